This is an optimization exercise on Yosys and OpenROAD, whose aim is small area and a short achievable clock period, not a production implementation.
RTL that was checked went through simulation tests only; none was proved equivalent to the original.
Runs are listed by start time; runs that overlapped did not see each other's results, and the first one shown may already differ from the original design.
The series may have gaps, and a smaller design here may also do less where the tests do not look.
Function not checked in runs 6 to 8: the RTL went through the layout flow alone.

$ cat flow/run.sh
#!/bin/bash
# synth_recipe.tcl (not shown) runs the flow's synth.tcl, then flattens the netlist and writes it again
# the make line also repeats each setting of config.mk as NAME=value (left out here)
make -C /OpenROAD-flow-scripts/flow DESIGN_CONFIG=/design/flow/config.mk WORK_HOME=/design/flow/orfs CLKGATE_MAP_FILE= SYNTH_SCRIPT=/design/flow/synth_recipe.tcl finish
$ cat flow/constraint.sdc
create_clock -name core_clock -period 1000.0 [get_ports {clk}]
set_input_delay 200.0000 -clock core_clock [delete_from_list [all_inputs] [get_ports {clk}]]
set_output_delay 200.0000 -clock core_clock [all_outputs]
set_load 0.01 [all_outputs]
$ cat flow/config.mk
export PLATFORM = sky130hd
export DESIGN_NAME = puzzle3_2
export DESIGN_NICKNAME = puzzle3_2
export VERILOG_FILES = /design/flow/design.v
export SDC_FILE = /design/flow/constraint.sdc
export NUM_CORES = 4
export LEC_CHECK = 0
export ABC_AREA = 1
export CAP_MARGIN = 20
export CORE_MARGIN = 2
export CORE_UTILIZATION = 40
export SLEW_MARGIN = 20
$ cat flow/design.v
module puzzle3_2 (
    input clk,
    input rst_n,
    input [3:0] data_in,
    input wr_en,
    input bank_end,
    output logic [63:0] sum
);
logic        w1, w2, be1;
logic [3:0]  cnt;
logic [2:0]  ph;
logic [3:0]  dl [0:10];
logic [3:0]  r  [1:9];
logic [33:0] J;
function automatic [39:0] radd40(input [39:0] a, input [39:0] b, input ci);
    logic c;
    c = ci;
    for (int i = 0; i < 40; i++) begin
        radd40[i] = a[i] ^ b[i] ^ c;
        c = (a[i] & b[i]) | (a[i] & c) | (b[i] & c);
    end
endfunction
function automatic [63:0] addsum(input [63:0] a, input [39:0] b);
    logic c;
    c = 1'b0;
    for (int i = 0; i < 64; i++) begin
        if (i < 40) begin
            addsum[i] = a[i] ^ b[i] ^ c;
            c = (a[i] & b[i]) | (a[i] & c) | (b[i] & c);
        end else begin
            addsum[i] = a[i] ^ c;
            c = a[i] & c;
        end
    end
endfunction
function automatic [39:0] mul10add(input [39:0] x, input [3:0] d);
    logic [2:0] u;
    u = d[3] ? 3'd7 : d[2:0];
    mul10add = radd40({x[36:0], u}, {x[38:0], d[3]}, d[3] & d[0]);
endfunction
function automatic [3:0] cnt9(input [9:1] t);
    cnt9 = '0;
    for (int v = 1; v <= 9; v++) cnt9 = cnt9 + {3'd0, t[v]};
endfunction
function automatic [3:0] pushval(input [3:0] x, input [3:0] f);
    logic [3:0] m;
    m = (x > f) ? x : f;
    pushval = (m == 4'd15) ? m : m + 4'd1;
endfunction
logic fresh, start, stream, drain;
assign fresh  = w1 & w2;
assign start  = fresh & be1;
assign stream = fresh & ~be1 & (cnt == 4'd10);
assign drain  = start | (ph != 3'd0);
logic [3:0] d1, d2, x1, x2, y1, y2, f1, f2, top1, top2;
logic [3:0] r1 [1:9];
logic [3:0] r2 [1:9];
logic [9:1] t1, t2;
logic [39:0] hz, h;
always_comb begin
    d1 = dl[4'd10 - {1'b0, ph}];
    d2 = dl[4'd9  - {1'b0, ph}];
    f1 = {ph, drain};
    f2 = {ph, 1'b0} + 4'd2;
    for (int v = 1; v <= 9; v++) t1[v] = r[v] > {ph, 1'b0};
    top1 = cnt9(t1);
    x1 = r[d1];
    y1 = pushval(x1, f1);
    for (int v = 1; v <= 9; v++) r1[v] = (v <= d1) ? y1 : r[v];
    for (int v = 1; v <= 9; v++) t2[v] = r1[v] > {ph, 1'b1};
    top2 = cnt9(t2);
    x2 = r1[d2];
    y2 = pushval(x2, f2);
    for (int v = 1; v <= 9; v++) r2[v] = (v <= d2) ? y2 : r1[v];
    hz = mul10add({6'd0, J}, top1);
    h  = mul10add(hz, top2);
end
always_ff @(posedge clk) begin
    dl[0] <= data_in;
    for (int k = 1; k <= 10; k++) dl[k] <= dl[k-1];
    for (int v = 1; v <= 9; v++)
        r[v] <= drain ? r2[v] : (stream ? r1[v] : 4'd0);
    J <= (drain && ph != 3'd5) ? h[33:0] : 34'd0;
end
always_ff @(posedge clk, negedge rst_n) begin
    if (!rst_n) begin
        w1  <= 1'b0;
        w2  <= 1'b0;
        be1 <= 1'b0;
        cnt <= '0;
        ph  <= '0;
        sum <= '0;
    end else begin
        w1  <= wr_en;
        w2  <= w1;
        be1 <= bank_end;
        cnt <= !fresh ? 4'd0 : (cnt == 4'd10) ? cnt : cnt + 4'd1;
        ph  <= start ? 3'd1 : (ph == 3'd0 || ph == 3'd5) ? 3'd0 : ph + 3'd1;
        sum <= addsum(sum, (ph == 3'd5) ? h : 40'd0);
    end
end
endmodule
==> results of run 1 <==
## worst paths after layout
| kind | to | slack (ns) | cells after the start |
|---|---|---|---|
| max | sum[15] | 798.58 | 1 |
| min | dl[1][0] | 0.36 | 0 |
| max reg2reg | sum[63] | 969.25 | 113 |
| min reg2reg | dl[1][0] | 0.36 | 0 |
| max in group asynchronous | sum[14] | 799.70 | 1 |
| min in group asynchronous | sum[42] | 199.68 | 1 |
## kinds of logic (layout without fill, tap and decap cells)
group / count (synthesis) / in the layout
and+or+nand+nor: 765 / 765
buffers and inverters: 314 / 391
adders and majority gates: 227 / 227
DFF: 188 / 188
AOI/OAI and AO/OA: 119 / 119
xor gates and xnor gates: 4 / 4
## final cells by class
type,instances,area share [%]
tap,448,3.69
sequential,188,27.2
timing repair buffer,77,4.95
multi-input combinational,1115,53.3
clock inverter,13,0.995
clock buffer,19,2.98
inverter,282,6.96
## worst reg2reg max path: cells and delay by family (launching register included)
family / cells / cell delay, ns
buf+inv: 12 / 1.48
simple gates: 22 / 3.46
xor+xnor: 1 / 0.16
fa+ha+maj: 72 / 23.81
flops: 1 / 0.58
compound gates: 6 / 1.10
## layout by cell type, fill, tap and decap left out, types with 10 or more instances in the layout
| master | n |
|---|---|
| a21oi_1 | 26 |
| nand4_1 | 25 |
| o22ai_1 | 10 |
| dfxtp_1 | 114 |
| inv_1 | 265 |
| o21ai_0 | 48 |
| dfrtp_1 | 74 |
| clkbuf_16 | 17 |
| inv_2 | 14 |
| or2_2 | 18 |
| nand3_1 | 169 |
| ha_1 | 106 |
| fa_1 | 121 |
| nor2_1 | 172 |
| o21ai_1 | 12 |
| nand2_1 | 309 |
| nand2_2 | 17 |
| clkdlybuf4s50_1 | 70 |
## metrics by stage
step / setup WS, ns / hold WS [ns]
finish: 798.58 / 0.359
global placement: 799.07 / 0.346
CTS: 798.55 / 0.361
floorplan: 799.60 / 0.331
global route: 798.53 / 0.365
detailed placement: 799.04 / 0.342
## Yosys cell counts (5+ instances only)
library cell  number
nand2_4            8
a21oi_1           26
a211oi_1           5
o21ai_1           12
o22ai_1           10
clkbuf_1          24
nand2_1          309
o21ai_0           48
ha_1             106
nand3_1          169
nor2_4             7
or2_2             18
inv_1            265
nor2_2             7
nand2_2           17
dfxtp_1          114
dfrtp_1           74
inv_2             14
nor2_1           172
fa_1             121
nand4_1           25
nand3_2            7
## layer usage
layer / part of all wire (%) / up-vias
met5: 0 / -
met2: 46 / 380
met4: 2.3 / 0
met1: 45 / 5311
met3: 6.6 / 61
li1: - / 5213
## sequential cells by signal (all words and copies together) (netlist names)
register	count
sum	64
dl	44
r	36
J	34
cnt	4
ph	3
be1	1
w1	1
w2	1
==> notes.md, run 1 <==
Routing usage on met3: 3.75%
Design area: 15200 um2
Crit path DAT: 1.42 ns
Reg2reg start: ph[1]
Overall global routing resource usage: 21.0%
Synth Net Count: 1852
Via Count: 11.0k
Post-layout minimum cycle time: 201.42 ns
DRT Wirelength: 35600 um
Worst path cell trace: clkdlybuf4s50_1
Met2 Use GR: 33.6%
RSZ-0062 raised after global routing: no
Die height: 187 um
Root cell of the clock tree: clkbuf_16
Routed WL per cell: 16.6 um
Hold Buf Count CTS: 0
GRT Max-Usage Layer: met2
M1 GR Usage: 29.0%
Final setup vio count: 0
Multi-input gate area in the final layout: 8100 um2
Resize count post-CTS: 0
Placed inst area: 14600 um2
Mapped cell area: 13400 um2
CP top delay family: buffers and inverters
Compound-cell area share of the yosys netlist: 5.23%
Port buffer count: 71
Yosys cell types: 51
DRC: 0
Ys Warns: 13
Simple-gate share of the synthesized area: 26.8%
Fin cells: 2142
Horiz. Die Dim: 187 um
Clock sinks: 188
HP Start: dl[0][0]
Initial core utilization: 40.4%
Critical path buffers and inverters: 1
Iter 0 DRT Violations: 887
Largest cells by area after synthesis: fa_1 18%, dfxtp_1 17%, dfrtp_1 14%, ha_1 9.9%, nand2_1 8.6%
Syn_area_per_cell: 8.31 um2
Slew @ Worst Pin: 0.930 ns
Max-capacitance violation count: 0
CP required: 800.00 ns
Final net count: 1916
CTS max path bufs: 2
Outcome: complete, no violations
CP startpoint: sum[15]
Total CTS buffers: 17
Top_reg_cell synth: dfxtp_1
Critical path peak fanout: 2
Placed Cells incl. Taps: 2110
Post-synthesis cell count: 1617
Vias in the first global route: 11.0k
Core Box Area: 33300 um2
CTS tree: done
Worst setup SP type: register
Rows: 67
Total congestion overflow: 0
Synth Area in Adders: 27.9%
CP max stage delay: 0.59 ns
Top Ports: 72
Critical Path Sink Type: primary output
Antenna-violating nets left: 0
Post-CTS setup buffer count: 0
Gpl congestion: 0.972
Area growth syn-to-layout: 13.2%
Fin crit share: 20.1%
Register area share after synthesis: 30.8%
1st-pass router iterations: 5
Slew Viols, Final: 0
Slowest CP cell: clkdlybuf4s50_1
Slew Limit Headroom: 38.0%
Synthesis-stage register bit count: 188
Latest clock arrival within the worst-skew pair: 0.45 ns
Post-synth ARST share: 39.4%
Antenna violations before repair: 0
Mux contribution to synthesized area: 0%
Utilization after layout: 45.7%
Largest net degree at the start of global routing: 75
Clock Skew: 0.0174 ns
Sum of negative setup slack: 0 ns
Clk pin slew, worst setup/hold paths: 0.07 ns
Storage element area: 4130 um2
H-Tree Depth: 4
Post-Synth XOR/XNOR Area: 0.261%
Vias/cell: 5.12
Synth top area share: 18.0%
Post-synth EDFFs: 0
Die area: 35100 um2
Post-detail-place hpwl: 26500 um
Layout cells sized above 1: 7.91%
Yosys top cell by area: fa_1
Max frequency: 0.00496 GHz
Fillers: 3298
First-pass GRT wire length: 58100 um
Critical path class: register to primary output
Final Hold Vio Count: 0
Largest family of logic cells by synthesized area: adder cells
ANT cells: 0
Worst hold path class: register to register
Power of run 1 is not shown: default switching activity piles up to over one toggle a cycle in this logic, so the estimate is an artifact.
==> run 2, diff against run 1 <==
==> flow/design.v (replaced) <==
module puzzle3_2 (
    input clk,
    input rst_n,
    input [3:0] data_in,
    input wr_en,
    input bank_end,
    output logic [63:0] sum
);
logic        w1, w2, be1;
logic [3:0]  cnt;
logic [2:0]  ph;
logic [3:0]  dl [0:10];
logic [3:0]  r  [2:9];
logic [33:0] J;
logic fresh, start, stream, drain;
assign fresh  = w1 & w2;
assign start  = fresh & be1;
assign stream = fresh & ~be1 & (cnt == 4'd10);
assign drain  = start | (ph != 3'd0);
logic [3:0] d1, d2, x1, x2, m1, m2, y1, y2, f1, f2, top1, top2, n2;
logic [9:1] le1, le2, eq1, eq2, t1, t2;
logic act;
function automatic [3:0] therm2bin(input [9:1] t);
    therm2bin[3] = t[8];
    therm2bin[2] = t[4] & ~t[8];
    therm2bin[1] = (t[2] & ~t[4]) | (t[6] & ~t[8]);
    therm2bin[0] = (t[1] & ~t[2]) | (t[3] & ~t[4]) | (t[5] & ~t[6]) | (t[7] & ~t[8]) | t[9];
endfunction
function automatic gt4(input [3:0] a, input [3:0] b);
    gt4 = 1'b0;
    for (int i = 0; i < 4; i++) gt4 = (a[i] & ~b[i]) | ((a[i] | ~b[i]) & gt4);
endfunction
function automatic [3:0] inc4s(input [3:0] a);
    logic s;
    s = a[3] & a[2] & a[1] & a[0];
    inc4s[0] = ~a[0] | s;
    inc4s[1] = (a[1] ^ a[0]) | s;
    inc4s[2] = (a[2] ^ (a[1] & a[0])) | s;
    inc4s[3] = a[3] | (a[2] & a[1] & a[0]);
endfunction
function automatic [3:0] dec4s(input [3:0] a);   
    logic z;
    z = ~(a[3] | a[2] | a[1] | a[0]);
    dec4s[0] = ~a[0] & ~z;
    dec4s[1] = a[1] ^ ~a[0] & ~z;
    dec4s[2] = (a[2] ^ (~a[1] & ~a[0])) & ~z;
    dec4s[3] = (a[3] ^ (~a[2] & ~a[1] & ~a[0])) & ~z;
endfunction
function automatic [9:1] dec_eq(input [3:0] d);
    dec_eq[1] = ~d[3] & ~d[2] & ~d[1] &  d[0];
    dec_eq[2] = ~d[3] & ~d[2] &  d[1] & ~d[0];
    dec_eq[3] = ~d[3] & ~d[2] &  d[1] &  d[0];
    dec_eq[4] = ~d[3] &  d[2] & ~d[1] & ~d[0];
    dec_eq[5] = ~d[3] &  d[2] & ~d[1] &  d[0];
    dec_eq[6] = ~d[3] &  d[2] &  d[1] & ~d[0];
    dec_eq[7] = ~d[3] &  d[2] &  d[1] &  d[0];
    dec_eq[8] =  d[3] & ~d[0];
    dec_eq[9] =  d[3] &  d[0];
endfunction
function automatic [9:1] dec_le(input [3:0] d);
    dec_le[1] = 1'b1;
    dec_le[2] = d[3] | d[2] | d[1];
    dec_le[3] = d[3] | d[2] | (d[1] & d[0]);
    dec_le[4] = d[3] | d[2];
    dec_le[5] = d[3] | (d[2] & (d[1] | d[0]));
    dec_le[6] = d[3] | (d[2] & d[1]);
    dec_le[7] = d[3] | (d[2] & d[1] & d[0]);
    dec_le[8] = d[3];
    dec_le[9] = d[3] & d[0];
endfunction
always_comb begin
    act = drain | stream;
    d1 = '0; d2 = '0;
    for (int k = 0; k < 6; k++) begin
        d1 = d1 | ({4{ph == 3'(k)}} & dl[10-k]);
        d2 = d2 | ({4{ph == 3'(k)}} & dl[9-k]);
    end
    f1 = {ph, drain};
    f2 = {ph[2] | (ph[1] & ph[0]), ph[1] ^ ph[0], ~ph[0], 1'b0};
    eq1 = dec_eq(d1); eq2 = dec_eq(d2);
    le1 = dec_le(d1); le2 = dec_le(d2);
    t1[1] = 1'b1; t2[1] = 1'b1;
    for (int v = 2; v <= 9; v++) begin
        t2[v] = gt4({1'b0, r[v][3:1]}, {1'b0, ph});
        t1[v] = gt4(r[v], {ph, 1'b0});
    end
    top1 = therm2bin(t1);
    n2   = therm2bin(t2);
    top2 = gt4(n2, d1) ? n2 : d1;
    x1 = '0; x2 = '0;
    for (int v = 2; v <= 9; v++) begin
        x1 = x1 | ({4{eq1[v]}} & r[v]);
        x2 = x2 | ({4{eq2[v]}} & r[v]);
    end
    m1 = gt4(x1, f1) ? x1 : f1;
    y1 = inc4s(m1);
    x2 = (|(eq2 & le1)) ? y1 : x2;
    m2 = gt4(x2, f2) ? x2 : f2;
    y2 = inc4s(m2);
end
logic [39:0] hz, h;
mul10add u_h1 (.x({6'd0, J}), .d(top1), .y(hz));
mul10add u_h2 (.x(hz), .d(top2), .y(h));
logic [63:0] sum_n;
addsum u_sum (.a(sum), .b((ph == 3'd5) ? h : 40'd0), .s(sum_n));
always_ff @(posedge clk) begin
    dl[0] <= data_in;
    for (int k = 1; k <= 10; k++) dl[k] <= dl[k-1];
    for (int v = 2; v <= 9; v++)
        r[v] <= ({4{drain & le2[v]}} & y2) |
                ({4{act & le1[v] & ~(drain & le2[v])}} & y1) |
                ({4{act & ~le1[v] & ~(drain & le2[v])}} & r[v]);
    J <= (drain && ph != 3'd5) ? h[33:0] : 34'd0;
end
always_ff @(posedge clk, negedge rst_n) begin
    if (!rst_n) begin
        w1  <= 1'b0;
        w2  <= 1'b0;
        be1 <= 1'b0;
        cnt <= '0;
        ph  <= '0;
        sum <= '0;
    end else begin
        w1  <= wr_en;
        w2  <= w1;
        be1 <= bank_end;
        cnt <= !fresh ? 4'd0 : (cnt == 4'd10) ? cnt : cnt + 4'd1;
        ph  <= start ? 3'd1 : (ph == 3'd0 || ph == 3'd5) ? 3'd0 : ph + 3'd1;
        sum <= sum_n;
    end
end
endmodule
module mul10add (
    input  [39:0] x,
    input  [3:0]  d,
    output logic [39:0] y
);
    logic [39:0] a, b;
    logic c;
    always_comb begin
        a = {x[36:0], d[3] ? 3'd7 : d[2:0]};
        b = {x[38:0], d[3]};
        c = d[3] & d[0];
        for (int i = 0; i < 40; i++) begin
            y[i] = a[i] ^ b[i] ^ c;
            c = (a[i] & b[i]) | (a[i] & c) | (b[i] & c);
        end
    end
endmodule
module addsum (
    input  [63:0] a,
    input  [39:0] b,
    output logic [63:0] s
);
    logic c;
    always_comb begin
        c = 1'b0;
        for (int i = 0; i < 64; i++) begin
            if (i < 40) begin
                s[i] = a[i] ^ b[i] ^ c;
                c = (a[i] & b[i]) | (a[i] & c) | (b[i] & c);
            end else begin
                s[i] = a[i] ^ c;
                c = a[i] & c;
            end
        end
    end
endmodule
==> notes.md, run 2 <==
Synthesis-stage register bit count: 184
Worst path cell trace: clkdlybuf4s50_1
DRT Wirelength: 25700 um
Yosys top cell by area: dfxtp_1
CP max stage delay: 0.57 ns
Sum of negative setup slack: 0 ns
Worst setup SP type: register
Post-synth ARST share: 40.2%
Die height: 165 um
Critical path class: register to primary output
Ys Warns: 5
CTS max path bufs: 2
Routed WL per cell: 16.6 um
Layout cells sized above 1: 6.75%
Post-Synth XOR/XNOR Area: 0.337%
Largest family of logic cells by synthesized area: adder cells
Post-synthesis cell count: 1129
Synth Area in Adders: 25.6%
Antenna violations before repair: 0
Placed Cells incl. Taps: 1512
H-Tree Depth: 4
Vias/cell: 5.09
First-pass GRT wire length: 42300 um
CP required: 800.00 ns
Resize count post-CTS: 0
Syn_area_per_cell: 9.20 um2
Crit path DAT: 1.39 ns
Hold Buf Count CTS: 0
Compound-cell area share of the yosys netlist: 7.11%
Commonest non-fill, non-tap cell in the layout: nand2_1
Post-layout minimum cycle time: 201.39 ns
Outcome: complete, no violations
Yosys cell types: 45
DRC: 0
Iter 0 DRT Violations: 592
Clk pin slew, worst setup/hold paths: 0.08 ns
Total CTS buffers: 17
Critical path buffers and inverters: 1
Biggest register: sum
Fin crit share: 20.1%
Latest clock arrival within the worst-skew pair: 0.44 ns
Synth cell count leaders: 217 x nand2_1, 163 x nor2_1, 138 x inv_1, 110 x dfxtp_1, 109 x fa_1
Rows: 58
Worst hold path class: register to register
Critical Path Sink Type: primary output
Antenna-violating nets left: 0
Synth top area share: 21.2%
Post-detail-place hpwl: 19600 um
Horiz. Die Dim: 165 um
Top_reg_cell synth: dfxtp_1
Largest register FFs: 64
Mux contribution to synthesized area: 0%
Fillers: 2384
Initial core utilization: 41.0%
Port buffer count: 71
Critical path peak fanout: 2
Final net count: 1357
Max frequency: 0.00497 GHz
Final Hold Vio Count: 0
Slew @ Worst Pin: 0.938 ns
Post-CTS setup buffer count: 0
Slew Viols, Final: 0
Slew Limit Headroom: 37.5%
CTS tree: done
Largest cells by area after synthesis: dfxtp_1 21%, fa_1 21%, dfrtp_1 18%, nand2_1 7.8%, nor2_1 5.9%
Most common cell in the netlist: nand2_1
Via Count: 7864
Max-capacitance violation count: 0
Top Ports: 72
Clock Skew: 0.0124 ns
Simple-gate share of the synthesized area: 21.7%
Clock sinks: 184
Gpl congestion: 0.936
Final setup vio count: 0
Fin cells: 1545
Total congestion overflow: 0
Most frequent cells in the layout: 217 x nand2_1, 163 x nor2_1, 138 x inv_1, 110 x dfxtp_1, 109 x fa_1
Area growth syn-to-layout: 15.9%
CP top delay family: buffers and inverters
Largest regs: sum: 64 flops, dl: 44 flops, J: 34 flops
1st-pass router iterations: 7
Synth Net Count: 1284
Mapped cell area: 10400 um2
Post-synth EDFFs: 0
Register area share after synthesis: 39.0%
Largest net degree at the start of global routing: 75
Root cell of the clock tree: clkbuf_16
Slowest CP cell: clkdlybuf4s50_1
Overall global routing resource usage: 20.2%
Vias in the first global route: 7947
Die area: 27300 um2
RSZ-0062 raised after global routing: no
Core Box Area: 25300 um2
ANT cells: 0
[run 2: path summary, 6_finish.rpt]
path                                from  endpoint  slack (ns)  cells after the start
worst max register to register     ph[1]   sum[63]      975.91                     83
min in group asynchronous          rst_n   sum[23]      199.70                      1
worst min-delay path            dl[0][1]  dl[1][1]        0.33                      0
worst min register to register  dl[0][1]  dl[1][1]        0.33                      0
worst max-delay path              sum[7]    sum[7]      798.61                      1
max in group asynchronous          rst_n    cnt[0]      799.69                      1
[run 2: area by class of cell]
type	instances	area, um2	area share (%)
clock inverter	14	151	1.26
multi-input combinational	780	5690	47.3
sequential	184	4050	33.7
clock buffer	18	450	3.74
timing repair buffer	76	746	6.19
tap	330	413	3.43
inverter	143	537	4.46
[run 2: cells by family after synthesis]
| kind of cell | after synthesis |
|---|---|
| AO/OA/AOI/OAI | 114 |
| XOR/XNOR | 4 |
| adder cells (fa/ha/maj) | 147 |
| buffers and inverters | 165 |
| flip-flops | 184 |
| AND/OR/NAND/NOR | 515 |
[run 2: per-stage QoR]
stage | utilization [%] | hold WS, ns | area [um2] | setup slack [ns]
6_report | 47.5 | 0.328 | 12000 | 798.61
5_1_grt | 47.5 | 0.334 | 12000 | 798.54
4_1_cts | 47.5 | 0.330 | 12000 | 798.58
3_5_place_dp | 45.1 | 0.312 | 11400 | 799.06
3_3_place_gp | 45.1 | 0.310 | 11400 | 799.08
2_1_floorplan | - | 0.310 | 10400 | 799.60
[run 2: layer usage]
metal / vias to the layer above / part of all wire, % / track usage [%]
met5: - / 0 / 0
met3: 32 / 6.2 / 4.00
met1: 3847 / 45 / 28.1
met2: 236 / 47 / 32.7
met4: 0 / 1.4 / 4.86
li1: 3749 / - / -
Power of run 2 is left out for the same reason.
==> run 3, diff against run 2 <==
==> flow/flow/run.sh (new file) <==
#!/bin/bash
# Layout flow: the standard synthesis, then its combinational logic
# re-mapped by ABC with a stronger area script (registers and adder cells
# untouched), then the standard layout with small port buffers and
# clock tree synthesis without dummy loads.
set -eo pipefail
R=$PWD/orfs/results/sky130hd/puzzle3_2/base
bash standard.sh $R/1_2_yosys.v > 1_standard_synth.log 2>&1
cp $R/1_2_yosys.v synth_standard.v
bash flow/reopt.sh synth_standard.v $R/1_2_yosys.v > reopt.ys
yosys -s reopt.ys > 2_reopt.log 2>&1
export BUFFER_PORTS_ARGS="-buffer_cell sky130_fd_sc_hd__buf_1"
export CTS_ARGS="-sink_clustering_enable -repair_clock_nets -dont_use_dummy_load"
bash standard.sh finish > 3_standard_layout.log 2>&1
==> flow/flow/dontuse.txt (new file) <==
-dont_use sky130_fd_sc_hd__lpflow_bleeder_1 -dont_use sky130_fd_sc_hd__lpflow_clkbufkapwr_1 -dont_use sky130_fd_sc_hd__lpflow_clkbufkapwr_16 -dont_use sky130_fd_sc_hd__lpflow_clkbufkapwr_2 -dont_use sky130_fd_sc_hd__lpflow_clkbufkapwr_4 -dont_use sky130_fd_sc_hd__lpflow_clkbufkapwr_8 -dont_use sky130_fd_sc_hd__lpflow_clkinvkapwr_1 -dont_use sky130_fd_sc_hd__lpflow_clkinvkapwr_16 -dont_use sky130_fd_sc_hd__lpflow_clkinvkapwr_2 -dont_use sky130_fd_sc_hd__lpflow_clkinvkapwr_4 -dont_use sky130_fd_sc_hd__lpflow_clkinvkapwr_8 -dont_use sky130_fd_sc_hd__lpflow_decapkapwr_12 -dont_use sky130_fd_sc_hd__lpflow_decapkapwr_3 -dont_use sky130_fd_sc_hd__lpflow_decapkapwr_4 -dont_use sky130_fd_sc_hd__lpflow_decapkapwr_6 -dont_use sky130_fd_sc_hd__lpflow_decapkapwr_8 -dont_use sky130_fd_sc_hd__lpflow_inputiso0n_1 -dont_use sky130_fd_sc_hd__lpflow_inputiso0p_1 -dont_use sky130_fd_sc_hd__lpflow_inputiso1n_1 -dont_use sky130_fd_sc_hd__lpflow_inputiso1p_1 -dont_use sky130_fd_sc_hd__lpflow_inputisolatch_1 -dont_use sky130_fd_sc_hd__lpflow_isobufsrc_1 -dont_use sky130_fd_sc_hd__lpflow_isobufsrc_16 -dont_use sky130_fd_sc_hd__lpflow_isobufsrc_2 -dont_use sky130_fd_sc_hd__lpflow_isobufsrc_4 -dont_use sky130_fd_sc_hd__lpflow_isobufsrc_8 -dont_use sky130_fd_sc_hd__lpflow_isobufsrckapwr_16 -dont_use sky130_fd_sc_hd__lpflow_lsbuf_lh_hl_isowell_tap_1 -dont_use sky130_fd_sc_hd__lpflow_lsbuf_lh_hl_isowell_tap_2 -dont_use sky130_fd_sc_hd__lpflow_lsbuf_lh_hl_isowell_tap_4 -dont_use sky130_fd_sc_hd__lpflow_lsbuf_lh_isowell_4 -dont_use sky130_fd_sc_hd__lpflow_lsbuf_lh_isowell_tap_1 -dont_use sky130_fd_sc_hd__lpflow_lsbuf_lh_isowell_tap_2 -dont_use sky130_fd_sc_hd__lpflow_lsbuf_lh_isowell_tap_4 -dont_use sky130_fd_sc_hd__probe_p_8 -dont_use sky130_fd_sc_hd__probec_p_8 
==> flow/flow/reopt.sh (new file) <==
#!/bin/bash
# Writes a Yosys script that re-maps the combinational logic of a mapped
# netlist ($1) with a stronger ABC script and writes the result to $2.
# Flip-flops, latches, adder cells and tie cells are kept as they are, so
# every register keeps its name and cell type.
LIB=$FLOW_HOME/platforms/sky130hd/lib/sky130_fd_sc_hd__tt_025C_1v80.lib
DU=$(cat $(dirname $0)/dontuse.txt)
cat <<EOT
read_liberty -ignore_miss_func $LIB
read_verilog $1
hierarchy -top $FLOW_TOP
setattr -mod -set blackbox 1 sky130_fd_sc_hd__df* sky130_fd_sc_hd__edf* sky130_fd_sc_hd__sdf* sky130_fd_sc_hd__sedf* sky130_fd_sc_hd__dl* sky130_fd_sc_hd__fa_* sky130_fd_sc_hd__ha_* sky130_fd_sc_hd__conb_*
flatten
opt_clean
stat -liberty $LIB
abc -liberty $LIB $DU -script +strash;&get,-n;&deepsyn,-T,60;&dch,-f;&nf,-R,1000;&put
opt_clean -purge
stat -liberty $LIB
write_verilog -noattr -nohex -nodec $2
EOT
==> flow/standard.sh (new file) <==
#!/bin/bash
# synth_recipe.tcl (not shown) runs the flow's synth.tcl, then flattens the netlist and writes it again
# the make line also repeats each setting of config.mk as NAME=value (left out here)
make -C /OpenROAD-flow-scripts/flow DESIGN_CONFIG=/design/flow/config.mk WORK_HOME=/design/flow/orfs CLKGATE_MAP_FILE= SYNTH_SCRIPT=/design/flow/synth_recipe.tcl "${@:-finish}"
removed: flow/run.sh
==> notes.md, run 3 <==
Wl on met1: 9970 um
First-pass GRT wire length: 36000 um
Cell depth of the worst setup path: 1
Vias/cell: 5.37
Worst path cell trace: buf_1
Sum of negative setup slack: 0 ns
Clk pin slew, worst setup/hold paths: 0.08 ns
Latest clock arrival within the worst-skew pair: 0.44 ns
Post-CTS setup buffer count: 0
Syn_area_per_cell: 11.4 um2
Utilization after layout: 45.1%
Biggest register: sum
Top sig layer: met4
ANT cells: 0
DRT Wirelength: 21600 um
CP top delay family: flip-flops
Port buffer count: 71
Max-capacitance violation count: 0
Crit path DAT: 1.01 ns
Initial core utilization: 40.3%
Top Ports: 72
Clock Skew: 0.0284 ns
Slew Limit Headroom: 24.7%
Critical path class: register to primary output
Iter 0 DRT Violations: 686
Worst setup SP type: register
Mapped cell area: 9370 um2
Slowest CP cell: dfrtp_1
Outcome: complete, no violations
1st-pass router iterations: 7
WL met3: 1290 um
Via Count: 6632
Die height: 157 um
Fin cells: 1236
Post-synthesis cell count: 825
Final setup vio count: 0
Antenna-violating nets left: 0
Ys Warns: 5
Horiz. Die Dim: 157 um
CTS tree: done
Commonest non-fill, non-tap cell in the layout: nor2_1
Gpl congestion: 0.921
Vias in the first global route: 6739
Die area: 24700 um2
Critical path peak fanout: 2
H-Tree Depth: 4
Critical Path Sink Type: primary output
Core Box Area: 23300 um2
Routed length on met2: 9800 um
CTS max path bufs: 2
Rows: 56
Placed Cells incl. Taps: 1219
Hold path depth: 0
Overall global routing resource usage: 19.0%
Final Hold Vio Count: 0
Fin crit share: 20.1%
Most frequent cells in the layout: 129 x nor2_1, 110 x dfxtp_1, 109 x fa_1, 74 x dfrtp_1, 70 x buf_1
Total CTS buffers: 17
Largest register FFs: 64
Routed WL per cell: 17.5 um
Largest regs: sum: 64 flops, dl: 44 flops, J: 34 flops
RSZ-0062 raised after global routing: no
Resize count post-CTS: 0
Synth Net Count: 980
DRC: 0
Max frequency: 0.00497 GHz
Final net count: 1074
Area growth syn-to-layout: 12.0%
Slew @ Worst Pin: 1.13 ns
Hold Buf Count CTS: 0
CP required: 800.00 ns
Largest net degree at the start of global routing: 75
Slew Viols, Final: 0
Post-layout minimum cycle time: 201.01 ns
Antenna violations before repair: 0
Worst hold path class: register to register
Critical path buffers and inverters: 1
Total congestion overflow: 0
CP max stage delay: 0.39 ns
Post-detail-place hpwl: 16400 um
Layout cells sized above 1: 2.40%
Clock sinks: 184
Reg2reg path depth: 77
Root cell of the clock tree: clkbuf_16
-- run 3: layer usage --
layer	global-route usage, %	up-vias
met3	3.14	52
met5	0	-
met4	7.40	0
li1	-	3057
met1	27.0	3273
met2	29.1	250
-- run 3: worst paths after layout --
check / startpoint / to / slack (ns)
max: sum[24] / sum[24] / 798.99
min: dl[2][0] / dl[3][0] / 0.33
max reg2reg: ph[0] / sum[63] / 975.85
min reg2reg: dl[2][0] / dl[3][0] / 0.33
max in group asynchronous: rst_n / be1 / 799.67
min in group asynchronous: rst_n / sum[24] / 199.70
-- run 3: cell type report --
cell class / count / area, um2
Timing Repair Buffer: 75 / 300
Sequential cell: 184 / 4050
Tap cell: 319 / 399
Multi-Input combinational cell: 577 / 5080
Inverter: 64 / 240
Clock buffer: 17 / 425
Fill cell: 2256 / 12800
-- run 3: through the flow --
stage	cell area [um2]	hold WS (ns)	setup WS (ns)
floorplan	9370	0.310	799.60
global placement	10100	0.310	799.08
detailed placement	10100	0.312	799.05
CTS	10500	0.328	798.96
global route	10500	0.332	798.92
finish	10500	0.326	798.99
Power of run 3 is left out for the same reason.
==> run 4, diff against run 3 <==
==> flow/run.sh (new file) <==
#!/bin/bash
# synth_recipe.tcl (not shown) runs the flow's synth.tcl, then flattens the netlist and writes it again
# the make line also repeats each setting of config.mk as NAME=value (left out here)
make -C /OpenROAD-flow-scripts/flow DESIGN_CONFIG=/design/flow/config.mk WORK_HOME=/design/flow/orfs CLKGATE_MAP_FILE= SYNTH_SCRIPT=/design/flow/synth_recipe.tcl finish
--- a/flow/config.mk
+++ b/flow/config.mk
@@ -9,4 +9,5 @@
 export CAP_MARGIN = 20
 export CORE_MARGIN = 2
 export CORE_UTILIZATION = 40
+export CTS_BUF_LIST = sky130_fd_sc_hd__clkbuf_4 sky130_fd_sc_hd__clkbuf_8
 export SLEW_MARGIN = 20
removed: flow/flow/run.sh
removed: flow/flow/dontuse.txt
removed: flow/flow/reopt.sh
removed: flow/standard.sh
==> notes.md, run 4 <==
Horiz. Die Dim: 165 um
CTS tree: done
Placed Cells incl. Taps: 1512
Final setup vio count: 0
Critical path class: register to primary output
Worst setup SP type: register
First-pass GRT wire length: 42300 um
Final net count: 1356
H-Tree Depth: 4
Die height: 165 um
Layout cells sized above 1: 6.75%
Clock Skew: 0.0162 ns
Total CTS buffers: 17
CP required: 800.00 ns
Iter 0 DRT Violations: 618
DRC: 0
Area growth syn-to-layout: 14.1%
Slew Limit Headroom: 37.7%
Yosys top cell by area: dfxtp_1
Final Hold Vio Count: 0
Total congestion overflow: 0
Outcome: complete, no violations
CTS max path bufs: 2
Biggest register: sum
Post-detail-place hpwl: 19600 um
Mapped cell area: 10400 um2
Vias in the first global route: 8008
Overall global routing resource usage: 20.2%
Synthesis-stage register bit count: 184
Slew @ Worst Pin: 0.935 ns
Sum of negative setup slack: 0 ns
Slew Viols, Final: 0
Yosys cell types: 45
Synth top area share: 21.2%
Largest regs: sum: 64 flops, dl: 44 flops, J: 34 flops
Register area share after synthesis: 39.0%
Root cell of the clock tree: clkbuf_8
Most common cell in the netlist: nand2_1
Slowest CP cell: clkdlybuf4s50_1
Hold Buf Count CTS: 0
Fin cells: 1544
Fin crit share: 20.1%
Antenna violations before repair: 0
Syn_area_per_cell: 9.20 um2
Crit path DAT: 1.44 ns
1st-pass router iterations: 5
ANT cells: 0
Routed WL per cell: 16.6 um
Clk pin slew, worst setup/hold paths: 0.11 ns
DRT Wirelength: 25700 um
Post-layout minimum cycle time: 201.44 ns
Critical Path Sink Type: primary output
Post-synth ARST share: 40.2%
Post-CTS setup buffer count: 0
Synth cell count leaders: 217 x nand2_1, 163 x nor2_1, 138 x inv_1, 110 x dfxtp_1, 109 x fa_1
Worst hold slack: 0.335 ns
Worst hold path class: register to register
Vias/cell: 5.12
Initial core utilization: 41.0%
Commonest non-fill, non-tap cell in the layout: nand2_1
Latest clock arrival within the worst-skew pair: 0.48 ns
Post-synth EDFFs: 0
RSZ-0062 raised after global routing: no
Synth Net Count: 1284
Max frequency: 0.00496 GHz
Most frequent cells in the layout: 217 x nand2_1, 162 x nor2_1, 138 x inv_1, 110 x dfxtp_1, 109 x fa_1
Worst path cell trace: clkdlybuf4s50_1
Core Box Area: 25300 um2
Resize count post-CTS: 0
Largest net degree at the start of global routing: 75
Max-capacitance violation count: 0
Largest cells by area after synthesis: dfxtp_1 21%, fa_1 21%, dfrtp_1 18%, nand2_1 7.8%, nor2_1 5.9%
CP top delay family: buffers and inverters
Gpl congestion: 0.936
Critical path buffers and inverters: 1
Rows: 58
Top Ports: 72
Ys Warns: 5
Port buffer count: 71
Top_reg_cell synth: dfxtp_1
Antenna-violating nets left: 0
Critical path peak fanout: 2
Largest register FFs: 64
Fillers: 2411
Clock sinks: 184
Via Count: 7898
CP max stage delay: 0.57 ns
Die area: 27300 um2
Post-synthesis cell count: 1129
==> run 4: routing by layer <==
metal / track usage, % / vias to the layer above / wire length [um] / share of wire [%]
met1: 28.4 / 3890 / 11600 / 45
met5: 0 / - / 0 / 0
met4: 5.49 / 0 / 402 / 1.6
li1: - / 3741 / - / -
met3: 3.45 / 32 / 1520 / 5.9
met2: 32.4 / 235 / 12100 / 47
==> run 4: logic make-up (layout without fill, tap and decap cells) <==
kind of cell / after synthesis / in the layout / synth area share (%)
AO/OA/AOI/OAI: 114 / 114 / 7.11
flip-flops: 184 / 184 / 39.0
buffers and inverters: 165 / 250 / 6.21
adder cells (fa/ha/maj): 147 / 147 / 25.6
AND/OR/NAND/NOR: 515 / 515 / 21.7
XOR/XNOR: 4 / 4 / 0.337
==> run 4: path summary, 6_finish.rpt <==
| path | startpoint | endpoint | slack [ns] | cells past startpoint |
|---|---|---|---|---|
| min reg2reg | dl[0][1] | dl[1][1] | 0.34 | 0 |
| min in group asynchronous | rst_n | sum[23] | 199.64 | 1 |
| min | dl[0][1] | dl[1][1] | 0.34 | 0 |
| max | sum[35] | sum[35] | 798.56 | 1 |
| max in group asynchronous | rst_n | cnt[0] | 799.74 | 1 |
| max reg2reg | ph[1] | sum[63] | 975.88 | 83 |
==> run 4: area by class of cell <==
type	count	area (um2)	area share, %
multi-input cells	780	5690	48.0
flip-flops and latches	184	4050	34.2
repair buffers	75	738	6.23
inverters	143	537	4.53
well taps	330	413	3.48
clock buffers	17	234	1.97
clock inverters	15	181	1.53
==> run 4: metrics by stage <==
| stage | area [um2] | utilization [%] | worst slack (ns) |
|---|---|---|---|
| after floorplan | 10400 | - | 799.60 |
| after global placement | 11400 | 45.1 | 799.08 |
| after detailed placement | 11400 | 45.1 | 799.06 |
| after CTS | 11800 | 46.8 | 798.52 |
| after global routing | 11800 | 46.8 | 798.48 |
| final | 11800 | 46.8 | 798.56 |
Power of run 4 is left out for the same reason.
==> run 5, diff against run 4 <==
==> flow/flow/run.sh (new file) <==
#!/bin/bash
# Layout flow: the standard synthesis, then its combinational logic
# re-mapped by ABC with a stronger area script (registers and adder cells
# untouched), then the standard layout with small port buffers and
# clock tree synthesis without dummy loads.
set -eo pipefail
R=$PWD/orfs/results/sky130hd/puzzle3_2/base
bash standard.sh $R/1_2_yosys.v > 1_standard_synth.log 2>&1
cp $R/1_2_yosys.v synth_standard.v
bash flow/reopt.sh synth_standard.v $R/1_2_yosys.v > reopt.ys
yosys -s reopt.ys > 2_reopt.log 2>&1
export BUFFER_PORTS_ARGS="-buffer_cell sky130_fd_sc_hd__buf_1"
export CTS_ARGS="-sink_clustering_enable -repair_clock_nets -dont_use_dummy_load"
bash standard.sh finish > 3_standard_layout.log 2>&1
==> flow/flow/dontuse.txt (new file) <==
-dont_use sky130_fd_sc_hd__lpflow_bleeder_1 -dont_use sky130_fd_sc_hd__lpflow_clkbufkapwr_1 -dont_use sky130_fd_sc_hd__lpflow_clkbufkapwr_16 -dont_use sky130_fd_sc_hd__lpflow_clkbufkapwr_2 -dont_use sky130_fd_sc_hd__lpflow_clkbufkapwr_4 -dont_use sky130_fd_sc_hd__lpflow_clkbufkapwr_8 -dont_use sky130_fd_sc_hd__lpflow_clkinvkapwr_1 -dont_use sky130_fd_sc_hd__lpflow_clkinvkapwr_16 -dont_use sky130_fd_sc_hd__lpflow_clkinvkapwr_2 -dont_use sky130_fd_sc_hd__lpflow_clkinvkapwr_4 -dont_use sky130_fd_sc_hd__lpflow_clkinvkapwr_8 -dont_use sky130_fd_sc_hd__lpflow_decapkapwr_12 -dont_use sky130_fd_sc_hd__lpflow_decapkapwr_3 -dont_use sky130_fd_sc_hd__lpflow_decapkapwr_4 -dont_use sky130_fd_sc_hd__lpflow_decapkapwr_6 -dont_use sky130_fd_sc_hd__lpflow_decapkapwr_8 -dont_use sky130_fd_sc_hd__lpflow_inputiso0n_1 -dont_use sky130_fd_sc_hd__lpflow_inputiso0p_1 -dont_use sky130_fd_sc_hd__lpflow_inputiso1n_1 -dont_use sky130_fd_sc_hd__lpflow_inputiso1p_1 -dont_use sky130_fd_sc_hd__lpflow_inputisolatch_1 -dont_use sky130_fd_sc_hd__lpflow_isobufsrc_1 -dont_use sky130_fd_sc_hd__lpflow_isobufsrc_16 -dont_use sky130_fd_sc_hd__lpflow_isobufsrc_2 -dont_use sky130_fd_sc_hd__lpflow_isobufsrc_4 -dont_use sky130_fd_sc_hd__lpflow_isobufsrc_8 -dont_use sky130_fd_sc_hd__lpflow_isobufsrckapwr_16 -dont_use sky130_fd_sc_hd__lpflow_lsbuf_lh_hl_isowell_tap_1 -dont_use sky130_fd_sc_hd__lpflow_lsbuf_lh_hl_isowell_tap_2 -dont_use sky130_fd_sc_hd__lpflow_lsbuf_lh_hl_isowell_tap_4 -dont_use sky130_fd_sc_hd__lpflow_lsbuf_lh_isowell_4 -dont_use sky130_fd_sc_hd__lpflow_lsbuf_lh_isowell_tap_1 -dont_use sky130_fd_sc_hd__lpflow_lsbuf_lh_isowell_tap_2 -dont_use sky130_fd_sc_hd__lpflow_lsbuf_lh_isowell_tap_4 -dont_use sky130_fd_sc_hd__probe_p_8 -dont_use sky130_fd_sc_hd__probec_p_8 
==> flow/flow/reopt.sh (new file) <==
#!/bin/bash
# Writes a Yosys script that re-maps the combinational logic of a mapped
# netlist ($1) with a stronger ABC script and writes the result to $2.
# Flip-flops, latches, adder cells and tie cells are kept as they are, so
# every register keeps its name and cell type.
LIB=$FLOW_HOME/platforms/sky130hd/lib/sky130_fd_sc_hd__tt_025C_1v80.lib
DU=$(cat $(dirname $0)/dontuse.txt)
cat <<EOT
read_liberty -ignore_miss_func $LIB
read_verilog $1
hierarchy -top $FLOW_TOP
setattr -mod -set blackbox 1 sky130_fd_sc_hd__df* sky130_fd_sc_hd__edf* sky130_fd_sc_hd__sdf* sky130_fd_sc_hd__sedf* sky130_fd_sc_hd__dl* sky130_fd_sc_hd__fa_* sky130_fd_sc_hd__ha_* sky130_fd_sc_hd__conb_*
flatten
opt_clean
stat -liberty $LIB
abc -liberty $LIB $DU -script +strash;&get,-n;&deepsyn,-T,60;&dch,-f;&nf,-R,1000;&put
opt_clean -purge
stat -liberty $LIB
write_verilog -noattr -nohex -nodec $2
EOT
==> flow/standard.sh (new file) <==
#!/bin/bash
# synth_recipe.tcl (not shown) runs the flow's synth.tcl, then flattens the netlist and writes it again
# the make line also repeats each setting of config.mk as NAME=value (left out here)
make -C /OpenROAD-flow-scripts/flow DESIGN_CONFIG=/design/flow/config.mk WORK_HOME=/design/flow/orfs CLKGATE_MAP_FILE= SYNTH_SCRIPT=/design/flow/synth_recipe.tcl "${@:-finish}"
removed: flow/run.sh
==> notes.md, run 5 <==
CP max stage delay: 0.39 ns
Iter 0 DRT Violations: 686
Syn_area_per_cell: 11.4 um2
Rows: 56
Sum of negative setup slack: 0 ns
Post-synthesis cell count: 825
Final net count: 1074
Antenna-violating nets left: 0
H-Tree Depth: 4
DRC: 0
Critical path buffers and inverters: 1
CP top delay family: flip-flops
Gpl congestion: 0.921
ANT cells: 0
Largest net degree at the start of global routing: 75
Biggest register: sum
Post-detail-place hpwl: 16400 um
Routed WL per cell: 17.5 um
Horiz. Die Dim: 157 um
Vias/cell: 5.37
CTS max path bufs: 2
First-pass GRT wire length: 36000 um
Clock sinks: 184
Worst setup SP type: register
Vias in the first global route: 6739
Mapped cell area: 9370 um2
Top Ports: 72
Synth Net Count: 980
Final setup vio count: 0
Commonest non-fill, non-tap cell in the layout: nor2_1
Largest register FFs: 64
Antenna violations before repair: 0
Post-CTS setup buffer count: 0
Worst path cell trace: buf_1
Fillers: 2256
Area growth syn-to-layout: 12.0%
Critical path peak fanout: 2
Ys Warns: 5
Resize count post-CTS: 0
Largest regs: sum: 64 flops, dl: 44 flops, J: 34 flops
Max-capacitance violation count: 0
Total congestion overflow: 0
Core Box Area: 23300 um2
Fin crit share: 20.1%
Max frequency: 0.00497 GHz
Die area: 24700 um2
Most frequent cells in the layout: 129 x nor2_1, 110 x dfxtp_1, 109 x fa_1, 74 x dfrtp_1, 70 x buf_1
CP required: 800.00 ns
Total CTS buffers: 17
Outcome: complete, no violations
Crit path DAT: 1.01 ns
Via Count: 6632
Latest clock arrival within the worst-skew pair: 0.44 ns
Final Hold Vio Count: 0
Critical path class: register to primary output
Storage element area: 4050 um2
1st-pass router iterations: 7
Slew Limit Headroom: 24.7%
Hold Buf Count CTS: 0
Root cell of the clock tree: clkbuf_16
Clock Skew: 0.0284 ns
Utilization after layout: 45.1%
RSZ-0062 raised after global routing: no
Port buffer count: 71
Slew @ Worst Pin: 1.13 ns
Multi-input gate area in the final layout: 5080 um2
CTS tree: done
Overall global routing resource usage: 19.0%
Slowest CP cell: dfrtp_1
Slew Viols, Final: 0
Worst hold path class: register to register
Clk pin slew, worst setup/hold paths: 0.08 ns
Initial core utilization: 40.3%
Die height: 157 um
Post-layout minimum cycle time: 201.01 ns
Layout cells sized above 1: 2.40%
DRT Wirelength: 21600 um
Critical Path Sink Type: primary output
[run 5: per-layer routing]
layer | part of all wire (%) | vias up | GRT usage [%]
li1 | - | 3057 | -
met1 | 46 | 3273 | 27.0
met2 | 45 | 250 | 29.1
met3 | 6.0 | 52 | 3.14
met4 | 2.7 | 0 | 7.40
met5 | 0 | - | 0
[run 5: cell type report]
cell class                 count  share of cell area [%]
clock buffer                  17                    4.05
multi-input combinational    577                    48.4
tap                          319                    3.80
timing repair buffer          75                    2.86
sequential                   184                    38.6
inverter                      64                    2.29
[run 5: path summary, 6_finish.rpt]
path	depth (start not counted)	slack, ns	endpoint	start
worst min-delay path	0	0.33	dl[3][0]	dl[2][0]
max in group asynchronous	1	799.67	be1	rst_n
worst max-delay path	1	798.99	sum[24]	sum[24]
worst max register to register	77	975.85	sum[63]	ph[0]
min in group asynchronous	1	199.70	sum[24]	rst_n
worst min register to register	0	0.33	dl[3][0]	dl[2][0]
[run 5: per-stage QoR]
step	worst slack [ns]	std cells	area (um2)	hold WS (ns)
floorplan	799.60	825	9370	0.310
global placement	799.08	1219	10100	0.310
detailed placement	799.05	1219	10100	0.312
CTS	798.96	1236	10500	0.328
global route	798.92	1236	10500	0.332
finish	798.99	1236	10500	0.326
Power of run 5 is left out for the same reason.
==> run 6, diff against run 5 <==
--- a/flow/design.v
+++ b/flow/design.v
@@ -11,7 +11,9 @@
 logic [2:0]  ph;
 logic [3:0]  dl [0:10];
 logic [3:0]  r  [2:9];
+logic [33:0] Jn;   
 logic [33:0] J;
+assign J = ~Jn;
 logic fresh, start, stream, drain;
 assign fresh  = w1 & w2;
 assign start  = fresh & be1;
@@ -110,7 +112,7 @@
         r[v] <= ({4{drain & le2[v]}} & y2) |
                 ({4{act & le1[v] & ~(drain & le2[v])}} & y1) |
                 ({4{act & ~le1[v] & ~(drain & le2[v])}} & r[v]);
-    J <= (drain && ph != 3'd5) ? h[33:0] : 34'd0;
+    Jn <= ~((drain && ph != 3'd5) ? h[33:0] : 34'd0);
 end
 always_ff @(posedge clk, negedge rst_n) begin
     if (!rst_n) begin
--- a/flow/flow/run.sh
+++ b/flow/flow/run.sh
@@ -7,8 +7,9 @@
 R=$PWD/orfs/results/sky130hd/puzzle3_2/base
 bash standard.sh $R/1_2_yosys.v > 1_standard_synth.log 2>&1
 cp $R/1_2_yosys.v synth_standard.v
-bash flow/reopt.sh synth_standard.v $R/1_2_yosys.v > reopt.ys
-yosys -s reopt.ys > 2_reopt.log 2>&1
+python3 flow/prep.py synth_standard.v synth_prep.v > 2_prep.log 2>&1
+bash flow/reopt.sh synth_prep.v $R/1_2_yosys.v > reopt.ys
+yosys -s reopt.ys > 3_reopt.log 2>&1
 export BUFFER_PORTS_ARGS="-buffer_cell sky130_fd_sc_hd__buf_1"
 export CTS_ARGS="-sink_clustering_enable -repair_clock_nets -dont_use_dummy_load"
-bash standard.sh finish > 3_standard_layout.log 2>&1
+bash standard.sh finish > 4_standard_layout.log 2>&1
==> flow/flow/prep.py (new file) <==
#!/usr/bin/env python3
# Half adders with an unused output are replaced by the plain gate for the
# output that is used (COUT = A & B, SUM = A ^ B), so that the re-mapping
# step can merge them into the surrounding logic.
import re, sys
src = open(sys.argv[1]).read()
cell_re = re.compile(r'(sky130_fd_sc_hd__\w+)(\s+)(\S+)(\s*)\((.*?)\);', re.S)
pin_re = re.compile(r'\.(\w+)\(([^()]*)\)')
OUT = ('Y', 'X', 'COUT', 'SUM', 'Q', 'Q_N', 'HI', 'LO')
used = {}
cells = list(cell_re.finditer(src))
for m in cells:
    for p, n in pin_re.findall(m.group(5)):
        if p not in OUT:
            used[n.strip()] = True
# nets that leave the module are used too
for m in re.finditer(r'^\s*output\s+(?:\[[^\]]*\]\s*)?([^;]+);', src, re.M):
    for n in m.group(1).split(','):
        used[n.strip()] = True
def port_used(n):
    n = n.strip()
    if n in used:
        return True
    base = re.sub(r'\s*\[\d+\]\s*$', '', n)
    return base in used
out = []
last = 0
nrep = 0
for m in cells:
    if m.group(1).startswith('sky130_fd_sc_hd__ha_'):
        pins = {p: n for p, n in pin_re.findall(m.group(5))}
        cu, su = port_used(pins['COUT']), port_used(pins['SUM'])
        rep = None
        if cu and not su:
            rep = 'sky130_fd_sc_hd__and2_1 %s (.A(%s), .B(%s), .X(%s));' % (m.group(3), pins['A'], pins['B'], pins['COUT'])
        elif su and not cu:
            rep = 'sky130_fd_sc_hd__xor2_1 %s (.A(%s), .B(%s), .X(%s));' % (m.group(3), pins['A'], pins['B'], pins['SUM'])
        if rep:
            nrep += 1
            out.append(src[last:m.start()])
            out.append(rep)
            last = m.end()
out.append(src[last:])
open(sys.argv[2], 'w').write(''.join(out))
print('replaced', nrep, 'half adders')
==> notes.md, run 6 <==
Largest register FFs: 64
Largest net degree at the start of global routing: 75
First-pass GRT wire length: 35000 um
Worst setup SP type: register
Horiz. Die Dim: 156 um
CP top delay family: flip-flops
Sum of negative setup slack: 0 ns
CTS max path bufs: 2
Commonest non-fill, non-tap cell in the layout: dfxtp_1
Die area: 24300 um2
Slew @ Worst Pin: 0.972 ns
Fillers: 2130
Ys Warns: 5
Hold Buf Count CTS: 0
H-Tree Depth: 4
ANT cells: 0
CP max stage delay: 0.40 ns
Routed WL per cell: 18.1 um
Syn_area_per_cell: 11.8 um2
Iter 0 DRT Violations: 529
Resize count post-CTS: 0
Mapped cell area: 9220 um2
Fin crit share: 20.1%
Max-capacitance violation count: 0
Gpl congestion: 0.991
Most frequent cells in the layout: 110 x dfxtp_1, 109 x fa_1, 94 x nor2_1, 74 x dfrtp_1, 70 x buf_1
Utilization after layout: 45.6%
Synth Net Count: 931
Crit path DAT: 1.03 ns
Layout cells sized above 1: 2.97%
Area growth syn-to-layout: 12.0%
DRT Wirelength: 21000 um
Critical path peak fanout: 2
Initial core utilization: 40.7%
Clock sinks: 184
Final net count: 1028
Overall global routing resource usage: 18.7%
Outcome: complete, no violations
Slew Limit Headroom: 34.5%
CP required: 800.00 ns
Clock Skew: 0.0307 ns
Antenna-violating nets left: 0
Core Box Area: 22600 um2
Worst hold path class: register to register
Vias/cell: 5.54
Slew Viols, Final: 0
Final setup vio count: 0
DRC: 0
Latest clock arrival within the worst-skew pair: 0.43 ns
Clk pin slew, worst setup/hold paths: 0.08 ns
CTS tree: done
Vias in the first global route: 6666
Worst path cell trace: buf_1
Max frequency: 0.00497 GHz
Post-detail-place hpwl: 15500 um
Total congestion overflow: 0
Slowest CP cell: dfrtp_1
1st-pass router iterations: 6
RSZ-0062 raised after global routing: no
Total CTS buffers: 17
Biggest register: sum
Setup ws final: 798.97 ns
Die height: 156 um
Top Ports: 72
Post-CTS setup buffer count: 0
Final Hold Vio Count: 0
Port buffer count: 71
Root cell of the clock tree: clkbuf_16
Critical Path Sink Type: primary output
Rows: 55
Post-layout minimum cycle time: 201.03 ns
Post-placement setup slack: 799.06 ns
Critical path buffers and inverters: 1
Largest regs: sum: 64 flops, dl: 44 flops, Jn: 34 flops
Critical path class: register to primary output
Post-synthesis cell count: 781
Antenna violations before repair: 0
Via Count: 6435
run 6: area by class of cell:
class / instances / area [um2] / area share (%)
multi-input combinational: 569 / 5070 / 49.0
sequential: 184 / 4050 / 39.2
tap: 285 / 357 / 3.45
clock buffer: 17 / 425 / 4.12
timing repair buffer: 78 / 323 / 3.12
inverter: 28 / 105 / 1.02
run 6: path summary, 6_finish.rpt:
kind / to / slack [ns] / start / cells after the start
max reg2reg: sum[63] / 975.74 / ph[0] / 76
max: sum[23] / 798.97 / sum[23] / 1
min: dl[4][3] / 0.32 / dl[3][3] / 0
min in group asynchronous: sum[30] / 199.70 / rst_n / 1
min reg2reg: dl[4][3] / 0.32 / dl[3][3] / 0
max in group asynchronous: be1 / 799.67 / rst_n / 1
run 6: per-stage QoR:
stage          cell area [um2]  hold WS (ns)  instances
2_1_floorplan             9220         0.310        781
6_report                 10300         0.316       1161
3_3_place_gp              9910         0.310       1144
3_5_place_dp              9910         0.312       1144
4_1_cts                  10300         0.322       1161
5_1_grt                  10300         0.330       1161
run 6: layer usage:
| layer | vias to the layer above | GRT usage [%] | share of wire (%) |
|---|---|---|---|
| met3 | 47 | 3.39 | 5.1 |
| met2 | 204 | 30.6 | 47 |
| met4 | 0 | 6.60 | 2.6 |
| met5 | - | 0 | 0 |
| li1 | 3000 | - | - |
| met1 | 3184 | 25.1 | 45 |
Power of run 6 is left out for the same reason.
==> run 7, diff against run 6 <==
--- a/flow/flow/run.sh
+++ b/flow/flow/run.sh
@@ -11,5 +11,5 @@
 bash flow/reopt.sh synth_prep.v $R/1_2_yosys.v > reopt.ys
 yosys -s reopt.ys > 3_reopt.log 2>&1
 export BUFFER_PORTS_ARGS="-buffer_cell sky130_fd_sc_hd__buf_1"
-export CTS_ARGS="-sink_clustering_enable -repair_clock_nets -dont_use_dummy_load"
+export CTS_ARGS="-sink_clustering_enable -repair_clock_nets -dont_use_dummy_load -buf_list sky130_fd_sc_hd__clkbuf_8"
 bash standard.sh finish > 4_standard_layout.log 2>&1
--- a/flow/config.mk
+++ b/flow/config.mk
@@ -9,5 +9,4 @@
 export CAP_MARGIN = 20
 export CORE_MARGIN = 2
 export CORE_UTILIZATION = 40
-export CTS_BUF_LIST = sky130_fd_sc_hd__clkbuf_4 sky130_fd_sc_hd__clkbuf_8
 export SLEW_MARGIN = 20
==> notes.md, run 7 <==
Outcome: complete, no violations
Mapped cell area: 9220 um2
Synth Net Count: 931
Most frequent cells in the layout: 110 x dfxtp_1, 109 x fa_1, 94 x nor2_1, 74 x dfrtp_1, 70 x buf_1
CP max stage delay: 0.41 ns
Syn_area_per_cell: 11.8 um2
Largest regs: sum: 64 flops, dl: 44 flops, Jn: 34 flops
Reg2reg start: ph[0]
Initial core utilization: 40.7%
Top Ports: 72
Max frequency: 0.00497 GHz
Worst hold path class: register to register
RSZ-0062 raised after global routing: no
1st-pass router iterations: 7
Via Count: 6445
Critical path peak fanout: 2
H-Tree Depth: 4
Slew Viols, Final: 0
Met2 Use GR: 30.5%
Latest clock arrival within the worst-skew pair: 0.47 ns
Antenna violations before repair: 0
First-pass GRT wire length: 34900 um
GRT Max-Usage Layer: met2
CTS tree: done
Worst path cell trace: buf_1
Gpl congestion: 0.991
Biggest register: sum
Final setup vio count: 0
Critical path class: register to primary output
Reg2reg path depth: 76
Post-layout minimum cycle time: 201.07 ns
Core Box Area: 22600 um2
Die height: 156 um
Largest net degree at the start of global routing: 75
Total congestion overflow: 0
DRT Wirelength: 21000 um
Routed WL per cell: 18.1 um
Antenna-violating nets left: 0
Clk pin slew, worst setup/hold paths: 0.11 ns
Hold Buf Count CTS: 0
Slowest CP cell: dfrtp_1
Critical Path Sink Type: primary output
Slew Limit Headroom: 34.8%
Clock sinks: 184
Horiz. Die Dim: 156 um
Slew @ Worst Pin: 0.968 ns
Reg2reg setup slack: 975.76 ns
Max-capacitance violation count: 0
Root cell of the clock tree: clkbuf_8
Rows: 55
Total CTS buffers: 17
Worst setup SP type: register
Largest register FFs: 64
Vias in the first global route: 6640
Routing usage on met3: 3.67%
Resize count post-CTS: 0
Post-CTS setup buffer count: 0
Worst hold slack: 0.313 ns
Area growth syn-to-layout: 9.96%
Worst flop-to-flop path endpoint: sum[63]
Hold path depth: 0
Commonest non-fill, non-tap cell in the layout: dfxtp_1
Vias/cell: 5.55
Sum of negative setup slack: 0 ns
Crit path DAT: 1.07 ns
ANT cells: 0
Clock Skew: 0.0504 ns
Port buffer count: 71
Hold Path End: dl[4][3]
Layout cells sized above 1: 2.97%
CP required: 800.00 ns
Critical path buffers and inverters: 1
M1 GR Usage: 25.1%
Fin crit share: 20.1%
Post-detail-place hpwl: 15500 um
Final Hold Vio Count: 0
HP Start: dl[3][3]
Cell depth of the worst setup path: 1
Overall global routing resource usage: 18.6%
CTS max path bufs: 2
Post-synthesis cell count: 781
CP top delay family: flip-flops
CP startpoint: sum[23]
Die area: 24300 um2
DRC: 0
Ys Warns: 5
Iter 0 DRT Violations: 532
Final net count: 1028
run 7: changes by cell type in the layout (fill, tap and decap cells not counted):
cell       previous run  this run
clkbuf_8              0        17
clkbuf_16            17         0
run 7: metal layers:
metal | part of all wire, % | up-vias
met5 | 0 | -
li1 | - | 3001
met1 | 45 | 3192
met3 | 5.4 | 39
met2 | 47 | 213
met4 | 2.4 | 0
run 7: layout make-up:
type,instances,area [um2]
clock buffers,17,234
fillers,2148,12500
inverters,28,105
multi-input cells,569,5070
flip-flops and latches,184,4050
well taps,285,357
repair buffers,78,323
run 7: worst max path at each step:
stage | end | slack, ns
4_1_cts | sum[23] | 798.88
3_3_place_gp | cnt[0] | 799.07
5_1_grt | sum[23] | 798.85
3_5_place_dp | cnt[0] | 799.06
6_report | sum[23] | 798.93
2_1_floorplan | sum[10] | 799.60
run 7: through the flow:
step	cell area, um2	util (%)	worst slack (ns)	cells
after floorplan	9220	-	799.60	781
after global placement	9910	43.8	799.07	1144
after detailed placement	9910	43.8	799.06	1144
after CTS	10100	44.8	798.88	1161
after global routing	10100	44.8	798.85	1161
final	10100	44.8	798.93	1161
Power of run 7 is left out for the same reason.
==> run 8, diff against run 7 <==
--- a/flow/config.mk
+++ b/flow/config.mk
@@ -8,5 +8,6 @@
 export ABC_AREA = 1
 export CAP_MARGIN = 20
 export CORE_MARGIN = 2
-export CORE_UTILIZATION = 40
+export CORE_UTILIZATION = 65
+export GPL_TIMING_DRIVEN = 0
 export SLEW_MARGIN = 20
==> notes.md, run 8 <==
Clk pin slew, worst setup/hold paths: 0.10 ns
Total congestion overflow: 0
Syn_area_per_cell: 11.8 um2
CP top delay family: flip-flops
1st-pass router iterations: 5
Routed WL per cell: 21.1 um
Worst setup SP type: register
ANT cells: 0
Largest net degree at the start of global routing: 40
RSZ-0062 raised after global routing: no
Post-layout minimum cycle time: 201.04 ns
Max-capacitance violation count: 0
Synth Net Count: 931
Layout cells sized above 1: 3.20%
Worst path cell trace: buf_1
Worst hold path class: register to register
CP required: 800.00 ns
Iter 0 DRT Violations: 703
Latest clock arrival within the worst-skew pair: 0.48 ns
Hold Buf Count CTS: 0
Post-CTS setup buffer count: 0
Critical path class: register to primary output
Critical path peak fanout: 2
DRT Wirelength: 22200 um
Vias/cell: 6.43
Core Box Area: 13900 um2
Critical path buffers and inverters: 1
Port buffer count: 71
Final Hold Vio Count: 0
Reg2reg path depth: 76
Mapped cell area: 9220 um2
Slew Viols, Final: 0
Largest register FFs: 64
Fin crit share: 20.1%
Biggest register: sum
Commonest non-fill, non-tap cell in the layout: dfxtp_1
Vias in the first global route: 6858
Crit path DAT: 1.05 ns
Max frequency: 0.00497 GHz
Final net count: 1026
CTS tree: done
Fillers: 974
Hold path depth: 0
Die area: 15200 um2
Most frequent cells in the layout: 110 x dfxtp_1, 109 x fa_1, 94 x nor2_1, 74 x dfrtp_1, 70 x buf_1
Rows: 43
First-pass GRT wire length: 35600 um
Hold Path End: dl[1][3]
Largest regs: sum: 64 flops, dl: 44 flops, Jn: 34 flops
Post-detail-place hpwl: 16700 um
Slowest CP cell: dfrtp_1
Total CTS buffers: 17
Ys Warns: 5
Worst flop-to-flop path endpoint: sum[63]
Final setup vio count: 0
Via Count: 6776
Outcome: complete, no violations
Post-synthesis cell count: 781
Gpl congestion: 0.968
H-Tree Depth: 4
Slew @ Worst Pin: 1.10 ns
DRC: 0
Root cell of the clock tree: clkbuf_8
Clock sinks: 184
Slew Limit Headroom: 25.8%
Clock Skew: 0.0402 ns
CP max stage delay: 0.40 ns
Resize count post-CTS: 0
Area growth syn-to-layout: 8.79%
Reg2reg start: ph[0]
Critical Path Sink Type: primary output
HP Start: dl[0][3]
Antenna violations before repair: 0
Initial core utilization: 66.4%
Horiz. Die Dim: 123 um
Sum of negative setup slack: 0 ns
Reg2reg setup slack: 975.52 ns
Die height: 123 um
Overall global routing resource usage: 31.2%
Top Ports: 72
Antenna-violating nets left: 0
CTS max path bufs: 2
run 8: metal layers:
metal | routed length (um) | GRT usage [%] | share of wire (%) | vias up
met2 | 10900 | 50.1 | 49 | 328
met5 | 0 | 0 | 0 | -
met4 | 623 | 11.4 | 2.8 | 0
met3 | 1530 | 6.50 | 6.9 | 58
li1 | - | - | - | 2983
met1 | 9110 | 42.3 | 41 | 3407
run 8: worst max-delay path by stage:
stage | startpoint | endpoint | slack (ns) | cells after the start
after floorplan | sum[10] | sum[10] | 799.60 | 0
after CTS | sum[29] | sum[29] | 798.93 | 1
after detailed placement | sum[22] | sum[22] | 799.44 | 1
after global placement | rst_n | sum[2] | 796.44 | 1
after global routing | sum[29] | sum[29] | 798.89 | 1
final | sum[29] | sum[29] | 798.96 | 1
run 8: layout make-up:
| class | count | area (um2) | share of cell area (%) |
|---|---|---|---|
| inverter | 28 | 105 | 1.05 |
| multi-input combinational | 569 | 5080 | 50.7 |
| sequential | 184 | 4050 | 40.4 |
| timing repair buffer | 76 | 330 | 3.29 |
| clock buffer | 17 | 234 | 2.33 |
| tap | 180 | 225 | 2.24 |
run 8: metrics by stage:
stage / hold WS (ns) / instance area, um2 / worst slack, ns / cells / util [%]
after CTS: 0.336 / 10000 / 798.93 / 1054 / 72.2
after global placement: 0.312 / 9710 / 796.44 / 1032 / 70.0
after floorplan: 0.310 / 9220 / 799.60 / 781 / -
after detailed placement: 0.313 / 9790 / 799.44 / 1037 / 70.6
final: 0.333 / 10000 / 798.96 / 1054 / 72.3
after global routing: 0.332 / 10000 / 798.89 / 1054 / 72.3
Power of run 8 is left out for the same reason.
==> run 9, diff against run 8 <==
--- a/flow/design.v
+++ b/flow/design.v
@@ -19,7 +19,7 @@
 assign start  = fresh & be1;
 assign stream = fresh & ~be1 & (cnt == 4'd10);
 assign drain  = start | (ph != 3'd0);
-logic [3:0] d1, d2, x1, x2, m1, m2, y1, y2, f1, f2, top1, top2, n2;
+logic [3:0] d1, d2, x1, x2, s2, m1, m2, y1, y2, f1, f2, top1, top2, n2;
 logic [9:1] le1, le2, eq1, eq2, t1, t2;
 logic act;
 function automatic [3:0] therm2bin(input [9:1] t);
@@ -39,14 +39,6 @@
     inc4s[1] = (a[1] ^ a[0]) | s;
     inc4s[2] = (a[2] ^ (a[1] & a[0])) | s;
     inc4s[3] = a[3] | (a[2] & a[1] & a[0]);
-endfunction
-function automatic [3:0] dec4s(input [3:0] a);   
-    logic z;
-    z = ~(a[3] | a[2] | a[1] | a[0]);
-    dec4s[0] = ~a[0] & ~z;
-    dec4s[1] = a[1] ^ ~a[0] & ~z;
-    dec4s[2] = (a[2] ^ (~a[1] & ~a[0])) & ~z;
-    dec4s[3] = (a[3] ^ (~a[2] & ~a[1] & ~a[0])) & ~z;
 endfunction
 function automatic [9:1] dec_eq(input [3:0] d);
     dec_eq[1] = ~d[3] & ~d[2] & ~d[1] &  d[0];
@@ -89,14 +81,14 @@
     top1 = therm2bin(t1);
     n2   = therm2bin(t2);
     top2 = gt4(n2, d1) ? n2 : d1;
-    x1 = '0; x2 = '0;
+    x1 = '0; s2 = '0;
     for (int v = 2; v <= 9; v++) begin
         x1 = x1 | ({4{eq1[v]}} & r[v]);
-        x2 = x2 | ({4{eq2[v]}} & r[v]);
+        s2 = s2 | ({4{eq2[v]}} & r[v]);
     end
     m1 = gt4(x1, f1) ? x1 : f1;
     y1 = inc4s(m1);
-    x2 = (|(eq2 & le1)) ? y1 : x2;
+    x2 = (|(eq2 & le1)) ? y1 : s2;
     m2 = gt4(x2, f2) ? x2 : f2;
     y2 = inc4s(m2);
 end
--- a/flow/config.mk
+++ b/flow/config.mk
@@ -8,6 +8,5 @@
 export ABC_AREA = 1
 export CAP_MARGIN = 20
 export CORE_MARGIN = 2
-export CORE_UTILIZATION = 65
-export GPL_TIMING_DRIVEN = 0
+export CORE_UTILIZATION = 40
 export SLEW_MARGIN = 20
==> notes.md, run 9 <==
Fin crit share: 20.1%
Port buffer count: 71
Reg2reg path depth: 79
Routed WL per cell: 18.1 um
Commonest non-fill, non-tap cell in the layout: dfxtp_1
Die area: 24300 um2
Critical Path Sink Type: primary output
Clk pin slew, worst setup/hold paths: 0.12 ns
Worst path cell trace: buf_1
Post-synthesis cell count: 790
Total congestion overflow: 0
Slowest CP cell: dfrtp_1
DRC: 0
Sum of negative setup slack: 0 ns
Iter 0 DRT Violations: 743
Most frequent cells in the layout: 110 x dfxtp_1, 109 x fa_1, 93 x nor2_1, 74 x dfrtp_1, 70 x buf_1
Via Count: 6528
Final setup vio count: 0
H-Tree Depth: 4
Post-layout minimum cycle time: 201.08 ns
Setup ws final: 798.92 ns
Outcome: complete, no violations
First-pass GRT wire length: 34900 um
Vias in the first global route: 6577
Clock sinks: 184
Initial core utilization: 40.8%
CTS max path bufs: 2
Overall global routing resource usage: 18.5%
Gpl congestion: 0.973
Syn_area_per_cell: 11.7 um2
Post-placement setup slack: 799.09 ns
ANT cells: 0
Largest net degree at the start of global routing: 75
CP top delay family: flip-flops
Biggest register: sum
Horiz. Die Dim: 156 um
Slew Viols, Final: 0
CP max stage delay: 0.41 ns
Critical path peak fanout: 2
Latest clock arrival within the worst-skew pair: 0.49 ns
Crit path DAT: 1.08 ns
RSZ-0062 raised after global routing: no
Total CTS buffers: 17
Cell depth of the worst setup path: 1
Hold path depth: 0
Antenna violations before repair: 0
Max-capacitance violation count: 0
Mapped cell area: 9230 um2
Final net count: 1041
Worst hold path class: register to register
Hold Buf Count CTS: 0
Placed inst area: 9940 um2
Post-detail-place hpwl: 15700 um
Design area: 10200 um2
Root cell of the clock tree: clkbuf_8
Critical path buffers and inverters: 1
Die height: 156 um
Largest regs: sum: 64 flops, dl: 44 flops, Jn: 34 flops
Slew @ Worst Pin: 1.01 ns
Resize count post-CTS: 0
Post-CTS setup buffer count: 0
1st-pass router iterations: 6
Area growth syn-to-layout: 10.2%
Layout cells sized above 1: 3.37%
Core Box Area: 22600 um2
CP required: 800.00 ns
Final Hold Vio Count: 0
Antenna-violating nets left: 0
Worst setup SP type: register
Synth Net Count: 940
DRT Wirelength: 21300 um
Ys Warns: 5
Max frequency: 0.00497 GHz
Top Ports: 72
Slew Limit Headroom: 32.8%
Largest register FFs: 64
Rows: 55
Critical path class: register to primary output
CTS tree: done
Vias/cell: 5.56
Clock Skew: 0.0560 ns
## run 9: cell type report
class,instances,area [um2]
fill,2120,12500
multi-input combinational,573,5050
sequential,184,4050
tap,285,357
timing repair buffer,82,353
clock buffer,17,234
inverter,33,124
## run 9: worst register-to-register path: cells and delay by family, from the launching register on
family          cells  cell delay [ns]
flops               1             0.58
simple gates        9             1.85
buf+inv             1             0.52
xor+xnor            1             0.16
compound gates      4             0.81
fa+ha+maj          64            20.30
## run 9: worst paths after layout
kind / start / to / slack (ns)
worst min register to register: dl[3][0] / dl[4][0] / 0.33
worst max register to register: ph[0] / sum[63] / 975.72
worst min-delay path: dl[3][0] / dl[4][0] / 0.33
worst max-delay path: sum[32] / sum[32] / 798.92
max in group asynchronous: rst_n / sum[8] / 799.73
min in group asynchronous: rst_n / sum[61] / 199.63
## run 9: metal layers
layer | share of wire [%] | up-vias | GRT usage, %
li1 | - | 3028 | -
met1 | 46 | 3211 | 25.9
met2 | 45 | 245 | 29.0
met3 | 6.1 | 44 | 3.72
met4 | 2.8 | 0 | 5.81
met5 | 0 | - | 0
## run 9: through the flow
| step | std cells | util [%] | hold slack (ns) |
|---|---|---|---|
| finish | 1174 | 44.9 | 0.331 |
| global route | 1174 | 44.9 | 0.341 |
| CTS | 1174 | 44.9 | 0.332 |
| detailed placement | 1157 | 43.9 | 0.312 |
| global placement | 1157 | 43.9 | 0.310 |
| floorplan | 790 | - | 0.310 |
Power of run 9 is left out for the same reason.
==> run 10, diff against run 9 <==
--- a/flow/config.mk
+++ b/flow/config.mk
@@ -6,7 +6,7 @@
 export NUM_CORES = 4
 export LEC_CHECK = 0
 export ABC_AREA = 1
-export CAP_MARGIN = 20
+export CAP_MARGIN = 0
 export CORE_MARGIN = 2
 export CORE_UTILIZATION = 40
-export SLEW_MARGIN = 20
+export SLEW_MARGIN = 0
==> notes.md, run 10 <==
Outcome: complete, no violations
Total CTS buffers: 17
Synth Net Count: 940
Placed Cells incl. Taps: 1157
Largest register FFs: 64
Clock sinks: 184
CP max stage delay: 0.41 ns
Sum of negative setup slack: 0 ns
Largest net degree at the start of global routing: 75
CP top delay family: flip-flops
Biggest register: sum
CTS tree: done
First-pass GRT wire length: 34900 um
Slowest CP cell: dfrtp_1
Post-detail-place hpwl: 15700 um
Root cell of the clock tree: clkbuf_8
Crit path DAT: 1.08 ns
DRT Wirelength: 21200 um
RSZ-0062 raised after global routing: no
Clk pin slew, worst setup/hold paths: 0.12 ns
Die area: 24300 um2
Resize count post-CTS: 0
Most frequent cells in the layout: 110 x dfxtp_1, 109 x fa_1, 93 x nor2_1, 74 x dfrtp_1, 70 x buf_1
Port buffer count: 71
Hold Buf Count CTS: 0
Post-layout minimum cycle time: 201.08 ns
Antenna-violating nets left: 0
Slew @ Worst Pin: 1.01 ns
Critical path buffers and inverters: 1
CTS max path bufs: 2
Iter 0 DRT Violations: 743
Syn_area_per_cell: 11.7 um2
Ys Warns: 5
Critical Path Sink Type: primary output
Worst hold path class: register to register
ANT cells: 0
Layout cells sized above 1: 3.37%
DRC: 0
Top Ports: 72
Worst path cell trace: buf_1
Max-capacitance violation count: 0
Latest clock arrival within the worst-skew pair: 0.49 ns
Post-CTS setup buffer count: 0
Setup ws final: 798.93 ns
Vias/cell: 5.56
Critical path peak fanout: 2
Mapped cell area: 9230 um2
Final Hold Vio Count: 0
1st-pass router iterations: 6
Horiz. Die Dim: 156 um
Rows: 55
Initial core utilization: 40.8%
Largest regs: sum: 64 flops, dl: 44 flops, Jn: 34 flops
Overall global routing resource usage: 18.5%
Gpl congestion: 0.973
Fin crit share: 20.1%
H-Tree Depth: 4
CP required: 800.00 ns
Core Box Area: 22600 um2
Fin cells: 1174
Area growth syn-to-layout: 10.2%
Commonest non-fill, non-tap cell in the layout: dfxtp_1
Die height: 156 um
Routed WL per cell: 18.1 um
Clock Skew: 0.0566 ns
Worst setup SP type: register
Slew Limit Headroom: 32.8%
Final net count: 1041
Total congestion overflow: 0
Post-placement setup slack: 799.09 ns
Fillers: 2120
Final setup vio count: 0
Max frequency: 0.00497 GHz
Slew Viols, Final: 0
Critical path class: register to primary output
Via Count: 6526
Antenna violations before repair: 0
Vias in the first global route: 6577
Post-synthesis cell count: 790
run 10: cell types whose count changed in the layout (fill, tap and decap cells not counted), sizes merged:
cell,before,now
clkbuf,17,18
buf,82,81
run 10: layout make-up:
class                           instances  area (um2)  share of cell area (%)
Sequential cell                       184        4050                    39.8
Inverter                               33         124                    1.22
Tap cell                              285         357                    3.50
Timing Repair Buffer                   82         353                    3.47
Clock buffer                           17         234                    2.30
Multi-Input combinational cell        573        5050                    49.7
run 10: stage by stage:
| step | hold slack (ns) | utilization, % | cell area [um2] |
|---|---|---|---|
| finish | 0.331 | 44.9 | 10200 |
| global route | 0.341 | 44.9 | 10200 |
| CTS | 0.332 | 44.9 | 10200 |
| detailed placement | 0.312 | 43.9 | 9940 |
| global placement | 0.310 | 43.9 | 9940 |
| floorplan | 0.310 | - | 9230 |
run 10: path summary, 6_finish.rpt:
check / startpoint / to / slack, ns / cells after the start
max in group asynchronous: rst_n / sum[8] / 799.63 / 1
max: sum[32] / sum[32] / 798.93 / 1
min reg2reg: dl[3][0] / dl[4][0] / 0.33 / 0
min in group asynchronous: rst_n / sum[61] / 199.68 / 1
max reg2reg: ph[0] / sum[63] / 975.71 / 79
min: dl[3][0] / dl[4][0] / 0.33 / 0
run 10: layer usage:
metal  GRT usage (%)  wire [um]
met1            25.9       9760
met2            29.0       9650
met3            3.72       1280
met4            5.81        554
met5               0          0
Power of run 10 is left out for the same reason.
==> run 11, diff against run 10 <==
--- a/flow/design.v
+++ b/flow/design.v
@@ -19,8 +19,9 @@
 assign start  = fresh & be1;
 assign stream = fresh & ~be1 & (cnt == 4'd10);
 assign drain  = start | (ph != 3'd0);
-logic [3:0] d1, d2, x1, x2, s2, m1, m2, y1, y2, f1, f2, top1, top2, n2;
-logic [9:1] le1, le2, eq1, eq2, t1, t2;
+logic [3:0] d1, d2, x, m, b, b1, fd, top1, top2, n2;
+logic [9:1] le1, le2, led, eqd, t1, t2;
+logic two;
 logic act;
 function automatic [3:0] therm2bin(input [9:1] t);
     therm2bin[3] = t[8];
@@ -69,10 +70,11 @@
         d1 = d1 | ({4{ph == 3'(k)}} & dl[10-k]);
         d2 = d2 | ({4{ph == 3'(k)}} & dl[9-k]);
     end
-    f1 = {ph, drain};
-    f2 = {ph[2] | (ph[1] & ph[0]), ph[1] ^ ph[0], ~ph[0], 1'b0};
-    eq1 = dec_eq(d1); eq2 = dec_eq(d2);
-    le1 = dec_le(d1); le2 = dec_le(d2);
+    le1 = dec_le(d1);
+    le2 = drain ? dec_le(d2) : 9'd0;
+    two = |(dec_eq(d2) & le1) & drain;
+    led = le1 | le2;
+    eqd = led & ~{1'b0, led[9:2]};
     t1[1] = 1'b1; t2[1] = 1'b1;
     for (int v = 2; v <= 9; v++) begin
         t2[v] = gt4({1'b0, r[v][3:1]}, {1'b0, ph});
@@ -81,16 +83,12 @@
     top1 = therm2bin(t1);
     n2   = therm2bin(t2);
     top2 = gt4(n2, d1) ? n2 : d1;
-    x1 = '0; s2 = '0;
-    for (int v = 2; v <= 9; v++) begin
-        x1 = x1 | ({4{eq1[v]}} & r[v]);
-        s2 = s2 | ({4{eq2[v]}} & r[v]);
-    end
-    m1 = gt4(x1, f1) ? x1 : f1;
-    y1 = inc4s(m1);
-    x2 = (|(eq2 & le1)) ? y1 : s2;
-    m2 = gt4(x2, f2) ? x2 : f2;
-    y2 = inc4s(m2);
+    x = '0;
+    for (int v = 2; v <= 9; v++) x = x | ({4{eqd[v]}} & r[v]);
+    fd = !drain ? 4'd0 : two ? {ph, 1'b1} : {ph + 3'd1, 1'b0};
+    m  = gt4(x, fd) ? x : fd;
+    b  = inc4s(m);
+    b1 = inc4s(b);
 end
 logic [39:0] hz, h;
 mul10add u_h1 (.x({6'd0, J}), .d(top1), .y(hz));
@@ -101,9 +99,9 @@
     dl[0] <= data_in;
     for (int k = 1; k <= 10; k++) dl[k] <= dl[k-1];
     for (int v = 2; v <= 9; v++)
-        r[v] <= ({4{drain & le2[v]}} & y2) |
-                ({4{act & le1[v] & ~(drain & le2[v])}} & y1) |
-                ({4{act & ~le1[v] & ~(drain & le2[v])}} & r[v]);
+        r[v] <= ({4{two & le2[v]}} & b1) |
+                ({4{act & led[v] & ~(two & le2[v])}} & b) |
+                ({4{act & ~led[v]}} & r[v]);
     Jn <= ~((drain && ph != 3'd5) ? h[33:0] : 34'd0);
 end
 always_ff @(posedge clk, negedge rst_n) begin
--- a/flow/config.mk
+++ b/flow/config.mk
@@ -6,7 +6,7 @@
 export NUM_CORES = 4
 export LEC_CHECK = 0
 export ABC_AREA = 1
-export CAP_MARGIN = 0
+export CAP_MARGIN = 20
 export CORE_MARGIN = 2
-export CORE_UTILIZATION = 40
-export SLEW_MARGIN = 0
+export CORE_UTILIZATION = 65
+export SLEW_MARGIN = 20
==> notes.md, run 11 <==
Outcome: complete, no violations
Die area: 14900 um2
RSZ-0062 raised after global routing: no
Total congestion overflow: 0
Slew @ Worst Pin: 1.11 ns
Biggest register: sum
Top Ports: 72
Max frequency: 0.00497 GHz
Largest register FFs: 64
Initial core utilization: 66.0%
Worst hold path class: register to register
Synth Net Count: 916
Via Count: 6459
Core Box Area: 13700 um2
Resize count post-CTS: 0
CTS max path bufs: 2
Post-detail-place hpwl: 15900 um
Worst setup SP type: register
Critical Path Sink Type: primary output
Critical path peak fanout: 2
Final setup vio count: 0
Reg2reg setup slack: 976.45 ns
Commonest non-fill, non-tap cell in the layout: dfxtp_1
Hold Buf Count CTS: 0
Critical path buffers and inverters: 1
First-pass GRT wire length: 34400 um
Storage element area: 4050 um2
Post-synthesis cell count: 766
Final net count: 1013
CP top delay family: flip-flops
Multi-input gate area in the final layout: 4860 um2
Reg2reg path depth: 74
Sum of negative setup slack: 0 ns
CP required: 800.00 ns
Critical path class: register to primary output
Rows: 43
Post-layout minimum cycle time: 201.03 ns
Largest net degree at the start of global routing: 75
Overall global routing resource usage: 30.5%
Total CTS buffers: 17
Mapped cell area: 9050 um2
Clock Skew: 0.0454 ns
Root cell of the clock tree: clkbuf_8
Port buffer count: 71
Most frequent cells in the layout: 110 x dfxtp_1, 109 x fa_1, 89 x nor2_1, 74 x dfrtp_1, 71 x nand2_1
Vias/cell: 6.20
Gpl congestion: 0.947
Slowest CP cell: dfrtp_1
Reg2reg start: ph[1]
Clock sinks: 184
Fillers: 937
Final Hold Vio Count: 0
Layout cells sized above 1: 3.02%
Routed WL per cell: 20.3 um
Post-CTS setup buffer count: 0
Clk pin slew, worst setup/hold paths: 0.12 ns
Setup ws final: 798.97 ns
Hold path depth: 0
Slew Limit Headroom: 25.9%
Worst path cell trace: buf_1
H-Tree Depth: 4
CP max stage delay: 0.41 ns
Worst flop-to-flop path endpoint: sum[63]
Vias in the first global route: 6711
Horiz. Die Dim: 122 um
Syn_area_per_cell: 11.8 um2
Die height: 122 um
Ys Warns: 5
Area growth syn-to-layout: 8.83%
Latest clock arrival within the worst-skew pair: 0.48 ns
Hold Path End: dl[4][3]
Post-placement setup slack: 799.09 ns
Largest regs: sum: 64 flops, dl: 44 flops, Jn: 34 flops
ANT cells: 0
DRT Wirelength: 21200 um
Antenna-violating nets left: 0
Max-capacitance violation count: 0
Antenna violations before repair: 0
HP Start: dl[3][3]
CTS tree: done
Slew Viols, Final: 0
Crit path DAT: 1.03 ns
Fin crit share: 20.1%
1st-pass router iterations: 7
DRC: 0
Iter 0 DRT Violations: 659
==> run 11: layer usage <==
metal	GRT usage, %	up-vias	routed length, um
met5	0	-	0
met4	13.2	0	839
met3	6.23	64	1400
met2	49.6	285	10500
met1	40.2	3223	8440
li1	-	2887	-
==> run 11: final cells by class <==
| cell class | count | area share, % |
|---|---|---|
| Clock buffer | 17 | 2.37 |
| Multi-Input combinational cell | 544 | 49.4 |
| Inverter | 38 | 1.45 |
| Tap cell | 180 | 2.29 |
| Sequential cell | 184 | 41.1 |
| Timing Repair Buffer | 78 | 3.40 |
==> run 11: metrics by stage <==
step,utilization [%],hold slack (ns),instance area [um2],instances
after detailed placement,70.0,0.312,9600,1023
after global placement,70.0,0.312,9600,1023
after CTS,71.7,0.341,9830,1040
final,71.8,0.336,9850,1041
after floorplan,-,0.310,9050,766
after global routing,71.8,0.348,9850,1041
==> run 11: worst max path at each step <==
stage,to,depth (start not counted),startpoint,slack (ns)
floorplan,sum[10],0,sum[10],799.60
global placement,be1,1,rst_n,799.16
detailed placement,be1,1,rst_n,799.09
CTS,sum[42],1,sum[42],798.95
global route,sum[27],1,sum[27],798.89
finish,sum[42],1,sum[42],798.97
Power of run 11 is left out for the same reason.
==> run 12, diff against run 11 <==
--- a/flow/config.mk
+++ b/flow/config.mk
@@ -8,5 +8,5 @@
 export ABC_AREA = 1
 export CAP_MARGIN = 20
 export CORE_MARGIN = 2
-export CORE_UTILIZATION = 65
+export CORE_UTILIZATION = 50
 export SLEW_MARGIN = 20
==> notes.md, run 12 <==
Critical path class: register to primary output
Hold Buf Count CTS: 0
Overall global routing resource usage: 22.3%
Vias/cell: 5.76
HP Start: dl[3][0]
Worst setup SP type: register
Clock sinks: 184
Ys Warns: 5
Reg2reg setup slack: 976.65 ns
Clock Skew: 0.0418 ns
Port buffer count: 71
1st-pass router iterations: 8
Via Count: 6273
CP startpoint: sum[31]
Slew Limit Headroom: 29.2%
Slew @ Worst Pin: 1.05 ns
Max-capacitance violation count: 0
Critical path buffers and inverters: 1
Reg2reg start: ph[0]
Horiz. Die Dim: 139 um
CP max stage delay: 0.40 ns
First-pass GRT wire length: 34200 um
Slowest CP cell: dfrtp_1
Post-CTS setup buffer count: 0
Post-placement setup slack: 799.07 ns
Fin crit share: 20.1%
CP required: 800.00 ns
Largest regs: sum: 64 flops, dl: 44 flops, Jn: 34 flops
Rows: 49
Synth Net Count: 916
CTS tree: done
Final net count: 1013
Reg2reg path depth: 75
Gpl congestion: 1.01
Total CTS buffers: 17
Mapped cell area: 9050 um2
CTS max path bufs: 2
Area growth syn-to-layout: 9.37%
Initial core utilization: 50.8%
Die height: 139 um
Outcome: complete, no violations
Clk pin slew, worst setup/hold paths: 0.11 ns
CP top delay family: flip-flops
Antenna violations before repair: 0
Sum of negative setup slack: 0 ns
Final setup vio count: 0
DRC: 0
Vias in the first global route: 6647
Die area: 19200 um2
Worst path cell trace: buf_1
Latest clock arrival within the worst-skew pair: 0.47 ns
Setup ws final: 798.98 ns
ANT cells: 0
Resize count post-CTS: 0
Critical path peak fanout: 2
H-Tree Depth: 4
DRT Wirelength: 19900 um
Worst hold path class: register to register
Biggest register: sum
Commonest non-fill, non-tap cell in the layout: dfxtp_1
Slew Viols, Final: 0
Setup crit end: sum[31]
Critical Path Sink Type: primary output
Antenna-violating nets left: 0
Post-detail-place hpwl: 15100 um
Top Ports: 72
Max frequency: 0.00497 GHz
Root cell of the clock tree: clkbuf_8
Most frequent cells in the layout: 110 x dfxtp_1, 109 x fa_1, 89 x nor2_1, 74 x dfrtp_1, 71 x nand2_1
Crit path DAT: 1.02 ns
RSZ-0062 raised after global routing: no
Largest register FFs: 64
Core Box Area: 17800 um2
Hold path depth: 0
Iter 0 DRT Violations: 564
Largest net degree at the start of global routing: 75
Post-layout minimum cycle time: 201.02 ns
Syn_area_per_cell: 11.8 um2
Post-synthesis cell count: 766
Total congestion overflow: 0
Layout cells sized above 1: 3.02%
Fillers: 1519
Final Hold Vio Count: 0
Cell depth of the worst setup path: 1
Routed WL per cell: 18.3 um
Worst flop-to-flop path endpoint: sum[63]
-- run 12: routing by layer --
layer / wire length, um / track usage, % / vias up
li1: - / - / 2882
met1: 8810 / 31.3 / 3141
met2: 9560 / 35.8 / 228
met3: 1320 / 5.15 / 22
met4: 231 / 5.26 / 0
met5: 0 / 0 / -
-- run 12: layout make-up --
| cell class | count | area (um2) | area share, % |
|---|---|---|---|
| multi-input cells | 544 | 4860 | 49.1 |
| flip-flops and latches | 184 | 4050 | 40.9 |
| well taps | 229 | 287 | 2.89 |
| clock buffers | 17 | 234 | 2.36 |
| inverters | 38 | 143 | 1.44 |
| repair buffers | 78 | 323 | 3.26 |
-- run 12: worst min-delay path by stage --
stage	endpoint	slack [ns]
floorplan	dl[1][0]	0.31
finish	dl[4][0]	0.31
CTS	dl[4][0]	0.31
global route	dl[4][0]	0.32
detailed placement	dl[3][3]	0.31
global placement	dl[2][0]	0.31
-- run 12: metrics by stage --
step,std cells,hold WS [ns],util (%),instance area [um2]
2_1_floorplan,766,0.310,-,9050
3_3_place_gp,1073,0.310,54.2,9670
3_5_place_dp,1073,0.312,54.2,9670
4_1_cts,1090,0.309,55.5,9900
5_1_grt,1090,0.319,55.5,9900
6_report,1090,0.314,55.5,9900
Power of run 12 is left out for the same reason.
==> run 13, diff against run 12 <==
==> flow/flow/run.sh (replaced) <==
#!/bin/bash
# Layout flow: the standard synthesis; half adders with one output
# unused turned into plain gates; the combinational logic then re-mapped
# by ABC with a stronger area script, three random seeds, the smallest
# result kept (registers and adder cells untouched); then the standard
# layout with buf_1 port buffers and a clock tree of clkbuf_8 without
# dummy loads.
set -eo pipefail
R=$PWD/orfs/results/sky130hd/puzzle3_2/base
bash standard.sh $R/1_2_yosys.v > 1_standard_synth.log 2>&1
cp $R/1_2_yosys.v synth_standard.v
python3 flow/prep.py synth_standard.v synth_prep.v > 2_prep.log 2>&1
for s in 1 2 3; do
  bash flow/reopt.sh synth_prep.v reopt_$s.v $s > reopt_$s.ys
  yosys -s reopt_$s.ys > 3_reopt_$s.log 2>&1 &
done
wait
best=$(for s in 1 2 3; do
  if [[ -s reopt_$s.v ]] && grep -q 'End of script' 3_reopt_$s.log; then
    echo "$(grep 'Chip area' 3_reopt_$s.log | tail -1 | awk '{print $NF}') $s"
  fi
done | sort -g | head -1 | awk '{print $2}')
echo "kept seed $best" > 3_reopt_pick.log
cp reopt_$best.v $R/1_2_yosys.v
export BUFFER_PORTS_ARGS="-buffer_cell sky130_fd_sc_hd__buf_1"
export CTS_ARGS="-sink_clustering_enable -repair_clock_nets -dont_use_dummy_load -buf_list sky130_fd_sc_hd__clkbuf_8"
bash standard.sh finish > 4_standard_layout.log 2>&1
==> flow/flow/reopt.sh (replaced) <==
#!/bin/bash
# Writes a Yosys script that re-maps the combinational logic of a mapped
# netlist ($1) with a stronger ABC script (random seed $3) and writes the
# result to $2. Flip-flops, adder cells and tie cells are kept as they are,
# so every register keeps its name and cell type.
LIB=$FLOW_HOME/platforms/sky130hd/lib/sky130_fd_sc_hd__tt_025C_1v80.lib
DU=$(cat $(dirname $0)/dontuse.txt)
cat <<EOT
read_liberty -ignore_miss_func $LIB
read_verilog $1
hierarchy -top $FLOW_TOP
setattr -mod -set blackbox 1 sky130_fd_sc_hd__df* sky130_fd_sc_hd__edf* sky130_fd_sc_hd__sdf* sky130_fd_sc_hd__sedf* sky130_fd_sc_hd__dl* sky130_fd_sc_hd__fa_* sky130_fd_sc_hd__ha_* sky130_fd_sc_hd__conb_*
flatten
opt_clean
stat -liberty $LIB
abc -liberty $LIB $DU -script +strash;&get,-n;&deepsyn,-T,40,-S,$3;&dch,-f;&nf,-R,1000;&put
opt_clean -purge
stat -liberty $LIB
write_verilog -noattr -nohex -nodec $2
EOT
==> notes.md, run 13 <==
Outcome: complete, no violations
Overall global routing resource usage: 23.2%
Wl on met1: 9380 um
Most frequent cells in the layout: 110 x dfxtp_1, 109 x fa_1, 78 x nand2_1, 76 x nor2_1, 74 x dfrtp_1
Largest net degree at the start of global routing: 75
Clock Skew: 0.0525 ns
Top sig layer: met4
Post-synthesis cell count: 746
Resize count post-CTS: 0
DRT Wirelength: 21100 um
Latest clock arrival within the worst-skew pair: 0.47 ns
Routed WL per cell: 19.8 um
Post-CTS setup buffer count: 0
Slew @ Worst Pin: 1.04 ns
Clock sinks: 184
Die height: 138 um
Ys Warns: 5
Iter 0 DRT Violations: 589
Port buffer count: 71
Fillers: 1537
First-pass GRT wire length: 35300 um
Horiz. Die Dim: 138 um
Total CTS buffers: 17
Rows: 49
Vias in the first global route: 6742
Slew Limit Headroom: 30.3%
CTS tree: done
Placed inst area: 9600 um2
Top Ports: 72
Via Count: 6243
Area growth syn-to-layout: 9.35%
1st-pass router iterations: 9
Post-layout minimum cycle time: 201.05 ns
Critical path peak fanout: 2
CTS max path bufs: 2
Critical path class: register to primary output
Syn_area_per_cell: 12.1 um2
Clk pin slew, worst setup/hold paths: 0.12 ns
Final setup vio count: 0
Max-capacitance violation count: 0
Utilization after layout: 55.3%
Critical path buffers and inverters: 1
DRC: 0
Max frequency: 0.00497 GHz
Antenna-violating nets left: 0
Routed length on met2: 10500 um
Vias/cell: 5.84
Sum of negative setup slack: 0 ns
Hold Buf Count CTS: 0
Post-detail-place hpwl: 16000 um
Core Box Area: 17800 um2
Die area: 19100 um2
Fin cells: 1069
Final net count: 992
Commonest non-fill, non-tap cell in the layout: dfxtp_1
Final Hold Vio Count: 0
Design area: 9840 um2
CP max stage delay: 0.41 ns
Worst path cell trace: buf_1
Worst setup SP type: register
Fin crit share: 20.1%
Slew Viols, Final: 0
CP top delay family: flip-flops
Worst hold path class: register to register
Initial core utilization: 50.6%
Largest register FFs: 64
Placed Cells incl. Taps: 1052
ANT cells: 0
Gpl congestion: 0.945
RSZ-0062 raised after global routing: no
Antenna violations before repair: 0
Crit path DAT: 1.05 ns
Root cell of the clock tree: clkbuf_8
Biggest register: sum
Critical Path Sink Type: primary output
Slowest CP cell: dfrtp_1
Mapped cell area: 9000 um2
Total congestion overflow: 0
Synth Net Count: 896
H-Tree Depth: 4
CP required: 800.00 ns
WL met3: 949 um
Largest regs: sum: 64 flops, dl: 44 flops, Jn: 34 flops
Layout cells sized above 1: 2.98%
run 13: final timing paths:
check                              start        to  slack [ns]  cells past startpoint
worst min register to register  dl[1][1]  dl[2][1]        0.33                      0
worst max-delay path             sum[32]   sum[32]      798.95                      1
worst min-delay path            dl[1][1]  dl[2][1]        0.33                      0
min in group asynchronous          rst_n   sum[62]      199.66                      1
max in group asynchronous          rst_n    cnt[2]      799.72                      1
worst max register to register     ph[0]   sum[63]      975.59                     79
run 13: metrics by stage:
step	setup slack, ns	hold WS, ns
floorplan	799.60	0.310
global placement	799.13	0.313
detailed placement	799.07	0.314
CTS	798.93	0.336
global route	798.87	0.325
finish	798.95	0.331
run 13: area by class of cell:
type	instances	area [um2]	share of cell area [%]
clock buffers	17	234	2.38
inverters	23	86.3	0.878
multi-input cells	539	4860	49.4
flip-flops and latches	184	4050	41.2
well taps	229	287	2.91
repair buffers	77	315	3.21
run 13: worst register-to-register path: cells and delay by family (launching register included):
kind            cells  cell delay [ns]
compound gates      5             1.48
xor+xnor            2             0.33
fa+ha+maj          64            20.34
buf+inv             2             0.63
flops               1             0.53
simple gates        6             1.04
run 13: routing by layer:
layer,track usage [%],vias up
met1,31.7,3201
met5,0,-
met2,38.4,173
met3,4.50,22
li1,-,2847
met4,6.18,0
Power of run 13 is left out for the same reason.
==> run 14, diff against run 13 <==
--- a/flow/design.v
+++ b/flow/design.v
@@ -6,19 +6,20 @@
     input bank_end,
     output logic [63:0] sum
 );
-logic        w1, w2, be1;
-logic [3:0]  cnt;
-logic [2:0]  ph;
+logic [3:0]  run;   
+logic [2:0]  ph;    
+logic [2:0]  q;     
 logic [3:0]  dl [0:10];
 logic [3:0]  r  [2:9];
 logic [33:0] Jn;   
 logic [33:0] J;
 assign J = ~Jn;
-logic fresh, start, stream, drain;
-assign fresh  = w1 & w2;
-assign start  = fresh & be1;
-assign stream = fresh & ~be1 & (cnt == 4'd10);
-assign drain  = start | (ph != 3'd0);
+logic stream, drain;
+assign stream = (ph == 3'd0) & (run == 4'd12);
+assign drain  = ph != 3'd0;
+assign q      = ph - 3'd1;
+logic [2:0]  k1;
+assign k1     = (ph == 3'd0) ? 3'd0 : q;
 logic [3:0] d1, d2, x, m, b, b1, fd, top1, top2, n2;
 logic [9:1] le1, le2, led, eqd, t1, t2;
 logic two;
@@ -67,25 +68,25 @@
     act = drain | stream;
     d1 = '0; d2 = '0;
     for (int k = 0; k < 6; k++) begin
-        d1 = d1 | ({4{ph == 3'(k)}} & dl[10-k]);
-        d2 = d2 | ({4{ph == 3'(k)}} & dl[9-k]);
+        d1 = d1 | ({4{k1 == 3'(k)}} & dl[10-k]);
+        d2 = d2 | ({4{q == 3'(k)}} & dl[9-k]);
     end
     le1 = dec_le(d1);
     le2 = drain ? dec_le(d2) : 9'd0;
-    two = |(dec_eq(d2) & le1) & drain;
+    two = ~gt4(d2, d1) & drain;
     led = le1 | le2;
     eqd = led & ~{1'b0, led[9:2]};
     t1[1] = 1'b1; t2[1] = 1'b1;
     for (int v = 2; v <= 9; v++) begin
-        t2[v] = gt4({1'b0, r[v][3:1]}, {1'b0, ph});
-        t1[v] = gt4(r[v], {ph, 1'b0});
+        t2[v] = gt4({1'b0, r[v][3:1]}, {1'b0, q});
+        t1[v] = gt4(r[v], {q, 1'b0});
     end
     top1 = therm2bin(t1);
     n2   = therm2bin(t2);
     top2 = gt4(n2, d1) ? n2 : d1;
     x = '0;
     for (int v = 2; v <= 9; v++) x = x | ({4{eqd[v]}} & r[v]);
-    fd = !drain ? 4'd0 : two ? {ph, 1'b1} : {ph + 3'd1, 1'b0};
+    fd = !drain ? 4'd0 : two ? {q, 1'b1} : {ph, 1'b0};
     m  = gt4(x, fd) ? x : fd;
     b  = inc4s(m);
     b1 = inc4s(b);
@@ -94,7 +95,7 @@
 mul10add u_h1 (.x({6'd0, J}), .d(top1), .y(hz));
 mul10add u_h2 (.x(hz), .d(top2), .y(h));
 logic [63:0] sum_n;
-addsum u_sum (.a(sum), .b((ph == 3'd5) ? h : 40'd0), .s(sum_n));
+addsum u_sum (.a(sum), .b((ph == 3'd6) ? h : 40'd0), .s(sum_n));
 always_ff @(posedge clk) begin
     dl[0] <= data_in;
     for (int k = 1; k <= 10; k++) dl[k] <= dl[k-1];
@@ -102,22 +103,16 @@
         r[v] <= ({4{two & le2[v]}} & b1) |
                 ({4{act & led[v] & ~(two & le2[v])}} & b) |
                 ({4{act & ~led[v]}} & r[v]);
-    Jn <= ~((drain && ph != 3'd5) ? h[33:0] : 34'd0);
+    Jn <= ~((drain && ph != 3'd6) ? h[33:0] : 34'd0);
 end
 always_ff @(posedge clk, negedge rst_n) begin
     if (!rst_n) begin
-        w1  <= 1'b0;
-        w2  <= 1'b0;
-        be1 <= 1'b0;
-        cnt <= '0;
+        run <= '0;
         ph  <= '0;
         sum <= '0;
     end else begin
-        w1  <= wr_en;
-        w2  <= w1;
-        be1 <= bank_end;
-        cnt <= !fresh ? 4'd0 : (cnt == 4'd10) ? cnt : cnt + 4'd1;
-        ph  <= start ? 3'd1 : (ph == 3'd0 || ph == 3'd5) ? 3'd0 : ph + 3'd1;
+        run <= !wr_en ? 4'd0 : (run == 4'd12) ? run : run + 4'd1;
+        ph  <= bank_end ? 3'd1 : (ph == 3'd0 || ph == 3'd6) ? 3'd0 : ph + 3'd1;
         sum <= sum_n;
     end
 end
==> flow/flow/run.sh (replaced) <==
#!/bin/bash
# Layout flow: the standard synthesis; its half adder cells split
# into plain gates; the combinational logic then re-mapped
# by ABC with a stronger area script, four random seeds, the smallest
# result kept (registers and full adder cells untouched); then the standard
# layout with buf_1 port buffers and a clock tree of clkbuf_8 without
# dummy loads.
set -eo pipefail
R=$PWD/orfs/results/sky130hd/puzzle3_2/base
bash standard.sh $R/1_2_yosys.v > 1_standard_synth.log 2>&1
cp $R/1_2_yosys.v synth_standard.v
python3 flow/prep.py synth_standard.v synth_prep.v > 2_prep.log 2>&1
for s in 1 2 3 4; do
  bash flow/reopt.sh synth_prep.v reopt_$s.v $s > reopt_$s.ys
  yosys -s reopt_$s.ys > 3_reopt_$s.log 2>&1 &
done
wait
best=$(for s in 1 2 3 4; do
  if [[ -s reopt_$s.v ]] && grep -q 'End of script' 3_reopt_$s.log; then
    echo "$(grep 'Chip area' 3_reopt_$s.log | tail -1 | awk '{print $NF}') $s"
  fi
done | sort -g | head -1 | awk '{print $2}')
echo "kept seed $best" > 3_reopt_pick.log
cp reopt_$best.v $R/1_2_yosys.v
export BUFFER_PORTS_ARGS="-buffer_cell sky130_fd_sc_hd__buf_1"
export CTS_ARGS="-sink_clustering_enable -repair_clock_nets -dont_use_dummy_load -buf_list sky130_fd_sc_hd__clkbuf_8"
bash standard.sh finish > 4_standard_layout.log 2>&1
==> flow/flow/prep.py (replaced) <==
#!/usr/bin/env python3
# Half adder cells are split into their two gates (COUT = A & B,
# SUM = A ^ B), so that the re-mapping step can merge them into the
# surrounding logic. Full adder cells are kept.
import re, sys
src = open(sys.argv[1]).read()
cell_re = re.compile(r'(sky130_fd_sc_hd__ha_\w+)(\s+)(\S+)(\s*)\((.*?)\);', re.S)
pin_re = re.compile(r'\.(\w+)\(([^()]*)\)')
n = 0
def rep(m):
    global n
    n += 1
    pins = {p: v for p, v in pin_re.findall(m.group(5))}
    return ('sky130_fd_sc_hd__and2_1 %s_c (.A(%s), .B(%s), .X(%s));\n'
            '  sky130_fd_sc_hd__xor2_1 %s_s (.A(%s), .B(%s), .X(%s));'
            % (m.group(3), pins['A'], pins['B'], pins['COUT'],
               m.group(3), pins['A'], pins['B'], pins['SUM']))
open(sys.argv[2], 'w').write(cell_re.sub(rep, src))
print('split', n, 'half adders')
==> notes.md, run 14 <==
Worst setup SP type: register
Max frequency: 0.00497 GHz
Horiz. Die Dim: 137 um
Critical path peak fanout: 5
Reg2reg setup slack: 978.67 ns
Final setup vio count: 0
CP top delay family: flip-flops
Slew Viols, Final: 0
Routed WL per cell: 17.8 um
Vias in the first global route: 6251
Post-layout minimum cycle time: 201.04 ns
Post-synthesis cell count: 758
Total congestion overflow: 0
Antenna violations before repair: 0
First-pass GRT wire length: 32000 um
Overall global routing resource usage: 22.4%
Sum of negative setup slack: 0 ns
Resize count post-CTS: 0
Crit path DAT: 1.04 ns
Outcome: complete, no violations
Syn_area_per_cell: 11.6 um2
Largest regs: sum: 64 flops, dl: 44 flops, Jn: 34 flops
Commonest non-fill, non-tap cell in the layout: dfxtp_1
CTS tree: done
Clock sinks: 181
Ys Warns: 5
DRT Wirelength: 19300 um
Most frequent cells in the layout: 110 x dfxtp_1, 109 x fa_1, 96 x nor2_1, 71 x dfrtp_1, 70 x buf_1
Top Ports: 72
Slowest CP cell: dfrtp_1
Post-CTS setup buffer count: 0
Critical path buffers and inverters: 1
Initial core utilization: 51.0%
Synth Net Count: 875
CTS max path bufs: 2
Hold Buf Count CTS: 0
Largest net degree at the start of global routing: 72
Die area: 18600 um2
Critical Path Sink Type: primary output
CP required: 800.00 ns
Gpl congestion: 0.953
Total CTS buffers: 17
Die height: 137 um
Max-capacitance violation count: 0
ANT cells: 0
Largest register FFs: 64
Post-detail-place hpwl: 14200 um
CP max stage delay: 0.43 ns
1st-pass router iterations: 5
Critical path class: register to primary output
Final net count: 973
Worst path cell trace: buf_1
Iter 0 DRT Violations: 538
Worst hold path class: register to register
Area growth syn-to-layout: 9.86%
Layout cells sized above 1: 3.16%
DRC: 0
Final Hold Vio Count: 0
Biggest register: sum
Clock Skew: 0.0432 ns
Vias/cell: 5.67
Via Count: 6122
Port buffer count: 71
Latest clock arrival within the worst-skew pair: 0.46 ns
Clk pin slew, worst setup/hold paths: 0.08 ns
Core Box Area: 17200 um2
Slew @ Worst Pin: 1.15 ns
Rows: 48
Mapped cell area: 8780 um2
RSZ-0062 raised after global routing: no
Fin crit share: 20.1%
Root cell of the clock tree: clkbuf_8
H-Tree Depth: 4
Slew Limit Headroom: 23.3%
Antenna-violating nets left: 0
==> run 14: final timing paths <==
check	startpoint	end	cells past startpoint
worst max register to register	ph[0]	sum[63]	68
min in group asynchronous	rst_n	sum[28]	1
max in group asynchronous	rst_n	ph[0]	2
worst min register to register	dl[3][2]	dl[4][2]	0
worst max-delay path	sum[59]	sum[59]	1
worst min-delay path	dl[3][2]	dl[4][2]	0
==> run 14: layer usage <==
layer | vias to the layer above | share of wire (%) | GRT usage [%]
li1 | 2832 | - | -
met1 | 3089 | 46 | 31.4
met2 | 181 | 47 | 35.1
met3 | 20 | 5.0 | 4.93
met4 | 0 | 1.3 | 6.66
met5 | - | 0 | 0
==> run 14: final cells by class <==
class,count,area (um2)
Clock buffer,17,234
Fill cell,1439,7590
Inverter,24,90.1
Multi-Input combinational cell,553,4720
Sequential cell,181,3980
Tap cell,225,282
Timing Repair Buffer,79,343
==> run 14: per-stage QoR <==
stage	util, %	area (um2)	hold WS [ns]	cells	worst slack (ns)
global placement	54.5	9390	0.311	1060	799.18
detailed placement	54.5	9390	0.312	1060	799.10
floorplan	-	8780	0.310	758	799.53
CTS	55.8	9620	0.336	1077	798.93
global route	56.0	9650	0.339	1079	798.87
finish	56.0	9650	0.332	1079	798.96
Power of run 14 is left out for the same reason.
==> run 15, diff against run 14 <==
--- a/flow/flow/run.sh
+++ b/flow/flow/run.sh
@@ -1,7 +1,7 @@
 #!/bin/bash
 # Layout flow: the standard synthesis; its half adder cells split
 # into plain gates; the combinational logic then re-mapped
-# by ABC with a stronger area script, four random seeds, the smallest
+# by ABC with a stronger area script, eight random seeds, the smallest
 # result kept (registers and full adder cells untouched); then the standard
 # layout with buf_1 port buffers and a clock tree of clkbuf_8 without
 # dummy loads.
@@ -10,12 +10,14 @@
 bash standard.sh $R/1_2_yosys.v > 1_standard_synth.log 2>&1
 cp $R/1_2_yosys.v synth_standard.v
 python3 flow/prep.py synth_standard.v synth_prep.v > 2_prep.log 2>&1
-for s in 1 2 3 4; do
-  bash flow/reopt.sh synth_prep.v reopt_$s.v $s > reopt_$s.ys
-  yosys -s reopt_$s.ys > 3_reopt_$s.log 2>&1 &
+for batch in "1 2 3 4" "5 6 7 8"; do
+  for s in $batch; do
+    bash flow/reopt.sh synth_prep.v reopt_$s.v $s > reopt_$s.ys
+    yosys -s reopt_$s.ys > 3_reopt_$s.log 2>&1 &
+  done
+  wait
 done
-wait
-best=$(for s in 1 2 3 4; do
+best=$(for s in 1 2 3 4 5 6 7 8; do
   if [[ -s reopt_$s.v ]] && grep -q 'End of script' 3_reopt_$s.log; then
     echo "$(grep 'Chip area' 3_reopt_$s.log | tail -1 | awk '{print $NF}') $s"
   fi
--- a/flow/flow/reopt.sh
+++ b/flow/flow/reopt.sh
@@ -13,7 +13,7 @@
 flatten
 opt_clean
 stat -liberty $LIB
-abc -liberty $LIB $DU -script +strash;&get,-n;&deepsyn,-T,40,-S,$3;&dch,-f;&nf,-R,1000;&put
+abc -liberty $LIB $DU -script +strash;&get,-n;&deepsyn,-T,20,-S,$3;&dch,-f;&nf,-R,1000;&put
 opt_clean -purge
 stat -liberty $LIB
 write_verilog -noattr -nohex -nodec $2
--- a/flow/config.mk
+++ b/flow/config.mk
@@ -9,4 +9,5 @@
 export CAP_MARGIN = 20
 export CORE_MARGIN = 2
 export CORE_UTILIZATION = 50
+export GPL_TIMING_DRIVEN = 0
 export SLEW_MARGIN = 20
==> notes.md, run 15 <==
Outcome: complete, no violations
Fillers: 1479
Die area: 18600 um2
Crit path DAT: 1.06 ns
Area growth syn-to-layout: 10.2%
Reg2reg path depth: 65
DRT Wirelength: 19200 um
Max-capacitance violation count: 0
Synth Net Count: 875
Final setup vio count: 0
Final net count: 970
Reg2reg start: ph[0]
Hold Buf Count CTS: 0
Routed WL per cell: 17.8 um
CP top delay family: flip-flops
Core Box Area: 17200 um2
Iter 0 DRT Violations: 486
Post-synthesis cell count: 758
Overall global routing resource usage: 22.2%
Root cell of the clock tree: clkbuf_8
Most frequent cells in the layout: 110 x dfxtp_1, 109 x fa_1, 95 x nor2_1, 70 x buf_1, 70 x dfrtp_1
Clk pin slew, worst setup/hold paths: 0.09 ns
Biggest register: sum
Critical path class: register to primary output
Vias/cell: 5.78
Gpl congestion: 0.955
DRC: 0
Die height: 137 um
Storage element area: 3980 um2
Rows: 48
Fin crit share: 20.1%
Total CTS buffers: 17
Horiz. Die Dim: 137 um
RSZ-0062 raised after global routing: no
First-pass GRT wire length: 31900 um
Total congestion overflow: 0
Port buffer count: 71
Critical path peak fanout: 5
Resize count post-CTS: 0
Final Hold Vio Count: 0
Hold path depth: 0
Largest net degree at the start of global routing: 35
Slew Limit Headroom: 26.5%
Commonest non-fill, non-tap cell in the layout: dfxtp_1
1st-pass router iterations: 6
Worst setup SP type: register
Largest regs: sum: 64 flops, dl: 44 flops, Jn: 34 flops
Slowest CP cell: dfrtp_1
Post-detail-place hpwl: 14500 um
Vias in the first global route: 6354
Largest register FFs: 64
Hold Path End: dl[2][2]
Via Count: 6218
Post-CTS setup buffer count: 0
CP required: 800.00 ns
Post-layout minimum cycle time: 201.06 ns
Top Ports: 72
Worst flop-to-flop path endpoint: sum[63]
Critical Path Sink Type: primary output
H-Tree Depth: 4
CTS max path bufs: 2
Sum of negative setup slack: 0 ns
Layout cells sized above 1: 3.29%
Latest clock arrival within the worst-skew pair: 0.46 ns
Slew @ Worst Pin: 1.10 ns
Max frequency: 0.00497 GHz
Antenna violations before repair: 0
Clock Skew: 0.0358 ns
Mapped cell area: 8780 um2
CTS tree: done
Slew Viols, Final: 0
Multi-input gate area in the final layout: 4730 um2
Ys Warns: 5
Worst path cell trace: buf_1
CP max stage delay: 0.43 ns
Initial core utilization: 51.0%
Syn_area_per_cell: 11.6 um2
ANT cells: 0
Critical path buffers and inverters: 1
Reg2reg setup slack: 978.44 ns
Clock sinks: 181
HP Start: dl[1][2]
Antenna-violating nets left: 0
Worst hold path class: register to register
## run 15: cell count changes in the layout (fill, tap and decap cells not counted), sizes merged
| cell | before | now |
|---|---|---|
| clkbuf | 18 | 17 |
| buf | 78 | 76 |
## run 15: layer usage
| layer | GRT usage, % | share of wire (%) |
|---|---|---|
| met5 | 0 | 0 |
| met4 | 6.77 | 1.6 |
| met3 | 4.70 | 5.8 |
| met2 | 35.9 | 49 |
| met1 | 30.3 | 44 |
## run 15: worst reg2reg max path, delay by kind of cell (launching register included)
kind	cells	cell delay, ns
AO/OA/AOI/OAI	4	0.86
XOR/XNOR	1	0.16
adder cells (fa/ha/maj)	40	15.26
flip-flops	1	0.76
AND/OR/NAND/NOR	20	4.46
## run 15: how the worst max path moves through the flow
stage / cells past startpoint / slack (ns) / startpoint / end
2_1_floorplan: 1 / 799.53 / bank_end / ph[0]
3_3_place_gp: 1 / 796.42 / rst_n / sum[44]
3_5_place_dp: 2 / 799.40 / bank_end / ph[0]
4_1_cts: 1 / 798.91 / sum[59] / sum[59]
5_1_grt: 1 / 798.87 / sum[47] / sum[47]
6_report: 1 / 798.94 / sum[59] / sum[59]
## run 15: area by class of cell
type | instances | share of cell area (%)
Multi-Input combinational cell | 553 | 48.9
Tap cell | 225 | 2.91
Timing Repair Buffer | 76 | 3.74
Sequential cell | 181 | 41.1
Inverter | 24 | 0.931
Clock buffer | 17 | 2.42
## run 15: through the flow
| step | worst slack, ns | util (%) | cells | hold slack (ns) | instance area, um2 |
|---|---|---|---|---|---|
| after global placement | 796.42 | 54.1 | 1054 | 0.311 | 9330 |
| after CTS | 798.91 | 56.1 | 1076 | 0.335 | 9680 |
| after detailed placement | 799.40 | 54.8 | 1059 | 0.312 | 9440 |
| after floorplan | 799.53 | - | 758 | 0.310 | 8780 |
| after global routing | 798.87 | 56.2 | 1076 | 0.344 | 9680 |
| final | 798.94 | 56.2 | 1076 | 0.335 | 9680 |
Power of run 15 is left out for the same reason.
==> run 16, diff against run 15 <==
--- a/flow/config.mk
+++ b/flow/config.mk
@@ -8,6 +8,5 @@
 export ABC_AREA = 1
 export CAP_MARGIN = 20
 export CORE_MARGIN = 2
-export CORE_UTILIZATION = 50
-export GPL_TIMING_DRIVEN = 0
+export CORE_UTILIZATION = 55
 export SLEW_MARGIN = 20
==> notes.md, run 16 <==
Outcome: complete, no violations
Critical path buffers and inverters: 1
Iter 0 DRT Violations: 548
1st-pass router iterations: 6
Worst setup SP type: register
Overall global routing resource usage: 24.8%
Latest clock arrival within the worst-skew pair: 0.46 ns
Post-CTS setup buffer count: 0
CTS tree: done
Critical path class: register to primary output
CTS max path bufs: 2
H-Tree Depth: 4
Largest net degree at the start of global routing: 72
Syn_area_per_cell: 11.6 um2
ANT cells: 0
Post-synthesis cell count: 758
Routed WL per cell: 18.5 um
Total CTS buffers: 17
Antenna violations before repair: 0
Commonest non-fill, non-tap cell in the layout: dfxtp_1
Clock Skew: 0.0371 ns
Vias in the first global route: 6353
Die height: 130 um
Rows: 46
Worst hold path class: register to register
CP top delay family: flip-flops
Root cell of the clock tree: clkbuf_8
Horiz. Die Dim: 130 um
Critical path peak fanout: 3
Max frequency: 0.00497 GHz
Final setup vio count: 0
Worst hold slack: 0.316 ns
Core Box Area: 15800 um2
Hold Buf Count CTS: 0
First-pass GRT wire length: 32300 um
Slew Viols, Final: 0
Initial core utilization: 55.7%
Antenna-violating nets left: 0
Layout cells sized above 1: 3.05%
Area growth syn-to-layout: 9.44%
Slowest CP cell: dfrtp_1
CP max stage delay: 0.39 ns
CP startpoint: sum[0]
RSZ-0062 raised after global routing: no
Clk pin slew, worst setup/hold paths: 0.11 ns
Reg2reg start: ph[0]
Resize count post-CTS: 0
Ys Warns: 5
HP Start: dl[1][3]
Port buffer count: 71
Most frequent cells in the layout: 110 x dfxtp_1, 109 x fa_1, 95 x nor2_1, 71 x dfrtp_1, 70 x buf_1
Fillers: 1332
Fin crit share: 20.1%
Final Hold Vio Count: 0
DRC: 0
Top Ports: 72
Post-detail-place hpwl: 14600 um
Total congestion overflow: 0
Gpl congestion: 0.935
Slew Limit Headroom: 21.4%
Mapped cell area: 8780 um2
Die area: 17000 um2
Critical Path Sink Type: primary output
Largest regs: sum: 64 flops, dl: 44 flops, Jn: 34 flops
CP required: 800.00 ns
Largest register FFs: 64
Crit path DAT: 1.05 ns
Vias/cell: 5.85
Worst path cell trace: buf_1
DRT Wirelength: 19800 um
Biggest register: sum
Via Count: 6248
Sum of negative setup slack: 0 ns
Post-layout minimum cycle time: 201.05 ns
Synth Net Count: 875
Max-capacitance violation count: 0
Slew @ Worst Pin: 1.18 ns
Clock sinks: 181
Final net count: 971
[run 16: per-stage QoR]
step	std cells	instance area [um2]	utilization (%)	worst slack, ns
after floorplan	758	8780	-	799.53
after global placement	1051	9380	59.5	799.19
after detailed placement	1051	9380	59.5	799.11
after CTS	1068	9610	61.0	798.92
after global routing	1068	9610	61.0	798.90
final	1068	9610	61.0	798.95
[run 16: metal layers]
layer / vias up / track usage (%) / share of wire, %
li1: 2826 / - / -
met5: - / 0 / 0
met4: 0 / 8.07 / 2.2
met1: 3169 / 32.9 / 42
met2: 220 / 41.9 / 50
met3: 33 / 4.64 / 6.0
[run 16: layout make-up]
type,count,area [um2],share of cell area [%]
Tap cell,216,270,2.81
Multi-Input combinational cell,553,4730,49.2
Timing Repair Buffer,77,315,3.28
Inverter,24,90.1,0.937
Clock buffer,17,234,2.43
Sequential cell,181,3980,41.4
[run 16: final timing paths]
path / end / slack (ns) / cells after the start
worst max-delay path: sum[0] / 798.95 / 1
worst min-delay path: dl[2][3] / 0.32 / 0
worst max register to register: sum[63] / 978.20 / 68
worst min register to register: dl[2][3] / 0.32 / 0
max in group asynchronous: sum[14] / 799.65 / 1
min in group asynchronous: sum[31] / 199.72 / 1
Power of run 16 is left out for the same reason.
==> run 17, diff against run 16 <==
--- a/flow/design.v
+++ b/flow/design.v
@@ -97,6 +97,7 @@
 logic [63:0] sum_n;
 addsum u_sum (.a(sum), .b((ph == 3'd6) ? h : 40'd0), .s(sum_n));
 always_ff @(posedge clk) begin
+    run <= !wr_en ? 4'd0 : (run == 4'd12) ? run : run + 4'd1;
     dl[0] <= data_in;
     for (int k = 1; k <= 10; k++) dl[k] <= dl[k-1];
     for (int v = 2; v <= 9; v++)
@@ -107,11 +108,9 @@
 end
 always_ff @(posedge clk, negedge rst_n) begin
     if (!rst_n) begin
-        run <= '0;
         ph  <= '0;
         sum <= '0;
     end else begin
-        run <= !wr_en ? 4'd0 : (run == 4'd12) ? run : run + 4'd1;
         ph  <= bank_end ? 3'd1 : (ph == 3'd0 || ph == 3'd6) ? 3'd0 : ph + 3'd1;
         sum <= sum_n;
     end
==> notes.md, run 17 <==
Resize count post-CTS: 0
Clock Skew: 0.0445 ns
H-Tree Depth: 4
Slew Limit Headroom: 23.2%
1st-pass router iterations: 5
Mapped cell area: 8850 um2
Reg2reg path depth: 70
Fin crit share: 20.1%
Post-synthesis cell count: 773
Critical Path Sink Type: primary output
Largest net degree at the start of global routing: 68
DRC: 0
Overall global routing resource usage: 25.0%
Final setup vio count: 0
Biggest register: sum
Vias in the first global route: 6263
Total congestion overflow: 0
Setup crit end: sum[59]
Final net count: 987
Slew Viols, Final: 0
Vias/cell: 5.69
Clk pin slew, worst setup/hold paths: 0.11 ns
Max-capacitance violation count: 0
Ys Warns: 5
Horiz. Die Dim: 131 um
RSZ-0062 raised after global routing: no
Iter 0 DRT Violations: 479
Fillers: 1337
Total CTS buffers: 17
Worst path cell trace: buf_1
Largest regs: sum: 64 flops, dl: 44 flops, Jn: 34 flops
Critical path class: register to primary output
Cell depth of the worst setup path: 1
DRT Wirelength: 19800 um
Outcome: complete, no violations
Hold path depth: 0
Hold Buf Count CTS: 0
Sum of negative setup slack: 0 ns
Antenna-violating nets left: 0
CP startpoint: sum[59]
CP top delay family: flip-flops
Syn_area_per_cell: 11.4 um2
Crit path DAT: 1.04 ns
CP max stage delay: 0.42 ns
Final Hold Vio Count: 0
First-pass GRT wire length: 32500 um
Layout cells sized above 1: 3.11%
Area growth syn-to-layout: 9.45%
CP required: 800.00 ns
Worst flop-to-flop path endpoint: sum[63]
Worst setup SP type: register
Most frequent cells in the layout: 114 x dfxtp_1, 109 x fa_1, 93 x nor2_1, 70 x buf_1, 67 x dfrtp_1
Worst hold path class: register to register
Critical path peak fanout: 5
Worst hold slack: 0.311 ns
Rows: 46
Slowest CP cell: dfrtp_1
Critical path buffers and inverters: 1
Top Ports: 72
Gpl congestion: 0.920
CTS tree: done
Antenna violations before repair: 0
Commonest non-fill, non-tap cell in the layout: dfxtp_1
Post-detail-place hpwl: 14900 um
Reg2reg start: ph[0]
Die area: 17100 um2
Port buffer count: 71
ANT cells: 0
Clock sinks: 181
Latest clock arrival within the worst-skew pair: 0.47 ns
Synth Net Count: 890
Reg2reg setup slack: 977.94 ns
Via Count: 6173
Slew @ Worst Pin: 1.15 ns
Routed WL per cell: 18.3 um
Post-CTS setup buffer count: 0
Root cell of the clock tree: clkbuf_8
Max frequency: 0.00497 GHz
Die height: 131 um
Core Box Area: 15800 um2
CTS max path bufs: 2
Post-layout minimum cycle time: 201.04 ns
Initial core utilization: 55.9%
Largest register FFs: 64
run 17: cell count changes in the layout (fill, tap and decap cells not counted), moves of 4 or more:
cell | before | now
and2_0 | 2 | 6
dfrtp_1 | 71 | 67
dfxtp_1 | 110 | 114
nand2_1 | 46 | 64
nand2b_1 | 5 | 1
o21ai_0 | 54 | 43
o22ai_1 | 12 | 8
run 17: routing by layer:
layer | part of all wire [%] | vias to the layer above | global-route usage [%]
li1 | - | 2872 | -
met1 | 44 | 3065 | 33.2
met5 | 0 | - | 0
met4 | 2.5 | 0 | 8.14
met2 | 49 | 202 | 41.4
met3 | 4.7 | 34 | 5.37
run 17: through the flow:
step	cell area (um2)	util, %	setup WS (ns)	cells
after CTS	9670	61.1	798.93	1084
after floorplan	8850	-	799.53	773
after global placement	9440	59.6	799.24	1067
after global routing	9680	61.2	798.86	1084
after detailed placement	9440	59.6	799.17	1067
final	9680	61.2	798.96	1084
run 17: worst min-delay path by stage:
stage / end / slack [ns] / start
after CTS: dl[1][3] / 0.32 / dl[0][3]
after detailed placement: dl[3][0] / 0.31 / dl[2][0]
final: dl[1][3] / 0.31 / dl[0][3]
after floorplan: dl[1][0] / 0.31 / dl[0][0]
after global placement: dl[1][0] / 0.31 / dl[0][0]
after global routing: dl[1][3] / 0.33 / dl[0][3]
run 17: layout make-up:
type / instances / area, um2 / share of cell area [%]
Multi-Input combinational cell: 568 / 4810 / 49.7
Sequential cell: 181 / 3960 / 40.9
Clock buffer: 17 / 234 / 2.42
Inverter: 24 / 90.1 / 0.930
Tap cell: 216 / 270 / 2.79
Timing Repair Buffer: 78 / 320 / 3.31
Power of run 17 is left out for the same reason.
==> run 18, diff against run 17 <==
--- a/flow/design.v
+++ b/flow/design.v
@@ -97,7 +97,6 @@
 logic [63:0] sum_n;
 addsum u_sum (.a(sum), .b((ph == 3'd6) ? h : 40'd0), .s(sum_n));
 always_ff @(posedge clk) begin
-    run <= !wr_en ? 4'd0 : (run == 4'd12) ? run : run + 4'd1;
     dl[0] <= data_in;
     for (int k = 1; k <= 10; k++) dl[k] <= dl[k-1];
     for (int v = 2; v <= 9; v++)
@@ -108,9 +107,11 @@
 end
 always_ff @(posedge clk, negedge rst_n) begin
     if (!rst_n) begin
+        run <= '0;
         ph  <= '0;
         sum <= '0;
     end else begin
+        run <= !wr_en ? 4'd0 : (run == 4'd12) ? run : run + 4'd1;
         ph  <= bank_end ? 3'd1 : (ph == 3'd0 || ph == 3'd6) ? 3'd0 : ph + 3'd1;
         sum <= sum_n;
     end
--- a/flow/flow/run.sh
+++ b/flow/flow/run.sh
@@ -1,7 +1,7 @@
 #!/bin/bash
 # Layout flow: the standard synthesis; its half adder cells split
 # into plain gates; the combinational logic then re-mapped
-# by ABC with a stronger area script, eight random seeds, the smallest
+# by ABC with a stronger area script, 24 random seeds, the smallest
 # result kept (registers and full adder cells untouched); then the standard
 # layout with buf_1 port buffers and a clock tree of clkbuf_8 without
 # dummy loads.
@@ -10,14 +10,14 @@
 bash standard.sh $R/1_2_yosys.v > 1_standard_synth.log 2>&1
 cp $R/1_2_yosys.v synth_standard.v
 python3 flow/prep.py synth_standard.v synth_prep.v > 2_prep.log 2>&1
-for batch in "1 2 3 4" "5 6 7 8"; do
+for batch in "1 2 3 4" "5 6 7 8" "9 10 11 12" "13 14 15 16" "17 18 19 20" "21 22 23 24"; do
   for s in $batch; do
     bash flow/reopt.sh synth_prep.v reopt_$s.v $s > reopt_$s.ys
     yosys -s reopt_$s.ys > 3_reopt_$s.log 2>&1 &
   done
   wait
 done
-best=$(for s in 1 2 3 4 5 6 7 8; do
+best=$(for s in $(seq 1 24); do
   if [[ -s reopt_$s.v ]] && grep -q 'End of script' 3_reopt_$s.log; then
     echo "$(grep 'Chip area' 3_reopt_$s.log | tail -1 | awk '{print $NF}') $s"
   fi
==> notes.md, run 18 <==
Outcome: complete, no violations
Largest net degree at the start of global routing: 72
Post-synthesis cell count: 758
Layout cells sized above 1: 3.05%
Resize count post-CTS: 0
Gpl congestion: 0.935
Max frequency: 0.00497 GHz
DRC: 0
Clock sinks: 181
Largest regs: sum: 64 flops, dl: 44 flops, Jn: 34 flops
Routing usage on met3: 4.64%
CP startpoint: sum[0]
Root cell of the clock tree: clkbuf_8
Hold Buf Count CTS: 0
Latest clock arrival within the worst-skew pair: 0.46 ns
Via Count: 6248
Syn_area_per_cell: 11.6 um2
Die area: 17000 um2
Final net count: 971
Worst flop-to-flop path endpoint: sum[63]
DRT Wirelength: 19800 um
First-pass GRT wire length: 32300 um
M1 GR Usage: 32.9%
Slew Limit Headroom: 21.4%
Overall global routing resource usage: 24.8%
Initial core utilization: 55.7%
Total congestion overflow: 0
Max-capacitance violation count: 0
Horiz. Die Dim: 130 um
Crit path DAT: 1.05 ns
Post-detail-place hpwl: 14600 um
Fin crit share: 20.1%
Iter 0 DRT Violations: 548
Hold path depth: 0
Ys Warns: 5
Slowest CP cell: dfrtp_1
Biggest register: sum
Vias in the first global route: 6353
Critical path class: register to primary output
Slew Viols, Final: 0
Slew @ Worst Pin: 1.18 ns
Commonest non-fill, non-tap cell in the layout: dfxtp_1
Largest register FFs: 64
Most frequent cells in the layout: 110 x dfxtp_1, 109 x fa_1, 95 x nor2_1, 71 x dfrtp_1, 70 x buf_1
GRT Max-Usage Layer: met2
Core Box Area: 15800 um2
Synth Net Count: 875
Reg2reg setup slack: 978.20 ns
Critical path peak fanout: 3
ANT cells: 0
Worst path cell trace: buf_1
CP max stage delay: 0.39 ns
Top Ports: 72
Final setup vio count: 0
Post-layout minimum cycle time: 201.05 ns
Critical Path Sink Type: primary output
1st-pass router iterations: 6
HP Start: dl[1][3]
Rows: 46
Fillers: 1332
Total CTS buffers: 17
Critical path buffers and inverters: 1
RSZ-0062 raised after global routing: no
Antenna-violating nets left: 0
Die height: 130 um
Worst setup SP type: register
Antenna violations before repair: 0
Mapped cell area: 8780 um2
Routed WL per cell: 18.5 um
Clock Skew: 0.0371 ns
CTS max path bufs: 2
Sum of negative setup slack: 0 ns
Hold Path End: dl[2][3]
Area growth syn-to-layout: 9.44%
CP required: 800.00 ns
CTS tree: done
Worst hold path class: register to register
Final Hold Vio Count: 0
Reg2reg start: ph[0]
H-Tree Depth: 4
Vias/cell: 5.85
Met2 Use GR: 41.9%
CP top delay family: flip-flops
Post-CTS setup buffer count: 0
Reg2reg path depth: 68
Clk pin slew, worst setup/hold paths: 0.11 ns
Cell depth of the worst setup path: 1
Port buffer count: 71
==> run 18: cell types whose count changed in the layout (fill, tap and decap cells not counted), sizes merged, moves of 3 or more <==
cell / change
dfxtp: -4
nor2: +3
nand2: -18
or2: -4
dfrtp: +4
a21o: -3
o21ai: +11
o22ai: +4
nand2b: +4
and2: -4
nor3: -4
==> run 18: layout make-up <==
class	instances	area [um2]	share of cell area, %
well taps	216	270	2.81
clock buffers	17	234	2.43
inverters	24	90.1	0.937
multi-input cells	553	4730	49.2
repair buffers	77	315	3.28
flip-flops and latches	181	3980	41.4
==> run 18: routing by layer <==
metal,part of all wire (%),vias up,wire (um)
li1,-,2826,-
met1,42,3169,8280
met2,50,220,9860
met3,6.0,33,1190
met4,2.2,0,430
met5,0,-,0
==> run 18: worst max path at each step <==
stage,endpoint
6_report,sum[0]
5_1_grt,sum[59]
4_1_cts,sum[0]
3_5_place_dp,sum[2]
3_3_place_gp,sum[2]
2_1_floorplan,ph[0]
==> run 18: stage by stage <==
stage	setup slack, ns	utilization [%]	hold WS [ns]	cells	area, um2
final	798.95	61.0	0.316	1068	9610
after global routing	798.90	61.0	0.329	1068	9610
after CTS	798.92	61.0	0.318	1068	9610
after detailed placement	799.11	59.5	0.314	1051	9380
after global placement	799.19	59.5	0.310	1051	9380
after floorplan	799.53	-	0.310	758	8780
Power of run 18 is left out for the same reason.
==> run 19, diff against run 18 <==
--- a/flow/flow/run.sh
+++ b/flow/flow/run.sh
@@ -1,7 +1,7 @@
 #!/bin/bash
 # Layout flow: the standard synthesis; its half adder cells split
 # into plain gates; the combinational logic then re-mapped
-# by ABC with a stronger area script, 24 random seeds, the smallest
+# by ABC with a stronger area script, eight random seeds, the smallest
 # result kept (registers and full adder cells untouched); then the standard
 # layout with buf_1 port buffers and a clock tree of clkbuf_8 without
 # dummy loads.
@@ -10,14 +10,14 @@
 bash standard.sh $R/1_2_yosys.v > 1_standard_synth.log 2>&1
 cp $R/1_2_yosys.v synth_standard.v
 python3 flow/prep.py synth_standard.v synth_prep.v > 2_prep.log 2>&1
-for batch in "1 2 3 4" "5 6 7 8" "9 10 11 12" "13 14 15 16" "17 18 19 20" "21 22 23 24"; do
+for batch in "1 2 3 4" "5 6 7 8"; do
   for s in $batch; do
     bash flow/reopt.sh synth_prep.v reopt_$s.v $s > reopt_$s.ys
     yosys -s reopt_$s.ys > 3_reopt_$s.log 2>&1 &
   done
   wait
 done
-best=$(for s in $(seq 1 24); do
+best=$(for s in 1 2 3 4 5 6 7 8; do
   if [[ -s reopt_$s.v ]] && grep -q 'End of script' 3_reopt_$s.log; then
     echo "$(grep 'Chip area' 3_reopt_$s.log | tail -1 | awk '{print $NF}') $s"
   fi
--- a/flow/config.mk
+++ b/flow/config.mk
@@ -8,5 +8,5 @@
 export ABC_AREA = 1
 export CAP_MARGIN = 20
 export CORE_MARGIN = 2
-export CORE_UTILIZATION = 55
+export CORE_UTILIZATION = 60
 export SLEW_MARGIN = 20
==> notes.md, run 19 <==
First-pass GRT wire length: 32300 um
CTS tree: done
DRC: 0
Biggest register: sum
Met2 Use GR: 42.7%
Reg2reg setup slack: 978.12 ns
Placed inst area: 9330 um2
DRT Wirelength: 19500 um
Final net count: 970
Hold path depth: 0
Slew Limit Headroom: 24.2%
Ys Warns: 5
CP startpoint: sum[0]
Horiz. Die Dim: 125 um
Slew Viols, Final: 0
Most frequent cells in the layout: 110 x dfxtp_1, 109 x fa_1, 95 x nor2_1, 71 x dfrtp_1, 70 x buf_1
Max-capacitance violation count: 0
Reg2reg path depth: 66
Largest register FFs: 64
Worst flop-to-flop path endpoint: sum[63]
Fin crit share: 20.1%
Fin cells: 1035
Antenna violations before repair: 0
Die area: 15600 um2
Layout cells sized above 1: 2.94%
Total congestion overflow: 0
Utilization after layout: 66.4%
CP required: 800.00 ns
Hold Path End: dl[2][0]
CTS max path bufs: 2
Die height: 125 um
Core Box Area: 14400 um2
ANT cells: 0
Clk pin slew, worst setup/hold paths: 0.11 ns
Antenna-violating nets left: 0
Total CTS buffers: 17
Worst path cell trace: buf_1
Gpl congestion: 0.972
Reg2reg start: ph[0]
Critical path buffers and inverters: 1
RSZ-0062 raised after global routing: no
Post-detail-place hpwl: 14600 um
Resize count post-CTS: 0
Mapped cell area: 8780 um2
CP max stage delay: 0.38 ns
Placed Cells incl. Taps: 1018
H-Tree Depth: 4
1st-pass router iterations: 5
Outcome: complete, no violations
Syn_area_per_cell: 11.6 um2
Rows: 44
Via Count: 6059
Final Hold Vio Count: 0
Routed WL per cell: 18.8 um
GRT Max-Usage Layer: met2
Commonest non-fill, non-tap cell in the layout: dfxtp_1
Post-CTS setup buffer count: 0
Sum of negative setup slack: 0 ns
Critical path class: register to primary output
Slowest CP cell: dfrtp_1
Post-synthesis cell count: 758
Clock sinks: 181
Hold Buf Count CTS: 0
Post-layout minimum cycle time: 201.04 ns
Routing usage on met3: 5.52%
Largest regs: sum: 64 flops, dl: 44 flops, Jn: 34 flops
HP Start: dl[1][0]
Top Ports: 72
M1 GR Usage: 35.1%
Clock Skew: 0.0477 ns
Critical path peak fanout: 3
Root cell of the clock tree: clkbuf_8
Largest net degree at the start of global routing: 72
Crit path DAT: 1.04 ns
Fillers: 1119
Iter 0 DRT Violations: 461
Latest clock arrival within the worst-skew pair: 0.47 ns
Port buffer count: 71
Vias/cell: 5.85
Max frequency: 0.00497 GHz
Worst setup SP type: register
Initial core utilization: 60.9%
Synth Net Count: 875
Overall global routing resource usage: 26.4%
Critical Path Sink Type: primary output
Slew @ Worst Pin: 1.14 ns
CP top delay family: flip-flops
Area growth syn-to-layout: 9.09%
Design area: 9580 um2
Worst hold path class: register to register
Final setup vio count: 0
Vias in the first global route: 6333
-- run 19: area by class of cell --
type	count	area, um2	share of cell area (%)
Inverter	24	90.1	0.940
Multi-Input combinational cell	553	4740	49.5
Tap cell	184	230	2.40
Sequential cell	181	3980	41.5
Timing Repair Buffer	76	308	3.21
Clock buffer	17	234	2.44
-- run 19: per-stage QoR --
stage                     setup slack (ns)  hold WS [ns]
after floorplan                     799.53         0.310
after global placement              799.19         0.311
after detailed placement            799.12         0.312
after CTS                           798.93         0.324
after global routing                798.88         0.320
final                               798.96         0.318
-- run 19: how the worst max path moves through the flow --
stage	cells after the start	slack [ns]	to
2_1_floorplan	1	799.53	ph[0]
3_3_place_gp	1	799.19	sum[3]
3_5_place_dp	1	799.12	sum[3]
4_1_cts	1	798.93	sum[59]
5_1_grt	1	798.88	sum[44]
6_report	1	798.96	sum[0]
-- run 19: routing by layer --
metal  up-vias  share of wire (%)
li1       2826                  -
met1      2991                 42
met2       196                 49
met3        46                5.4
met4         0                3.0
met5         -                  0
Power of run 19 is left out for the same reason.
==> run 20, diff against run 19 <==
--- a/flow/config.mk
+++ b/flow/config.mk
@@ -8,5 +8,5 @@
 export ABC_AREA = 1
 export CAP_MARGIN = 20
 export CORE_MARGIN = 2
-export CORE_UTILIZATION = 60
+export CORE_UTILIZATION = 65
 export SLEW_MARGIN = 20
==> notes.md, run 20 <==
Outcome: complete, no violations
Top Ports: 72
CP top delay family: flip-flops
Largest register FFs: 64
H-Tree Depth: 4
Iter 0 DRT Violations: 462
Worst hold path class: register to register
Horiz. Die Dim: 120 um
Max-capacitance violation count: 0
Commonest non-fill, non-tap cell in the layout: dfxtp_1
Fillers: 969
Resize count post-CTS: 0
Critical path buffers and inverters: 1
Syn_area_per_cell: 11.6 um2
Worst path cell trace: buf_1
Root cell of the clock tree: clkbuf_8
CTS tree: done
Ys Warns: 5
Clock Skew: 0.0435 ns
Initial core utilization: 66.3%
Post-layout minimum cycle time: 201.05 ns
1st-pass router iterations: 6
RSZ-0062 raised after global routing: no
Storage element area: 3980 um2
Die height: 120 um
Critical path peak fanout: 5
Vias in the first global route: 6438
DRC: 0
Die area: 14500 um2
Multi-input gate area in the final layout: 4730 um2
Max frequency: 0.00497 GHz
Final setup vio count: 0
Critical Path Sink Type: primary output
Clock sinks: 181
Final net count: 970
Total CTS buffers: 17
Slew Viols, Final: 0
ANT cells: 0
Post-detail-place hpwl: 14500 um
Largest regs: sum: 64 flops, dl: 44 flops, Jn: 34 flops
Routed WL per cell: 18.5 um
Critical path class: register to primary output
Layout cells sized above 1: 2.94%
Crit path DAT: 1.05 ns
Latest clock arrival within the worst-skew pair: 0.47 ns
Fin crit share: 20.1%
Overall global routing resource usage: 28.5%
First-pass GRT wire length: 31900 um
Port buffer count: 71
Largest net degree at the start of global routing: 72
Hold Buf Count CTS: 0
Core Box Area: 13200 um2
Post-CTS setup buffer count: 0
Sum of negative setup slack: 0 ns
Antenna violations before repair: 0
Antenna-violating nets left: 0
Biggest register: sum
Gpl congestion: 1.00
Vias/cell: 6.12
Via Count: 6288
Slew Limit Headroom: 28.9%
Clk pin slew, worst setup/hold paths: 0.08 ns
CTS max path bufs: 2
Slowest CP cell: dfrtp_1
Most frequent cells in the layout: 110 x dfxtp_1, 109 x fa_1, 95 x nor2_1, 71 x dfrtp_1, 70 x buf_1
CP required: 800.00 ns
DRT Wirelength: 19000 um
Area growth syn-to-layout: 8.76%
Rows: 42
Mapped cell area: 8780 um2
Worst setup SP type: register
Slew @ Worst Pin: 1.07 ns
CP max stage delay: 0.43 ns
Total congestion overflow: 0
Synth Net Count: 875
Post-synthesis cell count: 758
Final Hold Vio Count: 0
run 20: layout make-up:
| type | count | share of cell area, % |
|---|---|---|
| Multi-Input combinational cell | 553 | 49.5 |
| Sequential cell | 181 | 41.6 |
| Timing Repair Buffer | 76 | 3.20 |
| Clock buffer | 17 | 2.45 |
| Tap cell | 176 | 2.30 |
| Inverter | 24 | 0.943 |
run 20: per-stage QoR:
| step | cells | utilization (%) | area [um2] | setup slack [ns] | hold WS [ns] |
|---|---|---|---|---|---|
| after floorplan | 758 | - | 8780 | 799.53 | 0.310 |
| after global routing | 1027 | 72.1 | 9550 | 798.90 | 0.339 |
| final | 1027 | 72.1 | 9550 | 798.95 | 0.333 |
| after global placement | 1010 | 70.4 | 9320 | 799.20 | 0.310 |
| after detailed placement | 1010 | 70.4 | 9320 | 799.13 | 0.312 |
| after CTS | 1027 | 72.1 | 9550 | 798.93 | 0.336 |
run 20: path summary, 6_finish.rpt:
check / cells after the start / to / slack [ns] / from
max reg2reg: 66 / sum[63] / 978.24 / ph[0]
min: 0 / dl[3][0] / 0.33 / dl[2][0]
min reg2reg: 0 / dl[3][0] / 0.33 / dl[2][0]
max: 1 / sum[59] / 798.95 / sum[59]
max in group asynchronous: 2 / sum[0] / 799.65 / rst_n
min in group asynchronous: 2 / sum[28] / 199.75 / rst_n
run 20: per-layer routing:
metal  up-vias  GRT usage (%)  wire [um]  share of wire, %
met1      3137           38.5       7860                41
li1       2841              -          -                 -
met4         0           8.87        412               2.2
met2       270           46.4       9360                49
met5         -              0          0                 0
met3        40           6.70       1340               7.1
run 20: worst register-to-register path: cells and delay by family (launching register included):
kind / cells / cell delay (ns)
simple gates: 19 / 3.89
flops: 1 / 0.33
xor+xnor: 2 / 0.93
buf+inv: 1 / 0.34
compound gates: 4 / 0.90
fa+ha+maj: 40 / 15.34
Power of run 20 is left out for the same reason.

==> port drivers added, routing unchanged <==
The flow's constraints put no driver on any port. The routed layouts listed below were extracted and timed again, unchanged, in two steps.
Step 1 sets driving cells, clkbuf_16 on the clock port and buf_2 on the other inputs (assumed; they add their load-dependent delay and slew).
Step 2 times the ports against the registers' clock, not the clock port: input delays grow and output delays shrink by t, the midpoint of the rising clock arrivals with the driver on.
Three values: ideal, step 1, step 2; two values: the first two.
run | t, ns | setup slack, ns | worst slew at a driven data input, ns | cell pins on the clock port's net
run 1 | 0.497 | 798.577 / 798.524 / 799.021 | 0.03 | 1
run 2 | 0.478 | 798.610 / 798.562 / 799.041 | 0.04 | 1
run 3 | 0.472 | 798.992 / 798.943 / 799.226 | 0.03 | 1
run 4 | 0.519 | 798.557 / 798.512 / 799.031 | 0.04 | 1
run 5 | 0.472 | 798.992 / 798.943 / 799.226 | 0.03 | 1
run 6 | 0.468 | 798.974 / 798.925 / 799.227 | 0.03 | 1
run 7 | 0.487 | 798.929 / 798.885 / 799.223 | 0.03 | 1
run 8 | 0.500 | 798.955 / 798.914 / 799.415 | 0.04 | 1
run 9 | 0.503 | 798.924 / 798.881 / 799.241 | 0.05 | 1
run 10 | 0.502 | 798.925 / 798.881 / 799.149 | 0.05 | 1
run 11 | 0.493 | 798.974 / 798.937 / 799.388 | 0.06 | 1
run 12 | 0.490 | 798.977 / 798.935 / 799.225 | 0.05 | 1
run 13 | 0.488 | 798.946 / 798.906 / 799.245 | 0.05 | 1
run 14 | 0.479 | 798.959 / 798.919 / 799.377 | 0.05 | 1
run 15 | 0.482 | 798.942 / 798.901 / 799.365 | 0.05 | 1
run 16 | 0.484 | 798.951 / 798.912 / 799.178 | 0.05 | 1
run 17 | 0.491 | 798.956 / 798.916 / 799.231 | 0.04 | 1
run 18 | 0.484 | 798.951 / 798.912 / 799.178 | 0.05 | 1
run 19 | 0.488 | 798.956 / 798.917 / 799.176 | 0.05 | 1
run 20 | 0.488 | 798.953 / 798.914 / 799.176 | 0.05 | 1
After both steps every run listed still meets setup and hold. Setup slack includes reset recovery checks.
